This is an optimization exercise on Yosys and OpenROAD, whose aim is small area, not a production implementation.
Where RTL was checked, it was by simulation tests only, not by an equivalence proof against the original.
Order is by start time. A run may have started before the one above it ended, and the first run may already hold edits.
The series may have gaps, and a smaller design here may also do less where the tests do not look.
No functional check of the RTL was part of runs 4 to 8.
No activity file was given, so power comes from the tool's default toggle rates.

$ cat flow/config.mk
export PLATFORM = sky130hd
export DESIGN_NAME = top
export DESIGN_NICKNAME = top
export VERILOG_FILES = /design/flow/design.v
export SDC_FILE = /design/flow/constraint.sdc
export NUM_CORES = 4
export LEC_CHECK = 0
export CAP_MARGIN = 20
export CORE_MARGIN = 2
export CORE_UTILIZATION = 40
export SLEW_MARGIN = 20
$ cat flow/constraint.sdc
create_clock -name core_clock -period 10.0 [get_ports {clk}]
set_input_delay 2.0000 -clock core_clock [delete_from_list [all_inputs] [get_ports {clk}]]
set_output_delay 2.0000 -clock core_clock [all_outputs]
set_load 0.01 [all_outputs]
$ cat flow/design.v
`timescale 1ns / 1ps
module digits(
    input clk,
    input reset,
	input [2:0] state,
    input [5:0] seconds, minutes,
    input [4:0] hours,
    output reg [3:0] ones,
    output reg [3:0] tens,
    output reg [3:0] hundreds,
    output reg [3:0] thousands
    );
    always @(posedge clk or posedge reset)
    begin
        if (reset) begin
            ones <= 0;
            tens <= 0;
            hundreds <= 0;
            thousands <= 0;
        end 
        else begin
			if(state==0 || state==1 || state==4) begin
				ones <= minutes % 10;
				tens <= minutes / 10;
				hundreds <= hours % 10;
				thousands <= hours / 10;
			end
			else if(state==2 || state==3) begin
				ones <= seconds % 10;
				tens <= seconds / 10;
				hundreds <= minutes % 10;
				thousands <= minutes / 10;
			end
        end
    end
endmodule
`timescale 1ns / 1ps
module seven_seg(
    input clk_100MHz,
    input por,
    input reset,
    input [2:0] state,
    input start_stop,
    input inc,
    input tm_state,
	input sw_state,
	input alarm_state,
	input [31:0] scount,
    input [1:0] edit_place,
    input [3:0] ones,
    input [3:0] tens,
    input [3:0] hundreds,
    input [3:0] thousands,
    output reg [0:6] seg,       
    output reg [3:0] digit     
    );
    parameter ZERO  = 7'b000_0001;  
    parameter ONE   = 7'b100_1111;  
    parameter TWO   = 7'b001_0010;  
    parameter THREE = 7'b000_0110;  
    parameter FOUR  = 7'b100_1100;  
    parameter FIVE  = 7'b010_0100; 
    parameter SIX   = 7'b010_0000;  
    parameter SEVEN = 7'b000_1111;
    parameter EIGHT = 7'b000_0000;  
    parameter NINE  = 7'b000_0100;  
    reg [1:0] digit_select;      
    reg [16:0] digit_timer;      
     reg sclk;
     integer count;
     always @(posedge clk_100MHz) begin
          if(por) begin
              count<=0;
              sclk<=0;
          end
          else if(count==24) begin 
              count<=0;
              sclk<=~sclk;
          end 
          else count<=count+1;
     end
    always @(posedge clk_100MHz or posedge reset) begin
        if(reset) begin
            digit_select <= 0;
            digit_timer <= 0; 
        end
        else if(por) begin
            digit_select <= 0;
            digit_timer <= 0;
        end
        else                                         
            if(digit_timer == 3 ) begin 
                digit_timer <= 0;                    
                digit_select <=  digit_select + 1;
            end
            else
                digit_timer <=  digit_timer + 1;
    end
    always @(digit_select) begin
        case(digit_select) 
            2'b00 : digit = 4'b1110;  
            2'b01 : digit = 4'b1101;  
            2'b10 : digit = 4'b1011;  
            2'b11 : digit = 4'b0111;  
        endcase
    end
    always @* begin
        seg = 7'b111_1111;
        case(digit_select)
            2'b00 : begin 
						if(state==0 && alarm_state==1 && start_stop && scount>1) begin  
                            if(sclk==1'b0) begin
                                seg=7'b111_1111;
                            end
                            else begin
                                case(ones)
                                    4'b0000 : seg = ZERO;
                                    4'b0001 : seg = ONE;
                                    4'b0010 : seg = TWO;
                                    4'b0011 : seg = THREE;
                                    4'b0100 : seg = FOUR;
                                    4'b0101 : seg = FIVE;
                                    4'b0110 : seg = SIX;
                                    4'b0111 : seg = SEVEN;
                                    4'b1000 : seg = EIGHT;
                                    4'b1001 : seg = NINE;
                                endcase
                            end
                        end
						else if(state==0 && inc && scount>14) begin  
                            if(sclk==1'b0) begin
                                seg=7'b111_1111;
                            end
                            else begin
                                case(ones)
                                    4'b0000 : seg = ZERO;
                                    4'b0001 : seg = ONE;
                                    4'b0010 : seg = TWO;
                                    4'b0011 : seg = THREE;
                                    4'b0100 : seg = FOUR;
                                    4'b0101 : seg = FIVE;
                                    4'b0110 : seg = SIX;
                                    4'b0111 : seg = SEVEN;
                                    4'b1000 : seg = EIGHT;
                                    4'b1001 : seg = NINE;
                                endcase
                            end
                        end
                        else if(state==1  && edit_place==0) begin
                            if(sclk==1'b0) begin
                                seg=7'b111_1111;
                            end
                            else begin
                                case(ones)
                                    4'b0000 : seg = ZERO;
                                    4'b0001 : seg = ONE;
                                    4'b0010 : seg = TWO;
                                    4'b0011 : seg = THREE;
                                    4'b0100 : seg = FOUR;
                                    4'b0101 : seg = FIVE;
                                    4'b0110 : seg = SIX;
                                    4'b0111 : seg = SEVEN;
                                    4'b1000 : seg = EIGHT;
                                    4'b1001 : seg = NINE;
                                endcase
                            end
                        end
                        else if(state==1  && edit_place==2) begin
                            if(sclk==1'b0) begin
                                seg=7'b111_1111;
                            end
                            else begin
                                case(ones)
                                    4'b0000 : seg = ZERO;
                                    4'b0001 : seg = ONE;
                                    4'b0010 : seg = TWO;
                                    4'b0011 : seg = THREE;
                                    4'b0100 : seg = FOUR;
                                    4'b0101 : seg = FIVE;
                                    4'b0110 : seg = SIX;
                                    4'b0111 : seg = SEVEN;
                                    4'b1000 : seg = EIGHT;
                                    4'b1001 : seg = NINE;
                                endcase
                            end
                        end
                        else if(state==2 && tm_state==0 &&  edit_place==0) begin
                            if(sclk==1'b0) begin
                                seg=7'b111_1111;
                            end
                            else begin
                                case(ones)
                                    4'b0000 : seg = ZERO;
                                    4'b0001 : seg = ONE;
                                    4'b0010 : seg = TWO;
                                    4'b0011 : seg = THREE;
                                    4'b0100 : seg = FOUR;
                                    4'b0101 : seg = FIVE;
                                    4'b0110 : seg = SIX;
                                    4'b0111 : seg = SEVEN;
                                    4'b1000 : seg = EIGHT;
                                    4'b1001 : seg = NINE;
                                endcase
                            end
                        end
						else if(state==3 && sw_state==0) begin
                            if(sclk==1'b0) begin
                                seg=7'b111_1111;
                            end
                            else begin
                                case(ones)
                                    4'b0000 : seg = ZERO;
                                    4'b0001 : seg = ONE;
                                    4'b0010 : seg = TWO;
                                    4'b0011 : seg = THREE;
                                    4'b0100 : seg = FOUR;
                                    4'b0101 : seg = FIVE;
                                    4'b0110 : seg = SIX;
                                    4'b0111 : seg = SEVEN;
                                    4'b1000 : seg = EIGHT;
                                    4'b1001 : seg = NINE;
                                endcase
                            end
                        end
						else if(state==4 && alarm_state==0 &&  edit_place==0) begin
                            if(sclk==1'b0) begin
                                seg=7'b111_1111;
                            end
                            else begin
                                case(ones)
                                    4'b0000 : seg = ZERO;
                                    4'b0001 : seg = ONE;
                                    4'b0010 : seg = TWO;
                                    4'b0011 : seg = THREE;
                                    4'b0100 : seg = FOUR;
                                    4'b0101 : seg = FIVE;
                                    4'b0110 : seg = SIX;
                                    4'b0111 : seg = SEVEN;
                                    4'b1000 : seg = EIGHT;
                                    4'b1001 : seg = NINE;
                                endcase
                            end
                        end
                        else begin
                            case(ones)
                                4'b0000 : seg = ZERO;
                                4'b0001 : seg = ONE;
                                4'b0010 : seg = TWO;
                                4'b0011 : seg = THREE;
                                4'b0100 : seg = FOUR;
                                4'b0101 : seg = FIVE;
                                4'b0110 : seg = SIX;
                                4'b0111 : seg = SEVEN;
                                4'b1000 : seg = EIGHT;
                                4'b1001 : seg = NINE;
                            endcase
                        end
            end               
            2'b01 : begin      
						if(state==0 && alarm_state==1 && start_stop && scount>1) begin
                            if(sclk==1'b0) begin
                                seg=7'b111_1111;
                            end
                            else begin
                                case(tens)
                                    4'b0000 : seg = ZERO;
                                    4'b0001 : seg = ONE;
                                    4'b0010 : seg = TWO;
                                    4'b0011 : seg = THREE;
                                    4'b0100 : seg = FOUR;
                                    4'b0101 : seg = FIVE;
                                    4'b0110 : seg = SIX;
                                    4'b0111 : seg = SEVEN;
                                    4'b1000 : seg = EIGHT;
                                    4'b1001 : seg = NINE;
                                endcase
                            end
                        end
						else if(state==0 && inc && scount>14) begin  
                            if(sclk==1'b0) begin
                                seg=7'b111_1111;
                            end
                            else begin
                                case(tens)
                                    4'b0000 : seg = ZERO;
                                    4'b0001 : seg = ONE;
                                    4'b0010 : seg = TWO;
                                    4'b0011 : seg = THREE;
                                    4'b0100 : seg = FOUR;
                                    4'b0101 : seg = FIVE;
                                    4'b0110 : seg = SIX;
                                    4'b0111 : seg = SEVEN;
                                    4'b1000 : seg = EIGHT;
                                    4'b1001 : seg = NINE;
                                endcase
                            end
                        end
                        else if(state==1 && edit_place==0) begin
                            if(sclk==1'b0) begin
                                seg=7'b111_1111;
                            end
                            else begin
                                case(tens)
                                    4'b0000 : seg = ZERO;
                                    4'b0001 : seg = ONE;
                                    4'b0010 : seg = TWO;
                                    4'b0011 : seg = THREE;
                                    4'b0100 : seg = FOUR;
                                    4'b0101 : seg = FIVE;
                                    4'b0110 : seg = SIX;
                                    4'b0111 : seg = SEVEN;
                                    4'b1000 : seg = EIGHT;
                                    4'b1001 : seg = NINE;
                                endcase
                            end
                        end
                        else if(state==1  && edit_place==2) begin
                            if(sclk==1'b0) begin
                                seg=7'b111_1111;
                            end
                            else begin
                                case(tens)
                                    4'b0000 : seg = ZERO;
                                    4'b0001 : seg = ONE;
                                    4'b0010 : seg = TWO;
                                    4'b0011 : seg = THREE;
                                    4'b0100 : seg = FOUR;
                                    4'b0101 : seg = FIVE;
                                    4'b0110 : seg = SIX;
                                    4'b0111 : seg = SEVEN;
                                    4'b1000 : seg = EIGHT;
                                    4'b1001 : seg = NINE;
                                endcase
                            end
                        end
                        else if(state==2 && tm_state==0 && edit_place==0) begin
                            if(sclk==1'b0) begin
                                seg=7'b111_1111;
                            end
                            else begin
                                case(tens)
                                    4'b0000 : seg = ZERO;
                                    4'b0001 : seg = ONE;
                                    4'b0010 : seg = TWO;
                                    4'b0011 : seg = THREE;
                                    4'b0100 : seg = FOUR;
                                    4'b0101 : seg = FIVE;
                                    4'b0110 : seg = SIX;
                                    4'b0111 : seg = SEVEN;
                                    4'b1000 : seg = EIGHT;
                                    4'b1001 : seg = NINE;
                                endcase
                            end
                        end
						else if(state==3 && sw_state==0) begin
                            if(sclk==1'b0) begin
                                seg=7'b111_1111;
                            end
                            else begin
                                case(tens)
                                    4'b0000 : seg = ZERO;
                                    4'b0001 : seg = ONE;
                                    4'b0010 : seg = TWO;
                                    4'b0011 : seg = THREE;
                                    4'b0100 : seg = FOUR;
                                    4'b0101 : seg = FIVE;
                                    4'b0110 : seg = SIX;
                                    4'b0111 : seg = SEVEN;
                                    4'b1000 : seg = EIGHT;
                                    4'b1001 : seg = NINE;
                                endcase
                            end
                        end
						else if(state==4 && alarm_state==0 &&  edit_place==0) begin
                            if(sclk==1'b0) begin
                                seg=7'b111_1111;
                            end
                            else begin
                                case(tens)
                                    4'b0000 : seg = ZERO;
                                    4'b0001 : seg = ONE;
                                    4'b0010 : seg = TWO;
                                    4'b0011 : seg = THREE;
                                    4'b0100 : seg = FOUR;
                                    4'b0101 : seg = FIVE;
                                    4'b0110 : seg = SIX;
                                    4'b0111 : seg = SEVEN;
                                    4'b1000 : seg = EIGHT;
                                    4'b1001 : seg = NINE;
                                endcase
                            end
                        end
                        else begin
                            case(tens)
                                4'b0000 : seg = ZERO;
                                4'b0001 : seg = ONE;
                                4'b0010 : seg = TWO;
                                4'b0011 : seg = THREE;
                                4'b0100 : seg = FOUR;
                                4'b0101 : seg = FIVE;
                                4'b0110 : seg = SIX;
                                4'b0111 : seg = SEVEN;
                                4'b1000 : seg = EIGHT;
                                4'b1001 : seg = NINE;
                            endcase
                        end
                    end
            2'b10 : begin   
						if(state==0 && alarm_state==1 && start_stop && scount>1) begin  
                            if(sclk==1'b0) begin
                                seg=7'b111_1111;
                            end
                            else begin
                                case(hundreds)
                                    4'b0000 : seg = ZERO;
                                    4'b0001 : seg = ONE;
                                    4'b0010 : seg = TWO;
                                    4'b0011 : seg = THREE;
                                    4'b0100 : seg = FOUR;
                                    4'b0101 : seg = FIVE;
                                    4'b0110 : seg = SIX;
                                    4'b0111 : seg = SEVEN;
                                    4'b1000 : seg = EIGHT;
                                    4'b1001 : seg = NINE;
                                endcase
                            end
                        end
						else if(state==0 && inc && scount>14) begin  
                            if(sclk==1'b0) begin
                                seg=7'b111_1111;
                            end
                            else begin
                                case(hundreds)
                                    4'b0000 : seg = ZERO;
                                    4'b0001 : seg = ONE;
                                    4'b0010 : seg = TWO;
                                    4'b0011 : seg = THREE;
                                    4'b0100 : seg = FOUR;
                                    4'b0101 : seg = FIVE;
                                    4'b0110 : seg = SIX;
                                    4'b0111 : seg = SEVEN;
                                    4'b1000 : seg = EIGHT;
                                    4'b1001 : seg = NINE;
                                endcase
                            end
                        end
                        else if(state==1  && edit_place==1) begin
                            if(sclk==1'b0) begin
                                seg=7'b111_1111;
                            end
                            else begin
                                case(hundreds)
                                    4'b0000 : seg = ZERO;
                                    4'b0001 : seg = ONE;
                                    4'b0010 : seg = TWO;
                                    4'b0011 : seg = THREE;
                                    4'b0100 : seg = FOUR;
                                    4'b0101 : seg = FIVE;
                                    4'b0110 : seg = SIX;
                                    4'b0111 : seg = SEVEN;
                                    4'b1000 : seg = EIGHT;
                                    4'b1001 : seg = NINE;
                                endcase
                            end
                        end
                        else if(state==1  && edit_place==3) begin
                            if(sclk==1'b0) begin
                                seg=7'b111_1111;
                            end
                            else begin
                                case(hundreds)
                                    4'b0000 : seg = ZERO;
                                    4'b0001 : seg = ONE;
                                    4'b0010 : seg = TWO;
                                    4'b0011 : seg = THREE;
                                    4'b0100 : seg = FOUR;
                                    4'b0101 : seg = FIVE;
                                    4'b0110 : seg = SIX;
                                    4'b0111 : seg = SEVEN;
                                    4'b1000 : seg = EIGHT;
                                    4'b1001 : seg = NINE;
                                endcase
                            end
                        end
                        else if(state==2 && tm_state==0 && edit_place==1) begin
                            if(sclk==1'b0) begin
                                seg=7'b111_1111;
                            end
                            else begin
                                case(hundreds)
                                    4'b0000 : seg = ZERO;
                                    4'b0001 : seg = ONE;
                                    4'b0010 : seg = TWO;
                                    4'b0011 : seg = THREE;
                                    4'b0100 : seg = FOUR;
                                    4'b0101 : seg = FIVE;
                                    4'b0110 : seg = SIX;
                                    4'b0111 : seg = SEVEN;
                                    4'b1000 : seg = EIGHT;
                                    4'b1001 : seg = NINE;
                                endcase
                            end
                        end
						else if(state==3 && sw_state==0) begin
                            if(sclk==1'b0) begin
                                seg=7'b111_1111;
                            end
                            else begin
                                case(hundreds)
                                    4'b0000 : seg = ZERO;
                                    4'b0001 : seg = ONE;
                                    4'b0010 : seg = TWO;
                                    4'b0011 : seg = THREE;
                                    4'b0100 : seg = FOUR;
                                    4'b0101 : seg = FIVE;
                                    4'b0110 : seg = SIX;
                                    4'b0111 : seg = SEVEN;
                                    4'b1000 : seg = EIGHT;
                                    4'b1001 : seg = NINE;
                                endcase
                            end
                        end
						else if(state==4 && alarm_state==0 && edit_place==1) begin
                            if(sclk==1'b0) begin
                                seg=7'b111_1111;
                            end
                            else begin
                                case(hundreds)
                                    4'b0000 : seg = ZERO;
                                    4'b0001 : seg = ONE;
                                    4'b0010 : seg = TWO;
                                    4'b0011 : seg = THREE;
                                    4'b0100 : seg = FOUR;
                                    4'b0101 : seg = FIVE;
                                    4'b0110 : seg = SIX;
                                    4'b0111 : seg = SEVEN;
                                    4'b1000 : seg = EIGHT;
                                    4'b1001 : seg = NINE;
                                endcase
                            end
                        end
                        else begin
                            case(hundreds)
                                4'b0000 : seg = ZERO;
                                4'b0001 : seg = ONE;
                                4'b0010 : seg = TWO;
                                4'b0011 : seg = THREE;
                                4'b0100 : seg = FOUR;
                                4'b0101 : seg = FIVE;
                                4'b0110 : seg = SIX;
                                4'b0111 : seg = SEVEN;
                                4'b1000 : seg = EIGHT;
                                4'b1001 : seg = NINE;
                            endcase
                        end
                    end
            2'b11 : begin     
						if(state==0 && alarm_state==1 && start_stop && scount>1) begin  
                            if(sclk==1'b0) begin
                                seg=7'b111_1111;
                            end
                            else begin
                                case(thousands)
                                    4'b0000 : seg = ZERO;
                                    4'b0001 : seg = ONE;
                                    4'b0010 : seg = TWO;
                                    4'b0011 : seg = THREE;
                                    4'b0100 : seg = FOUR;
                                    4'b0101 : seg = FIVE;
                                    4'b0110 : seg = SIX;
                                    4'b0111 : seg = SEVEN;
                                    4'b1000 : seg = EIGHT;
                                    4'b1001 : seg = NINE;
                                endcase
                            end
                        end
						else if(state==0 && inc && scount>14) begin  
                            if(sclk==1'b0) begin
                                seg=7'b111_1111;
                            end
                            else begin
                                case(thousands)
                                    4'b0000 : seg = ZERO;
                                    4'b0001 : seg = ONE;
                                    4'b0010 : seg = TWO;
                                    4'b0011 : seg = THREE;
                                    4'b0100 : seg = FOUR;
                                    4'b0101 : seg = FIVE;
                                    4'b0110 : seg = SIX;
                                    4'b0111 : seg = SEVEN;
                                    4'b1000 : seg = EIGHT;
                                    4'b1001 : seg = NINE;
                                endcase
                            end
                        end
                        else if(state==1  && edit_place==1) begin
                            if(sclk==1'b0) begin
                                seg=7'b111_1111;
                            end
                            else begin
                                case(thousands)
                                    4'b0000 : seg = ZERO;
                                    4'b0001 : seg = ONE;
                                    4'b0010 : seg = TWO;
                                    4'b0011 : seg = THREE;
                                    4'b0100 : seg = FOUR;
                                    4'b0101 : seg = FIVE;
                                    4'b0110 : seg = SIX;
                                    4'b0111 : seg = SEVEN;
                                    4'b1000 : seg = EIGHT;
                                    4'b1001 : seg = NINE;
                                endcase
                            end
                        end
                        else if(state==1  && edit_place==3) begin
                            if(sclk==1'b0) begin
                                seg=7'b111_1111;
                            end
                            else begin
                                case(thousands)
                                    4'b0000 : seg = ZERO;
                                    4'b0001 : seg = ONE;
                                    4'b0010 : seg = TWO;
                                    4'b0011 : seg = THREE;
                                    4'b0100 : seg = FOUR;
                                    4'b0101 : seg = FIVE;
                                    4'b0110 : seg = SIX;
                                    4'b0111 : seg = SEVEN;
                                    4'b1000 : seg = EIGHT;
                                    4'b1001 : seg = NINE;
                                endcase
                            end
                        end
                        else if(state==2 && tm_state==0 && edit_place==1) begin
                            if(sclk==1'b0) begin
                                seg=7'b111_1111;
                            end
                            else begin
                                case(thousands)
                                    4'b0000 : seg = ZERO;
                                    4'b0001 : seg = ONE;
                                    4'b0010 : seg = TWO;
                                    4'b0011 : seg = THREE;
                                    4'b0100 : seg = FOUR;
                                    4'b0101 : seg = FIVE;
                                    4'b0110 : seg = SIX;
                                    4'b0111 : seg = SEVEN;
                                    4'b1000 : seg = EIGHT;
                                    4'b1001 : seg = NINE;
                                endcase
                            end
                        end
						else if(state==3 && sw_state==0) begin
                            if(sclk==1'b0) begin
                                seg=7'b111_1111;
                            end
                            else begin
                                case(thousands)
                                    4'b0000 : seg = ZERO;
                                    4'b0001 : seg = ONE;
                                    4'b0010 : seg = TWO;
                                    4'b0011 : seg = THREE;
                                    4'b0100 : seg = FOUR;
                                    4'b0101 : seg = FIVE;
                                    4'b0110 : seg = SIX;
                                    4'b0111 : seg = SEVEN;
                                    4'b1000 : seg = EIGHT;
                                    4'b1001 : seg = NINE;
                                endcase
                            end
                        end
						else if(state==4 && alarm_state==0 && edit_place==1) begin
                            if(sclk==1'b0) begin
                                seg=7'b111_1111;
                            end
                            else begin
                                case(thousands)
                                    4'b0000 : seg = ZERO;
                                    4'b0001 : seg = ONE;
                                    4'b0010 : seg = TWO;
                                    4'b0011 : seg = THREE;
                                    4'b0100 : seg = FOUR;
                                    4'b0101 : seg = FIVE;
                                    4'b0110 : seg = SIX;
                                    4'b0111 : seg = SEVEN;
                                    4'b1000 : seg = EIGHT;
                                    4'b1001 : seg = NINE;
                                endcase
                            end
                        end
                        else begin
                            case(thousands)
                                4'b0000 : seg = ZERO;
                                4'b0001 : seg = ONE;
                                4'b0010 : seg = TWO;
                                4'b0011 : seg = THREE;
                                4'b0100 : seg = FOUR;
                                4'b0101 : seg = FIVE;
                                4'b0110 : seg = SIX;
                                4'b0111 : seg = SEVEN;
                                4'b1000 : seg = EIGHT;
                                4'b1001 : seg = NINE;
                            endcase
                        end
                    end
        endcase
    end
endmodule
module top(input clk, por, reset, start_stop, mode, edit_shift, inc, output reg buzzer, output [0:6] seg,output [3:0] digit,output reg [4:0] mode_value);
reg [1:0] edit_place;
reg [5:0] seconds,minutes;
reg [4:0] hours;
reg [5:0] seconds_temp,minutes_temp;
reg [4:0] hours_temp;
reg [5:0] al_minutes;
reg [4:0] al_hours;
reg [4:0] day_temp;
reg [3:0] month_temp;
wire [3:0] ones,tens,hundreds,thousands;
parameter clock = 0;
parameter edit =1;
parameter timer =2; 
parameter stop_watch=3;
parameter alarm=4;
parameter tm_stop=0;
parameter tm_start=1;
parameter sw_stop=0;
parameter sw_start=1;
parameter alarm_off=0;
parameter alarm_on=1;
reg tm_state, tm_nstate;
reg sw_state, sw_nstate;
reg alarm_state, alarm_nstate;
reg [2:0] state, nstate;   
reg trigger;
reg sclk;
integer count;
reg[31:0] scount;
reg[31:0] a_count;
digits digits_1(clk,reset,state,seconds,minutes,hours,ones,tens,hundreds,thousands);
seven_seg seven_seg_1(clk,por,reset,state,start_stop,inc,tm_state,sw_state,alarm_state,scount,edit_place,ones,tens,hundreds,thousands,seg,digit);
 always @(posedge clk) begin
     if(por) begin
         count<=0;
         sclk<=0;
     end
     else if(count==49) begin 
         count<=0;
         sclk<=~sclk;
     end 
     else count<=count+1;
 end
 always @(posedge clk) begin
  if(por) begin
	seconds_temp<=0;
	minutes_temp<=0;
	hours_temp<=0;
	buzzer<=0;
	a_count<=0;
  end
  else begin
	if(state==edit) begin
		if(edit_place==0 || edit_place==1) begin
			if (reset==1 && scount==16) begin
				hours_temp<=hours;
				minutes_temp<=minutes;
				seconds_temp<=seconds;
			end
			else if (inc==1 && scount==16) begin
				hours_temp<=hours;
				minutes_temp<=minutes;
			end
		end
	end
	if(sclk==1'b1 && count==0) begin  
		seconds_temp<=seconds_temp + 1; 
		if(seconds_temp==59) begin 
			seconds_temp<=0;  
			minutes_temp<=minutes_temp + 1;
			if(minutes_temp==59) begin 
				minutes_temp<=0; 
				hours_temp<=hours_temp + 1; 
			   if(hours_temp==23) begin  
					hours_temp<=0; 
				end 
			end
		end     
	end
	if(hours_temp==al_hours && minutes_temp==al_minutes && alarm_state==alarm_on) begin
		if(seconds_temp==0)
			buzzer<=1;
		else if(start_stop && buzzer==1) begin
			if(a_count<15)
				a_count<=a_count + 1;
			else if(start_stop && a_count==15) begin
				buzzer<=0;
				a_count<=a_count + 1;
			end
			else
				a_count<=a_count + 1;		
		end
		else
			a_count<=0;
	end
	else begin
		a_count<=0;
		buzzer<=0;
	end
  end
 end
always @(posedge clk) begin
    if(por)
        mode_value<=5'b10000;
    else if(state==clock)
        mode_value<=5'b10000;
    else if(state==edit)
        mode_value<=5'b01000;
    else if(state==timer)
        mode_value<=5'b00100;
    else if(state==stop_watch)
        mode_value<=5'b00010;
	else if(state==alarm)
        mode_value<=5'b00001;
end
always@(posedge clk) begin
  if(por) begin
	day_temp<=1;
	month_temp<=1;
  end
  else begin
	if(state==edit) begin
		if(edit_place==2 || edit_place==3) begin
			if (reset==1 && scount==16) begin
				day_temp<=hours;
				month_temp<=minutes;
			end
			else if (inc==1 && scount==16) begin
				day_temp<=hours;
				month_temp<=minutes;
			end
		end
	end
	if(seconds_temp==59 && minutes_temp==59 && hours_temp==23 && sclk==1 && count==49) begin
		day_temp<=day_temp + 1;
		if(month_temp==2 && day_temp==28) begin
			day_temp<=1;
			month_temp<=month_temp + 1;
		end
		else if(day_temp== (30+(month_temp & 1)^(month_temp>7))) begin 
			day_temp<=1;
			month_temp<=month_temp + 1;
			if(month_temp==12) 
				month_temp<=1;
		end
	end
  end
end
always @(posedge(clk)) begin
  if(por) begin
	edit_place<=0;
	seconds<=0;
	minutes<=0;
	hours<=0;
	al_minutes<=0;
	al_hours<=0;
	tm_state<=tm_stop;
	tm_nstate<=tm_stop;
	sw_state<=sw_stop;
	sw_nstate<=sw_stop;
	alarm_state<=alarm_off;
	alarm_nstate<=alarm_off;
	state<=clock;
	nstate<=clock;
	trigger<=0;
	scount<=0;
  end
  else
	case(state)
	clock: begin
		if(mode) begin
            if(scount<15)  
                scount<=scount+1;
            else begin
                if(mode && scount==15) begin  
					nstate<=edit;
					trigger<=1; 
                    scount<=scount+1;
                end
                else begin
					nstate<=nstate;
                    scount<=scount+1;
                end
            end
        end
		else if(alarm_state==alarm_on && start_stop) begin
			if(scount<15)
					scount<=scount + 1;
				else begin
					hours<=al_hours;
					minutes<=al_minutes;
				end
		end
		else if(inc) begin 
			if(scount<15)
				scount<=scount + 1;
			else begin
				hours<=day_temp;
				minutes<=month_temp;
			end
		end
		else begin
		    scount<=0;
			state<=nstate;
			hours<=hours_temp;
			minutes<=minutes_temp;
			seconds<=seconds_temp;
			alarm_state<=alarm_nstate;
		end
	end
	edit: begin
		if(trigger) begin
			edit_place<=0;
			trigger<=0;
		end
		if(reset) begin 
			if(scount<15)  
				scount<=scount+1;
			else begin
				if(reset && scount==15) begin  
					if(edit_place==0 || edit_place==1) begin
						seconds<=0;
						minutes<=0;
						hours<=0;
					end
					else begin
						hours<=1;
						minutes<=1;
					end
					scount<=scount+1;
				end
				else begin
					scount<=scount+1;
				end
			end
		end
		else if(mode) begin
			if(scount<15)  
				scount<=scount+1;
			else begin
				if(mode && scount==15) begin  
					nstate<=timer;
					scount<=scount+1;
				end
				else begin
					nstate<=nstate;
					scount<=scount+1;
					trigger<=1;
				end
			end
		end
		else if(edit_shift) begin
			if(scount<15)  
				scount<=scount+1;
			else begin
				if(edit_shift && scount==15) begin  
					scount<=scount+1;
					if(edit_place<3)
						edit_place<=edit_place + 1;
					else
						edit_place<=0;
				end
				else begin
					scount<=scount+1;
					edit_place<=edit_place;
				end
			end
		end
		else if(inc) begin
			if(scount<15)  
				scount<=scount+1;
			else begin
				if(inc && scount==15) begin  
					if(edit_place==0) begin  
						if(minutes<59)
							minutes<=minutes+1;
						else
							minutes<=0;
					end
					else if(edit_place==1) begin  
						if(hours<23)
							hours<=hours+1;
						else
							hours<=0;
					end 
					else if(edit_place==2) begin  
						if(minutes<12)
							minutes<=minutes + 1;
						else
							minutes<=1;
					end
					else if(edit_place==3) begin  
						if(minutes==2) begin
							if(hours<28)
								hours<=hours + 1;
							else
								hours<=1;
						end
						else begin
							if(hours < (30+(month_temp & 1)^(month_temp>7)))
								hours<=hours + 1;
							else
								hours<=1;
						end
					end
					scount<=scount+1;
				end
				else begin
					scount<=scount+1;
				end
			end
		end
		else begin
			if(edit_place==0 || edit_place==1) begin
				if(minutes!=minutes_temp || hours!=hours_temp) begin
					minutes<=minutes_temp;
					hours<=hours_temp;
				end
			end
			else begin
				if(minutes!=month_temp || hours!=day_temp) begin
					minutes<=month_temp;
					hours<=day_temp;
				end
			end
			scount<=0;
			if (nstate==timer)
				trigger<=1;
			state<=nstate;
		end
	  end
	timer: begin
		if(trigger) begin
			edit_place<=0;
			minutes<=0;
			seconds<=0;
			trigger<=0;
		end
		case(tm_state)
			tm_stop: begin
				if(reset == 1'b1) begin 
					if(scount<15)  
						scount<=scount+1;
					else begin
						if(reset && scount==15) begin  
							seconds<=0;
							minutes<=0;
							scount<=scount+1;
						end
						else begin
							seconds<=seconds;
							minutes<=minutes;
							scount<=scount+1;
						end
					end
				end
				else if(mode) begin
					if(scount<15)  
						scount<=scount+1;
					else begin
						if(mode && scount==15) begin   
							nstate<=stop_watch;
							trigger<=1;
							scount<=scount+1;
						end
						else begin
							nstate<=nstate;
							scount<=scount+1;
						end
					end
				end
				else if(inc) begin
					if(scount<15)  
						scount<=scount+1;
					else begin
						if(inc && scount==15) begin  
							if(edit_place==1) begin
								if(minutes<60)
									minutes<=minutes+1;
								else
									minutes<=0;
							end 
							else begin
								if(seconds<59)
									seconds<=seconds+1;
								else
									seconds<=0;
							end
							scount<=scount+1;
						end
						else begin
							scount<=scount+1;
							minutes<=minutes;
							seconds<=seconds;
						end
					end
				end
				else if(edit_shift) begin
					if(scount<15)  
						scount<=scount+1;
					else begin
						if(edit_shift && scount==15) begin  
							scount<=scount+1;
							if(edit_place<1)
								edit_place<=edit_place + 1;
							else
								edit_place<=0;
						end
						else begin
							edit_place<=edit_place;
							scount<=scount+1;
						end
					end
				end
				else if(start_stop) begin
					if(scount<15)  
						scount<=scount+1;
					else begin
						if(start_stop && scount==15) begin  
							tm_nstate<=tm_start;
							scount<=scount+1;
						end
						else begin
							tm_nstate<=tm_nstate;
							scount<=scount+1;
						end
					end
				end
				else begin
					scount<=0;
					if (nstate==stop_watch)
						trigger<=1;
					state<=nstate;
					tm_state<=tm_nstate;
				end
			end
			tm_start: begin
				if(start_stop) begin
					if(scount<15)  
						scount<=scount+1;
					else begin
						if(start_stop && scount==15) begin  
							tm_nstate<=tm_stop;
							scount<=scount+1;
						end
						else begin
							tm_nstate<=tm_nstate;
							scount<=scount+1;
						end
					end
				end
				else begin
					scount<=0;
					tm_state<=tm_nstate;
					if(sclk==1'b1 && count==0 && tm_nstate==tm_start) begin  
						if(minutes>0) begin
							if(seconds>0) 
								seconds<=seconds-1;
							else begin
								minutes<=minutes-1;
								seconds<=6'd59;
							end
						end
						else begin
							if(seconds==0) begin
							    tm_nstate<=tm_stop;
								seconds<=seconds;
								minutes<=minutes;
							end
							else
								seconds<=seconds-1;
						end		
					end
				end
			end
			default: begin
				tm_state<=tm_stop;
				seconds<=seconds;
				minutes<=minutes;
			end
		endcase
		end
		stop_watch: begin
			if(trigger) begin
				edit_place<=0;
				minutes<=0;
				seconds<=0;
				trigger<=0;
			end
			case(sw_state)
			sw_stop: begin
				if(reset == 1'b1) begin 
					if(scount<15)  
						scount<=scount+1;
					else begin
						if(reset && scount==15) begin  
							seconds<=0;
							minutes<=0;
							scount<=scount+1;
						end
						else begin
							seconds<=seconds;
							minutes<=minutes;
							scount<=scount+1;
						end
					end
				end
				else if(mode) begin
					if(scount<15)  
						scount<=scount+1;
					else begin
						if(mode && scount==15) begin   
							nstate<=alarm;
							scount<=scount+1;
						end
						else begin
							nstate<=nstate;
							scount<=scount+1;
							trigger<=1;
						end
					end
				end
				else if(start_stop) begin
					if(scount<15)  
						scount<=scount+1;
					else begin
						if(start_stop && scount==15) begin  
							sw_nstate<=sw_start;
							scount<=scount+1;
						end
						else begin
							sw_nstate<=sw_nstate;
							scount<=scount+1;
						end
					end
				end
				else begin
					scount<=0;
					if (nstate==alarm)
						trigger<=1;
					state<=nstate;
					sw_state<=sw_nstate;
				end
			end
			sw_start: begin
				if(start_stop) begin
					if(scount<15)  
						scount<=scount+1;
					else begin
						if(start_stop && scount==15) begin  
							sw_nstate<=sw_stop;
							scount<=scount+1;
						end
						else begin
							sw_nstate<=sw_nstate;
							scount<=scount+1;
						end
					end
				end
				else begin
					scount<=0;
					sw_state<=sw_nstate;
					if(sclk==1'b1 && count==0 && sw_nstate==sw_start) begin  
						if(minutes<59) begin
							if(seconds<59) 
								seconds<=seconds+1;
							else begin
								minutes<=minutes+1;
								seconds<=6'd00;
							end
						end
						else begin
							if(seconds==6'd59) begin
							    sw_nstate<=sw_stop;
								seconds<=seconds;
								minutes<=minutes;
							end
							else
								seconds<=seconds+1;
						end		
					end
				end
			end
			default: begin
				sw_state<=sw_stop;
				seconds<=seconds;
				minutes<=minutes;
			end
			endcase
		end
		alarm: begin
			if(trigger) begin
				edit_place<=0;
				minutes<=al_minutes;
				hours  <=al_hours;
				trigger<=0;
			end
			case(alarm_state)
				alarm_off: begin
					if(mode) begin
						if(scount<15)  
							scount<=scount+1;
						else begin
							if(mode && scount==15) begin   
								nstate<=clock;
								scount<=scount+1;
							end
							else begin
								nstate<=nstate;
								scount<=scount+1;
							end
						end
					end
					else if(start_stop) begin
						if(scount<15)  
							scount<=scount+1;
						else begin
							if(start_stop && scount==15) begin  
								alarm_nstate<=alarm_on;
								scount<=scount+1;
							end
							else begin
								alarm_nstate<=alarm_nstate;
								scount<=scount+1;
							end
						end
					end
					else if(inc) begin
						if(scount<15)  
							scount<=scount+1;
						else begin
							if(inc && scount==15) begin  
								if(edit_place==1) begin
									if(hours<23)
										hours<=hours+1;
									else
										hours<=0;
								end 
								else if(edit_place==0) begin
									if(minutes<59)
										minutes<=minutes+1;
									else
										minutes<=0;
								end
								scount<=scount+1;
							end
							else begin
								scount<=scount+1;
							end
						end
					end
					else if(edit_shift) begin
						if(scount<15)  
							scount<=scount+1;
						else begin
							if(edit_shift && scount==15) begin  
								scount<=scount+1;
								if(edit_place<1)
									edit_place<=edit_place + 1;
								else
									edit_place<=0;
							end
							else begin
								edit_place<=edit_place;
								scount<=scount+1;
							end
						end
					end
					else begin
						scount<=0;
						al_minutes<=minutes;
						al_hours<=hours;
						state<=nstate;
						alarm_state<=alarm_nstate;
					end
				end
				alarm_on: begin
					if(mode) begin
						if(scount<15)  
							scount<=scount+1;
						else begin
							if(mode && scount==15) begin   
								nstate<=clock;
								scount<=scount+1;
							end
							else begin
								nstate<=nstate;
								scount<=scount+1;
							end
						end
					end
					else if(start_stop) begin
						if(scount<15)  
							scount<=scount+1;
						else begin
							if(start_stop && scount==15) begin  
								alarm_nstate<=alarm_off;
								scount<=scount+1;
							end
							else begin
								alarm_nstate<=alarm_nstate;
								scount<=scount+1;
							end
						end
					end
					else begin
						scount<=0;
						state<=nstate;
						alarm_state<=alarm_nstate;
					end
				end
			endcase
		end
		default: begin
			state<=clock;
			seconds<=seconds;
			minutes<=minutes;
			hours<=hours;
		end
	endcase
end
endmodule
$ cat flow/run.sh
#!/bin/bash
# synth_recipe.tcl (not shown) runs the flow's synth.tcl, then flattens the netlist and writes it again
# the make line also repeats each setting of config.mk as NAME=value (left out here)
make -C /OpenROAD-flow-scripts/flow DESIGN_CONFIG=/design/flow/config.mk WORK_HOME=/design/flow/orfs CLKGATE_MAP_FILE= SYNTH_SCRIPT=/design/flow/synth_recipe.tcl finish
==> results of run 1 <==
-- power breakdown --
group / total, mW / switching, mW / internal [mW]
clock network: 1.15 / 0.451 / 0.695
logic: 0.308 / 0.193 / 0.114
registers: 0.995 / 0.0309 / 0.964
total: 2.45 / 0.675 / 1.77
-- cell usage after synthesis, types with 21 or more instances --
cell type,instances
a21oi_1,160
a31oi_1,27
dfrtp_1,33
xnor2_1,79
clkbuf_1,109
a211oi_1,27
or3_1,21
nor2_1,309
dfxtp_1,205
o21ai_0,151
nand2_1,190
nor3_1,51
nand2b_1,22
mux2i_1,51
nand3_1,96
buf_2,26
nor2b_1,21
o211ai_1,23
and3_1,39
nor4_1,34
nand4_1,57
ha_1,75
xor2_1,78
inv_1,81
-- stage by stage --
step	hold slack [ps]	instance area [µm²]	instances	util (%)	worst slack (ps)
after floorplan	430	17700	2326	-	4270
after global placement	441	18300	2813	41.5	2560
after detailed placement	448	18300	2814	41.5	2570
after CTS	461	19300	2870	43.9	2570
after global routing	492	19300	2871	43.9	2270
final	459	19300	2871	43.9	2520
-- cell families (layout without fill, tap and decap cells) --
logic type                 count (synthesis)  in the layout  share of synthesized area [%]
and+or+nand+nor                          985            985                           29.4
AOI/OAI and AO/OA                        569            569                           20.6
buffers and inverters                    239            192                           5.45
adders and majority gates                 76             76                           5.35
muxes                                     61             61                           3.53
DFF                                      238            238                           27.8
xor gates and xnor gates                 158            158                           7.88
-- flip-flops by register name, summed over array words and instances, names as in the netlist, 6 cells and up --
register                 flops
a_count                     32
al_minutes                   6
count                       32
minutes                      6
minutes_temp                 6
scount                      32
seconds                      6
seconds_temp                 6
seven_seg_1.count           32
seven_seg_1.digit_timer     17
-- worst max-delay path by stage --
stage,start,endpoint,slack [ps],cells past startpoint
after floorplan,inc,seg[0],4270,9
after global placement,start_stop,seg[3],2560,10
after detailed placement,start_stop,seg[3],2570,10
after CTS,start_stop,seg[3],2570,10
after global routing,start_stop,seg[3],2270,10
final,start_stop,seg[3],2520,10
-- routing by layer --
| metal | up-vias | track usage (%) |
|---|---|---|
| li1 | 8245 | - |
| met1 | 8315 | 32.3 |
| met2 | 700 | 38.0 |
| met3 | 139 | 5.11 |
| met4 | 4 | 9.14 |
| met5 | - | 0 |
-- cell type report --
| class | instances | share of cell area [%] |
|---|---|---|
| Clock buffer | 44 | 4.41 |
| Clock inverter | 12 | 0.977 |
| Inverter | 83 | 1.61 |
| Multi-Input combinational cell | 1849 | 61.3 |
| Sequential cell | 238 | 25.5 |
| Tap cell | 592 | 3.83 |
| Timing Repair Buffer | 53 | 2.33 |
==> results.sh, run 1 <==
export IMPL_min_period_ps=7480
export IMPL_die_area_um2=46000
export IMPL_r2r_cells=13
export IMPL_met1_length_mm=25.0
export IMPL_drt_pass1_iterations=6
export IMPL_rrSetupSlack_ps=5870
export IMPL_hold_buffers=0
export IMPL_gp_congestion=0.993
export IMPL_syn_inst=2326
export IMPL_endpoint_kind="output pin"
export IMPL_cpPeakStageDelay_ps=640
export IMPL_hold_class="flop to flop"
export IMPL_post_cts_setup_buffer_count=0
export IMPL_ys_seq_area_share_pct=27.8
export IMPL_post_cts_resized=0
export IMPL_tightest_slew_ps=1160
export IMPL_synth_largest_area_cell="dfxtp_1"
export IMPL_status="no timing/DRC/antenna violations"
export IMPL_yosys_top_cells_area="dfxtp_1, nor2_1, ha_1"
export IMPL_floorplan_initialDensity_pct=40.3
export IMPL_yosysTopAreaCellShare_pct=23.1
export IMPL_grt_max_degree=57
export IMPL_grt_pass1_wl_mm=91.0
export IMPL_grt_overflow_total=0
export IMPL_period_share_pct=74.8
export IMPL_ys_warn_count=3
export IMPL_fin_skew_ps=20.9
export IMPL_antenna_found_initial=2
export IMPL_root_buffer="clkbuf_16"
export IMPL_ys_types=107
export IMPL_synth_edff_count=0
export IMPL_seq_area_um2=4930
export IMPL_portBuffers=23
export IMPL_ys_ff_latch=238
export IMPL_wl_met2_mm=24.9
export IMPL_synth_net_count=2408
export IMPL_htreeDepth=1
export IMPL_tns_ps=0
export IMPL_cp_num_buf_inv=3
export IMPL_min_to="seven_seg_1.count[0]"
export IMPL_drive_gt1_share_pct=6.80
export IMPL_route_met3_wl_mm=4.83
export IMPL_max_slew_margin_pct=20.7
export IMPL_dr_total_vias=17400
export IMPL_cpLargestDelayFamily="buffers and inverters"
export IMPL_drv_slew=0
export IMPL_total_power_mw=2.45
export IMPL_fin_nets=2337
export IMPL_grtUsageTotal_pct=24.1
export IMPL_rows=77
export IMPL_critPathRequiredTime_ps=8000
export IMPL_clkSinkCount=238
export IMPL_place_hpwl_mm=40.4
export IMPL_routed_wl_mm=56.9
export IMPL_cp_arrival_ps=5480
export IMPL_routed_top_layer="met5"
export IMPL_multi_input_area_um2=11900
export IMPL_worstHoldStart="seven_seg_1.count[0]"
export IMPL_finalSetupViolations=0
export IMPL_peakVddDrop_v=0.0000839
export IMPL_maxCapViolCount=0
export IMPL_final_cell_mix="nor2_1, dfxtp_1, nand2_1"
export IMPL_clock_latency_ps=600
export IMPL_grt_setup_unrepaired="no"
export IMPL_hold_violations=0
export IMPL_area_growth_pct=9.00
export IMPL_ant_nets=0
export IMPL_grt_pass1_vias=16500
export IMPL_vias_per_cell=6.06
export IMPL_mostFrequentLayoutCell="nor2_1"
export IMPL_power_density_nw_per_um2=127
export IMPL_die_y_um=215
export IMPL_cp_slowest_cell="a31oi_1"
export IMPL_clock_fmax_mhz=134
export IMPL_critical_path_cell_chain="clkdlybuf4s50_1 > buf_4 > nand2_1 > o21ai_0 > a31oi_1 > a31oi_1 > nor2_1 > o21a_1 > a31oi_1 > clkdlybuf4s50_1"
export IMPL_fill_cells=4405
export IMPL_die_w_um=215
export IMPL_syn_area_um2=17700
export IMPL_cp_max_fo=31
export IMPL_hold_depth=1
export IMPL_criticalPathCategory="input pin to output pin"
export IMPL_wl_per_cell_um=19.8
export IMPL_pin_count=24
export IMPL_p_leak_nw=6.98
export IMPL_synth_flop_cell="dfxtp_1"
export IMPL_worstSetupStartpointType="input pin"
export IMPL_diodes=0
export IMPL_core_um2=44000
export IMPL_cts_tree="yes"
export IMPL_avgSynthCellArea_um2=7.63
export IMPL_clock_path_buffers=3
export IMPL_cts_buffers=30
export IMPL_cts_clk_slew_worst_paths_ps=60
export IMPL_drt_iter0_drc=1856
export IMPL_path_common_cell="a31oi_1"
export IMPL_drc=0
export IMPL_async_flop_share_pct=13.9
export IMPL_r2r_start="seconds[4]"
export IMPL_rr_endpoint="digits_1.ones[3]"
==> inputs of run 2 (changes only) <==
==> flow/design.v (replaced) <==
`timescale 1ns / 1ps
module digits(
    input  [5:0] value,
    input        sel_tens,
    output [3:0] bcd
    );
    wire [3:0] tens = value / 10;
    wire [3:0] ones = value % 10;
    assign bcd = sel_tens ? tens : ones;
endmodule
`timescale 1ns / 1ps
module seven_seg(
    input clk,
    input por,
    input reset,
    input st23,                
    input [5:0] seconds,
    input [5:0] minutes,
    input [4:0] hours,
    input blink_lo,            
    input blink_hi,            
    input blink_phase,         
    output reg [0:6] seg,
    output reg [3:0] digit
    );
    reg [3:0] scan;            
    reg [3:0] cur;             
    wire [3:0] scan_nxt = por ? 4'd0 : scan + 4'd1;
    wire [1:0] sel_nxt  = scan_nxt[3:2];
    always @(posedge clk or posedge reset)
        if (reset) scan <= 0;
        else       scan <= scan_nxt;
    wire [5:0] val = sel_nxt[1] ? (st23 ? minutes : {1'b0, hours})
                                : (st23 ? seconds : minutes);
    wire [3:0] bcd;
    digits digits_1(.value(val), .sel_tens(sel_nxt[0]), .bcd(bcd));
    always @(posedge clk or posedge reset)
        if (reset) cur <= 0;
        else       cur <= bcd;
    always @* begin
        case (scan[3:2])
            2'b00: digit = 4'b1110;
            2'b01: digit = 4'b1101;
            2'b10: digit = 4'b1011;
            2'b11: digit = 4'b0111;
        endcase
    end
    wire dark = ~blink_phase & (scan[3] ? blink_hi : blink_lo);
    always @* begin
        seg = 7'b111_1111;
        if (!dark)
            case (cur)
                4'd0: seg = 7'b000_0001;
                4'd1: seg = 7'b100_1111;
                4'd2: seg = 7'b001_0010;
                4'd3: seg = 7'b000_0110;
                4'd4: seg = 7'b100_1100;
                4'd5: seg = 7'b010_0100;
                4'd6: seg = 7'b010_0000;
                4'd7: seg = 7'b000_1111;
                4'd8: seg = 7'b000_0000;
                4'd9: seg = 7'b000_0100;
                default: seg = 7'b111_1111;
            endcase
    end
endmodule
`timescale 1ns / 1ps
module top(input clk, por, reset, start_stop, mode, edit_shift, inc,
           output reg buzzer, output [0:6] seg, output [3:0] digit, output [4:0] mode_value);
reg [1:0] edit_place;
reg [5:0] seconds, minutes;
reg [4:0] hours;
reg [5:0] seconds_temp, minutes_temp;
reg [4:0] hours_temp;
reg [5:0] al_minutes;
reg [4:0] al_hours;
reg [4:0] day_temp;
reg [3:0] month_temp;
reg tm_state, tm_nstate;
reg sw_state, sw_nstate;
reg alarm_state, alarm_nstate;
reg [2:0] state;     
reg adv;             
reg moved;           
reg trigger;
reg [4:0] scount;    
reg [4:0] a_count;   
wire st0 = ~state[2] & ~state[1] & ~state[0];
wire st1 = ~state[1] & state[0];
wire st2 = state[1] & ~state[0];
wire st3 = state[1] & state[0];
wire st4 = state[2];
wire [2:0] state_nxt = state[2] ? 3'd0 : state + 3'd1;
assign mode_value = moved ? {st1, st2, st3, st4, st0} : {st0, st1, st2, st3, st4};
reg [4:0] c25;
reg half, sclk;
wire c25_end = c25[4] & c25[3];    
always @(posedge clk) begin
    if (por) begin
        c25 <= 0; half <= 0; sclk <= 0;
    end else if (c25_end) begin
        c25 <= 0;
        half <= ~half;
        if (half) sclk <= ~sclk;
    end else
        c25 <= c25 + 5'd1;
end
wire tick    = sclk & ~half & (c25 == 5'd0);    
wire tick_49 = sclk & half & c25_end;           
wire lt15 = scount < 5'd15;
wire s15  = scount == 5'd15;
wire s16  = scount == 5'd16;
wire gt15 = ~lt15 & ~s15;
wire ge15 = ~lt15;
wire [4:0] sc_inc = scount + {4'd0, ~&scount};
wire R = reset, M = mode, E = edit_shift, I = inc, S = start_stop;
wire al = alarm_state, tm = tm_state, sw = sw_state;
wire trig = trigger;
wire [1:0] ep = edit_place;
wire ep0 = ep == 2'd0, ep1 = ep == 2'd1;
wire c_AS  = st0 & ~M & al & S;
wire c_I   = st0 & ~M & ~(al & S) & I;
wire c_rel = st0 & ~M & ~(al & S) & ~I;
wire e_R   = st1 & R;
wire e_M   = st1 & ~R & M;
wire e_E   = st1 & ~R & ~M & E;
wire e_I   = st1 & ~R & ~M & ~E & I;
wire e_rel = st1 & ~R & ~M & ~E & ~I;
wire t0    = st2 & ~tm;
wire t_R   = t0 & R;
wire t_M   = t0 & ~R & M;
wire t_I   = t0 & ~R & ~M & I;
wire t_E   = t0 & ~R & ~M & ~I & E;
wire t_S   = t0 & ~R & ~M & ~I & ~E & S;
wire t_rel = t0 & ~R & ~M & ~I & ~E & ~S;
wire t_S1  = st2 & tm & S;
wire t_run = st2 & tm & ~S & tick & tm_nstate;
wire w0    = st3 & ~sw;
wire w_R   = w0 & R;
wire w_M   = w0 & ~R & M;
wire w_S   = w0 & ~R & ~M & S;
wire w_rel = w0 & ~R & ~M & ~S;
wire w_S1  = st3 & sw & S;
wire w_run = st3 & sw & ~S & tick & sw_nstate;
wire a_M   = st4 & M;
wire a_S   = st4 & ~M & S;
wire a_I   = st4 & ~M & ~S & ~al & I;
wire a_E   = st4 & ~M & ~S & ~al & ~I & E;
wire a_rel = st4 & ~M & ~S & ~(~al & (I | E));
wire any_M = st0 & M | e_M | t_M | w_M | a_M;
wire step  = c_rel | e_rel | t_rel | w_rel | a_rel;         
wire idle  = step | st2 & tm & ~S | st3 & sw & ~S;          
wire sec_z   = seconds == 6'd0;
wire sec_59  = seconds == 6'd59;
wire sec_lt59 = seconds < 6'd59;
wire min_z   = minutes == 6'd0;
wire min_lt59 = minutes < 6'd59;
wire [5:0] sec_up = sec_lt59 ? seconds + 6'd1 : 6'd0;
wire [5:0] sec_dn = sec_z ? 6'd59 : seconds - 6'd1;
wire c1 = st1 & ep[1];         
wire min_lt = c1 ? (minutes < 6'd12) : st2 ? (minutes < 6'd60) : min_lt59;
wire [5:0] min_up = min_lt ? minutes + 6'd1 : {5'd0, c1};
wire [5:0] min_dn = minutes - 6'd1;
wire [4:0] mlen = {4'b1111, month_temp[0] ^ month_temp[3]};    
wire hr_lt = c1 ? ((minutes == 6'd2) ? (hours < 5'd28) : (hours < mlen)) : (hours < 5'd23);
wire [4:0] hr_up = hr_lt ? hours + 5'd1 : {4'd0, c1};
wire t_keep = t_R & gt15 | t_I & gt15 | t_run & min_z & sec_z;
wire w_keep = w_R & gt15 | w_run & ~min_lt59 & sec_59;
wire m_up  = e_I & s15 & ~ep[0] | t_I & s15 & ep1 | w_run & min_lt59 & ~sec_lt59 | a_I & s15 & ep0;
wire m_dn  = t_run & ~min_z & sec_z;
wire m_c   = e_R & s15 | t_R & s15 | w_R & s15 |
             trig & (st2 & ~t_keep & ~m_up & ~m_dn | st3 & ~w_keep & ~m_up);
wire m_al  = c_AS & ge15 | trig & st4 & ~m_up;
wire m_mo  = c_I & ge15 | e_rel & ep[1];
wire m_mt  = c_rel | e_rel & ~ep[1];
wire m_keep = ~(m_up | m_dn | m_c | m_al | m_mo | m_mt);
wire [5:0] minutes_nxt = {6{m_keep}} & minutes | {6{m_up}} & min_up | {6{m_dn}} & min_dn |
                         {6{m_c}} & {5'd0, c1} | {6{m_al}} & al_minutes |
                         {6{m_mo}} & {2'd0, month_temp} | {6{m_mt}} & minutes_temp;
wire s_up = t_I & s15 & ~ep1 | w_run & ~(~min_lt59 & sec_59);
wire s_dn = t_run & ~(min_z & sec_z);
wire s_z  = e_R & s15 & ~ep[1] | t_R & s15 | w_R & s15 |
            trig & (st2 & ~t_keep & ~s_up & ~s_dn | st3 & ~w_keep & ~s_up);
wire s_t  = c_rel;
wire s_keep = ~(s_up | s_dn | s_z | s_t);
wire [5:0] seconds_nxt = {6{s_keep}} & seconds | {6{s_up}} & sec_up | {6{s_dn}} & sec_dn |
                         {6{s_t}} & seconds_temp;
wire h_up = e_I & s15 & ep[0] | a_I & s15 & ep1;
wire h_c  = e_R & s15;
wire h_al = c_AS & ge15 | trig & st4 & ~h_up;
wire h_dy = c_I & ge15 | e_rel & ep[1];
wire h_ht = c_rel | e_rel & ~ep[1];
wire h_keep = ~(h_up | h_c | h_al | h_dy | h_ht);
wire [4:0] hours_nxt = {5{h_keep}} & hours | {5{h_up}} & hr_up | {5{h_c}} & {4'd0, c1} |
                       {5{h_al}} & al_hours | {5{h_dy}} & day_temp | {5{h_ht}} & hours_temp;
wire blink_any = (st0 & al & S & scount > 5'd1) | (st0 & I & scount > 5'd14) | (st3 & ~sw);
seven_seg seven_seg_1(
    .clk(clk), .por(por), .reset(reset), .st23(state[1]),
    .seconds(seconds), .minutes(minutes), .hours(hours),
    .blink_lo(blink_any | (st1 & ~ep[0]) | (st2 & ~tm & ep0) | (st4 & ~al & ep0)),
    .blink_hi(blink_any | (st1 & ep[0]) | (st2 & ~tm & ep1) | (st4 & ~al & ep1)),
    .blink_phase(half), .seg(seg), .digit(digit));
wire commit_t = st1 & ~ep[1] & s16;
wire sec_t59 = seconds_temp == 6'd59;
wire min_t59 = minutes_temp == 6'd59;
wire hr_t23  = hours_temp == 5'd23;
always @(posedge clk) begin
  if (por) begin
    seconds_temp <= 0;
    minutes_temp <= 0;
    hours_temp <= 0;
    buzzer <= 0;
    a_count <= 0;
  end else begin
    if (tick)
      seconds_temp <= sec_t59 ? 6'd0 : seconds_temp + 6'd1;
    else if (commit_t & R)
      seconds_temp <= seconds;
    if (tick & sec_t59)
      minutes_temp <= min_t59 ? 6'd0 : minutes_temp + 6'd1;
    else if (commit_t & (R | I))
      minutes_temp <= minutes;
    if (tick & sec_t59 & min_t59)
      hours_temp <= hr_t23 ? 5'd0 : hours_temp + 5'd1;
    else if (commit_t & (R | I))
      hours_temp <= hours;
    if (hours_temp == al_hours && minutes_temp == al_minutes && al) begin
      if (seconds_temp == 0)
        buzzer <= 1;
      else if (S && buzzer) begin
        if (a_count == 15)
          buzzer <= 0;
        a_count <= a_count + {4'd0, ~a_count[4]};
      end else
        a_count <= 0;
    end else begin
      a_count <= 0;
      buzzer <= 0;
    end
  end
end
wire day_end = sec_t59 & min_t59 & hr_t23 & tick_49;
wire commit_d = st1 & ep[1] & s16 & (R | I);
wire roll = (month_temp == 4'd2 & day_temp == 5'd28) | (day_temp == mlen);
always @(posedge clk) begin
  if (por) begin
    day_temp <= 1;
    month_temp <= 1;
  end else begin
    if (day_end)
      day_temp <= roll ? 5'd1 : day_temp + 5'd1;
    else if (commit_d)
      day_temp <= hours;
    if (day_end & roll)
      month_temp <= (month_temp == 4'd12) ? 4'd1 : month_temp + 4'd1;
    else if (commit_d)
      month_temp <= minutes[3:0];
  end
end
always @(posedge clk) begin
  if (por) begin
    edit_place <= 0;
    seconds <= 0;
    minutes <= 0;
    hours <= 0;
    al_minutes <= 0;
    al_hours <= 0;
    tm_state <= 0;
    tm_nstate <= 0;
    sw_state <= 0;
    sw_nstate <= 0;
    alarm_state <= 0;
    alarm_nstate <= 0;
    state <= 0;
    adv <= 0;
    moved <= 0;
    trigger <= 0;
    scount <= 0;
  end else begin
    seconds <= seconds_nxt;
    minutes <= minutes_nxt;
    hours <= hours_nxt;
    scount <= idle ? 5'd0 : ((c_AS | c_I) & ge15) ? scount : sc_inc;
    moved <= step & adv;
    if (step & adv) begin
      state <= state_nxt;
      adv <= 0;
    end else if (any_M & s15)
      adv <= 1;
    trigger <= st0 & (trig | M & s15) | e_M & gt15 | e_rel & adv |
               t_M & s15 | t_rel & adv | w_M & gt15 | w_rel & adv;
    if (e_E & s15)
      edit_place <= ep + 2'd1;
    else if ((t_E | a_E) & s15)
      edit_place <= {1'b0, ep0};
    else if (trig & ~st0)
      edit_place <= 0;
    if (t_S & s15) tm_nstate <= 1;
    else if (t_S1 & s15 | t_run & min_z & sec_z) tm_nstate <= 0;
    if (t_rel | st2 & tm & ~S) tm_state <= tm_nstate;
    if (w_S & s15) sw_nstate <= 1;
    else if (w_S1 & s15 | w_run & ~min_lt59 & sec_59) sw_nstate <= 0;
    if (w_rel | st3 & sw & ~S) sw_state <= sw_nstate;
    if (a_S & s15) alarm_nstate <= ~al;
    if (c_rel | a_rel) alarm_state <= alarm_nstate;
    if (a_rel & ~al) begin
      al_minutes <= minutes;
      al_hours <= hours;
    end
  end
end
endmodule
==> results.sh, run 2 <==
export IMPL_status="no timing/DRC/antenna violations"
export IMPL_cpPeakStageDelay_ps=690
export IMPL_min_period_ps=6440
export IMPL_mostFrequentLayoutCell="nand2_1"
export IMPL_core_um2=16500
export IMPL_async_flop_share_pct=8.51
export IMPL_clock_fmax_mhz=155
export IMPL_fin_nets=925
export IMPL_multi_input_area_um2=4450
export IMPL_ys_types=74
export IMPL_syn_area_um2=6750
export IMPL_critPathRequiredTime_ps=10280
export IMPL_dr_total_vias=6578
export IMPL_drive_gt1_share_pct=5.73
export IMPL_maxCapViolCount=0
export IMPL_grtUsageTotal_pct=21.5
export IMPL_diodes=0
export IMPL_routed_top_layer="met4"
export IMPL_seq_area_um2=1920
export IMPL_root_buffer="clkbuf_16"
export IMPL_clkPwrFrac_pct=47.9
export IMPL_clock_latency_ps=360
export IMPL_ys_seq_area_share_pct=28.5
export IMPL_grt_setup_unrepaired="no"
export IMPL_met1_length_mm=9.02
export IMPL_wl_per_cell_um=17.0
export IMPL_hold_violations=0
export IMPL_fill_cells=1630
export IMPL_area_growth_pct=9.72
export IMPL_critical_path_cell_chain="buf_2 > buf_4 > nor2_1 > mux2i_1 > inv_1 > and3_1 > or4_1 > nor2_1 > inv_1 > ha_1 > nor2b_1 > nor4_1 > a31oi_1 > o31ai_1 > o21a_1 > o31ai_2"
export IMPL_avgSynthCellArea_um2=7.50
export IMPL_grt_pass1_vias=5942
export IMPL_clock_path_buffers=2
export IMPL_post_cts_resized=0
export IMPL_ys_ff_latch=94
export IMPL_drt_iter0_drc=653
export IMPL_tns_ps=0
export IMPL_cp_depth=16
export IMPL_antenna_found_initial=0
export IMPL_power_density_nw_per_um2=111
export IMPL_die_y_um=134
export IMPL_pin_count=24
export IMPL_endpoint_kind="flop"
export IMPL_tightest_slew_ps=1000
export IMPL_clkSinkCount=94
export IMPL_cp_num_buf_inv=4
export IMPL_peakVddDrop_v=0.0000938
export IMPL_setup_ws_ps=3560
export IMPL_routed_wl_mm=18.9
export IMPL_drc=0
export IMPL_synth_common_cells="nand2_1, nor2_1, dfxtp_1"
export IMPL_drt_pass1_iterations=7
export IMPL_fin_skew_ps=7.23
export IMPL_cpLargestDelayFamily="simple AND/OR/NAND/NOR gates"
export IMPL_hold_class="flop to flop"
export IMPL_p_leak_nw=2.72
export IMPL_seq_power_share_pct=46.8
export IMPL_cts_buffers=9
export IMPL_yosysTopAreaCellShare_pct=25.5
export IMPL_grt_max_degree=85
export IMPL_htreeDepth=3
export IMPL_die_w_um=134
export IMPL_r2r_start="seven_seg_1.scan[2]"
export IMPL_rr_endpoint="seven_seg_1.cur[1]"
export IMPL_rrSetupSlack_ps=5450
export IMPL_worstSetupStartpointType="input pin"
export IMPL_finalSetupViolations=0
export IMPL_yosys_top_cells_area="dfxtp_1, ha_1, nand2_1"
export IMPL_total_power_uw=818
export IMPL_final_cell_mix="nand2_1, nor2_1, dfxtp_1"
export IMPL_power_switching_uw=200
export IMPL_synth_net_count=940
export IMPL_worstSetupEndpoint="seven_seg_1.cur[1]"
export IMPL_ys_warn_count=2
export IMPL_place_hpwl_mm=13.5
export IMPL_r2r_cells=14
export IMPL_rows=47
export IMPL_dp_slack_ps=3230
export IMPL_die_area_um2=17900
export IMPL_switching_share_pct=24.5
export IMPL_cp_max_fo=84
export IMPL_criticalPathCategory="input pin to flop"
export IMPL_wl_met2_mm=8.39
export IMPL_grt_overflow_total=0
export IMPL_cts_tree="yes"
export IMPL_synth_largest_area_cell="dfxtp_1"
export IMPL_grt_pass1_wl_mm=31.1
export IMPL_power_frac_comb_pct=5.3
export IMPL_route_met3_wl_um=894
export IMPL_cp_slowest_cell="buf_4"
export IMPL_portBuffers=23
export IMPL_synth_flop_cell="dfxtp_1"
export IMPL_synth_edff_count=0
export IMPL_internal_power_uw=618
export IMPL_max_slew_margin_pct=33.2
export IMPL_post_cts_setup_buffer_count=0
export IMPL_cts_clk_slew_worst_paths_ps=70
export IMPL_ant_nets=0
export IMPL_syn_inst=900
export IMPL_period_share_pct=64.4
export IMPL_hold_buffers=0
export IMPL_drv_slew=0
export IMPL_vias_per_cell=5.93
export IMPL_cp_arrival_ps=6710
export IMPL_cp_startpoint="por"
export IMPL_floorplan_initialDensity_pct=40.8
export IMPL_gp_congestion=0.889
export IMPL_yosysMostFrequentCell="nand2_1"
## run 2: changes by cell type in the layout (fill, tap and decap cells not counted), moves of 52 or more
cell,delta
a21oi_1,-93
o21ai_0,-103
nand2_1,-91
nand3_1,-52
xor2_1,-53
nor2_1,-214
dfxtp_1,-119
xnor2_1,-64
## run 2: cells by family after synthesis
family | count (synthesis) | share of synthesized area, %
compound gates | 236 | 23.0
xor+xnor | 40 | 5.19
fa+ha+maj | 34 | 6.29
buf+inv | 95 | 5.66
flops | 94 | 28.5
mux | 20 | 3.04
simple gates | 381 | 28.3
## run 2: power groups by stage
stage	Clock (mW)	Sequential (mW)	Combinational (mW)
floorplan	0	0.390	0.0284
global placement	0	0.392	0.0429
detailed placement	0	0.392	0.0431
CTS	0.398	0.383	0.0432
global route	0.414	0.384	0.0485
finish	0.392	0.383	0.0432
## run 2: worst reg2reg max path: stages (launching register included)
cell,delay (ps)
dfrtp_1,420
and3_1,200
mux2i_1,640
inv_1,330
and3_1,280
or4_1,670
nor2_1,220
inv_1,120
ha_1,330
nor2b_1,390
nor4_1,110
a31oi_1,190
o31ai_1,120
o21a_1,250
o31ai_2,200
## run 2: area by class of cell
| class | count | area share (%) |
|---|---|---|
| Timing Repair Buffer | 31 | 3.85 |
| Inverter | 38 | 1.93 |
| Sequential cell | 94 | 26.0 |
| Clock buffer | 9 | 3.04 |
| Tap cell | 220 | 3.72 |
| Clock inverter | 7 | 1.42 |
| Multi-Input combinational cell | 711 | 60.1 |
## run 2: worst min path at each step
stage,start,endpoint,slack [ps],cells past startpoint
after floorplan,seven_seg_1.scan[0],seven_seg_1.scan[0],420,1
after global placement,seven_seg_1.scan[0],seven_seg_1.scan[0],440,1
after detailed placement,seven_seg_1.scan[0],seven_seg_1.scan[0],450,1
after CTS,seven_seg_1.scan[0],seven_seg_1.scan[0],460,1
after global routing,seven_seg_1.scan[0],seven_seg_1.scan[0],480,1
final,seven_seg_1.scan[0],seven_seg_1.scan[0],450,1
## run 2: layer usage
metal / global-route usage (%) / up-vias
met5: 0 / -
met4: 9.93 / 0
met1: 29.6 / 3101
met3: 2.49 / 36
met2: 33.6 / 197
li1: - / 3244
## run 2: stage by stage
stage | area, µm² | hold slack [ps] | std cells | util (%)
2_1_floorplan | 6750 | 417 | 900 | -
3_3_place_gp | 7070 | 442 | 1094 | 42.8
3_5_place_dp | 7070 | 446 | 1094 | 42.8
4_1_cts | 7400 | 457 | 1110 | 44.8
5_1_grt | 7400 | 482 | 1110 | 44.8
6_report | 7400 | 450 | 1110 | 44.8
==> inputs of run 3 (changes only) <==
--- a/flow/design.v
+++ b/flow/design.v
@@ -295,3 +295,3 @@
       edit_place <= {1'b0, ep0};
-    else if (trig & ~st0)
+    else if (trig & ~st0 & ~((e_E | t_E | a_E) & gt15))
       edit_place <= 0;
==> results.sh, run 3 <==
export IMPL_syn_inst=889
export IMPL_ys_warn_count=2
export IMPL_fin_skew_ps=6.58
export IMPL_synth_largest_area_cell="dfxtp_1"
export IMPL_cp_arrival_ps=4510
export IMPL_ys_types=73
export IMPL_vias_per_cell=5.74
export IMPL_async_flop_share_pct=8.51
export IMPL_tns_ps=0
export IMPL_pin_count=24
export IMPL_diodes=0
export IMPL_fin_nets=912
export IMPL_maxCapViolCount=0
export IMPL_post_cts_setup_buffer_count=0
export IMPL_floorplan_initialDensity_pct=40.4
export IMPL_instances_no_fill=1097
export IMPL_clkSinkCount=94
export IMPL_grt_overflow_total=0
export IMPL_cts_clk_slew_worst_paths_ps=60
export IMPL_rows=47
export IMPL_dp_cells=1081
export IMPL_synth_net_count=929
export IMPL_routed_wl_mm=17.7
export IMPL_drc=0
export IMPL_core_um2=16400
export IMPL_ys_ff_latch=94
export IMPL_worstSetupEndpoint="seg[3]"
export IMPL_grt_pass1_vias=5862
export IMPL_dpl_instance_area_um2=6950
export IMPL_synth_common_cells="nor2_1, nand2_1, dfxtp_1"
export IMPL_die_y_um=133
export IMPL_busiest_layer="met2"
export IMPL_max_slew_margin_pct=28.8
export IMPL_yosys_top_cells_area="dfxtp_1, ha_1, nor2_1"
export IMPL_cp_startpoint="start_stop"
export IMPL_hold_class="flop to flop"
export IMPL_mostFrequentLayoutCell="nor2_1"
export IMPL_yosysMostFrequentCell="nor2_1"
export IMPL_root_buffer="clkbuf_16"
export IMPL_grt_pass1_wl_mm=29.5
export IMPL_ys_seq_area_share_pct=29.0
export IMPL_grt_setup_unrepaired="no"
export IMPL_rr_endpoint="seven_seg_1.cur[2]"
export IMPL_portBuffers=23
export IMPL_met2_usage_pct=31.9
export IMPL_cp_max_fo=15
export IMPL_r2r_cells=14
export IMPL_clock_path_buffers=2
export IMPL_peakVddDrop_v=0.0000908
export IMPL_synth_flop_cell="dfxtp_1"
export IMPL_drt_iter0_drc=582
export IMPL_gp_congestion=0.855
export IMPL_yosysTopAreaCellShare_pct=25.9
export IMPL_cts_tree="yes"
export IMPL_drt_pass1_iterations=5
export IMPL_rrSetupSlack_ps=5960
export IMPL_syn_area_um2=6640
export IMPL_grtUsageTotal_pct=20.5
export IMPL_drv_slew=0
export IMPL_wl_per_cell_um=16.2
export IMPL_final_cell_mix="nor2_1, nand2_1, dfxtp_1"
export IMPL_total_power_uw=804
export IMPL_antenna_found_initial=0
export IMPL_finalSetupViolations=0
export IMPL_worstSetupStartpointType="input pin"
export IMPL_die_w_um=133
export IMPL_synth_edff_count=0
export IMPL_endpoint_kind="output pin"
export IMPL_die_area_um2=17600
export IMPL_period_share_pct=65.1
export IMPL_post_cts_resized=0
export IMPL_use_met3_pct=2.18
export IMPL_criticalPathCategory="input pin to output pin"
export IMPL_status="no timing/DRC/antenna violations"
export IMPL_cts_buffers=9
export IMPL_final_cell_area_um2=7280
export IMPL_r2r_start="seven_seg_1.scan[2]"
export IMPL_htreeDepth=3
export IMPL_tightest_slew_ps=1060
export IMPL_avgSynthCellArea_um2=7.46
export IMPL_hold_buffers=0
export IMPL_place_hpwl_mm=13.0
export IMPL_min_period_ps=6510
export IMPL_clock_latency_ps=350
export IMPL_dr_total_vias=6293
export IMPL_grt_max_degree=78
export IMPL_ant_nets=0
export IMPL_clock_fmax_mhz=154
export IMPL_grt_use_met1_pct=28.4
export IMPL_critPathRequiredTime_ps=8000
export IMPL_p_leak_nw=2.72
export IMPL_hold_violations=0
export IMPL_area_growth_pct=9.73
export IMPL_drive_gt1_share_pct=5.25
export IMPL_power_density_nw_per_um2=110
-- run 3: cell types whose count changed after synthesis, sizes merged, moves of 7 or more --
cell	change
nand2	-10
a21oi	+8
nor2b	+7
nand2b	-8
nor4	-10
-- run 3: final cells by class --
type | count | area, µm²
clock inverter | 5 | 81.3
multi-input combinational | 698 | 4340
fill | 1662 | 9130
sequential | 94 | 1920
inverter | 43 | 161
tap | 220 | 275
timing repair buffer | 26 | 248
clock buffer | 11 | 253
-- run 3: routing by layer --
layer	wire length, µm	up-vias
met5	0	-
met4	610	0
met3	690	32
met2	7730	166
met1	8710	2934
li1	-	3161
-- run 3: how the worst min path moves through the flow --
stage / start / endpoint / depth (start not counted)
after detailed placement: seven_seg_1.scan[0] / seven_seg_1.scan[0] / 1
final: seven_seg_1.scan[0] / seven_seg_1.scan[0] / 1
after global routing: al_hours[1] / al_hours[1] / 2
after CTS: seven_seg_1.scan[0] / seven_seg_1.scan[0] / 1
after floorplan: seven_seg_1.scan[0] / seven_seg_1.scan[0] / 1
after global placement: seven_seg_1.scan[0] / seven_seg_1.scan[0] / 1
-- run 3: report_power, final --
part | leakage, nW | switching [mW] | internal (mW)
Combinational | 1.75 | 0.0243 | 0.0148
Clock | 0.162 | 0.150 | 0.233
Sequential | 0.803 | 0.00390 | 0.378
-- run 3: kinds of logic (layout without fill, tap and decap cells) --
family	count (synthesis)	count (layout)	share of synthesized area, %
and+or+nand+nor	375	375	28.4
AOI/OAI and AO/OA	230	230	22.2
buffers and inverters	97	85	5.71
DFF	94	94	29.0
xor gates and xnor gates	39	39	5.15
adders and majority gates	34	34	6.39
muxes	20	20	3.17
-- run 3: worst max-delay path: stages --
cell and delay, ps:
clkdlybuf4s50_1 740, and2_0 400, o21ai_0 190, a21oi_1 90, o21bai_1 260, and2_1 240, o21ai_0 110, clkdlybuf4s50_1 490
-- run 3: metrics by stage --
step                      hold WS (ps)  utilization, %  setup WS (ps)
after global placement             443            42.3           3560
after floorplan                    417               -           5050
after detailed placement           442            42.3           3510
final                              446            44.4           3490
after global routing               506            44.4           3210
after CTS                          451            44.4           3510
==> inputs of run 4 (changes only) <==
--- a/flow/design.v
+++ b/flow/design.v
@@ -48,19 +48,11 @@
     wire dark = ~blink_phase & (scan[3] ? blink_hi : blink_lo);
-    always @* begin
-        seg = 7'b111_1111;
-        if (!dark)
-            case (cur)
-                4'd0: seg = 7'b000_0001;
-                4'd1: seg = 7'b100_1111;
-                4'd2: seg = 7'b001_0010;
-                4'd3: seg = 7'b000_0110;
-                4'd4: seg = 7'b100_1100;
-                4'd5: seg = 7'b010_0100;
-                4'd6: seg = 7'b010_0000;
-                4'd7: seg = 7'b000_1111;
-                4'd8: seg = 7'b000_0000;
-                4'd9: seg = 7'b000_0100;
-                default: seg = 7'b111_1111;
-            endcase
-    end
+    wire A = cur[3], B = cur[2], C = cur[1], D = cur[0];
+    wire sa = A | C | B & D | ~B & ~D;
+    wire sb = ~B | ~C & ~D | C & D;
+    wire sc = B | ~C | D;
+    wire sd = A | ~B & ~D | ~B & C | C & ~D | B & ~C & D;
+    wire se = ~B & ~D | C & ~D;
+    wire sf = A | ~C & ~D | B & ~C | B & ~D;
+    wire sg = A | ~B & C | B & ~C | C & ~D;
+    always @* seg = ~({sa, sb, sc, sd, se, sf, sg} & {7{~dark}});
 endmodule
==> flow/flow/run.sh (new file) <==
#!/bin/bash
# Own layout flow: the standard flow (standard.sh) with
#  - an area-oriented ABC script for the combinational logic in synthesis
#    (same Yosys synthesis otherwise: -nofsm -noshare, flatten, renames; registers untouched),
#  - the smallest buffer cell for the port buffers,
#  - a clock tree without dummy loads, from smaller clock buffers,
#  - power recovery (downsizing of non-critical cells) after global routing.
# Every tool's output goes to the ORFS logs under orfs/logs/, make's output to flow.log.
set -euo pipefail
W=$(pwd)
CTS="-sink_clustering_enable -repair_clock_nets -dont_use_dummy_load ${CTS_EXTRA:-}"
{
  printf 'proc abc {args} { set i [lsearch $args -script]; if {$i >= 0} { lset args [expr {$i+1}] %s }; yosys abc {*}$args }\n' "$W/flow/abc_area.script"
  cat synth_recipe.tcl
} > my_synth.tcl
sed -e "s|SYNTH_SCRIPT=[^ ]*|SYNTH_SCRIPT=$W/my_synth.tcl|" \
    -e "s|\"\${@:-finish}\"|RECOVER_POWER=100 \"BUFFER_PORTS_ARGS=-buffer_cell sky130_fd_sc_hd__buf_1\" \"CTS_ARGS=$CTS\" \"\${@:-finish}\"|" \
    standard.sh > my_standard.sh
bash my_standard.sh > flow.log 2>&1
==> flow/flow/abc_area.script (new file) <==
strash
balance
rewrite
refactor
balance
rewrite
rewrite -z
balance
refactor -z
rewrite -z
balance
dch -f
amap
topo
==> flow/standard.sh (new file) <==
#!/bin/bash
# synth_recipe.tcl (not shown) runs the flow's synth.tcl, then flattens the netlist and writes it again
# the make line also repeats each setting of config.mk as NAME=value (left out here)
make -C /OpenROAD-flow-scripts/flow DESIGN_CONFIG=/design/flow/config.mk WORK_HOME=/design/flow/orfs CLKGATE_MAP_FILE= SYNTH_SCRIPT=/design/flow/synth_recipe.tcl "${@:-finish}"
removed: flow/run.sh
==> results.sh, run 4 <==
export IMPL_floorplan_initialDensity_pct=41.1
export IMPL_hold_buffers=0
export IMPL_r2r_cells=17
export IMPL_cts_tree="yes"
export IMPL_r2r_start="seven_seg_1.scan[2]"
export IMPL_synth_flop_cell="dfxtp_1"
export IMPL_period_share_pct=65.2
export IMPL_status="finished with violations"
export IMPL_criticalPathCategory="input pin to flop"
export IMPL_ys_ff_latch=94
export IMPL_synth_edff_count=0
export IMPL_min_period_ps=6520
export IMPL_clkSinkCount=94
export IMPL_critPathRequiredTime_ps=10230
export IMPL_hold_class="flop to flop"
export IMPL_syn_area_um2=5990
export IMPL_peakVddDrop_v=0.0000868
export IMPL_max_slew_margin_pct=-56.8
export IMPL_tns_ps=0
export IMPL_grtUsageTotal_pct=23.5
export IMPL_yosys_top_cells_area="dfxtp_1, clkinv_1, nor2_1"
export IMPL_cp_startpoint="por"
export IMPL_final_cell_mix="clkinv_1, nor2_1, dfxtp_1"
export IMPL_synth_net_count=859
export IMPL_p_leak_nw=2.14
export IMPL_drt_pass1_iterations=5
export IMPL_drc=0
export IMPL_clock_fmax_mhz=153
export IMPL_worstHoldStart="scount[3]"
export IMPL_async_flop_share_pct=8.51
export IMPL_clock_path_buffers=2
export IMPL_die_y_um=126
export IMPL_total_power_uw=712
export IMPL_area_growth_pct=9.50
export IMPL_gp_congestion=0.928
export IMPL_wl_per_cell_um=17.7
export IMPL_die_area_um2=16000
export IMPL_root_buffer="clkbuf_16"
export IMPL_fin_skew_ps=13.0
export IMPL_core_um2=14600
export IMPL_syn_inst=824
export IMPL_ys_seq_area_share_pct=32.1
export IMPL_ant_nets=0
export IMPL_rows=44
export IMPL_post_cts_resized=0
export IMPL_pin_count=24
export IMPL_mostFrequentLayoutCell="clkinv_1"
export IMPL_dr_total_vias=6245
export IMPL_grt_pass1_vias=5707
export IMPL_worstSetupStartpointType="input pin"
export IMPL_vias_per_cell=5.97
export IMPL_cts_clk_slew_worst_paths_ps=60
export IMPL_fin_util_pct=45.0
export IMPL_grt_pass1_wl_mm=30.2
export IMPL_finalSetupViolations=0
export IMPL_hold_depth=2
export IMPL_grt_max_degree=49
export IMPL_drive_gt1_share_pct=1.28
export IMPL_place_hpwl_mm=14.3
export IMPL_power_density_nw_per_um2=109
export IMPL_rr_endpoint="seven_seg_1.cur[1]"
export IMPL_yosysTopAreaCellShare_pct=28.7
export IMPL_maxCapViolCount=1
export IMPL_drt_iter0_drc=504
export IMPL_antenna_found_initial=0
export IMPL_hold_violations=0
export IMPL_grt_setup_unrepaired="no"
export IMPL_cts_buffers=9
export IMPL_post_cts_setup_buffer_count=0
export IMPL_grt_overflow_total=0
export IMPL_synth_common_cells="clkinv_1, nor2_1, dfxtp_1"
export IMPL_diodes=0
export IMPL_avgSynthCellArea_um2=7.27
export IMPL_cp_max_fo=17
export IMPL_clock_latency_ps=350
export IMPL_rrSetupSlack_ps=5840
export IMPL_violations="max-capacitance violations, max-slew violations"
export IMPL_endpoint_kind="flop"
export IMPL_routed_wl_mm=18.5
export IMPL_die_w_um=126
export IMPL_portBuffers=23
export IMPL_yosysMostFrequentCell="clkinv_1"
export IMPL_htreeDepth=3
export IMPL_tightest_slew_ps=2350
export IMPL_ys_types=47
export IMPL_ys_warn_count=2
export IMPL_drv_slew=49
export IMPL_min_to="scount[3]"
export IMPL_synth_largest_area_cell="dfxtp_1"
export IMPL_timing_hold_ws_ps=452
export IMPL_fin_nets=899
export IMPL_cp_arrival_ps=6750
run 4: cell count changes in the layout (fill, tap and decap cells not counted), sizes merged, moves of 19 or more:
| cell | before | now |
|---|---|---|
| nand3 | 46 | 24 |
| clkdlybuf4s50 | 22 | 0 |
| and3 | 21 | 2 |
| nand2 | 89 | 56 |
| o22ai | 5 | 36 |
| inv | 43 | 0 |
| clkinv | 2 | 133 |
| a21oi | 75 | 37 |
| nor3 | 17 | 45 |
| nor2 | 103 | 131 |
| xor2 | 23 | 0 |
run 4: critical path, stage by stage:
cell and delay, ps:
clkbuf_2 80, clkbuf_1 370, clkinv_1 110, clkbuf_1 650, o21ai_0 200, a21oi_1 530
clkinv_1 340, o32ai_1 520, clkinv_1 240, a22oi_1 290, nand2_1 110, clkinv_1 60
o211ai_1 130, nand2_1 130, o21ai_0 110, nor2_1 190, nor2_1 100, nor2_1 180
nor2_1 60, o32a_1 330
run 4: kinds of logic after synthesis:
kind of cell    synth area share, %
fa+ha+maj                      5.85
compound gates                 31.6
simple gates                   22.1
flops                          32.1
buf+inv                        8.33
run 4: layer usage:
metal	track usage (%)	vias up	share of wire, %
met2	37.0	194	45
li1	-	3140	-
met3	5.06	24	6.2
met5	0	-	0
met4	7.05	0	2.0
met1	32.2	2887	47
run 4: area by class of cell:
| class | count | area, µm² |
|---|---|---|
| Clock buffer | 9 | 225 |
| Inverter | 133 | 499 |
| Sequential cell | 94 | 1920 |
| Tap cell | 184 | 230 |
| Timing Repair Buffer | 29 | 114 |
| Multi-Input combinational cell | 597 | 3570 |
| Fill cell | 1513 | 8030 |
run 4: where the power goes:
part / switching [mW] / internal, mW
clock network: 0.135 / 0.159
logic: 0.0256 / 0.0101
registers: 0.00465 / 0.379
run 4: through the flow:
step	instances	cell area (µm²)	setup WS, ps
finish	1046	6560	3480
global route	1046	6560	2870
CTS	1046	6580	4050
detailed placement	1037	6360	3940
global placement	1037	6360	4060
floorplan	824	5990	4860
run 4: worst max-delay path by stage:
stage	endpoint	depth (start not counted)
global route	seven_seg_1.cur[1]	20
CTS	seg[6]	8
detailed placement	seven_seg_1.cur[1]	20
global placement	seven_seg_1.cur[1]	20
floorplan	seg[0]	6
finish	seven_seg_1.cur[1]	20
==> inputs of run 5 (changes only) <==
--- a/flow/flow/run.sh
+++ b/flow/flow/run.sh
@@ -6,3 +6,2 @@
 #  - a clock tree without dummy loads, from smaller clock buffers,
-#  - power recovery (downsizing of non-critical cells) after global routing.
 # Every tool's output goes to the ORFS logs under orfs/logs/, make's output to flow.log.
@@ -10,3 +9,3 @@
 W=$(pwd)
-CTS="-sink_clustering_enable -repair_clock_nets -dont_use_dummy_load ${CTS_EXTRA:-}"
+CTS="-sink_clustering_enable -repair_clock_nets -dont_use_dummy_load $(cat flow/cts_args)"
 {
@@ -16,3 +15,3 @@
 sed -e "s|SYNTH_SCRIPT=[^ ]*|SYNTH_SCRIPT=$W/my_synth.tcl|" \
-    -e "s|\"\${@:-finish}\"|RECOVER_POWER=100 \"BUFFER_PORTS_ARGS=-buffer_cell sky130_fd_sc_hd__buf_1\" \"CTS_ARGS=$CTS\" \"\${@:-finish}\"|" \
+    -e "s|\"\${@:-finish}\"|\"BUFFER_PORTS_ARGS=-buffer_cell sky130_fd_sc_hd__buf_1\" \"CTS_ARGS=$CTS\" \"\${@:-finish}\"|" \
     standard.sh > my_standard.sh
==> flow/flow/cts_args (new file) <==
-buf_list sky130_fd_sc_hd__clkbuf_8 -sink_clustering_size 30 -sink_clustering_max_diameter 100
==> results.sh, run 5 <==
export IMPL_root_buffer="clkbuf_8"
export IMPL_fin_skew_ps=21.2
export IMPL_switching_share_pct=24.7
export IMPL_clock_latency_ps=380
export IMPL_instances_no_fill=1046
export IMPL_criticalPathCategory="input pin to flop"
export IMPL_avgSynthCellArea_um2=7.27
export IMPL_seq_power_share_pct=61.3
export IMPL_ys_warn_count=2
export IMPL_fin_nets=899
export IMPL_hold_violations=0
export IMPL_clock_fmax_mhz=174
export IMPL_drive_gt1_share_pct=1.97
export IMPL_tns_ps=0
export IMPL_mostFrequentLayoutCell="clkinv_1"
export IMPL_synth_compound_area_share_pct=31.6
export IMPL_cts_tree="yes"
export IMPL_synth_largest_area_cell="dfxtp_1"
export IMPL_synth_common_cells="clkinv_1, nor2_1, dfxtp_1"
export IMPL_met2_usage_pct=36.5
export IMPL_htreeDepth=3
export IMPL_routed_wl_mm=18.5
export IMPL_synth_flop_cell="dfxtp_1"
export IMPL_hold_class="flop to flop"
export IMPL_final_cell_mix="clkinv_1, nor2_1, dfxtp_1"
export IMPL_grt_overflow_total=0
export IMPL_antenna_found_initial=0
export IMPL_yosysTopAreaCellShare_pct=28.7
export IMPL_vias_per_cell=5.97
export IMPL_clkSinkCount=94
export IMPL_p_leak_nw=2.11
export IMPL_drc=0
export IMPL_yosys_top_cells_area="dfxtp_1, clkinv_1, nor2_1"
export IMPL_synth_top_family_by_area="compound AO/OA/AOI/OAI gates"
export IMPL_final_cell_area_um2=6490
export IMPL_synth_edff_count=0
export IMPL_yosys_area_share_simple_pct=22.1
export IMPL_finalSetupViolations=0
export IMPL_internal_power_uw=470
export IMPL_hold_depth=2
export IMPL_grt_pass1_wl_mm=30.2
export IMPL_grt_pass1_vias=5697
export IMPL_tightest_slew_ps=967
export IMPL_power_density_nw_per_um2=96.2
export IMPL_drt_pass1_iterations=5
export IMPL_yosysMostFrequentCell="clkinv_1"
export IMPL_hold_buffers=0
export IMPL_ys_ff_latch=94
export IMPL_total_power_uw=624
export IMPL_cp_arrival_ps=6030
export IMPL_ys_seq_area_share_pct=32.1
export IMPL_dp_cells=1037
export IMPL_power_frac_comb_pct=5.9
export IMPL_dpl_instance_area_um2=6360
export IMPL_post_cts_resized=0
export IMPL_rows=44
export IMPL_gp_congestion=0.928
export IMPL_grt_max_degree=49
export IMPL_power_switching_uw=154
export IMPL_die_area_um2=16000
export IMPL_cp_max_fo=17
export IMPL_clock_path_buffers=2
export IMPL_wl_per_cell_um=17.7
export IMPL_period_share_pct=57.6
export IMPL_clkPwrFrac_pct=32.8
export IMPL_die_w_um=126
export IMPL_grt_setup_unrepaired="no"
export IMPL_r2r_cells=17
export IMPL_peakVddDrop_v=0.0000846
export IMPL_diodes=0
export IMPL_core_um2=14600
export IMPL_synth_net_count=859
export IMPL_place_hpwl_mm=14.3
export IMPL_area_growth_pct=8.25
export IMPL_drt_iter0_drc=492
export IMPL_cts_clk_slew_worst_paths_ps=80
export IMPL_grtUsageTotal_pct=23.4
export IMPL_cts_buffers=9
export IMPL_syn_area_um2=5990
export IMPL_portBuffers=23
export IMPL_floorplan_initialDensity_pct=41.1
export IMPL_synth_mux_area_share_pct=0
export IMPL_grt_use_met1_pct=32.4
export IMPL_ant_nets=0
export IMPL_worstSetupStartpointType="input pin"
export IMPL_post_cts_setup_buffer_count=0
export IMPL_drv_slew=0
export IMPL_rrSetupSlack_ps=5820
export IMPL_critPathRequiredTime_ps=10270
export IMPL_die_y_um=126
export IMPL_status="no timing/DRC/antenna violations"
export IMPL_endpoint_kind="flop"
export IMPL_ys_types=47
export IMPL_use_met3_pct=5.31
export IMPL_yosys_area_share_adder_pct=5.85
export IMPL_timing_hold_ws_ps=454
export IMPL_dr_total_vias=6241
export IMPL_busiest_layer="met2"
export IMPL_maxCapViolCount=0
export IMPL_synthXorXnorAreaFrac_pct=0
export IMPL_pin_count=24
export IMPL_syn_inst=824
export IMPL_max_slew_margin_pct=35.0
export IMPL_min_period_ps=5760
export IMPL_async_flop_share_pct=8.51
## run 5: cell counts after synthesis
Identical to the previous run, type by type.
## run 5: logic make-up after synthesis
family	Yosys count
flip-flops	94
AO/OA/AOI/OAI	270
adder cells (fa/ha/maj)	28
buffers and inverters	133
AND/OR/NAND/NOR	299
## run 5: worst max-delay path, cell delays in order
cell,delay (ps)
clkbuf_2,80
buf_4,190
clkinv_1,60
buf_4,230
o21ai_0,120
a21oi_1,500
clkinv_1,340
o32ai_1,520
clkinv_1,230
a22oi_1,290
nand2_1,110
clkinv_1,70
o211ai_1,140
nand2_1,140
o21ai_0,110
nor2_1,190
nor2_1,100
nor2_1,180
nor2_1,70
o32a_1,330
## run 5: layout make-up
class                           instances  area [µm²]
Tap cell                              184         230
Inverter                              133         499
Sequential cell                        94        1920
Clock buffer                            9         124
Multi-Input combinational cell        597        3580
Fill cell                            1521        8100
Timing Repair Buffer                   29         133
## run 5: worst paths after layout
check	start	end
min	scount[3]	scount[3]
min in group asynchronous	reset	seven_seg_1.cur[1]
max	por	seven_seg_1.cur[1]
max in group asynchronous	reset	seven_seg_1.scan[3]
max reg2reg	seven_seg_1.scan[2]	seven_seg_1.cur[1]
min reg2reg	scount[3]	scount[3]
## run 5: power by group through the flow
stage | registers (mW) | clock network (mW) | logic (mW)
floorplan | 0.390 | 0 | 0.0197
global placement | 0.391 | 0 | 0.0363
detailed placement | 0.391 | 0 | 0.0359
CTS | 0.383 | 0.215 | 0.0362
global route | 0.384 | 0.227 | 0.0405
finish | 0.383 | 0.205 | 0.0366
## run 5: stage by stage
step | setup WS [ps] | util [%]
floorplan | 4860 | -
finish | 4240 | 44.5
global route | 3740 | 44.5
CTS | 4050 | 44.4
detailed placement | 3940 | 43.6
global placement | 4060 | 43.6
## run 5: layer usage
metal  routed length (µm)  share of wire, %
met5                    0                 0
met4                  383               2.1
met3                 1250               6.8
met2                 8280                45
met1                 8600                46
==> inputs of run 6 (changes only) <==
==> flow/flow/cts_args (replaced) <==
-buf_list sky130_fd_sc_hd__clkbuf_4 -root_buf sky130_fd_sc_hd__clkbuf_8 -sink_clustering_size 20 -sink_clustering_max_diameter 100
==> results.sh, run 6 <==
export IMPL_cp_num_buf_inv=7
export IMPL_diodes=0
export IMPL_peakVddDrop_v=0.0000846
export IMPL_grt_setup_unrepaired="no"
export IMPL_hold_class="flop to flop"
export IMPL_yosys_area_share_simple_pct=22.1
export IMPL_r2r_cells=17
export IMPL_final_cell_mix="clkinv_1, nor2_1, dfxtp_1"
export IMPL_drc=0
export IMPL_worstHoldStart="scount[3]"
export IMPL_cpLargestDelayFamily="compound AO/OA/AOI/OAI gates"
export IMPL_tightest_slew_ps=967
export IMPL_avgSynthCellArea_um2=7.27
export IMPL_grt_pass1_vias=5697
export IMPL_min_period_ps=5760
export IMPL_synth_top_family_by_area="compound AO/OA/AOI/OAI gates"
export IMPL_cts_clk_slew_worst_paths_ps=80
export IMPL_tns_ps=0
export IMPL_min_to="scount[3]"
export IMPL_synth_mux_area_share_pct=0
export IMPL_yosysMostFrequentCell="clkinv_1"
export IMPL_clock_path_buffers=2
export IMPL_hold_violations=0
export IMPL_synthXorXnorAreaFrac_pct=0
export IMPL_post_cts_setup_buffer_count=0
export IMPL_yosysTopAreaCellShare_pct=28.7
export IMPL_setup_ws_ps=4240
export IMPL_r2r_start="seven_seg_1.scan[2]"
export IMPL_ys_seq_area_share_pct=32.1
export IMPL_synth_largest_area_cell="dfxtp_1"
export IMPL_yosys_area_share_adder_pct=5.85
export IMPL_synth_compound_area_share_pct=31.6
export IMPL_rows=44
export IMPL_die_area_um2=16000
export IMPL_fin_util_pct=44.5
export IMPL_cp_slowest_cell="o32ai_1"
export IMPL_gp_congestion=0.928
export IMPL_hold_buffers=0
export IMPL_vias_per_cell=5.97
export IMPL_portBuffers=23
export IMPL_ys_warn_count=2
export IMPL_pin_count=24
export IMPL_synth_flop_cell="dfxtp_1"
export IMPL_max_slew_margin_pct=35.0
export IMPL_ant_nets=0
export IMPL_core_um2=14600
export IMPL_maxCapViolCount=0
export IMPL_cpPeakStageDelay_ps=520
export IMPL_critPathRequiredTime_ps=10270
export IMPL_criticalPathCategory="input pin to flop"
export IMPL_p_leak_nw=2.11
export IMPL_clock_latency_ps=380
export IMPL_die_y_um=126
export IMPL_routed_wl_mm=18.5
export IMPL_endpoint_kind="flop"
export IMPL_clock_fmax_mhz=174
export IMPL_async_flop_share_pct=8.51
export IMPL_rr_endpoint="seven_seg_1.cur[1]"
export IMPL_grt_overflow_total=0
export IMPL_finalSetupViolations=0
export IMPL_drv_slew=0
export IMPL_drt_pass1_iterations=5
export IMPL_worstSetupStartpointType="input pin"
export IMPL_cp_arrival_ps=6030
export IMPL_floorplan_initialDensity_pct=41.1
export IMPL_dp_slack_ps=3940
export IMPL_hold_depth=2
export IMPL_cp_max_fo=17
export IMPL_fin_skew_ps=21.2
export IMPL_syn_area_um2=5990
export IMPL_grt_pass1_wl_mm=30.2
export IMPL_mostFrequentLayoutCell="clkinv_1"
export IMPL_synth_net_count=859
export IMPL_post_cts_resized=0
export IMPL_total_power_uw=624
export IMPL_fin_nets=899
export IMPL_status="no timing/DRC/antenna violations"
export IMPL_period_share_pct=57.6
export IMPL_drive_gt1_share_pct=1.97
export IMPL_critical_path_cell_chain="clkbuf_2 > buf_4 > clkinv_1 > buf_4 > o21ai_0 > a21oi_1 > clkinv_1 > o32ai_1 > clkinv_1 > a22oi_1 > nand2_1 > clkinv_1 > o211ai_1 > nand2_1 > o21ai_0 > nor2_1 > nor2_1 > nor2_1 > nor2_1 > o32a_1"
export IMPL_clkSinkCount=94
export IMPL_syn_inst=824
export IMPL_ys_ff_latch=94
export IMPL_rrSetupSlack_ps=5820
export IMPL_htreeDepth=3
export IMPL_dpl_instance_area_um2=6360
export IMPL_area_growth_pct=8.25
export IMPL_fill_cells=1521
export IMPL_dr_total_vias=6241
export IMPL_power_density_nw_per_um2=96.2
export IMPL_antenna_found_initial=0
export IMPL_root_buffer="clkbuf_8"
export IMPL_final_cell_area_um2=6490
export IMPL_grtUsageTotal_pct=23.4
export IMPL_ys_types=47
export IMPL_drt_iter0_drc=492
export IMPL_grt_max_degree=49
export IMPL_yosys_top_cells_area="dfxtp_1, clkinv_1, nor2_1"
export IMPL_die_w_um=126
export IMPL_synth_common_cells="clkinv_1, nor2_1, dfxtp_1"
export IMPL_cts_tree="yes"
export IMPL_wl_per_cell_um=17.7
export IMPL_place_hpwl_mm=14.3
export IMPL_synth_edff_count=0
export IMPL_cts_buffers=9
==> run 6: where the power goes <==
part           internal (mW)  switching [mW]
sequential             0.378         0.00457
combinational         0.0108          0.0258
clock                 0.0809           0.124
total                  0.470           0.154
==> run 6: cell families after synthesis <==
kind of cell,Yosys count
simple gates,299
compound gates,270
buf+inv,133
flops,94
fa+ha+maj,28
==> run 6: cell type report <==
class	count	area (µm²)	share of cell area, %
multi-input combinational	597	3580	55.2
inverter	133	499	7.70
tap	184	230	3.55
sequential	94	1920	29.6
timing repair buffer	29	133	2.04
clock buffer	9	124	1.91
==> run 6: worst max-delay path by stage <==
| stage | start | endpoint | slack (ps) | cells past startpoint |
|---|---|---|---|---|
| global route | por | seven_seg_1.cur[1] | 3740 | 20 |
| floorplan | start_stop | seg[0] | 4860 | 6 |
| global placement | por | seven_seg_1.cur[1] | 4060 | 20 |
| finish | por | seven_seg_1.cur[1] | 4240 | 20 |
| detailed placement | por | seven_seg_1.cur[1] | 3940 | 20 |
| CTS | start_stop | seg[6] | 4050 | 8 |
==> run 6: metal layers <==
| layer | up-vias | share of wire (%) | global-route usage, % |
|---|---|---|---|
| met4 | 0 | 2.1 | 6.92 |
| met1 | 2882 | 46 | 32.4 |
| met3 | 27 | 6.8 | 5.31 |
| met2 | 196 | 45 | 36.5 |
| met5 | - | 0 | 0 |
| li1 | 3136 | - | - |
==> run 6: tightest hold or removal path, stage by stage (launching register included) <==
cell,delay [ps]
dfxtp_1,320
clkinv_1,40
a21oi_1,50
==> run 6: through the flow <==
step                hold WS, ps  instances
floorplan                   421        824
global placement            440       1037
detailed placement          442       1037
CTS                         464       1046
global route                488       1046
finish                      454       1046
==> inputs of run 7 (changes only) <==
==> flow/flow/abc_area.script (replaced) <==
strash
dch -f
amap
strash
&get -n
&deepsyn -T 20
&put
dch -f
amap
topo
==> flow/flow/cts_args (replaced) <==
-buf_list sky130_fd_sc_hd__clkbuf_16 -sink_clustering_size 50 -sink_clustering_max_diameter 500
==> results.sh, run 7 <==
export IMPL_mostFrequentLayoutCell="clkinv_1"
export IMPL_async_flop_share_pct=8.51
export IMPL_p_leak_nw=2.16
export IMPL_instances_no_fill=1026
export IMPL_path_common_cell="clkinv_1"
export IMPL_gp_congestion=0.986
export IMPL_cp_arrival_ps=6780
export IMPL_post_cts_setup_buffer_count=0
export IMPL_grt_overflow_total=0
export IMPL_power_density_nw_per_um2=121
export IMPL_rows=43
export IMPL_critical_path_cell_chain="clkbuf_2 > buf_4 > clkinv_1 > o21ai_0 > a31oi_1 > nor2_1 > nor2_1 > a222oi_1 > clkinv_1 > nand3_1 > o21ai_0 > nor3_1 > clkinv_1 > a31oi_1 > clkinv_1 > o21ai_0 > clkinv_1 > o221ai_1 > nand3_1 > nand2_1 > nand2_1 > clkinv_1 > o22ai_1 > a32o_1"
export IMPL_root_buffer="clkbuf_16"
export IMPL_ys_seq_area_share_pct=33.2
export IMPL_endpoint_kind="flop"
export IMPL_drt_pass1_iterations=6
export IMPL_pin_count=24
export IMPL_critPathRequiredTime_ps=10240
export IMPL_tns_ps=0
export IMPL_diodes=0
export IMPL_ys_types=48
export IMPL_cp_slowest_cell="clkinv_1"
export IMPL_switching_share_pct=26.0
export IMPL_hold_depth=1
export IMPL_wl_per_cell_um=17.6
export IMPL_power_switching_uw=199
export IMPL_area_growth_pct=9.91
export IMPL_antenna_found_initial=0
export IMPL_cts_buffers=9
export IMPL_grtUsageTotal_pct=23.1
export IMPL_drv_slew=0
export IMPL_synth_edff_count=0
export IMPL_criticalPathCategory="input pin to flop"
export IMPL_avgSynthCellArea_um2=7.14
export IMPL_grt_pass1_wl_mm=28.8
export IMPL_final_cell_mix="clkinv_1, nor2_1, dfxtp_1"
export IMPL_htreeDepth=3
export IMPL_peakVddDrop_v=0.0000763
export IMPL_hold_class="flop to flop"
export IMPL_grt_max_degree=39
export IMPL_die_y_um=124
export IMPL_fill_cells=1456
export IMPL_dp_cells=1017
export IMPL_fin_skew_ps=13.1
export IMPL_synth_flop_cell="dfxtp_1"
export IMPL_cp_max_fo=38
export IMPL_portBuffers=23
export IMPL_ys_ff_latch=94
export IMPL_ys_warn_count=2
export IMPL_routed_wl_mm=18.1
export IMPL_finalSetupViolations=0
export IMPL_max_slew_margin_pct=48.6
export IMPL_post_cts_resized=0
export IMPL_grt_setup_unrepaired="no"
export IMPL_tightest_slew_ps=762
export IMPL_clock_path_buffers=2
export IMPL_yosysMostFrequentCell="clkinv_1"
export IMPL_dr_total_vias=6069
export IMPL_status="no timing/DRC/antenna violations"
export IMPL_cts_tree="yes"
export IMPL_syn_inst=810
export IMPL_min_period_ps=6540
export IMPL_clkSinkCount=94
export IMPL_final_cell_area_um2=6360
export IMPL_dpl_instance_area_um2=6130
export IMPL_drt_iter0_drc=580
export IMPL_core_um2=14000
export IMPL_worstSetupStartpointType="input pin"
export IMPL_fin_nets=883
export IMPL_drive_gt1_share_pct=1.77
export IMPL_synth_common_cells="clkinv_1, nor2_1, dfxtp_1"
export IMPL_die_area_um2=15400
export IMPL_syn_area_um2=5780
export IMPL_seq_power_share_pct=51.0
export IMPL_grt_pass1_vias=5484
export IMPL_synth_net_count=845
export IMPL_cts_clk_slew_worst_paths_ps=60
export IMPL_place_hpwl_mm=13.9
export IMPL_clock_fmax_mhz=153
export IMPL_floorplan_initialDensity_pct=41.3
export IMPL_power_frac_comb_pct=10.4
export IMPL_yosys_top_cells_area="dfxtp_1, clkinv_1, nor2_1"
export IMPL_die_w_um=124
export IMPL_period_share_pct=65.4
export IMPL_vias_per_cell=5.92
export IMPL_drc=0
export IMPL_internal_power_uw=568
export IMPL_total_power_uw=767
export IMPL_hold_buffers=0
export IMPL_ant_nets=0
export IMPL_r2r_cells=17
export IMPL_hold_violations=0
export IMPL_clock_latency_ps=350
export IMPL_yosysTopAreaCellShare_pct=29.8
export IMPL_clkPwrFrac_pct=38.6
export IMPL_cpPeakStageDelay_ps=670
export IMPL_maxCapViolCount=0
export IMPL_synth_largest_area_cell="dfxtp_1"
## run 7: final timing paths
check	start	end	slack [ps]
setup reg to reg	minutes[0]	minutes[5]	5480
hold reg to reg	c25[0]	c25[0]	460
setup / recovery	por	seven_seg_1.cur[2]	3460
min in group asynchronous	reset	seven_seg_1.scan[3]	1700
hold / removal	c25[0]	c25[0]	460
max in group asynchronous	reset	seven_seg_1.scan[2]	8050
## run 7: metrics by stage
stage	util, %	hold WS (ps)	setup WS [ps]
6_report	45.4	457	3460
5_1_grt	45.4	476	2840
4_1_cts	45.4	456	3530
3_3_place_gp	43.8	441	3390
2_1_floorplan	-	415	4610
3_5_place_dp	43.8	440	3170
## run 7: layout make-up
type / instances / area [µm²] / share of cell area [%]
clock buffer: 9 / 225 / 3.54
inverter: 139 / 522 / 8.21
multi-input combinational: 577 / 3340 / 52.6
sequential: 94 / 1920 / 30.2
tap: 180 / 225 / 3.54
timing repair buffer: 27 / 118 / 1.85
## run 7: critical path: cells and delay by family
kind,cells,cell delay [ps]
buf+inv,8,1720
simple gates,7,1240
compound gates,9,1780
## run 7: power by group through the flow
stage	clock, mW	sequential, mW	combinational [mW]
global route	0.315	0.392	0.0902
CTS	0.304	0.391	0.0791
global placement	0	0.400	0.0786
detailed placement	0	0.399	0.0789
floorplan	0	0.397	0.0537
finish	0.296	0.391	0.0797
## run 7: logic make-up after synthesis
kind of cell	after synthesis	share of synthesized area (%)
AND/OR/NAND/NOR	311	23.9
AO/OA/AOI/OAI	238	27.8
buffers and inverters	139	9.02
flip-flops	94	33.2
adder cells (fa/ha/maj)	28	6.06
## run 7: routing by layer
| layer | up-vias | GRT usage, % | wire (µm) |
|---|---|---|---|
| li1 | 3030 | - | - |
| met1 | 2794 | 32.2 | 8250 |
| met2 | 220 | 36.5 | 8240 |
| met3 | 25 | 4.09 | 1310 |
| met4 | 0 | 7.34 | 295 |
| met5 | - | 0 | 0 |
==> inputs of run 8 (changes only) <==
==> flow/flow/cts_args (replaced) <==
-buf_list sky130_fd_sc_hd__clkbuf_8 -sink_clustering_size 100 -sink_clustering_max_diameter 500
==> results.sh, run 8 <==
export IMPL_switching_share_pct=28.0
export IMPL_ant_nets=0
export IMPL_cp_arrival_ps=6830
export IMPL_die_w_um=124
export IMPL_maxCapViolCount=0
export IMPL_status="no timing/DRC/antenna violations"
export IMPL_cts_clk_slew_worst_paths_ps=90
export IMPL_clkSinkCount=94
export IMPL_grt_setup_unrepaired="no"
export IMPL_cts_tree="yes"
export IMPL_area_growth_pct=8.16
export IMPL_syn_area_um2=5780
export IMPL_grt_pass1_vias=5482
export IMPL_power_frac_comb_pct=11.7
export IMPL_syn_inst=810
export IMPL_drv_slew=0
export IMPL_yosysMostFrequentCell="clkinv_1"
export IMPL_avgSynthCellArea_um2=7.14
export IMPL_hold_buffers=0
export IMPL_cpPeakStageDelay_ps=700
export IMPL_fin_util_pct=44.7
export IMPL_yosys_top_cells_area="dfxtp_1, clkinv_1, nor2_1"
export IMPL_die_area_um2=15400
export IMPL_peakVddDrop_v=0.0000571
export IMPL_drt_pass1_iterations=5
export IMPL_finalSetupViolations=0
export IMPL_ys_ff_latch=94
export IMPL_worstHoldStart="c25[0]"
export IMPL_setup_ws_ps=3450
export IMPL_min_period_ps=6550
export IMPL_gp_congestion=0.986
export IMPL_fin_skew_ps=19.4
export IMPL_worstSetupStartpointType="input pin"
export IMPL_grt_overflow_total=0
export IMPL_cp_slowest_cell="clkinv_1"
export IMPL_ys_types=48
export IMPL_hold_depth=1
export IMPL_r2r_cells=17
export IMPL_tightest_slew_ps=798
export IMPL_fill_cells=1465
export IMPL_final_cell_mix="clkinv_1, nor2_1, dfxtp_1"
export IMPL_min_to="c25[0]"
export IMPL_criticalPathCategory="input pin to flop"
export IMPL_post_cts_setup_buffer_count=0
export IMPL_die_y_um=124
export IMPL_tns_ps=0
export IMPL_max_slew_margin_pct=46.2
export IMPL_diodes=0
export IMPL_power_density_nw_per_um2=109
export IMPL_r2r_start="minutes[0]"
export IMPL_synth_net_count=845
export IMPL_synth_largest_area_cell="dfxtp_1"
export IMPL_seq_power_share_pct=57.5
export IMPL_clkPwrFrac_pct=30.7
export IMPL_place_hpwl_mm=13.9
export IMPL_antenna_found_initial=0
export IMPL_async_flop_share_pct=8.51
export IMPL_synth_flop_cell="dfxtp_1"
export IMPL_wl_per_cell_um=17.5
export IMPL_hold_class="flop to flop"
export IMPL_clock_path_buffers=2
export IMPL_mostFrequentLayoutCell="clkinv_1"
export IMPL_pin_count=24
export IMPL_vias_per_cell=5.91
export IMPL_endpoint_kind="flop"
export IMPL_root_buffer="clkbuf_8"
export IMPL_cpLargestDelayFamily="compound AO/OA/AOI/OAI gates"
export IMPL_rrSetupSlack_ps=5470
export IMPL_critical_path_cell_chain="clkbuf_2 > buf_4 > clkinv_1 > o21ai_0 > a31oi_1 > nor2_1 > nor2_1 > a222oi_1 > clkinv_1 > nand3_1 > o21ai_0 > nor3_1 > clkinv_1 > a31oi_1 > clkinv_1 > o21ai_0 > clkinv_1 > o221ai_1 > nand3_1 > nand2_1 > nand2_1 > clkinv_1 > o22ai_1 > a32o_1"
export IMPL_rr_endpoint="minutes[5]"
export IMPL_period_share_pct=65.5
export IMPL_drt_iter0_drc=563
export IMPL_p_leak_nw=2.11
export IMPL_cp_startpoint="por"
export IMPL_floorplan_initialDensity_pct=41.3
export IMPL_internal_power_uw=489
export IMPL_clock_latency_ps=390
export IMPL_cts_buffers=9
export IMPL_cp_max_fo=38
export IMPL_post_cts_resized=0
export IMPL_power_switching_uw=190
export IMPL_cp_num_buf_inv=8
export IMPL_fin_nets=883
export IMPL_ys_seq_area_share_pct=33.2
export IMPL_dp_slack_ps=3170
export IMPL_dr_total_vias=6066
export IMPL_grtUsageTotal_pct=23.1
export IMPL_path_common_cell="clkinv_1"
export IMPL_ys_warn_count=2
export IMPL_drc=0
export IMPL_critPathRequiredTime_ps=10280
export IMPL_synth_common_cells="clkinv_1, nor2_1, dfxtp_1"
export IMPL_portBuffers=23
export IMPL_clock_fmax_mhz=153
export IMPL_htreeDepth=3
export IMPL_hold_violations=0
export IMPL_rows=43
export IMPL_drive_gt1_share_pct=1.77
export IMPL_grt_pass1_wl_mm=28.8
export IMPL_core_um2=14000
export IMPL_yosysTopAreaCellShare_pct=29.8
export IMPL_routed_wl_mm=18.0
export IMPL_synth_edff_count=0
export IMPL_grt_max_degree=39
-- run 8: cell counts after synthesis --
No cell type changed its count.
-- run 8: cell families (layout without fill, tap and decap cells) --
| family | Yosys count | in the layout | synth area share (%) |
|---|---|---|---|
| compound gates | 238 | 238 | 27.8 |
| buf+inv | 139 | 175 | 9.02 |
| fa+ha+maj | 28 | 28 | 6.06 |
| simple gates | 311 | 311 | 23.9 |
| flops | 94 | 94 | 33.2 |
-- run 8: final cells by class --
cell class	count	area, µm²	area share [%]
multi-input cells	577	3340	53.5
flip-flops and latches	94	1920	30.7
inverters	139	522	8.34
well taps	180	225	3.60
clock buffers	9	124	1.98
repair buffers	27	118	1.88
-- run 8: worst max path at each step --
stage / end / slack, ps / cells after the start
floorplan: seven_seg_1.cur[2] / 4610 / 22
global placement: seven_seg_1.cur[2] / 3390 / 24
detailed placement: seven_seg_1.cur[2] / 3170 / 24
CTS: seven_seg_1.cur[2] / 3580 / 24
global route: seven_seg_1.cur[2] / 2890 / 24
finish: seven_seg_1.cur[2] / 3450 / 24
-- run 8: metrics by stage --
stage	power, mW	cells	cell area (µm²)	hold WS (ps)
6_report	0.679	1026	6250	461
5_1_grt	0.709	1026	6250	479
3_5_place_dp	0.478	1017	6130	440
4_1_cts	0.687	1026	6250	459
3_3_place_gp	0.478	1017	6130	441
2_1_floorplan	0.451	810	5780	415
-- run 8: power by group through the flow --
stage          sequential (mW)  combinational [mW]  clock [mW]
2_1_floorplan            0.397              0.0537           0
3_3_place_gp             0.400              0.0786           0
3_5_place_dp             0.399              0.0789           0
4_1_cts                  0.391              0.0791       0.217
5_1_grt                  0.392              0.0902       0.227
6_report                 0.391              0.0797       0.209
-- run 8: per-layer routing --
| metal | wire, µm | vias up | GRT usage (%) |
|---|---|---|---|
| li1 | - | 3023 | - |
| met1 | 8310 | 2811 | 32.0 |
| met2 | 8210 | 203 | 36.5 |
| met3 | 1210 | 29 | 4.60 |
| met4 | 275 | 0 | 6.54 |
| met5 | 0 | - | 0 |
==> inputs of run 9 (changes only) <==
--- a/flow/design.v
+++ b/flow/design.v
@@ -149,11 +149,16 @@
 wire min_lt59 = minutes < 6'd59;
-wire [5:0] sec_up = sec_lt59 ? seconds + 6'd1 : 6'd0;
-wire [5:0] sec_dn = sec_z ? 6'd59 : seconds - 6'd1;
+wire use_hr  = st1 & ep[0] | st4 & ep1;
+wire use_min = st1 & ~ep[0] | st2 & (tm ? sec_z : ep1) | st3 & ~sec_lt59 | st4 & ep0;
+wire dn = st2 & tm;
+wire [5:0] opnd = use_min ? minutes : use_hr ? {1'b0, hours} : seconds;
+wire [5:0] pm1 = opnd + {{5{dn}}, 1'b1};
+wire [5:0] sec_up = sec_lt59 ? pm1 : 6'd0;
+wire [5:0] sec_dn = sec_z ? 6'd59 : pm1;
 wire c1 = st1 & ep[1];         
 wire min_lt = c1 ? (minutes < 6'd12) : st2 ? (minutes < 6'd60) : min_lt59;
-wire [5:0] min_up = min_lt ? minutes + 6'd1 : {5'd0, c1};
-wire [5:0] min_dn = minutes - 6'd1;
+wire [5:0] min_up = min_lt ? pm1 : {5'd0, c1};
+wire [5:0] min_dn = pm1;
 wire [4:0] mlen = {4'b1111, month_temp[0] ^ month_temp[3]};    
 wire hr_lt = c1 ? ((minutes == 6'd2) ? (hours < 5'd28) : (hours < mlen)) : (hours < 5'd23);
-wire [4:0] hr_up = hr_lt ? hours + 5'd1 : {4'd0, c1};
+wire [4:0] hr_up = hr_lt ? pm1[4:0] : {4'd0, c1};
 wire t_keep = t_R & gt15 | t_I & gt15 | t_run & min_z & sec_z;
==> results.sh, run 9 <==
export IMPL_grt_setup_unrepaired="no"
export IMPL_drc=0
export IMPL_switching_share_pct=26.9
export IMPL_vias_per_cell=6.15
export IMPL_cpLargestDelayFamily="compound AO/OA/AOI/OAI gates"
export IMPL_hold_violations=0
export IMPL_cp_max_fo=9
export IMPL_diodes=0
export IMPL_peakVddDrop_v=0.0000752
export IMPL_timing_hold_ws_ps=446
export IMPL_yosysMostFrequentCell="nor2_1"
export IMPL_tns_ps=0
export IMPL_root_buffer="clkbuf_8"
export IMPL_antenna_found_initial=0
export IMPL_post_cts_resized=0
export IMPL_dr_total_vias=6142
export IMPL_status="no timing/DRC/antenna violations"
export IMPL_cp_slowest_cell="a2111oi_0"
export IMPL_p_leak_nw=2.04
export IMPL_tightest_slew_ps=924
export IMPL_cpPeakStageDelay_ps=660
export IMPL_dp_slack_ps=3770
export IMPL_ys_warn_count=2
export IMPL_grt_max_degree=44
export IMPL_critPathRequiredTime_ps=8000
export IMPL_grt_overflow_total=0
export IMPL_min_period_ps=6270
export IMPL_floorplan_initialDensity_pct=41.2
export IMPL_clkPwrFrac_pct=30.7
export IMPL_pin_count=24
export IMPL_seq_power_share_pct=58.4
export IMPL_yosys_top_cells_area="dfxtp_1, nor2_1, clkinv_1"
export IMPL_maxCapViolCount=0
export IMPL_cp_arrival_ps=4270
export IMPL_grt_pass1_wl_mm=30.4
export IMPL_worstSetupStartpointType="input pin"
export IMPL_cp_num_buf_inv=4
export IMPL_period_share_pct=62.7
export IMPL_synth_flop_cell="dfxtp_1"
export IMPL_drt_iter0_drc=616
export IMPL_core_um2=14000
export IMPL_hold_buffers=0
export IMPL_drv_slew=0
export IMPL_cts_clk_slew_worst_paths_ps=70
export IMPL_drive_gt1_share_pct=1.71
export IMPL_power_frac_comb_pct=10.9
export IMPL_synth_common_cells="nor2_1, clkinv_1, dfxtp_1"
export IMPL_max_slew_margin_pct=37.9
export IMPL_ys_types=48
export IMPL_routed_wl_mm=19.1
export IMPL_finalSetupViolations=0
export IMPL_clock_fmax_mhz=159
export IMPL_avgSynthCellArea_um2=7.36
export IMPL_gp_congestion=0.938
export IMPL_criticalPathCategory="input pin to output pin"
export IMPL_synth_edff_count=0
export IMPL_fin_skew_ps=20.1
export IMPL_die_area_um2=15400
export IMPL_portBuffers=23
export IMPL_final_cell_area_um2=6230
export IMPL_grt_pass1_vias=5729
export IMPL_ant_nets=0
export IMPL_htreeDepth=3
export IMPL_ys_seq_area_share_pct=33.4
export IMPL_rows=43
export IMPL_critical_path_cell_chain="buf_1 > clkinv_1 > nor2_1 > clkinv_1 > nand2_1 > o21ai_0 > o21ai_0 > a2111oi_0 > nor2_1 > a31o_1 > or2_0 > buf_1"
export IMPL_synth_net_count=817
export IMPL_dpl_instance_area_um2=6100
export IMPL_drt_pass1_iterations=7
export IMPL_grtUsageTotal_pct=25.9
export IMPL_post_cts_setup_buffer_count=0
export IMPL_clock_latency_ps=380
export IMPL_die_w_um=124
export IMPL_async_flop_share_pct=8.51
export IMPL_power_density_nw_per_um2=107
export IMPL_instances_no_fill=999
export IMPL_yosysTopAreaCellShare_pct=29.9
export IMPL_ys_ff_latch=94
export IMPL_synth_largest_area_cell="dfxtp_1"
export IMPL_area_growth_pct=8.10
export IMPL_syn_inst=783
export IMPL_die_y_um=124
export IMPL_total_power_uw=665
export IMPL_internal_power_uw=486
export IMPL_setup_ws_ps=3730
export IMPL_clock_path_buffers=2
export IMPL_dp_cells=990
export IMPL_endpoint_kind="output pin"
export IMPL_syn_area_um2=5760
export IMPL_cts_tree="yes"
export IMPL_power_switching_uw=179
export IMPL_fin_nets=855
export IMPL_mostFrequentLayoutCell="nor2_1"
export IMPL_final_cell_mix="nor2_1, clkinv_1, dfxtp_1"
export IMPL_hold_class="flop to flop"
export IMPL_fin_util_pct=44.5
export IMPL_clkSinkCount=94
export IMPL_cts_buffers=9
export IMPL_wl_per_cell_um=19.2
export IMPL_place_hpwl_mm=14.7
## run 9: changes by cell type after synthesis, moves of 4 or more
| cell | previous run | this run |
|---|---|---|
| nand2_1 | 70 | 52 |
| nor3_1 | 47 | 29 |
| a21oi_1 | 40 | 26 |
| or2_0 | 5 | 19 |
| o21ai_0 | 52 | 39 |
| clkinv_1 | 139 | 129 |
| a221oi_1 | 7 | 16 |
| a31oi_1 | 11 | 18 |
| nor2_1 | 124 | 130 |
| o22a_1 | 1 | 6 |
| o22ai_1 | 40 | 44 |
## run 9: path summary, 6_finish.rpt
path	from	to	slack [ps]	cells past startpoint
worst max-delay path	start_stop	seg[3]	3730	12
worst min-delay path	seven_seg_1.scan[0]	seven_seg_1.scan[0]	450	1
worst max register to register	state[0]	hours[4]	4950	20
worst min register to register	seven_seg_1.scan[0]	seven_seg_1.scan[0]	450	1
max in group asynchronous	reset	seven_seg_1.scan[3]	8050	2
min in group asynchronous	reset	seven_seg_1.scan[2]	1640	2
## run 9: per-layer routing
layer / routed length (µm) / track usage [%] / up-vias
met5: 0 / 0 / -
met1: 8590 / 34.3 / 2888
met4: 410 / 7.87 / 0
met2: 8780 / 42.2 / 263
li1: - / - / 2962
met3: 1360 / 5.77 / 29
## run 9: final cells by class
type / count / area [µm²]
well taps: 180 / 225
repair buffers: 27 / 118
clock buffers: 9 / 124
flip-flops and latches: 94 / 1920
multi-input cells: 560 / 3350
fillers: 1414 / 7760
inverters: 129 / 484
## run 9: cell families after synthesis
logic type,Yosys count,synth area share [%]
DFF,94,33.4
AOI/OAI and AO/OA,236,28.9
buffers and inverters,129,8.41
and+or+nand+nor,297,23.3
adders and majority gates,27,5.99
## run 9: power by group through the flow
stage | Clock (mW) | Sequential (mW) | Combinational (mW)
after floorplan | 0 | 0.395 | 0.0468
after global placement | 0 | 0.397 | 0.0684
after detailed placement | 0 | 0.397 | 0.0713
after CTS | 0.215 | 0.389 | 0.0717
after global routing | 0.228 | 0.390 | 0.0808
final | 0.204 | 0.389 | 0.0724
==> inputs of run 10 (changes only) <==
--- a/flow/flow/run.sh
+++ b/flow/flow/run.sh
@@ -2,4 +2,5 @@
 # Own layout flow: the standard flow (standard.sh) with
-#  - an area-oriented ABC script for the combinational logic in synthesis
-#    (same Yosys synthesis otherwise: -nofsm -noshare, flatten, renames; registers untouched),
+#  - an area-oriented ABC script for the combinational logic in synthesis, and adders left
+#    to ABC instead of ORFS's adder cell mapping (same Yosys synthesis otherwise: -nofsm
+#    -noshare, flatten, renames; registers untouched),
 #  - the smallest buffer cell for the port buffers,
@@ -15,3 +16,3 @@
 sed -e "s|SYNTH_SCRIPT=[^ ]*|SYNTH_SCRIPT=$W/my_synth.tcl|" \
-    -e "s|\"\${@:-finish}\"|\"BUFFER_PORTS_ARGS=-buffer_cell sky130_fd_sc_hd__buf_1\" \"CTS_ARGS=$CTS\" \"\${@:-finish}\"|" \
+    -e "s|\"\${@:-finish}\"|ADDER_MAP_FILE= \"BUFFER_PORTS_ARGS=-buffer_cell sky130_fd_sc_hd__buf_1\" \"CTS_ARGS=$CTS\" \"\${@:-finish}\"|" \
     standard.sh > my_standard.sh
==> flow/flow/abc_area.script (replaced) <==
strash
balance -l
resub -K 6 -l
rewrite -l
resub -K 6 -N 2 -l
refactor -l
resub -K 8 -l
balance -l
resub -K 8 -N 2 -l
rewrite -l
resub -K 10 -l
rewrite -z -l
resub -K 10 -N 2 -l
balance -l
resub -K 12 -l
refactor -z -l
resub -K 12 -N 2 -l
rewrite -z -l
balance -l
dch -f
amap
strash
&get -n
&deepsyn -T 30
&put
dch -f
amap -F 2 -A 8
topo
==> results.sh, run 10 <==
export IMPL_period_share_pct=62.3
export IMPL_timing_hold_ws_ps=427
export IMPL_critical_path_cell_chain="buf_1 > clkinv_1 > nor2_1 > clkinv_1 > nand2_1 > o21ai_0 > o21ai_0 > a211oi_1 > nor2_1 > clkinv_1 > o21ai_0 > or2_0 > buf_1"
export IMPL_routed_wl_mm=16.9
export IMPL_critPathRequiredTime_ps=8000
export IMPL_r2r_cells=17
export IMPL_worstSetupEndpoint="seg[3]"
export IMPL_fill_cells=1339
export IMPL_gp_congestion=0.953
export IMPL_worstSetupStartpointType="input pin"
export IMPL_maxCapViolCount=0
export IMPL_dr_total_vias=5685
export IMPL_diodes=0
export IMPL_status="no timing/DRC/antenna violations"
export IMPL_syn_area_um2=5220
export IMPL_cp_arrival_ps=4230
export IMPL_clkSinkCount=94
export IMPL_ys_seq_area_share_pct=36.8
export IMPL_cts_buffers=9
export IMPL_finalSetupViolations=0
export IMPL_grt_max_degree=36
export IMPL_drt_iter0_drc=623
export IMPL_r2r_start="state[1]"
export IMPL_floorplan_initialDensity_pct=41.2
export IMPL_ant_nets=0
export IMPL_grt_overflow_total=0
export IMPL_peakVddDrop_v=0.000111
export IMPL_clock_fmax_mhz=161
export IMPL_die_area_um2=14000
export IMPL_drc=0
export IMPL_grt_pass1_vias=5367
export IMPL_cp_depth=13
export IMPL_synth_edff_count=0
export IMPL_wl_per_cell_um=18.4
export IMPL_drive_gt1_share_pct=1.60
export IMPL_max_slew_margin_pct=37.7
export IMPL_drv_slew=0
export IMPL_cp_slowest_cell="clkinv_1"
export IMPL_hold_buffers=0
export IMPL_cpPeakStageDelay_ps=320
export IMPL_criticalPathCategory="input pin to output pin"
export IMPL_fin_nets=758
export IMPL_synth_common_cells="clkinv_1, nor2_1, dfxtp_1"
export IMPL_final_cell_mix="clkinv_1, nor2_1, dfxtp_1"
export IMPL_ys_ff_latch=94
export IMPL_pin_count=24
export IMPL_rrSetupSlack_ps=5420
export IMPL_clock_latency_ps=380
export IMPL_cts_clk_slew_worst_paths_ps=60
export IMPL_cp_max_fo=9
export IMPL_yosysMostFrequentCell="clkinv_1"
export IMPL_area_growth_pct=8.59
export IMPL_drt_pass1_iterations=9
export IMPL_synth_largest_area_cell="dfxtp_1"
export IMPL_instances_no_fill=921
export IMPL_die_w_um=118
export IMPL_core_um2=12700
export IMPL_rr_endpoint="seconds[5]"
export IMPL_place_hpwl_mm=13.2
export IMPL_grt_setup_unrepaired="no"
export IMPL_cp_num_buf_inv=5
export IMPL_cpLargestDelayFamily="buffers and inverters"
export IMPL_dp_cells=912
export IMPL_p_leak_nw=1.91
export IMPL_mostFrequentLayoutCell="clkinv_1"
export IMPL_power_density_nw_per_um2=110
export IMPL_yosys_top_cells_area="dfxtp_1, clkinv_1, nor2_1"
export IMPL_cts_tree="yes"
export IMPL_synth_net_count=721
export IMPL_clock_path_buffers=2
export IMPL_endpoint_kind="output pin"
export IMPL_ys_warn_count=2
export IMPL_root_buffer="clkbuf_8"
export IMPL_yosysTopAreaCellShare_pct=33.0
export IMPL_die_y_um=118
export IMPL_portBuffers=23
export IMPL_hold_class="flop to flop"
export IMPL_grt_pass1_wl_mm=27.4
export IMPL_tightest_slew_ps=927
export IMPL_min_period_ps=6230
export IMPL_rows=41
export IMPL_syn_inst=714
export IMPL_post_cts_setup_buffer_count=0
export IMPL_htreeDepth=3
export IMPL_post_cts_resized=0
export IMPL_ys_types=47
export IMPL_hold_violations=0
export IMPL_synth_flop_cell="dfxtp_1"
export IMPL_antenna_found_initial=0
export IMPL_vias_per_cell=6.17
export IMPL_tns_ps=0
export IMPL_grtUsageTotal_pct=24.5
export IMPL_cp_startpoint="start_stop"
export IMPL_avgSynthCellArea_um2=7.31
export IMPL_async_flop_share_pct=8.51
export IMPL_fin_skew_ps=20.8
[run 10: logic make-up (layout without fill, tap and decap cells)]
logic type	after synthesis	after routing	synth area share [%]
compound gates	234	234	32.1
simple gates	265	265	22.3
flops	94	94	36.8
buf+inv	121	156	8.71
[run 10: through the flow]
| step | instance area [µm²] | setup WS [ps] | total power, mW | utilization, % |
|---|---|---|---|---|
| after global placement | 5540 | 3990 | 0.426 | 43.7 |
| after detailed placement | 5540 | 3850 | 0.427 | 43.7 |
| after global routing | 5660 | 3480 | 0.643 | 44.7 |
| final | 5660 | 3770 | 0.622 | 44.7 |
| after CTS | 5660 | 3840 | 0.626 | 44.7 |
| after floorplan | 5220 | 4640 | 0.412 | - |
[run 10: worst min path at each step]
stage	from	end	slack [ps]	cells past startpoint
after floorplan	c25[0]	c25[0]	400	1
after global placement	c25[0]	c25[0]	410	1
after detailed placement	c25[0]	c25[0]	420	1
after CTS	c25[0]	c25[0]	440	1
after global routing	c25[0]	c25[0]	460	1
final	c25[0]	c25[0]	430	1
[run 10: layer usage]
metal  track usage (%)  vias up  part of all wire (%)
met5                 0        -                     0
met4              7.23        0                   2.3
met3              5.65       26                   8.5
met2              38.8      252                    44
met1              33.2     2675                    45
li1                  -     2732                     -
[run 10: final cells by class]
type	count	area [µm²]	share of cell area, %
multi-input combinational	499	2840	50.1
sequential	94	1920	33.9
inverter	121	454	8.02
tap	172	215	3.80
clock buffer	9	124	2.19
timing repair buffer	26	109	1.92
[run 10: power by group]
group	internal, mW	switching, mW	total (mW)
clock network	0.0808	0.122	0.203
logic	0.0101	0.0276	0.0377
registers	0.378	0.00365	0.382
==> inputs of run 11 (changes only) <==
--- a/flow/design.v
+++ b/flow/design.v
@@ -106,3 +106,3 @@
 wire ge15 = ~lt15;
-wire [4:0] sc_inc = scount + {4'd0, ~&scount};
+wire [4:0] sc_inc = scount + {4'd0, ~(scount[4] & scount[3])};    
 wire R = reset, M = mode, E = edit_shift, I = inc, S = start_stop;
@@ -149,16 +149,11 @@
 wire min_lt59 = minutes < 6'd59;
-wire use_hr  = st1 & ep[0] | st4 & ep1;
-wire use_min = st1 & ~ep[0] | st2 & (tm ? sec_z : ep1) | st3 & ~sec_lt59 | st4 & ep0;
-wire dn = st2 & tm;
-wire [5:0] opnd = use_min ? minutes : use_hr ? {1'b0, hours} : seconds;
-wire [5:0] pm1 = opnd + {{5{dn}}, 1'b1};
-wire [5:0] sec_up = sec_lt59 ? pm1 : 6'd0;
-wire [5:0] sec_dn = sec_z ? 6'd59 : pm1;
+wire [5:0] sec_up = sec_lt59 ? seconds + 6'd1 : 6'd0;
+wire [5:0] sec_dn = sec_z ? 6'd59 : seconds - 6'd1;
 wire c1 = st1 & ep[1];         
 wire min_lt = c1 ? (minutes < 6'd12) : st2 ? (minutes < 6'd60) : min_lt59;
-wire [5:0] min_up = min_lt ? pm1 : {5'd0, c1};
-wire [5:0] min_dn = pm1;
+wire [5:0] min_up = min_lt ? minutes + 6'd1 : {5'd0, c1};
+wire [5:0] min_dn = minutes - 6'd1;
 wire [4:0] mlen = {4'b1111, month_temp[0] ^ month_temp[3]};    
 wire hr_lt = c1 ? ((minutes == 6'd2) ? (hours < 5'd28) : (hours < mlen)) : (hours < 5'd23);
-wire [4:0] hr_up = hr_lt ? pm1[4:0] : {4'd0, c1};
+wire [4:0] hr_up = hr_lt ? hours + 5'd1 : {4'd0, c1};
 wire t_keep = t_R & gt15 | t_I & gt15 | t_run & min_z & sec_z;
==> results.sh, run 11 <==
export IMPL_status="no timing/DRC/antenna violations"
export IMPL_synth_net_count=748
export IMPL_worstSetupStartpointType="input pin"
export IMPL_max_slew_margin_pct=47.3
export IMPL_ant_nets=0
export IMPL_synth_edff_count=0
export IMPL_cts_buffers=9
export IMPL_cp_max_fo=7
export IMPL_core_um2=12700
export IMPL_peakVddDrop_v=0.000108
export IMPL_cp_num_buf_inv=3
export IMPL_rows=41
export IMPL_area_growth_pct=8.37
export IMPL_critical_path_cell_chain="buf_1 > o211ai_1 > a21oi_1 > o21ai_0 > clkinv_1 > a221o_1 > or2_0 > buf_1"
export IMPL_pin_count=24
export IMPL_ys_seq_area_share_pct=36.5
export IMPL_hold_depth=1
export IMPL_grt_pass1_wl_mm=27.9
export IMPL_cp_arrival_ps=3960
export IMPL_fin_skew_ps=21.5
export IMPL_floorplan_initialDensity_pct=41.4
export IMPL_avgSynthCellArea_um2=7.10
export IMPL_drc=0
export IMPL_portBuffers=23
export IMPL_syn_area_um2=5260
export IMPL_die_y_um=119
export IMPL_cpPeakStageDelay_ps=600
export IMPL_drt_pass1_iterations=6
export IMPL_criticalPathCategory="input pin to output pin"
export IMPL_grtUsageTotal_pct=25.0
export IMPL_power_density_nw_per_um2=107
export IMPL_endpoint_kind="output pin"
export IMPL_ys_types=40
export IMPL_place_hpwl_mm=13.3
export IMPL_period_share_pct=59.6
export IMPL_clkSinkCount=94
export IMPL_min_period_ps=5960
export IMPL_hold_violations=0
export IMPL_hold_class="flop to flop"
export IMPL_dp_cells=938
export IMPL_fill_cells=1387
export IMPL_clock_path_buffers=2
export IMPL_htreeDepth=3
export IMPL_cpLargestDelayFamily="compound AO/OA/AOI/OAI gates"
export IMPL_yosysMostFrequentCell="clkinv_1"
export IMPL_wl_per_cell_um=18.5
export IMPL_cts_tree="yes"
export IMPL_die_area_um2=14100
export IMPL_tns_ps=0
export IMPL_p_leak_nw=1.83
export IMPL_critPathRequiredTime_ps=8000
export IMPL_tightest_slew_ps=787
export IMPL_ys_warn_count=2
export IMPL_drv_slew=0
export IMPL_post_cts_resized=0
export IMPL_yosys_top_cells_area="dfxtp_1, clkinv_1, nor2_1"
export IMPL_grt_setup_unrepaired="no"
export IMPL_grt_max_degree=34
export IMPL_clock_latency_ps=380
export IMPL_die_w_um=119
export IMPL_drt_iter0_drc=716
export IMPL_async_flop_share_pct=8.51
export IMPL_fin_nets=784
export IMPL_syn_inst=741
export IMPL_yosysTopAreaCellShare_pct=32.7
export IMPL_cp_slowest_cell="o21ai_0"
export IMPL_synth_common_cells="clkinv_1, nor2_1, dfxtp_1"
export IMPL_ys_ff_latch=94
export IMPL_antenna_found_initial=0
export IMPL_grt_pass1_vias=5373
export IMPL_cts_clk_slew_worst_paths_ps=80
export IMPL_gp_congestion=0.945
export IMPL_maxCapViolCount=0
export IMPL_hold_buffers=0
export IMPL_post_cts_setup_buffer_count=0
export IMPL_final_cell_mix="clkinv_1, nor2_1, dfxtp_1"
export IMPL_r2r_cells=15
export IMPL_routed_wl_mm=17.5
export IMPL_synth_largest_area_cell="dfxtp_1"
export IMPL_root_buffer="clkbuf_8"
export IMPL_path_common_cell="buf_1"
export IMPL_drive_gt1_share_pct=1.42
export IMPL_mostFrequentLayoutCell="clkinv_1"
export IMPL_vias_per_cell=6.13
export IMPL_dr_total_vias=5803
export IMPL_clock_fmax_mhz=168
export IMPL_finalSetupViolations=0
export IMPL_diodes=0
export IMPL_cp_depth=8
export IMPL_grt_overflow_total=0
export IMPL_synth_flop_cell="dfxtp_1"
export IMPL_instances_no_fill=947
run 11: cell types whose count changed after synthesis, sizes merged, moves of 6 or more:
cell    delta
a211oi     +7
a222oi     -6
clkinv    +15
nor2       +9
nor3       +6
o21ai     +14
or2        -6
run 11: power by group:
group	total, mW	switching, mW	internal, mW
clock network	0.204	0.123	0.0808
registers	0.379	0.00200	0.377
logic	0.0289	0.0222	0.00672
total	0.612	0.147	0.465
run 11: metal layers:
layer / vias up / part of all wire [%] / wire (µm) / track usage [%]
met4: 0 / 1.8 / 318 / 7.66
met1: 2672 / 46 / 8010 / 34.9
met2: 308 / 44 / 7770 / 38.2
met3: 34 / 8.0 / 1400 / 5.74
li1: 2789 / - / - / -
met5: - / 0 / 0 / 0
run 11: through the flow:
stage	util [%]	area [µm²]	worst slack (ps)	hold slack, ps	total power, mW
floorplan	-	5260	4830	399	0.404
global placement	43.9	5580	4170	412	0.416
detailed placement	43.9	5580	4000	415	0.416
CTS	44.8	5700	3990	428	0.621
global route	44.8	5700	3880	438	0.637
finish	44.8	5700	4040	421	0.612
run 11: final cells by class:
| type | count | area (µm²) | share of cell area [%] |
|---|---|---|---|
| multi-input combinational | 511 | 2830 | 49.6 |
| sequential | 94 | 1920 | 33.7 |
| inverter | 136 | 510 | 8.95 |
| tap | 172 | 215 | 3.77 |
| clock buffer | 9 | 124 | 2.17 |
| timing repair buffer | 25 | 101 | 1.78 |
run 11: worst paths after layout:
check,start,end,slack [ps]
max,start_stop,seg[3],4040
min,c25[0],c25[0],420
max reg2reg,state[1],seconds[3],6000
min reg2reg,c25[0],c25[0],420
max in group asynchronous,reset,seven_seg_1.cur[0],8110
min in group asynchronous,reset,seven_seg_1.scan[2],1620
run 11: worst register-to-register path, delay by kind of cell (launching register included):
kind,cells,cell delay (ps)
flip-flops,1,560
AO/OA/AOI/OAI,3,1010
buffers and inverters,3,670
AND/OR/NAND/NOR,9,1640
run 11: cells by family after synthesis:
logic type             Yosys count  share of synthesized area [%]
AO/OA/AOI/OAI                  243                           31.9
AND/OR/NAND/NOR                268                           21.9
buffers and inverters          136                           9.70
flip-flops                      94                           36.5
==> inputs of run 12 (changes only) <==
--- a/flow/config.mk
+++ b/flow/config.mk
@@ -9,3 +9,3 @@
 export CORE_MARGIN = 2
-export CORE_UTILIZATION = 40
+export CORE_UTILIZATION = 65
 export SLEW_MARGIN = 20
==> results.sh, run 12 <==
export IMPL_dr_total_vias=6117
export IMPL_synth_flop_cell="dfxtp_1"
export IMPL_criticalPathCategory="input pin to output pin"
export IMPL_critPathRequiredTime_ps=8000
export IMPL_grt_pass1_wl_mm=26.9
export IMPL_drt_pass1_iterations=9
export IMPL_cp_max_fo=7
export IMPL_synthXorXnorAreaFrac_pct=0
export IMPL_hold_buffers=0
export IMPL_vias_per_cell=6.97
export IMPL_syn_area_um2=5260
export IMPL_diodes=0
export IMPL_portBuffers=23
export IMPL_ys_warn_count=2
export IMPL_ys_seq_area_share_pct=36.5
export IMPL_synth_edff_count=0
export IMPL_r2r_cells=15
export IMPL_p_leak_nw=1.83
export IMPL_grt_max_degree=34
export IMPL_final_cell_area_um2=5620
export IMPL_worstSetupStartpointType="input pin"
export IMPL_seq_power_share_pct=62.3
export IMPL_dp_slack_ps=4130
export IMPL_post_cts_setup_buffer_count=0
export IMPL_fin_util_pct=72.3
export IMPL_power_density_nw_per_um2=108
export IMPL_synth_compound_area_share_pct=31.9
export IMPL_hold_class="flop to flop"
export IMPL_synth_mux_area_share_pct=0
export IMPL_wl_per_cell_um=18.8
export IMPL_hold_violations=0
export IMPL_fin_skew_ps=23.2
export IMPL_cts_buffers=9
export IMPL_setup_ws_ps=4060
export IMPL_drv_slew=0
export IMPL_grt_overflow_total=0
export IMPL_timing_hold_ws_ps=425
export IMPL_die_area_um2=8830
export IMPL_grt_setup_unrepaired="no"
export IMPL_power_switching_uw=144
export IMPL_async_flop_share_pct=8.51
export IMPL_synth_net_count=748
export IMPL_grt_pass1_vias=5540
export IMPL_die_y_um=94.0
export IMPL_gp_congestion=1.06
export IMPL_synth_largest_area_cell="dfxtp_1"
export IMPL_period_share_pct=59.4
export IMPL_tightest_slew_ps=761
export IMPL_clkPwrFrac_pct=33.0
export IMPL_pin_count=24
export IMPL_drive_gt1_share_pct=1.42
export IMPL_post_cts_resized=0
export IMPL_avgSynthCellArea_um2=7.10
export IMPL_yosysMostFrequentCell="clkinv_1"
export IMPL_drc=0
export IMPL_ant_nets=0
export IMPL_hold_depth=1
export IMPL_area_growth_pct=6.70
export IMPL_total_power_uw=609
export IMPL_rows=32
export IMPL_status="no timing/DRC/antenna violations"
export IMPL_internal_power_uw=465
export IMPL_antenna_found_initial=0
export IMPL_yosysTopAreaCellShare_pct=32.7
export IMPL_routed_wl_mm=16.5
export IMPL_finalSetupViolations=0
export IMPL_power_frac_comb_pct=4.7
export IMPL_dp_cells=868
export IMPL_clock_fmax_mhz=168
export IMPL_min_period_ps=5940
export IMPL_final_cell_mix="clkinv_1, nor2_1, dfxtp_1"
export IMPL_mostFrequentLayoutCell="clkinv_1"
export IMPL_tns_ps=0
export IMPL_yosys_top_cells_area="dfxtp_1, clkinv_1, nor2_1"
export IMPL_fin_nets=784
export IMPL_synth_top_family_by_area="compound AO/OA/AOI/OAI gates"
export IMPL_clock_path_buffers=2
export IMPL_place_hpwl_mm=12.4
export IMPL_cp_arrival_ps=3940
export IMPL_endpoint_kind="output pin"
export IMPL_max_slew_margin_pct=49.1
export IMPL_dpl_instance_area_um2=5490
export IMPL_htreeDepth=3
export IMPL_yosys_area_share_adder_pct=0
export IMPL_syn_inst=741
export IMPL_yosys_area_share_simple_pct=21.9
export IMPL_core_um2=7770
export IMPL_maxCapViolCount=0
export IMPL_root_buffer="clkbuf_8"
export IMPL_peakVddDrop_v=0.0000760
export IMPL_clkSinkCount=94
export IMPL_drt_iter0_drc=1182
export IMPL_clock_latency_ps=360
export IMPL_instances_no_fill=877
export IMPL_synth_common_cells="clkinv_1, nor2_1, dfxtp_1"
export IMPL_die_w_um=94.0
export IMPL_ys_ff_latch=94
export IMPL_grtUsageTotal_pct=38.7
export IMPL_ys_types=40
export IMPL_cts_tree="yes"
export IMPL_floorplan_initialDensity_pct=67.8
export IMPL_cts_clk_slew_worst_paths_ps=90
export IMPL_switching_share_pct=23.6
-- run 12: cell families after synthesis --
logic type / Yosys count
compound gates: 243
flops: 94
simple gates: 268
buf+inv: 136
-- run 12: power by group through the flow --
stage	registers, mW	logic, mW	clock network, mW
finish	0.379	0.0286	0.201
global placement	0.388	0.0264	0
floorplan	0.387	0.0166	0
global route	0.380	0.0317	0.212
CTS	0.379	0.0277	0.198
detailed placement	0.388	0.0276	0
-- run 12: worst paths after layout --
kind	start	endpoint	slack [ps]
max	start_stop	seg[3]	4060
min	c25[0]	c25[0]	420
max reg2reg	state[1]	seconds[3]	5960
min reg2reg	c25[0]	c25[0]	420
max in group asynchronous	reset	seven_seg_1.scan[3]	8100
min in group asynchronous	reset	seven_seg_1.scan[2]	1650
-- run 12: cell type report --
type                       instances  area [µm²]
clock buffer                       9         124
timing repair buffer              25         101
fill                             645        2150
inverter                         136         510
multi-input combinational        511        2830
tap                              102         128
sequential                        94        1920
-- run 12: critical path: stages --
cell      delay (ps)
buf_1            170
o211ai_1         140
a21oi_1          130
o21ai_0          580
clkinv_1         260
a221o_1          340
or2_0            200
buf_1            120
-- run 12: layer usage --
layer	track usage, %	vias up	part of all wire (%)
li1	-	2779	-
met1	52.4	2776	40
met2	60.6	477	44
met3	5.38	85	11
met4	18.7	0	4.6
met5	0	-	0
==> inputs of run 13 (changes only) <==
--- a/flow/design.v
+++ b/flow/design.v
@@ -149,11 +149,16 @@
 wire min_lt59 = minutes < 6'd59;
-wire [5:0] sec_up = sec_lt59 ? seconds + 6'd1 : 6'd0;
-wire [5:0] sec_dn = sec_z ? 6'd59 : seconds - 6'd1;
+wire use_hr  = st1 & ep[0] | st4 & ep1;
+wire use_min = st1 & ~ep[0] | st2 & (tm ? sec_z : ep1) | st3 & ~sec_lt59 | st4 & ep0;
+wire dn = st2 & tm;
+wire [5:0] opnd = use_min ? minutes : use_hr ? {1'b0, hours} : seconds;
+wire [5:0] pm1 = opnd + {{5{dn}}, 1'b1};
+wire [5:0] sec_up = sec_lt59 ? pm1 : 6'd0;
+wire [5:0] sec_dn = sec_z ? 6'd59 : pm1;
 wire c1 = st1 & ep[1];         
 wire min_lt = c1 ? (minutes < 6'd12) : st2 ? (minutes < 6'd60) : min_lt59;
-wire [5:0] min_up = min_lt ? minutes + 6'd1 : {5'd0, c1};
-wire [5:0] min_dn = minutes - 6'd1;
+wire [5:0] min_up = min_lt ? pm1 : {5'd0, c1};
+wire [5:0] min_dn = pm1;
 wire [4:0] mlen = {4'b1111, month_temp[0] ^ month_temp[3]};    
 wire hr_lt = c1 ? ((minutes == 6'd2) ? (hours < 5'd28) : (hours < mlen)) : (hours < 5'd23);
-wire [4:0] hr_up = hr_lt ? hours + 5'd1 : {4'd0, c1};
+wire [4:0] hr_up = hr_lt ? pm1[4:0] : {4'd0, c1};
 wire t_keep = t_R & gt15 | t_I & gt15 | t_run & min_z & sec_z;
==> flow/flow/run.sh (replaced) <==
#!/bin/bash
# Own layout flow: the standard flow (standard.sh) with
#  - an area-oriented ABC mapping of the combinational logic in synthesis: flow/abc_area.script
#    is run with several random seeds for its &deepsyn step and the smallest mapping is kept
#    (flow/abc_best.tcl); adders are left to ABC instead of ORFS's adder cell mapping. The Yosys
#    synthesis is otherwise the standard flow's (-nofsm -noshare, flatten, renames); registers are untouched,
#  - the smallest buffer cell for the port buffers,
#  - a clock tree without dummy loads, from smaller clock buffers (flow/cts_args).
# Every tool's output goes to the ORFS logs under orfs/logs/, make's output to flow.log.
set -euo pipefail
W=$(pwd)
CTS="-sink_clustering_enable -repair_clock_nets -dont_use_dummy_load $(cat flow/cts_args)"
mkdir -p abc
scripts=""
for s in 0 1 2 3 4 5; do
  sed "s/SEED/$s/" flow/abc_area.script > abc/abc_s$s.script
  scripts="$scripts $W/abc/abc_s$s.script"
done
{
  echo "set ::ABC_SCRIPTS [list$scripts]"
  cat flow/abc_best.tcl
  cat synth_recipe.tcl
} > my_synth.tcl
sed -e "s|SYNTH_SCRIPT=[^ ]*|SYNTH_SCRIPT=$W/my_synth.tcl|" \
    -e "s|\"\${@:-finish}\"|ADDER_MAP_FILE= \"BUFFER_PORTS_ARGS=-buffer_cell sky130_fd_sc_hd__buf_1\" \"CTS_ARGS=$CTS\" \"\${@:-finish}\"|" \
    standard.sh > my_standard.sh
bash my_standard.sh > flow.log 2>&1
--- a/flow/flow/abc_area.script
+++ b/flow/flow/abc_area.script
@@ -23,3 +23,3 @@
 &get -n
-&deepsyn -T 30
+&deepsyn -T 30 -S SEED
 &put
==> flow/flow/abc_best.tcl (new file) <==
# Replaces the abc command of ORFS's synthesis: runs each ABC script in ABC_SCRIPTS on the same
# logic and keeps the mapping with the smallest cell area. Registers are not touched.
proc abc {args} {
  set i [lsearch $args -script]
  set best 1e18
  yosys design -save abc_pre
  foreach s $::ABC_SCRIPTS {
    yosys design -load abc_pre
    lset args [expr {$i + 1}] $s
    yosys abc {*}$args
    set st [tee -q -s result.string stat {*}$::lib_args]
    regexp {Chip area for module '\\top': ([0-9.]+)} $st -> a
    puts "abc script $s: area $a"
    if {$a < $best} {
      set best $a
      yosys design -save abc_best
    }
  }
  yosys design -load abc_best
  puts "abc: kept area $best"
}
--- a/flow/config.mk
+++ b/flow/config.mk
@@ -9,3 +9,3 @@
 export CORE_MARGIN = 2
-export CORE_UTILIZATION = 65
+export CORE_UTILIZATION = 40
 export SLEW_MARGIN = 20
==> results.sh, run 13 <==
export IMPL_criticalPathCategory="input pin to output pin"
export IMPL_synthXorXnorAreaFrac_pct=0
export IMPL_grt_overflow_total=0
export IMPL_cp_arrival_ps=3590
export IMPL_clock_path_buffers=2
export IMPL_synth_net_count=716
export IMPL_synth_compound_area_share_pct=32.1
export IMPL_clkSinkCount=94
export IMPL_min_period_ps=5590
export IMPL_cp_slowest_cell="a31oi_1"
export IMPL_yosysMostFrequentCell="clkinv_1"
export IMPL_yosysTopAreaCellShare_pct=33.3
export IMPL_pin_count=24
export IMPL_yosys_area_share_simple_pct=21.9
export IMPL_drv_slew=0
export IMPL_drc=0
export IMPL_finalSetupViolations=0
export IMPL_ys_types=42
export IMPL_core_um2=12600
export IMPL_ys_warn_count=2
export IMPL_ys_seq_area_share_pct=37.1
export IMPL_area_growth_pct=8.80
export IMPL_yosys_area_share_adder_pct=0
export IMPL_peakVddDrop_v=0.0000592
export IMPL_antenna_found_initial=0
export IMPL_cpPeakStageDelay_ps=330
export IMPL_routed_wl_mm=17.2
export IMPL_synth_flop_cell="dfxtp_1"
export IMPL_cts_tree="yes"
export IMPL_critical_path_cell_chain="buf_1 > nand2_1 > nor2_1 > o21ai_0 > a31oi_1 > clkinv_1 > o21ai_0 > buf_1"
export IMPL_cp_num_buf_inv=3
export IMPL_grt_pass1_vias=5287
export IMPL_worstSetupStartpointType="input pin"
export IMPL_endpoint_kind="output pin"
export IMPL_dp_cells=908
export IMPL_floorplan_initialDensity_pct=41.0
export IMPL_r2r_cells=18
export IMPL_power_density_nw_per_um2=110
export IMPL_cts_buffers=9
export IMPL_dr_total_vias=5678
export IMPL_portBuffers=23
export IMPL_synth_edff_count=0
export IMPL_clock_latency_ps=380
export IMPL_cp_depth=8
export IMPL_synth_largest_area_cell="dfxtp_1"
export IMPL_instances_no_fill=917
export IMPL_tns_ps=0
export IMPL_root_buffer="clkbuf_8"
export IMPL_cp_max_fo=7
export IMPL_clock_fmax_mhz=179
export IMPL_hold_class="flop to flop"
export IMPL_fin_nets=754
export IMPL_mostFrequentLayoutCell="clkinv_1"
export IMPL_fin_skew_ps=19.8
export IMPL_cts_clk_slew_worst_paths_ps=80
export IMPL_drt_pass1_iterations=7
export IMPL_drt_iter0_drc=740
export IMPL_drive_gt1_share_pct=1.74
export IMPL_hold_buffers=0
export IMPL_die_y_um=118
export IMPL_avgSynthCellArea_um2=7.30
export IMPL_hold_violations=0
export IMPL_grt_pass1_wl_mm=27.7
export IMPL_grt_max_degree=34
export IMPL_place_hpwl_mm=13.4
export IMPL_die_w_um=118
export IMPL_syn_inst=709
export IMPL_post_cts_resized=0
export IMPL_grtUsageTotal_pct=25.1
export IMPL_yosys_top_cells_area="dfxtp_1, clkinv_1, nor2_1"
export IMPL_grt_setup_unrepaired="no"
export IMPL_syn_area_um2=5180
export IMPL_vias_per_cell=6.19
export IMPL_ys_ff_latch=94
export IMPL_synth_mux_area_share_pct=0
export IMPL_final_cell_mix="clkinv_1, nor2_1, dfxtp_1"
export IMPL_gp_congestion=0.927
export IMPL_die_area_um2=13900
export IMPL_maxCapViolCount=0
export IMPL_wl_per_cell_um=18.8
export IMPL_async_flop_share_pct=8.51
export IMPL_status="no timing/DRC/antenna violations"
export IMPL_period_share_pct=55.9
export IMPL_cpLargestDelayFamily="buffers and inverters"
export IMPL_synth_top_family_by_area="compound AO/OA/AOI/OAI gates"
export IMPL_max_slew_margin_pct=34.1
export IMPL_post_cts_setup_buffer_count=0
export IMPL_rrSetupSlack_ps=5690
export IMPL_p_leak_nw=1.85
export IMPL_htreeDepth=3
export IMPL_tightest_slew_ps=980
export IMPL_hold_depth=1
export IMPL_synth_common_cells="clkinv_1, nor2_1, dfxtp_1"
export IMPL_critPathRequiredTime_ps=8000
export IMPL_ant_nets=0
export IMPL_diodes=0
export IMPL_rows=41
run 13: cell types whose count changed after synthesis, sizes merged, moves of 3 or more:
cell / delta
a21oi: -17
a222oi: +5
a31oi: +6
clkinv: -14
nand2: +4
nand3: +10
nor2: -25
nor3: -4
o21a: -3
o22a: +3
o32a: -4
or2: +3
run 13: area by class of cell:
| class | count | area, µm² |
|---|---|---|
| clock buffer | 9 | 124 |
| fill | 1340 | 6990 |
| inverter | 122 | 458 |
| multi-input combinational | 493 | 2800 |
| sequential | 94 | 1920 |
| tap | 172 | 215 |
| timing repair buffer | 27 | 116 |
run 13: final timing paths:
kind                                  endpoint       start
hold / removal                          c25[0]      c25[0]
setup / recovery                        seg[5]  start_stop
min in group asynchronous  seven_seg_1.scan[0]       reset
setup reg to reg                    minutes[5]    state[1]
hold reg to reg                         c25[0]      c25[0]
max in group asynchronous   seven_seg_1.cur[2]       reset
run 13: cells by family (layout without fill, tap and decap cells):
family | Yosys count | in the layout
AOI/OAI and AO/OA | 235 | 235
DFF | 94 | 94
buffers and inverters | 122 | 158
and+or+nand+nor | 258 | 258
run 13: metal layers:
metal	vias to the layer above	GRT usage, %	routed length (µm)
met5	-	0	0
met3	40	5.96	1410
met2	247	40.4	7820
met1	2657	32.0	7360
li1	2734	-	-
met4	0	11.3	640
run 13: power by group:
part | internal (mW) | switching [mW]
sequential | 0.378 | 0.00247
combinational | 0.00765 | 0.0238
clock | 0.0809 | 0.124
run 13: stage by stage:
| stage | area, µm² | utilization [%] | hold WS, ps | setup WS (ps) | total power [mW] |
|---|---|---|---|---|---|
| floorplan | 5180 | - | 413 | 5250 | 0.406 |
| detailed placement | 5510 | 43.6 | 442 | 4440 | 0.420 |
| global route | 5630 | 44.6 | 480 | 4260 | 0.642 |
| global placement | 5510 | 43.6 | 422 | 4520 | 0.419 |
| finish | 5630 | 44.6 | 457 | 4410 | 0.617 |
| CTS | 5630 | 44.6 | 463 | 4440 | 0.622 |
==> inputs of run 14 (changes only) <==
==> flow/flow/run.sh (replaced) <==
#!/bin/bash
# Own layout flow: the standard flow (standard.sh) with
#  - an area-oriented ABC script for the combinational logic in synthesis, and adders left
#    to ABC instead of ORFS's adder cell mapping (same Yosys synthesis otherwise: -nofsm
#    -noshare, flatten, renames; registers untouched),
#  - the smallest buffer cell for the port buffers,
#  - a clock tree without dummy loads, from smaller clock buffers,
# Every tool's output goes to the ORFS logs under orfs/logs/, make's output to flow.log.
set -euo pipefail
W=$(pwd)
CTS="-sink_clustering_enable -repair_clock_nets -dont_use_dummy_load $(cat flow/cts_args)"
{
  printf 'proc abc {args} { set i [lsearch $args -script]; if {$i >= 0} { lset args [expr {$i+1}] %s }; yosys abc {*}$args }\n' "$W/flow/abc_area.script"
  cat synth_recipe.tcl
} > my_synth.tcl
sed -e "s|SYNTH_SCRIPT=[^ ]*|SYNTH_SCRIPT=$W/my_synth.tcl|" \
    -e "s|\"\${@:-finish}\"|ADDER_MAP_FILE= \"BUFFER_PORTS_ARGS=-buffer_cell sky130_fd_sc_hd__buf_1\" \"CTS_ARGS=$CTS\" \"\${@:-finish}\"|" \
    standard.sh > my_standard.sh
bash my_standard.sh > flow.log 2>&1
--- a/flow/flow/abc_area.script
+++ b/flow/flow/abc_area.script
@@ -23,3 +23,3 @@
 &get -n
-&deepsyn -T 30 -S SEED
+&deepsyn -T 30
 &put
==> flow/flow/cts_args (replaced) <==
-buf_list sky130_fd_sc_hd__clkbuf_16 -sink_clustering_size 100 -sink_clustering_max_diameter 500 -sink_buffer_max_cap_derate 1.0
removed: flow/flow/abc_best.tcl
==> results.sh, run 14 <==
export IMPL_drive_gt1_share_pct=1.93
export IMPL_period_share_pct=59.6
export IMPL_timing_hold_ws_ps=420
export IMPL_ys_types=40
export IMPL_clock_path_buffers=2
export IMPL_grt_pass1_vias=5277
export IMPL_grt_max_degree=50
export IMPL_syn_inst=741
export IMPL_hold_violations=0
export IMPL_synth_edff_count=0
export IMPL_portBuffers=23
export IMPL_antenna_found_initial=0
export IMPL_die_w_um=119
export IMPL_mostFrequentLayoutCell="nor2_1"
export IMPL_setup_ws_ps=4040
export IMPL_min_to="c25[0]"
export IMPL_rrSetupSlack_ps=5280
export IMPL_diodes=0
export IMPL_p_leak_nw=1.93
export IMPL_power_density_nw_per_um2=119
export IMPL_routed_wl_mm=17.8
export IMPL_ys_ff_latch=94
export IMPL_final_cell_mix="nor2_1, clkinv_1, dfxtp_1"
export IMPL_synth_flop_cell="dfxtp_1"
export IMPL_ant_nets=0
export IMPL_cpPeakStageDelay_ps=720
export IMPL_root_buffer="clkbuf_16"
export IMPL_fin_nets=787
export IMPL_r2r_start="state[1]"
export IMPL_syn_area_um2=5280
export IMPL_grtUsageTotal_pct=25.2
export IMPL_die_area_um2=14100
export IMPL_fin_skew_ps=16.0
export IMPL_synth_common_cells="nor2_1, clkinv_1, dfxtp_1"
export IMPL_dr_total_vias=5871
export IMPL_total_power_uw=695
export IMPL_met2_usage_pct=38.4
export IMPL_cts_tree="yes"
export IMPL_tns_ps=0
export IMPL_fill_cells=1345
export IMPL_yosys_top_cells_area="dfxtp_1, nor2_1, clkinv_1"
export IMPL_power_frac_comb_pct=3.8
export IMPL_criticalPathCategory="input pin to flop"
export IMPL_drt_pass1_iterations=6
export IMPL_post_cts_setup_buffer_count=0
export IMPL_hold_class="flop to flop"
export IMPL_hold_buffers=0
export IMPL_drv_slew=0
export IMPL_worstSetupStartpointType="input pin"
export IMPL_clkSinkCount=94
export IMPL_maxCapViolCount=0
export IMPL_clkPwrFrac_pct=41.6
export IMPL_cp_arrival_ps=6210
export IMPL_finalSetupViolations=0
export IMPL_die_y_um=119
export IMPL_async_flop_share_pct=8.51
export IMPL_rows=41
export IMPL_cp_slowest_cell="a222oi_1"
export IMPL_status="no timing/DRC/antenna violations"
export IMPL_peakVddDrop_v=0.000142
export IMPL_dpl_instance_area_um2=5620
export IMPL_path_common_cell="nor2_1"
export IMPL_min_period_ps=5960
export IMPL_wl_per_cell_um=18.8
export IMPL_ys_seq_area_share_pct=36.4
export IMPL_critPathRequiredTime_ps=10250
export IMPL_dp_slack_ps=3800
export IMPL_power_switching_uw=153
export IMPL_instances_no_fill=950
export IMPL_vias_per_cell=6.18
export IMPL_synth_net_count=748
export IMPL_use_met3_pct=5.12
export IMPL_switching_share_pct=22.0
export IMPL_tightest_slew_ps=1010
export IMPL_grt_pass1_wl_mm=28.3
export IMPL_yosysTopAreaCellShare_pct=32.6
export IMPL_endpoint_kind="flop"
export IMPL_worstHoldStart="c25[0]"
export IMPL_r2r_cells=17
export IMPL_rr_endpoint="seconds[3]"
export IMPL_fin_util_pct=45.8
export IMPL_htreeDepth=3
export IMPL_drc=0
export IMPL_ys_warn_count=2
export IMPL_avgSynthCellArea_um2=7.12
export IMPL_max_slew_margin_pct=31.6
export IMPL_yosysMostFrequentCell="nor2_1"
export IMPL_post_cts_resized=0
export IMPL_cts_clk_slew_worst_paths_ps=60
export IMPL_place_hpwl_mm=13.9
export IMPL_drt_iter0_drc=848
export IMPL_hold_depth=1
export IMPL_internal_power_uw=542
export IMPL_grt_setup_unrepaired="no"
export IMPL_critical_path_cell_chain="clkbuf_2 > buf_4 > clkinv_1 > o21ai_0 > a21oi_1 > nor2_1 > nor2_1 > a222oi_1 > clkinv_1 > o21ai_0 > nor2b_1 > o22ai_1 > nor2b_1 > nor2_1 > nor2_1 > o31ai_1"
export IMPL_clock_fmax_mhz=168
export IMPL_pin_count=24
export IMPL_final_cell_area_um2=5840
export IMPL_dp_cells=941
export IMPL_cp_max_fo=49
export IMPL_grt_use_met1_pct=35.3
export IMPL_area_growth_pct=10.7
export IMPL_cts_buffers=9
export IMPL_clock_latency_ps=350
export IMPL_seq_power_share_pct=54.6
export IMPL_busiest_layer="met2"
export IMPL_grt_overflow_total=0
export IMPL_floorplan_initialDensity_pct=41.3
export IMPL_synth_largest_area_cell="dfxtp_1"
export IMPL_gp_congestion=0.968
export IMPL_core_um2=12800
-- run 14: changes by cell type after synthesis, moves of 4 or more --
cell	change
o221ai_1	-16
nor2_1	+36
nand2_1	-12
a2111oi_0	+4
clkinv_1	+7
nor3_1	+6
a211oi_1	-7
a21oi_1	+13
o22ai_1	+4
nand3_1	-8
a31oi_1	-7
a222oi_1	+6
-- run 14: cell families after synthesis --
logic type      count (synthesis)  share of synthesized area, %
simple gates                  289                          24.1
compound gates                229                          30.3
buf+inv                       129                          9.17
flops                          94                          36.4
-- run 14: critical path: cells and delay by family --
kind / cells / cell delay, ps
compound gates: 6 / 1600
buf+inv: 4 / 1510
simple gates: 6 / 1090
-- run 14: worst max-delay path by stage --
| stage | from | endpoint | cells past startpoint |
|---|---|---|---|
| finish | por | seven_seg_1.cur[1] | 16 |
| global route | por | seven_seg_1.cur[1] | 16 |
| CTS | start_stop | seg[3] | 10 |
| detailed placement | por | seven_seg_1.cur[1] | 16 |
| global placement | por | seven_seg_1.cur[1] | 16 |
| floorplan | start_stop | seg[3] | 8 |
-- run 14: routing by layer --
layer | up-vias | wire length [µm]
li1 | 2802 | -
met1 | 2754 | 7900
met2 | 273 | 7900
met3 | 42 | 1560
met4 | 0 | 459
met5 | - | 0
-- run 14: final cells by class --
type	instances	area, µm²	share of cell area [%]
Clock buffer	9	225	3.85
Multi-Input combinational cell	518	2870	49.2
Tap cell	172	215	3.68
Timing Repair Buffer	28	125	2.14
Inverter	129	484	8.29
Sequential cell	94	1920	32.9
-- run 14: power groups by stage --
stage | Sequential, mW | Combinational, mW | Clock [mW]
CTS | 0.380 | 0.0261 | 0.299
global placement | 0.388 | 0.0259 | 0
floorplan | 0.387 | 0.0142 | 0
finish | 0.380 | 0.0266 | 0.289
detailed placement | 0.388 | 0.0261 | 0
global route | 0.380 | 0.0294 | 0.310
==> inputs of run 15 (changes only) <==
==> flow/flow/cts_args (replaced) <==
-buf_list sky130_fd_sc_hd__clkbuf_8 -sink_clustering_size 40 -sink_clustering_max_diameter 500 -sink_buffer_max_cap_derate 1.0
==> results.sh, run 15 <==
export IMPL_async_flop_share_pct=8.51
export IMPL_cts_tree="yes"
export IMPL_avgSynthCellArea_um2=7.12
export IMPL_yosysMostFrequentCell="nor2_1"
export IMPL_r2r_start="state[1]"
export IMPL_fin_util_pct=45.0
export IMPL_syn_area_um2=5280
export IMPL_routed_wl_mm=17.8
export IMPL_area_growth_pct=8.79
export IMPL_diodes=0
export IMPL_hold_violations=0
export IMPL_max_slew_margin_pct=29.8
export IMPL_synth_largest_area_cell="dfxtp_1"
export IMPL_post_cts_setup_buffer_count=0
export IMPL_period_share_pct=59.7
export IMPL_dp_cells=941
export IMPL_ys_types=40
export IMPL_htreeDepth=3
export IMPL_cts_clk_slew_worst_paths_ps=80
export IMPL_place_hpwl_mm=13.9
export IMPL_vias_per_cell=6.21
export IMPL_maxCapViolCount=0
export IMPL_drc=0
export IMPL_clock_fmax_mhz=168
export IMPL_antenna_found_initial=0
export IMPL_endpoint_kind="flop"
export IMPL_syn_inst=741
export IMPL_worstHoldStart="c25[0]"
export IMPL_synth_edff_count=0
export IMPL_mostFrequentLayoutCell="nor2_1"
export IMPL_dr_total_vias=5895
export IMPL_cp_slowest_cell="a222oi_1"
export IMPL_rr_endpoint="seconds[3]"
export IMPL_status="no timing/DRC/antenna violations"
export IMPL_cpPeakStageDelay_ps=750
export IMPL_grt_max_degree=50
export IMPL_peakVddDrop_v=0.000113
export IMPL_rrSetupSlack_ps=5240
export IMPL_dpl_instance_area_um2=5620
export IMPL_root_buffer="clkbuf_8"
export IMPL_min_to="c25[0]"
export IMPL_pin_count=24
export IMPL_rows=41
export IMPL_r2r_cells=17
export IMPL_gp_congestion=0.968
export IMPL_timing_hold_ws_ps=423
export IMPL_die_w_um=119
export IMPL_fin_nets=787
export IMPL_drt_iter0_drc=752
export IMPL_hold_buffers=0
export IMPL_final_cell_area_um2=5740
export IMPL_final_cell_mix="nor2_1, clkinv_1, dfxtp_1"
export IMPL_synth_common_cells="nor2_1, clkinv_1, dfxtp_1"
export IMPL_clock_path_buffers=2
export IMPL_dp_slack_ps=3800
export IMPL_fin_skew_ps=21.2
export IMPL_critPathRequiredTime_ps=10280
export IMPL_multi_input_area_um2=2870
export IMPL_cp_arrival_ps=6250
export IMPL_min_period_ps=5970
export IMPL_core_um2=12800
export IMPL_drt_pass1_iterations=9
export IMPL_fill_cells=1354
export IMPL_clock_latency_ps=380
export IMPL_ant_nets=0
export IMPL_die_y_um=119
export IMPL_path_common_cell="nor2_1"
export IMPL_drive_gt1_share_pct=1.93
export IMPL_worstSetupStartpointType="input pin"
export IMPL_critical_path_cell_chain="clkbuf_2 > buf_4 > clkinv_1 > o21ai_0 > a21oi_1 > nor2_1 > nor2_1 > a222oi_1 > clkinv_1 > o21ai_0 > nor2b_1 > o22ai_1 > nor2b_1 > nor2_1 > nor2_1 > o31ai_1"
export IMPL_cp_num_buf_inv=4
export IMPL_hold_depth=1
export IMPL_power_density_nw_per_um2=106
export IMPL_grt_pass1_wl_mm=28.2
export IMPL_instances_no_fill=950
export IMPL_tns_ps=0
export IMPL_ys_warn_count=2
export IMPL_setup_ws_ps=4030
export IMPL_floorplan_initialDensity_pct=41.3
export IMPL_grt_pass1_vias=5249
export IMPL_post_cts_resized=0
export IMPL_grtUsageTotal_pct=25.2
export IMPL_portBuffers=23
export IMPL_finalSetupViolations=0
export IMPL_ys_seq_area_share_pct=36.4
export IMPL_grt_overflow_total=0
export IMPL_criticalPathCategory="input pin to flop"
export IMPL_cpLargestDelayFamily="compound AO/OA/AOI/OAI gates"
export IMPL_ys_ff_latch=94
export IMPL_wl_per_cell_um=18.7
export IMPL_cp_max_fo=49
export IMPL_cts_buffers=9
export IMPL_clkSinkCount=94
export IMPL_seq_area_um2=1920
export IMPL_tightest_slew_ps=1040
export IMPL_synth_net_count=748
export IMPL_grt_setup_unrepaired="no"
export IMPL_die_area_um2=14100
export IMPL_hold_class="flop to flop"
export IMPL_p_leak_nw=1.88
export IMPL_yosys_top_cells_area="dfxtp_1, nor2_1, clkinv_1"
export IMPL_yosysTopAreaCellShare_pct=32.6
export IMPL_drv_slew=0
export IMPL_synth_flop_cell="dfxtp_1"
export IMPL_total_power_uw=607
==> run 15: logic make-up after synthesis <==
| family | after synthesis | share of synthesized area (%) |
|---|---|---|
| and+or+nand+nor | 289 | 24.1 |
| AOI/OAI and AO/OA | 229 | 30.3 |
| buffers and inverters | 129 | 9.17 |
| DFF | 94 | 36.4 |
==> run 15: routing by layer <==
| metal | track usage, % | routed length (µm) | share of wire [%] |
|---|---|---|---|
| met3 | 6.23 | 1480 | 8.3 |
| met2 | 37.9 | 7810 | 44 |
| met5 | 0 | 0 | 0 |
| met1 | 35.0 | 8000 | 45 |
| met4 | 8.78 | 516 | 2.9 |
==> run 15: cell type report <==
cell class / instances / share of cell area, %
flip-flops and latches: 94 / 33.5
multi-input cells: 518 / 50.0
repair buffers: 28 / 2.18
clock buffers: 9 / 2.16
inverters: 129 / 8.43
well taps: 172 / 3.75
==> run 15: how the worst max path moves through the flow <==
stage / slack (ps) / from / depth (start not counted) / end
2_1_floorplan: 4720 / start_stop / 8 / seg[3]
3_3_place_gp: 4090 / por / 16 / seven_seg_1.cur[1]
3_5_place_dp: 3800 / por / 16 / seven_seg_1.cur[1]
4_1_cts: 4110 / start_stop / 10 / seg[3]
5_1_grt: 3690 / por / 16 / seven_seg_1.cur[1]
6_report: 4030 / por / 16 / seven_seg_1.cur[1]
==> run 15: report_power, final <==
part           internal [mW]  leakage [nW]  switching [mW]  total (mW)
Combinational        0.00631          1.02          0.0203      0.0266
Clock                 0.0808        0.0647           0.121       0.202
Sequential             0.377         0.803         0.00223       0.379
==> inputs of run 16 (changes only) <==
==> flow/flow/run.sh (replaced) <==
#!/bin/bash
# Own layout flow: the standard flow (standard.sh) with
#  - an area-oriented ABC mapping of the combinational logic in synthesis: flow/abc_area.script
#    is run with several random seeds for its &deepsyn step and the smallest mapping is kept
#    (flow/abc_best.tcl); adders are left to ABC instead of ORFS's adder cell mapping. The Yosys
#    synthesis is otherwise the standard flow's (-nofsm -noshare, flatten, renames); registers are untouched,
#  - the smallest buffer cell for the port buffers,
#  - a clock tree without dummy loads, from smaller clock buffers (flow/cts_args).
# Every tool's output goes to the ORFS logs under orfs/logs/, make's output to flow.log.
set -euo pipefail
W=$(pwd)
CTS="-sink_clustering_enable -repair_clock_nets -dont_use_dummy_load $(cat flow/cts_args)"
mkdir -p abc
scripts=""
for s in 0 1 2 3 4 5 6 7 8 9 10 11; do
  sed "s/SEED/$s/" flow/abc_area.script > abc/abc_s$s.script
  scripts="$scripts $W/abc/abc_s$s.script"
done
{
  echo "set ::ABC_SCRIPTS [list$scripts]"
  cat flow/abc_best.tcl
  cat synth_recipe.tcl
} > my_synth.tcl
sed -e "s|SYNTH_SCRIPT=[^ ]*|SYNTH_SCRIPT=$W/my_synth.tcl|" \
    -e "s|\"\${@:-finish}\"|ADDER_MAP_FILE= \"BUFFER_PORTS_ARGS=-buffer_cell sky130_fd_sc_hd__buf_1\" \"CTS_ARGS=$CTS\" \"\${@:-finish}\"|" \
    standard.sh > my_standard.sh
bash my_standard.sh > flow.log 2>&1
--- a/flow/flow/abc_area.script
+++ b/flow/flow/abc_area.script
@@ -23,3 +23,3 @@
 &get -n
-&deepsyn -T 30
+&deepsyn -T 30 -S SEED
 &put
==> flow/flow/abc_best.tcl (new file) <==
# Replaces the abc command of ORFS's synthesis: runs each ABC script in ABC_SCRIPTS on the same
# logic and keeps the mapping with the smallest cell area. Registers are not touched.
proc abc {args} {
  set i [lsearch $args -script]
  set best 1e18
  yosys design -save abc_pre
  foreach s $::ABC_SCRIPTS {
    yosys design -load abc_pre
    lset args [expr {$i + 1}] $s
    yosys abc {*}$args
    set st [tee -q -s result.string stat {*}$::lib_args]
    regexp {Chip area for module '\\top': ([0-9.]+)} $st -> a
    puts "abc script $s: area $a"
    if {$a < $best} {
      set best $a
      yosys design -save abc_best
    }
  }
  yosys design -load abc_best
  puts "abc: kept area $best"
}
==> flow/flow/cts_args (replaced) <==
-buf_list sky130_fd_sc_hd__clkbuf_8 -sink_clustering_size 100 -sink_clustering_max_diameter 500
==> results.sh, run 16 <==
export IMPL_drt_iter0_drc=740
export IMPL_tns_ps=0
export IMPL_rrSetupSlack_ps=5690
export IMPL_antenna_found_initial=0
export IMPL_drt_pass1_iterations=7
export IMPL_hold_violations=0
export IMPL_root_buffer="clkbuf_8"
export IMPL_routed_wl_mm=17.2
export IMPL_cp_slowest_cell="a31oi_1"
export IMPL_ys_seq_area_share_pct=37.1
export IMPL_cpLargestDelayFamily="buffers and inverters"
export IMPL_max_slew_margin_pct=34.1
export IMPL_dp_cells=908
export IMPL_rr_endpoint="minutes[5]"
export IMPL_floorplan_initialDensity_pct=41.0
export IMPL_cp_startpoint="start_stop"
export IMPL_cts_clk_slew_worst_paths_ps=80
export IMPL_maxCapViolCount=0
export IMPL_ys_ff_latch=94
export IMPL_diodes=0
export IMPL_cpPeakStageDelay_ps=330
export IMPL_multi_input_area_um2=2800
export IMPL_criticalPathCategory="input pin to output pin"
export IMPL_r2r_cells=18
export IMPL_r2r_start="state[1]"
export IMPL_vias_per_cell=6.19
export IMPL_grt_max_degree=34
export IMPL_synth_common_cells="clkinv_1, nor2_1, dfxtp_1"
export IMPL_die_y_um=118
export IMPL_post_cts_resized=0
export IMPL_status="no timing/DRC/antenna violations"
export IMPL_cp_arrival_ps=3590
export IMPL_min_to="c25[0]"
export IMPL_syn_area_um2=5180
export IMPL_synth_largest_area_cell="dfxtp_1"
export IMPL_endpoint_kind="output pin"
export IMPL_min_period_ps=5590
export IMPL_grt_overflow_total=0
export IMPL_fin_skew_ps=19.8
export IMPL_hold_buffers=0
export IMPL_worstHoldStart="c25[0]"
export IMPL_power_switching_uw=151
export IMPL_worstSetupStartpointType="input pin"
export IMPL_die_area_um2=13900
export IMPL_peakVddDrop_v=0.0000592
export IMPL_avgSynthCellArea_um2=7.30
export IMPL_fill_cells=1340
export IMPL_synth_flop_cell="dfxtp_1"
export IMPL_syn_inst=709
export IMPL_cp_max_fo=7
export IMPL_rows=41
export IMPL_pin_count=24
export IMPL_drive_gt1_share_pct=1.74
export IMPL_ys_types=42
export IMPL_clkPwrFrac_pct=33.3
export IMPL_instances_no_fill=917
export IMPL_ant_nets=0
export IMPL_power_density_nw_per_um2=110
export IMPL_synth_edff_count=0
export IMPL_portBuffers=23
export IMPL_cts_tree="yes"
export IMPL_switching_share_pct=24.4
export IMPL_yosysMostFrequentCell="clkinv_1"
export IMPL_grt_setup_unrepaired="no"
export IMPL_timing_hold_ws_ps=457
export IMPL_critPathRequiredTime_ps=8000
export IMPL_hold_depth=1
export IMPL_mostFrequentLayoutCell="clkinv_1"
export IMPL_internal_power_uw=466
export IMPL_seq_area_um2=1920
export IMPL_clock_latency_ps=380
export IMPL_dr_total_vias=5678
export IMPL_finalSetupViolations=0
export IMPL_clkSinkCount=94
export IMPL_clock_path_buffers=2
export IMPL_final_cell_mix="clkinv_1, nor2_1, dfxtp_1"
export IMPL_hold_class="flop to flop"
export IMPL_cts_buffers=9
export IMPL_seq_power_share_pct=61.6
export IMPL_yosysTopAreaCellShare_pct=33.3
export IMPL_async_flop_share_pct=8.51
export IMPL_period_share_pct=55.9
export IMPL_synth_net_count=716
export IMPL_p_leak_nw=1.85
export IMPL_die_w_um=118
export IMPL_power_frac_comb_pct=5.1
export IMPL_ys_warn_count=2
export IMPL_post_cts_setup_buffer_count=0
export IMPL_gp_congestion=0.927
export IMPL_core_um2=12600
export IMPL_drc=0
export IMPL_grtUsageTotal_pct=25.1
export IMPL_htreeDepth=3
export IMPL_fin_nets=754
export IMPL_drv_slew=0
export IMPL_wl_per_cell_um=18.8
export IMPL_tightest_slew_ps=980
export IMPL_grt_pass1_vias=5287
export IMPL_yosys_top_cells_area="dfxtp_1, clkinv_1, nor2_1"
export IMPL_critical_path_cell_chain="buf_1 > nand2_1 > nor2_1 > o21ai_0 > a31oi_1 > clkinv_1 > o21ai_0 > buf_1"
export IMPL_clock_fmax_mhz=179
export IMPL_place_hpwl_mm=13.4
export IMPL_grt_pass1_wl_mm=27.7
export IMPL_cp_num_buf_inv=3
export IMPL_area_growth_pct=8.80
run 16: cell count changes after synthesis, sizes merged, moves of 4 or more:
cell     delta
a2111oi     -4
a31oi       +7
clkinv      -7
a21oi      -13
nand2      +12
o221ai     +16
nor3        -6
nor2       -36
a211oi      +7
nand3       +8
a222oi      -6
o22ai       -4
run 16: cell families after synthesis:
logic type	Yosys count	share of synthesized area (%)
AOI/OAI and AO/OA	235	32.1
buffers and inverters	122	8.85
DFF	94	37.1
and+or+nand+nor	258	21.9
run 16: power by group through the flow:
stage	clock network, mW	registers, mW	logic (mW)
6_report	0.205	0.380	0.0314
5_1_grt	0.226	0.381	0.0349
4_1_cts	0.211	0.380	0.0311
3_5_place_dp	0	0.389	0.0310
3_3_place_gp	0	0.389	0.0304
2_1_floorplan	0	0.388	0.0183
run 16: per-stage QoR:
step                      area [µm²]  util, %  worst slack, ps  power [mW]
final                           5630     44.6             4410       0.617
after CTS                       5630     44.6             4440       0.622
after global routing            5630     44.6             4260       0.642
after detailed placement        5510     43.6             4440       0.420
after global placement          5510     43.6             4520       0.419
after floorplan                 5180        -             5250       0.406
run 16: layout make-up:
cell class | count | area share (%)
Tap cell | 172 | 3.82
Inverter | 122 | 8.13
Sequential cell | 94 | 34.1
Clock buffer | 9 | 2.20
Timing Repair Buffer | 27 | 2.07
Multi-Input combinational cell | 493 | 49.7
run 16: worst max path at each step:
| stage | end | slack [ps] | cells after the start |
|---|---|---|---|
| final | seg[5] | 4410 | 8 |
| after global routing | seg[2] | 4260 | 8 |
| after CTS | seg[5] | 4440 | 8 |
| after detailed placement | seg[5] | 4440 | 8 |
| after global placement | seg[5] | 4520 | 8 |
| after floorplan | seg[2] | 5250 | 6 |
run 16: routing by layer:
metal,wire length (µm),share of wire (%),vias up,global-route usage (%)
met5,0,0,-,0
met4,640,3.7,0,11.3
met3,1410,8.2,40,5.96
met2,7820,45,247,40.4
met1,7360,43,2657,32.0
li1,-,-,2734,-
==> inputs of run 17 (changes only) <==
--- a/flow/flow/run.sh
+++ b/flow/flow/run.sh
@@ -3,3 +3,3 @@
 #  - an area-oriented ABC mapping of the combinational logic in synthesis: flow/abc_area.script
-#    is run with several random seeds for its &deepsyn step and the smallest mapping is kept
+#    is run with several random seeds for its &deepsyn steps and the smallest mapping is kept
 #    (flow/abc_best.tcl); adders are left to ABC instead of ORFS's adder cell mapping. The Yosys
@@ -14,4 +14,4 @@
 scripts=""
-for s in 0 1 2 3 4 5 6 7 8 9 10 11; do
-  sed "s/SEED/$s/" flow/abc_area.script > abc/abc_s$s.script
+for s in 0 1 2 3 4 5 6 7; do
+  sed "s/SEED2/$((s + 50))/; s/SEED/$s/" flow/abc_area.script > abc/abc_s$s.script
   scripts="$scripts $W/abc/abc_s$s.script"
--- a/flow/flow/abc_area.script
+++ b/flow/flow/abc_area.script
@@ -26,3 +26,9 @@
 dch -f
-amap -F 2 -A 8
+amap -F 4 -A 16
+strash
+&get -n
+&deepsyn -T 30 -S SEED2
+&put
+dch -f
+amap -F 4 -A 16
 topo
==> results.sh, run 17 <==
export IMPL_status="no timing/DRC/antenna violations"
export IMPL_yosys_top_cells_area="dfxtp_1, clkinv_1, nor2_1"
export IMPL_grt_use_met1_pct=34.5
export IMPL_fin_skew_ps=25.7
export IMPL_diodes=0
export IMPL_p_leak_nw=1.78
export IMPL_syn_inst=698
export IMPL_clock_path_buffers=2
export IMPL_endpoint_kind="output pin"
export IMPL_ys_warn_count=2
export IMPL_cts_buffers=9
export IMPL_floorplan_initialDensity_pct=40.8
export IMPL_drt_pass1_iterations=5
export IMPL_yosysTopAreaCellShare_pct=33.6
export IMPL_hold_class="flop to flop"
export IMPL_gp_congestion=0.981
export IMPL_tightest_slew_ps=1090
export IMPL_period_share_pct=57.7
export IMPL_max_slew_margin_pct=26.4
export IMPL_drt_iter0_drc=588
export IMPL_synth_common_cells="clkinv_1, nor2_1, dfxtp_1"
export IMPL_synth_flop_cell="dfxtp_1"
export IMPL_grt_pass1_wl_mm=26.6
export IMPL_grt_setup_unrepaired="no"
export IMPL_pin_count=24
export IMPL_antenna_found_initial=0
export IMPL_grt_overflow_total=0
export IMPL_async_flop_share_pct=8.51
export IMPL_core_um2=12600
export IMPL_rrSetupSlack_ps=5730
export IMPL_worstSetupStartpointType="input pin"
export IMPL_dp_slack_ps=4220
export IMPL_busiest_layer="met2"
export IMPL_avgSynthCellArea_um2=7.35
export IMPL_post_cts_setup_buffer_count=0
export IMPL_fin_nets=743
export IMPL_tns_ps=0
export IMPL_dr_total_vias=5543
export IMPL_ant_nets=0
export IMPL_clock_fmax_mhz=173
export IMPL_post_cts_resized=0
export IMPL_drc=0
export IMPL_total_power_uw=620
export IMPL_cts_clk_slew_worst_paths_ps=60
export IMPL_dp_cells=897
export IMPL_instances_no_fill=906
export IMPL_mostFrequentLayoutCell="clkinv_1"
export IMPL_grt_pass1_vias=5053
export IMPL_clkSinkCount=94
export IMPL_hold_violations=0
export IMPL_yosysMostFrequentCell="clkinv_1"
export IMPL_peakVddDrop_v=0.0000869
export IMPL_met2_usage_pct=39.8
export IMPL_clock_latency_ps=380
export IMPL_die_area_um2=13700
export IMPL_die_y_um=117
export IMPL_drive_gt1_share_pct=1.77
export IMPL_cp_max_fo=8
export IMPL_dpl_instance_area_um2=5460
export IMPL_ys_ff_latch=94
export IMPL_final_cell_mix="clkinv_1, nor2_1, dfxtp_1"
export IMPL_die_w_um=117
export IMPL_routed_wl_mm=17.0
export IMPL_hold_buffers=0
export IMPL_critPathRequiredTime_ps=8000
export IMPL_finalSetupViolations=0
export IMPL_drv_slew=0
export IMPL_rows=41
export IMPL_use_met3_pct=6.49
export IMPL_synth_edff_count=0
export IMPL_cp_arrival_ps=3770
export IMPL_power_density_nw_per_um2=111
export IMPL_final_cell_area_um2=5580
export IMPL_vias_per_cell=6.12
export IMPL_root_buffer="clkbuf_8"
export IMPL_portBuffers=23
export IMPL_synth_net_count=705
export IMPL_area_growth_pct=8.88
export IMPL_cts_tree="yes"
export IMPL_maxCapViolCount=0
export IMPL_htreeDepth=3
export IMPL_ys_types=49
export IMPL_wl_per_cell_um=18.8
export IMPL_timing_hold_ws_ps=422
export IMPL_fin_util_pct=44.4
export IMPL_criticalPathCategory="input pin to output pin"
export IMPL_min_period_ps=5770
export IMPL_place_hpwl_mm=13.0
export IMPL_setup_ws_ps=4230
export IMPL_grtUsageTotal_pct=25.6
export IMPL_synth_largest_area_cell="dfxtp_1"
export IMPL_syn_area_um2=5130
export IMPL_grt_max_degree=28
export IMPL_ys_seq_area_share_pct=37.5
==> run 17: changes by cell type after synthesis, sizes merged, moves of 4 or more <==
cell	change
o21ai	+4
a31oi	-4
nand3	-10
nor3	-10
o22a	-4
a211oi	-7
nand2	-13
nor2	+8
nor4	+8
a21oi	+11
==> run 17: cell type report <==
class	count	area [µm²]
Tap cell	172	215
Inverter	120	450
Fill cell	1340	6990
Multi-Input combinational cell	484	2760
Timing Repair Buffer	27	116
Sequential cell	94	1920
Clock buffer	9	124
==> run 17: worst paths after layout <==
check                                       to  cells past startpoint       start
min reg2reg                             c25[0]                      1      c25[0]
max reg2reg                         seconds[5]                     16    state[1]
max                                     seg[3]                      9  start_stop
min in group asynchronous  seven_seg_1.scan[0]                      2       reset
max in group asynchronous  seven_seg_1.scan[3]                      2       reset
min                                     c25[0]                      1      c25[0]
==> run 17: critical path, stage by stage <==
cell and delay, ps:
buf_1 290, nand2_1 160, o22ai_1 270, a222oi_1 130, nor2_1 260, or3_1 170
a21boi_0 210, nand2b_1 130, buf_1 140
==> run 17: where the power goes <==
group	leakage (nW)	internal (mW)	switching (mW)
logic	0.918	0.00920	0.0260
clock network	0.0647	0.0809	0.124
registers	0.802	0.378	0.00269
==> run 17: cells by family (layout without fill, tap and decap cells) <==
| kind of cell | Yosys count | count (layout) | synth area share (%) |
|---|---|---|---|
| compound gates | 236 | 236 | 32.0 |
| buf+inv | 120 | 156 | 8.78 |
| flops | 94 | 94 | 37.5 |
| simple gates | 248 | 248 | 21.8 |
==> run 17: layer usage <==
metal | part of all wire [%] | wire length, µm
met1 | 44 | 7440
met2 | 44 | 7520
met3 | 9.1 | 1550
met4 | 3.0 | 505
met5 | 0 | 0
==> inputs of run 18 (changes only) <==
--- a/flow/flow/run.sh
+++ b/flow/flow/run.sh
@@ -14,3 +14,3 @@
 scripts=""
-for s in 0 1 2 3 4 5 6 7; do
+for s in 0 1 2 3 4 5 6 7 8 9 10 11 12 13 14 15; do
   sed "s/SEED2/$((s + 50))/; s/SEED/$s/" flow/abc_area.script > abc/abc_s$s.script
==> results.sh, run 18 <==
export IMPL_cpPeakStageDelay_ps=290
export IMPL_ys_warn_count=2
export IMPL_power_frac_comb_pct=5.7
export IMPL_cpLargestDelayFamily="simple AND/OR/NAND/NOR gates"
export IMPL_endpoint_kind="output pin"
export IMPL_finalSetupViolations=0
export IMPL_pin_count=24
export IMPL_grtUsageTotal_pct=25.6
export IMPL_period_share_pct=57.7
export IMPL_internal_power_uw=468
export IMPL_ys_ff_latch=94
export IMPL_final_cell_mix="clkinv_1, nor2_1, dfxtp_1"
export IMPL_drt_iter0_drc=588
export IMPL_power_density_nw_per_um2=111
export IMPL_switching_share_pct=24.6
export IMPL_diodes=0
export IMPL_cts_clk_slew_worst_paths_ps=60
export IMPL_synth_edff_count=0
export IMPL_clkPwrFrac_pct=33.0
export IMPL_yosysMostFrequentCell="clkinv_1"
export IMPL_place_hpwl_mm=13.0
export IMPL_clkSinkCount=94
export IMPL_synth_net_count=705
export IMPL_hold_violations=0
export IMPL_async_flop_share_pct=8.51
export IMPL_total_power_uw=620
export IMPL_clock_latency_ps=380
export IMPL_synth_largest_area_cell="dfxtp_1"
export IMPL_critical_path_cell_chain="buf_1 > nand2_1 > o22ai_1 > a222oi_1 > nor2_1 > or3_1 > a21boi_0 > nand2b_1 > buf_1"
export IMPL_post_cts_resized=0
export IMPL_routed_wl_mm=17.0
export IMPL_cp_arrival_ps=3770
export IMPL_cts_tree="yes"
export IMPL_hold_buffers=0
export IMPL_max_slew_margin_pct=26.4
export IMPL_drv_slew=0
export IMPL_avgSynthCellArea_um2=7.35
export IMPL_die_w_um=117
export IMPL_peakVddDrop_v=0.0000869
export IMPL_grt_max_degree=28
export IMPL_fin_util_pct=44.4
export IMPL_power_switching_uw=152
export IMPL_die_area_um2=13700
export IMPL_status="no timing/DRC/antenna violations"
export IMPL_criticalPathCategory="input pin to output pin"
export IMPL_tightest_slew_ps=1090
export IMPL_fin_nets=743
export IMPL_min_period_ps=5770
export IMPL_maxCapViolCount=0
export IMPL_grt_overflow_total=0
export IMPL_tns_ps=0
export IMPL_yosysTopAreaCellShare_pct=33.6
export IMPL_yosys_top_cells_area="dfxtp_1, clkinv_1, nor2_1"
export IMPL_rows=41
export IMPL_hold_class="flop to flop"
export IMPL_gp_congestion=0.981
export IMPL_p_leak_nw=1.78
export IMPL_die_y_um=117
export IMPL_critPathRequiredTime_ps=8000
export IMPL_mostFrequentLayoutCell="clkinv_1"
export IMPL_grt_pass1_vias=5053
export IMPL_ant_nets=0
export IMPL_grt_setup_unrepaired="no"
export IMPL_drive_gt1_share_pct=1.77
export IMPL_cp_slowest_cell="buf_1"
export IMPL_cp_max_fo=8
export IMPL_wl_per_cell_um=18.8
export IMPL_post_cts_setup_buffer_count=0
export IMPL_cts_buffers=9
export IMPL_ys_seq_area_share_pct=37.5
export IMPL_synth_common_cells="clkinv_1, nor2_1, dfxtp_1"
export IMPL_seq_power_share_pct=61.3
export IMPL_grt_pass1_wl_mm=26.6
export IMPL_vias_per_cell=6.12
export IMPL_syn_area_um2=5130
export IMPL_fin_skew_ps=25.7
export IMPL_portBuffers=23
export IMPL_ys_types=49
export IMPL_area_growth_pct=8.88
export IMPL_floorplan_initialDensity_pct=40.8
export IMPL_root_buffer="clkbuf_8"
export IMPL_antenna_found_initial=0
export IMPL_cp_num_buf_inv=2
export IMPL_drt_pass1_iterations=5
export IMPL_synth_flop_cell="dfxtp_1"
export IMPL_clock_fmax_mhz=173
export IMPL_drc=0
export IMPL_dr_total_vias=5543
export IMPL_clock_path_buffers=2
export IMPL_core_um2=12600
export IMPL_htreeDepth=3
export IMPL_worstSetupStartpointType="input pin"
export IMPL_syn_inst=698
export IMPL_path_common_cell="buf_1"
run 18: cell counts in the layout (fill, tap and decap cells not counted):
Identical to the previous run, type by type.
run 18: power groups by stage:
| stage | registers (mW) | clock network [mW] | logic, mW |
|---|---|---|---|
| global route | 0.381 | 0.227 | 0.0392 |
| detailed placement | 0.389 | 0 | 0.0346 |
| finish | 0.381 | 0.205 | 0.0352 |
| floorplan | 0.388 | 0 | 0.0211 |
| global placement | 0.389 | 0 | 0.0339 |
| CTS | 0.381 | 0.212 | 0.0348 |
run 18: worst paths after layout:
kind | startpoint | end | slack, ps | depth (start not counted)
max | start_stop | seg[3] | 4230 | 9
max in group asynchronous | reset | seven_seg_1.scan[3] | 8020 | 2
min | c25[0] | c25[0] | 420 | 1
min in group asynchronous | reset | seven_seg_1.scan[0] | 1690 | 2
min reg2reg | c25[0] | c25[0] | 420 | 1
max reg2reg | state[1] | seconds[5] | 5730 | 16
run 18: cell type report:
type                            count  area, µm²
Timing Repair Buffer               27        116
Fill cell                        1340       6990
Clock buffer                        9        124
Sequential cell                    94       1920
Inverter                          120        450
Tap cell                          172        215
Multi-Input combinational cell    484       2760
run 18: routing by layer:
layer  track usage (%)  wire, µm
met1              34.5      7440
met2              39.8      7520
met3              6.49      1550
met4              9.18       505
met5                 0         0
run 18: stage by stage:
| step | setup slack, ps | cell area (µm²) | cells | hold WS, ps |
|---|---|---|---|---|
| after floorplan | 4670 | 5130 | 698 | 401 |
| after global placement | 4330 | 5460 | 897 | 417 |
| after detailed placement | 4220 | 5460 | 897 | 417 |
| after CTS | 4220 | 5580 | 906 | 427 |
| after global routing | 4040 | 5580 | 906 | 450 |
| final | 4230 | 5580 | 906 | 422 |
run 18: cell families after synthesis:
family,count (synthesis),synth area share [%]
and+or+nand+nor,248,21.8
DFF,94,37.5
buffers and inverters,120,8.78
AOI/OAI and AO/OA,236,32.0

[separate check: timing with driven ports]
The flow's constraints put no driver on any port. The routed layouts listed below were extracted and timed again, unchanged, in two steps. Step 1: set_driving_cell puts a clkbuf_16 on clk and a buf_2 on each other input, an assumption about the parent block. Step 2 moves the port delays by t, midway between the first and last clock arrival at a register: inputs arrive t later, outputs are due t later. That takes back most of the time a late clock gives input paths. a / b / c = ideal ports / drivers / drivers and shift; a / b = the first two.
| run | t, ns | setup WS [ns] | worst hold slack (ns) | worst register clock-pin slew, ns | worst data-port slew with drivers (ns) |
|---|---|---|---|---|---|
| run 1 | 0.643 | 2.522 / 2.456 / 2.456 | 0.459 / 0.459 / 0.459 | 0.07 / 0.07 | 0.09 |
| run 2 | 0.405 | 3.565 / 3.589 / 3.183 | 0.450 / 0.450 / 0.450 | 0.07 / 0.07 | 0.05 |
| run 3 | 0.393 | 3.493 / 3.469 / 3.469 | 0.446 / 0.446 / 0.446 | 0.07 / 0.07 | 0.04 |
| run 4 | 0.388 | 3.483 / 3.506 / 3.118 | 0.452 / 0.452 / 0.452 | 0.06 / 0.06 | 0.03 |
| run 5 | 0.407 | 4.239 / 4.256 / 3.848 | 0.454 / 0.454 / 0.454 | 0.09 / 0.09 | 0.03 |
| run 6 | 0.407 | 4.239 / 4.256 / 3.848 | 0.454 / 0.454 / 0.454 | 0.09 / 0.09 | 0.03 |
| run 7 | 0.391 | 3.457 / 3.476 / 3.086 | 0.457 / 0.457 / 0.457 | 0.07 / 0.07 | 0.03 |
| run 8 | 0.415 | 3.452 / 3.465 / 3.050 | 0.461 / 0.461 / 0.461 | 0.10 / 0.10 | 0.03 |
| run 9 | 0.403 | 3.725 / 3.706 / 3.706 | 0.446 / 0.446 / 0.446 | 0.09 / 0.09 | 0.03 |
| run 10 | 0.401 | 3.774 / 3.753 / 3.753 | 0.427 / 0.427 / 0.427 | 0.09 / 0.09 | 0.03 |
| run 11 | 0.409 | 4.044 / 4.020 / 4.020 | 0.421 / 0.421 / 0.421 | 0.09 / 0.09 | 0.03 |
| run 12 | 0.385 | 4.056 / 4.034 / 4.034 | 0.425 / 0.425 / 0.425 | 0.09 / 0.09 | 0.03 |
| run 13 | 0.406 | 4.412 / 4.389 / 4.389 | 0.457 / 0.457 / 0.457 | 0.09 / 0.09 | 0.04 |
| run 14 | 0.381 | 4.044 / 4.044 / 3.679 | 0.420 / 0.420 / 0.420 | 0.07 / 0.07 | 0.04 |
| run 15 | 0.409 | 4.032 / 4.031 / 3.638 | 0.423 / 0.423 / 0.423 | 0.09 / 0.09 | 0.04 |
| run 16 | 0.406 | 4.412 / 4.389 / 4.389 | 0.457 / 0.457 / 0.457 | 0.09 / 0.09 | 0.04 |
| run 17 | 0.407 | 4.229 / 4.207 / 4.207 | 0.422 / 0.422 / 0.422 | 0.10 / 0.10 | 0.03 |
| run 18 | 0.407 | 4.229 / 4.207 / 4.207 | 0.422 / 0.422 / 0.422 | 0.10 / 0.10 | 0.03 |
For run 8, which loses most, drivers alone change the setup slack by +0.013 ns; drivers and shift together by -0.402 ns.
